This is an optimization exercise on Yosys and OpenROAD, whose aim is a short achievable clock period and few clock cycles, not a production implementation. Where RTL was checked, it was by simulation tests only, not by an equivalence proof against the original. Order is by start time. A run may have started before the one above it ended, and the first run may already hold edits. The series may have gaps, and a smaller design here may also do less where the tests do not look. For runs 1, 9, 12 and 13, only the layout was checked, not whether the RTL still works. No activity file was given, so power comes from the tool's default toggle rates.

==> design/flow/design.v <==
package definitions_pkg;
typedef enum logic [5:0] {
	R_TYPE  = 6'd0,
	ADDI = 6'd1,
	SUBI = 6'd2,	
	ANDI = 6'd3,
	ORI  = 6'd4,
	XORI = 6'd5,
	LUI  = 6'd6,
	LLI  = 6'd7,
	LWR  = 6'd8,
	SWR  = 6'd9,
	LWI  = 6'd10,
	SWI  = 6'd11,
	BEQ  = 6'd12,
	BNE  = 6'd13,
	J    = 6'd14,
	JAL  = 6'd15,
	RET  = 6'd16,
	BLTE = 6'd17
} op_t;
typedef enum logic [5:0] {
	ADD_R  = 6'd0,
	SUB_R  = 6'd1,	
	AND_R  = 6'd2,
	OR_R   = 6'd3,
	XOR_R  = 6'd4,
	SLL_R  = 6'd5,
	SRL_R  = 6'd6,
	SLA_R  = 6'd7,
	SRA_R  = 6'd8
} func_t;
typedef enum logic [3:0] {
	ADD =	4'b0000,
	SUB =	4'b0001,	
	AND =	4'b0010,
	OR =	4'b0011,
	XOR =	4'b0100,
	SLL =	4'b0101,
	SRL =	4'b0110,
	SLA =	4'b0111,
	SRA =	4'b1000,
	LU =	4'b1001,
	LL =	4'b1010,
	NO_OP = 4'b1011
} alu_op_t;
typedef enum logic [1:0] {
	INCREMENT =	2'd0,
	BRANCH    = 2'd1,
	JUMP 		 = 2'd2,
	RETURN 	 = 2'd3
} pc_sel_t;
typedef enum logic [1:0] {
	ALU_RESULT  =	2'd0,
	DATA_MEM    =  2'd1,
	R31_DATA 	=  2'd2
} data_write_t;
typedef enum logic [1:0] {
	RD_VALUE    =	2'd0,
	RT_VALUE   =  2'd1,
	R31_ADDR 	=  2'd2
} rd_t;
typedef enum logic {
	IMM_VALUE    =	1'd0,
	QT_VALUE   =  1'd1
} b_t;
typedef enum logic {
	ADDR_RT_VALUE =  1'd0,
	ADDR_R31      =  1'd1
} rt_t;
endpackage
module extend #(parameter N_IN=16, parameter N_OUT = 32)(
		input logic [N_IN-1:0]	immediate,
		input sign,
		output logic [N_OUT -1:0]	extended	
		);
		logic [N_OUT -1:0] zero_extended;
		logic [N_OUT -1:0] sign_extended;
		always_comb begin
			if(sign) extended = sign_extended;
			else extended = zero_extended;
		end
		assign zero_extended = {{N_OUT - N_IN{1'b0}},immediate};
		assign sign_extended = immediate[N_IN-1] ? {{N_OUT - N_IN{1'b1}},immediate}:{{N_OUT - N_IN{1'b0}},immediate};
endmodule
module controller(
	input clk,
	input definitions_pkg::op_t op,
	input definitions_pkg::func_t func,
	input logic equal,
	input logic lte,
	output logic we,
	output logic muxSel_sa,
	output logic dm_we,
	output definitions_pkg::rd_t muxSel_rd,
	output definitions_pkg::rt_t muxSel_rt,
	output definitions_pkg::b_t muxSel_b,
	output definitions_pkg::data_write_t muxSel_result,
	output logic muxSel_dm_address,
	output definitions_pkg::pc_sel_t muxSel_pc,
	output logic sel_sign
	);
	always_comb begin	
		case(op)
			definitions_pkg::R_TYPE:begin
				case(func)
					definitions_pkg::SLL : muxSel_sa = 1'b1;
					definitions_pkg::SRL : muxSel_sa = 1'b1;
					definitions_pkg::SLA : muxSel_sa = 1'b1;
					definitions_pkg::SRA : muxSel_sa = 1'b1;
					default : muxSel_sa = 1'b0;
				endcase
			end
			default muxSel_sa = 1'b0;
		endcase
	end
	always_comb begin	
		case(op)
			definitions_pkg::R_TYPE:muxSel_rd = definitions_pkg::RD_VALUE;
			definitions_pkg::JAL   :muxSel_rd = definitions_pkg::R31_ADDR;
			default muxSel_rd = definitions_pkg::RT_VALUE;
		endcase
	end
	always_comb begin	
		case(op)
			definitions_pkg::R_TYPE:muxSel_b = definitions_pkg::QT_VALUE;
			definitions_pkg::BEQ : muxSel_b = definitions_pkg::QT_VALUE;
			definitions_pkg::BNE : muxSel_b = definitions_pkg::QT_VALUE;
			definitions_pkg::BLTE : muxSel_b = definitions_pkg::QT_VALUE;
			default muxSel_b = definitions_pkg::IMM_VALUE;
		endcase
	end
	always_comb begin	
		case(op)
			definitions_pkg::RET : muxSel_rt = definitions_pkg::ADDR_R31;
			default muxSel_rt = definitions_pkg::ADDR_RT_VALUE;
		endcase
	end
	always_comb begin	
		case(op)
			definitions_pkg::SWR : we = 1'b0;
			definitions_pkg::SWI : we = 1'b0;
			definitions_pkg::BEQ : we = 1'b0;
			definitions_pkg::BNE : we = 1'b0;
			definitions_pkg::BLTE: we = 1'b0;
			definitions_pkg::J   : we = 1'b0;
			definitions_pkg::RET : we = 1'b0;
			default we = 1'b1;
		endcase
	end
	always_comb begin	
		case(op)
			definitions_pkg::SWR : dm_we = 1'b1;
			definitions_pkg::SWI :  dm_we = 1'b1;
			default dm_we = 1'b0;
		endcase
	end
	always_comb begin	
		case(op)
			definitions_pkg::LWR : muxSel_result = definitions_pkg::DATA_MEM;
			definitions_pkg::LWI : muxSel_result = definitions_pkg::DATA_MEM;
			definitions_pkg::JAL : muxSel_result = definitions_pkg::R31_DATA;
			default muxSel_result = definitions_pkg::ALU_RESULT;
		endcase
	end
	always_comb begin	
		case(op)
			definitions_pkg::LWR : muxSel_dm_address = 1'b1;
			definitions_pkg::SWR : muxSel_dm_address = 1'b1;
			definitions_pkg::LWI : muxSel_dm_address = 1'b0;
			definitions_pkg::SWI : muxSel_dm_address = 1'b0;
			default muxSel_dm_address = 1'b0;
		endcase
	end
	always_comb begin	
		case(op)
			definitions_pkg::BEQ : muxSel_pc = (equal)  ? definitions_pkg::BRANCH : definitions_pkg::INCREMENT;
			definitions_pkg::BNE : muxSel_pc = (~equal) ? definitions_pkg::BRANCH : definitions_pkg::INCREMENT;
			definitions_pkg::BLTE: muxSel_pc = (lte) ? definitions_pkg::BRANCH : definitions_pkg::INCREMENT;
			definitions_pkg::J   : muxSel_pc = definitions_pkg::JUMP;
			definitions_pkg::JAL : muxSel_pc = definitions_pkg::JUMP;
			definitions_pkg::RET : muxSel_pc = definitions_pkg::RETURN;
			default muxSel_pc = definitions_pkg::INCREMENT;
		endcase
	end
	always_comb begin	
		case(op)
			definitions_pkg::ANDI : sel_sign = 1'b0;
			definitions_pkg::ORI  : sel_sign = 1'b0;
			definitions_pkg::XORI : sel_sign = 1'b0;
			default sel_sign = 1'b1;
		endcase
	end
endmodule
module instruction_decoder(
	input definitions_pkg::op_t op,
	input definitions_pkg::func_t func,
	output definitions_pkg::alu_op_t alu_op
	);
	always_comb begin
		case(op)
			definitions_pkg::R_TYPE:begin
				case(func)
					definitions_pkg::ADD_R: 	alu_op	=	definitions_pkg::ADD;
					definitions_pkg::SUB_R:	alu_op	=	definitions_pkg::SUB;
					definitions_pkg::AND_R:	alu_op	=	definitions_pkg::AND;
					definitions_pkg::OR_R:	alu_op	=	definitions_pkg::OR;
					definitions_pkg::XOR_R:	alu_op	=	definitions_pkg::XOR;
					definitions_pkg::SLL_R:	alu_op	=	definitions_pkg::SLL;
					definitions_pkg::SRL_R:	alu_op	=	definitions_pkg::SRL;
					definitions_pkg::SLA_R:	alu_op	=	definitions_pkg::SLA;
					definitions_pkg::SRA_R:	alu_op	= 	definitions_pkg::SRA;
					default alu_op = definitions_pkg::NO_OP;
				endcase
			end
			definitions_pkg::ADDI: alu_op	=	definitions_pkg::ADD;
			definitions_pkg::SUBI:	alu_op	=	definitions_pkg::SUB;
			definitions_pkg::ANDI:	alu_op	=	definitions_pkg::AND;
			definitions_pkg::ORI:	alu_op	=	definitions_pkg::OR;
			definitions_pkg::XORI:	alu_op	=	definitions_pkg::XOR;
			definitions_pkg::LUI:	alu_op	=	definitions_pkg::LU;
			definitions_pkg::LLI:	alu_op	=	definitions_pkg::LL;
			default alu_op = definitions_pkg::NO_OP;
		endcase
	end
endmodule
module alu(
	input logic  [31:0] a,
	input logic  [31:0] b,
	input definitions_pkg::alu_op_t op,
	output logic Z,
	output logic C,
	output logic N,
	output logic O,
	output logic lte,
	output logic equal,
	output logic [31:0] r
	);
	logic extend;
	logic [32:0] extended_sum;
	logic [31:0] sum_result;
	always_comb begin
		case(op)
			definitions_pkg::ADD: 	r	=	sum_result;
			definitions_pkg::SUB:	r	=	a-b;
			definitions_pkg::AND:	r	=	a&b;
			definitions_pkg::OR:	r	=	a|b;
			definitions_pkg::XOR:	r	=	a^b;
			definitions_pkg::SLL:	r	=	b<<a;
			definitions_pkg::SRL:	r	=	b>>a;
			definitions_pkg::SLA:	r	=	$signed(b)<<<a;
			definitions_pkg::SRA:	r	= 	$signed(b)>>>a;
			definitions_pkg::LU:	r	=	{b[15:0],16'b0};
			definitions_pkg::LL:	r	=	{16'b0,b[15:0]};
			default: r = '0;
		endcase
	end
	always_comb begin
		extended_sum = {1'b0, a} + {1'b0, b}; 
		C = extended_sum[32];
		{extend, sum_result} = {a[31], a} + {b[31], b}; 
		O = ({extend, sum_result[31]} == 2'b01);
	end
		assign Z	= (r==0);
		assign N = r[31];
		assign equal = (a==b);
		assign lte = (b <= a);
endmodule
module regfile #(parameter SECT=5)(
	input logic clk,
	input logic we,
	input logic [SECT-1:0]	rs,
	input logic [SECT-1:0]	rt,
	input logic	[SECT-1:0]	rd,
	input logic	[31:0]	d,
	output logic	[31:0]	qs,
	output logic	[31:0]	qt
	);
	logic [31:0] RF	[31:0];
	assign qs = RF[rs];
	assign qt = RF[rt];
	always_ff @(posedge clk)begin	
		if(we) RF[rd] <= d;
	end
endmodule
module status_reg(
	input logic clk,
	input logic asyn_n_rst,
	input logic Z_in,
	input logic C_in,
	input logic N_in,
	input logic O_in,
	output logic Z,
	output logic C,
	output logic N,
	output logic O
	);
	always_ff @(posedge clk or negedge asyn_n_rst) begin
		if(!asyn_n_rst) begin
			{Z,C,N,O} <= 4'b0;
		end else begin
			{Z,C,N,O} <= {Z_in, C_in, N_in, O_in};
		end
	end
endmodule
module PC(
input logic clk,
	input logic asyn_n_rst,
	input logic [31:0] D,
	output logic [31:0] PC
	);
	always_ff @(posedge clk or negedge asyn_n_rst) begin	
		if(!asyn_n_rst) PC <= 32'b0;
		else PC <= D;
	end
endmodule
module mips_single_cycle(
	input logic asyn_n_rst,
	input logic clk,
	input logic [31:0] instruction,
	input logic [31:0] dm_q,
	output logic [31:0] PC,
	output logic [15:0] dm_address,
	output logic [31:0] dm_d,
	output logic dm_we
	);
	definitions_pkg::op_t op;
	definitions_pkg::func_t func;
	definitions_pkg::alu_op_t alu_op;
	logic [31:0] next_pc;
	logic we;
	logic muxSel_sa;
	definitions_pkg::b_t muxSel_b;
	definitions_pkg::rd_t muxSel_rd;
	definitions_pkg::rt_t muxSel_rt;
	definitions_pkg::data_write_t muxSel_result;
	logic muxSel_dm_address;
	definitions_pkg::pc_sel_t muxSel_pc;
	logic sel_sign;
	logic [31:0] a;
	logic [31:0] qt;
	logic [31:0] d;
	logic [31:0] r;
	logic [31:0] qs;
	logic [31:0] b;
	logic [15:0] imm;
	logic [25:0] addr;
	logic [31:0] imm_b;
	logic [31:0] sa_extend;
	logic [4:0] sa;
	logic [4:0] rs;
	logic [4:0] rt;
	logic [4:0] rd;
	logic [4:0] rt_in;
	logic Z;
	logic C;
	logic N;
	logic O;
	logic Z_flag;
	logic C_flag;
	logic N_flag;
	logic O_flag;
	logic equal;
	logic lte;
	assign op = definitions_pkg::op_t'(instruction[31:26]);
	assign func = definitions_pkg::func_t'(instruction[5:0]);
	assign rs = instruction[25:21];
	assign rt = instruction[20:16];
	assign sa = instruction[10:6];
	assign imm = instruction[15:0];
	assign addr = instruction[25:0];
	assign dm_d = qt;
	always_comb begin	
		if(muxSel_dm_address)
			dm_address = qs[15:0];
		else
			dm_address = imm;
	end
	extend #(.N_IN(16), .N_OUT(32)) signExtend_imm (
		.immediate(imm),
		.extended(imm_b),
		.sign(sel_sign)
		);
	extend #(.N_IN(5), .N_OUT(32)) signExtend_sa (
		.immediate(sa),
		.extended(sa_extend),
		.sign(1'b1)	
		);
	controller control_unit(
	.clk(clk),
	.op(op),
	.func(func),
	.equal(equal),
	.lte(lte),
	.we(we),
	.muxSel_sa(muxSel_sa),
	.dm_we(dm_we),
	.muxSel_rd(muxSel_rd),
	.muxSel_rt(muxSel_rt),
	.muxSel_result(muxSel_result),
	.muxSel_b(muxSel_b),
	.muxSel_dm_address(muxSel_dm_address),
	.muxSel_pc(muxSel_pc),
	.sel_sign(sel_sign)
	);
	instruction_decoder i_decoder(
	.op(op),
	.func(func),
	.alu_op(alu_op)
	);
	always_comb begin		
		case(muxSel_result)
			definitions_pkg::ALU_RESULT : d = r;
			definitions_pkg::DATA_MEM   : d = dm_q;
			definitions_pkg::R31_DATA   : d = PC + 32'd1;
			default d = r;
		endcase
	end
	always_comb begin		
		case(muxSel_rd)
			definitions_pkg::RD_VALUE : rd = instruction[15:11];
			definitions_pkg::RT_VALUE : rd = rt;
			definitions_pkg::R31_ADDR : rd = 5'd31;
			default rd = rt;
		endcase
	end
	always_comb begin	
		case(muxSel_rt)
			definitions_pkg::ADDR_RT_VALUE  : rt_in = rt;
			definitions_pkg::ADDR_R31 : rt_in = 5'd31;
			default rt_in = rt;
		endcase
	end
	regfile rf(
	.clk(clk),
	.we(we),
	.rs(rs),
	.rt(rt_in),
	.rd(rd),
	.d(d),
	.qs(qs),
	.qt(qt)
	);
	always_comb begin	
		if(muxSel_sa)
			a = sa_extend;
		else
			a = qs;
	end
	always_comb begin	
		case(muxSel_b)
			definitions_pkg::QT_VALUE  : b = qt;
			definitions_pkg::IMM_VALUE : b = imm_b;
			default b = imm_b;
		endcase
	end
	alu alu(
	.a(a),
	.b(b),
	.op(alu_op),
	.Z(Z),
	.C(C),
	.N(N),
	.O(O),
	.equal(equal),
	.lte(lte),
	.r(r)
	);
 status_reg status_reg(
	.clk(clk),
	.asyn_n_rst(asyn_n_rst),
	.Z_in(Z),
	.C_in(C),
	.N_in(N),
	.O_in(O),
	.Z(Z_flag),
	.C(C_flag),
	.N(N_flag),
	.O(O_flag)
	);
	always_comb begin	
		case(muxSel_pc)
			definitions_pkg::INCREMENT : next_pc = PC + 32'd1;
			definitions_pkg::BRANCH    : next_pc = imm_b;
			definitions_pkg::JUMP      : next_pc = {{6'b0},addr};
			definitions_pkg::RETURN    : next_pc = qt;
			default     next_pc = PC;
		endcase
	end
	PC program_counter(
	.clk(clk),
	.asyn_n_rst(asyn_n_rst),
	.D(next_pc),
	.PC(PC)
	);
endmodule
==> design/flow/run.sh <==
#!/bin/bash
# synth_recipe.tcl (not shown) runs the flow's synth.tcl, then flattens the netlist and writes it again
# the make line also repeats each setting of config.mk as NAME=value (left out here)
make -C /OpenROAD-flow-scripts/flow DESIGN_CONFIG=/design/flow/config.mk WORK_HOME=/design/flow/orfs CLKGATE_MAP_FILE= SYNTH_SCRIPT=/design/flow/synth_recipe.tcl finish
==> design/flow/config.mk <==
export PLATFORM = sky130hd
export DESIGN_NAME = mips_single_cycle
export DESIGN_NICKNAME = mips_single_cycle
export VERILOG_FILES = /design/flow/design.v
export SDC_FILE = /design/flow/constraint.sdc
export NUM_CORES = 4
export LEC_CHECK = 0
export CAP_MARGIN = 20
export CORE_MARGIN = 2
export CORE_UTILIZATION = 40
export SLEW_MARGIN = 20
==> design/flow/constraint.sdc <==
create_clock -name core_clock -period 9.0 [get_ports {clk}]
set_input_delay 1.8000 -clock core_clock [delete_from_list [all_inputs] [get_ports {clk}]]
set_output_delay 1.8000 -clock core_clock [all_outputs]
set_load 0.01 [all_outputs]
==> results of run 1 <==
## per-stage QoR
step / std cells / instance area [um2] / hold WS, ns / worst slack (ns) / power (mW)
after global routing: 7562 / 73000 / 0.6037 / 0.4287 / 13.71
after global placement: 7346 / 69100 / 0.5293 / 0.3172 / 8.549
after floorplan: 5012 / 61920 / 0.4850 / 0.7534 / 7.141
after CTS: 7559 / 72920 / 0.5487 / 0.8832 / 13.31
after detailed placement: 7347 / 69120 / 0.5411 / 0.1409 / 8.539
final: 7575 / 73040 / 0.5824 / 0.5648 / 13.44
## how the worst min path moves through the flow
stage	end	startpoint	depth (start not counted)	slack [ns]
2_1_floorplan	program_counter.PC[29]	rf.RF[31][29]	2	0.49
3_3_place_gp	program_counter.PC[0]	program_counter.PC[0]	1	0.53
3_5_place_dp	program_counter.PC[0]	program_counter.PC[0]	1	0.54
4_1_cts	program_counter.PC[0]	program_counter.PC[0]	1	0.55
5_1_grt	program_counter.PC[0]	program_counter.PC[0]	1	0.60
6_report	program_counter.PC[0]	program_counter.PC[0]	1	0.58
## where the power goes
| part | switching, mW | internal (mW) |
|---|---|---|
| Combinational | 1.93 | 1.08 |
| Sequential | 0.111 | 5.46 |
| Clock | 2.11 | 2.75 |
| Total | 4.15 | 9.29 |
## final cells by class
type                       instances  area (um2)
fill                           13698       80830
antenna                           13       32.53
tap                             2044        2557
clock buffer                     131        2874
multi-input combinational       3434       28450
inverter                         131       491.7
clock inverter                    81       932.1
sequential                      1056       31550
timing repair buffer             685        6150
## registers in the layout, summed over array words and instances (netlist names)
name / flops
rf.RF: 1024
program_counter.PC: 32
## layer usage
| metal | vias to the layer above | part of all wire |
|---|---|---|
| li1 | 20875 | - |
| met1 | 26751 | 0.36 |
| met2 | 4758 | 0.42 |
| met3 | 1108 | 0.15 |
| met4 | 32 | 0.075 |
| met5 | - | 0.0013 |
## synth_stat cells, drive strengths merged (37+ instances only)
| master | count | area, um2 |
|---|---|---|
| edfxtp | 1024 | 30750 |
| nand2 | 369 | 1388 |
| nor2 | 360 | 1380 |
| mux2i | 343 | 3433 |
| mux4 | 307 | 6914 |
| a21oi | 244 | 1225 |
| o21ai | 237 | 1209 |
| buf | 219 | 1271 |
| clkbuf | 172 | 645.6 |
| inv | 129 | 484.2 |
| a22oi | 126 | 945.9 |
| nand3 | 123 | 620.6 |
| ha | 100 | 1251 |
| o22ai | 94 | 600.6 |
| a211oi | 80 | 605.6 |
| o211ai | 79 | 611.8 |
| nor3 | 68 | 356.6 |
| mux2 | 66 | 743.2 |
| a31oi | 57 | 362.8 |
| a221oi | 51 | 446.7 |
| nor2b | 42 | 262.8 |
| and2 | 41 | 256.5 |
| xnor2 | 38 | 332.8 |
| nand2b | 37 | 231.5 |
## critical path: stages
cell	delay, ns
clkdlybuf4s50_1	0.51
or4_4	0.80
a22oi_1	0.38
buf_4	0.22
o221ai_1	0.13
a211oi_1	0.35
o21bai_1	0.27
nor2_1	0.08
nor2_1	0.35
inv_1	0.12
ha_1	0.26
or3_1	0.40
a211oi_1	0.31
o21ai_0	0.21
nand3_1	0.29
o211ai_1	0.20
a2111o_1	0.43
a2111oi_0	0.58
o31ai_1	0.21
a22oi_1	0.21
nor4_1	0.08
a311oi_1	0.29
buf_4	0.17
o21ai_2	0.06
buf_12	0.16
## cells by family (layout without fill, tap and decap cells)
logic type | Yosys count | count (layout)
AND/OR/NAND/NOR | 1206 | 1206
other | 0 | 13
flip-flops | 1056 | 1056
adder cells (fa/ha/maj) | 102 | 102
multiplexers | 716 | 716
AO/OA/AOI/OAI | 1352 | 1352
XOR/XNOR | 58 | 58
buffers and inverters | 522 | 1028
==> results by group, run 1 <==
Floorplan
  • Starting density of the core: 0.4024
  • Die height: 397.4 um
  • Die ar.: 158,000 um2
  • Top Ports: around 150
  • Die X: 397.4 um
  • Core box area: 153,900 um2
  • Core Rows: roughly 140

Final layout
  • Most frequent cells in the layout: 1,024 x edfxtp_1, 490 x buf_4, 367 x nand2_1
  • Nets@finish: 5,588
  • Commonest non-fill, non-tap cell in the layout: edfxtp_1
  • Share of layout cells above drive strength 1: 0.2224
  • Util after Layout: 0.4747
  • Area growth from synthesis to layout: 17.95%

Timing
  • Final slew viol count: 0
  • Clock period minus worst slack: between 8 and 9 ns
  • Setup-failing EPs final: 0
  • Fmax: roughly 120 MHz
  • Slew @ Worst Pin: about 1.2 ns
  • Post-Route Setup TNS: 0 ns
  • Count of final hold-check violations: 0
  • Relative slew margins: 0.1694
  • Final period utilization: 0.9372
  • Worst Clk Skew: about 0.093 ns
  • RSZ-0062 raised after global routing: false

Clocking
  • Hold_buf cts: 0
  • Root Driver: clkbuf_16
  • Clock sinks: 1,056
  • Worst-Skew Late Latency: ~0.78 ns
  • H-tree levels: 3
  • Num CTS Buffers: about 110
  • Worst-path clk slew: 0.06 ns
  • Post CTS Setup Buffer Count: 0
  • Gates resized, CTS repair: 0
  • Max Root-Sink Buffers: 3
  • CTS tree: done

Global routing
  • Met1 Use GR: 0.4947
  • GRT Total Usage: 0.3836
  • Top Usage Layer GRT: met2
  • Grt met3 use: 0.1375
  • Met2 Track Usage GR: 0.5480
  • Grt total ovfl: 0
  • Largest net degree at the start of global routing: 56
  • Antenna violations before repair: 34
  • Number of global-route vias before repair: 51.22k
  • First-pass GRT wire length: 420.6 mm

Flow run
  • Maxcap violations: 0

Placement
  • Detailed Place HPWL: about 230 mm
  • RD Place Congestion: 1.103
  • PortBufs: 146

Critical path
  • Reg2reg path depth: 21
  • Worst r2r dst: rf.RF[1][29]
  • Flop2flop setup slack: 2.39 ns
  • Startpoint Class: input pin
  • Worst Setup EP: rf.RF[1][29]
  • Worst EP arrival: between 8 and 9 ns
  • Crit. Startpoint: instruction[26]
  • Reg-to-Reg Start: rf.RF[31][7]
  • Worst Path Required: between 9 and 10 ns
  • CP Max Fanout: 32
  • Worst setup EP type: register
  • Critical path class: in -> reg

Routing
  • Vias per std cell: around 7.1
  • Remaining DRCs: 0
  • DR WL/cell: between 40 and 50 um
  • DRT Wirelength: slightly above 300 mm
  • Drt first-iter violations: between 9k and 10k
  • Routed vias: roughly 54k
  • DRT Pass-1 Iters: 9
  • Antenna viol nets, final: 0

Logic synthesis
  • Sequential element share of the synthesized area: 0.5095
  • Count of cell types in the netlist: ~110
  • Synth Area in Adders: 0.02085
  • #FFs+latches synth: between 1k and 1.5k
  • Post-Syn Area: 61,920 um2
  • Compound-Gate Fraction of Synth Area: 0.1517
  • Post-synthesis xor/xnor area fraction: 0.008204
  • Ys flop type: edfxtp_1
  • Synth Area in Simple Gates: 0.09170
  • Main combinational cell family by area after synthesis: multiplexers
  • Post-synth net total: 5,180
  • Mux contribution to synthesized area: 0.1791
  • Cells after synthesis: 5,012
  • Async S/R FF share, synth: 0.03030
  • Mapped Avg Cell Area: approximately 12 um2
  • Post-synth EDFFs: roughly 1k
  • Yosys warning count: 9

Pwr
  • Peak supply drop: 167.8 uV
  • Power Dens Cells: between 150 and 200 nW/um2
  • Standby leakage power: between 20 and 30 nW

Worst hold path
  • HP Class: reg -> reg

Status
  • Outcome: complete, no violations
==> inputs of run 2 (changes only) <==
--- a/design/flow/design.v
+++ b/design/flow/design.v
@@ -324,173 +324,208 @@
 	output logic [31:0] dm_d,
 	output logic dm_we
 	);
-	definitions_pkg::op_t op;
-	definitions_pkg::func_t func;
-	definitions_pkg::alu_op_t alu_op;
-	logic [31:0] next_pc;
-	logic we;
-	logic muxSel_sa;
-	definitions_pkg::b_t muxSel_b;
-	definitions_pkg::rd_t muxSel_rd;
-	definitions_pkg::rt_t muxSel_rt;
-	definitions_pkg::data_write_t muxSel_result;
-	logic muxSel_dm_address;
-	definitions_pkg::pc_sel_t muxSel_pc;
-	logic sel_sign;
-	logic [31:0] a;
-	logic [31:0] qt;
-	logic [31:0] d;
-	logic [31:0] r;
-	logic [31:0] qs;
-	logic [31:0] b;
-	logic [15:0] imm;
-	logic [25:0] addr;
-	logic [31:0] imm_b;
-	logic [31:0] sa_extend;
-	logic [4:0] sa;
-	logic [4:0] rs;
-	logic [4:0] rt;
-	logic [4:0] rd;
-	logic [4:0] rt_in;
-	logic Z;
-	logic C;
-	logic N;
-	logic O;
-	logic Z_flag;
-	logic C_flag;
-	logic N_flag;
-	logic O_flag;
-	logic equal;
-	logic lte;
-	assign op = definitions_pkg::op_t'(instruction[31:26]);
-	assign func = definitions_pkg::func_t'(instruction[5:0]);
-	assign rs = instruction[25:21];
-	assign rt = instruction[20:16];
-	assign sa = instruction[10:6];
-	assign imm = instruction[15:0];
-	assign addr = instruction[25:0];
-	assign dm_d = qt;
-	always_comb begin	
-		if(muxSel_dm_address)
-			dm_address = qs[15:0];
-		else
-			dm_address = imm;
-	end
-	extend #(.N_IN(16), .N_OUT(32)) signExtend_imm (
-		.immediate(imm),
-		.extended(imm_b),
-		.sign(sel_sign)
-		);
-	extend #(.N_IN(5), .N_OUT(32)) signExtend_sa (
-		.immediate(sa),
-		.extended(sa_extend),
-		.sign(1'b1)	
-		);
-	controller control_unit(
-	.clk(clk),
-	.op(op),
-	.func(func),
-	.equal(equal),
-	.lte(lte),
-	.we(we),
-	.muxSel_sa(muxSel_sa),
-	.dm_we(dm_we),
-	.muxSel_rd(muxSel_rd),
-	.muxSel_rt(muxSel_rt),
-	.muxSel_result(muxSel_result),
-	.muxSel_b(muxSel_b),
-	.muxSel_dm_address(muxSel_dm_address),
-	.muxSel_pc(muxSel_pc),
-	.sel_sign(sel_sign)
-	);
-	instruction_decoder i_decoder(
-	.op(op),
-	.func(func),
-	.alu_op(alu_op)
-	);
-	always_comb begin		
-		case(muxSel_result)
-			definitions_pkg::ALU_RESULT : d = r;
-			definitions_pkg::DATA_MEM   : d = dm_q;
-			definitions_pkg::R31_DATA   : d = PC + 32'd1;
-			default d = r;
-		endcase
-	end
-	always_comb begin		
-		case(muxSel_rd)
-			definitions_pkg::RD_VALUE : rd = instruction[15:11];
-			definitions_pkg::RT_VALUE : rd = rt;
-			definitions_pkg::R31_ADDR : rd = 5'd31;
-			default rd = rt;
-		endcase
-	end
-	always_comb begin	
-		case(muxSel_rt)
-			definitions_pkg::ADDR_RT_VALUE  : rt_in = rt;
-			definitions_pkg::ADDR_R31 : rt_in = 5'd31;
-			default rt_in = rt;
-		endcase
-	end
-	regfile rf(
-	.clk(clk),
-	.we(we),
-	.rs(rs),
-	.rt(rt_in),
-	.rd(rd),
-	.d(d),
-	.qs(qs),
-	.qt(qt)
-	);
-	always_comb begin	
-		if(muxSel_sa)
-			a = sa_extend;
-		else
-			a = qs;
-	end
-	always_comb begin	
-		case(muxSel_b)
-			definitions_pkg::QT_VALUE  : b = qt;
-			definitions_pkg::IMM_VALUE : b = imm_b;
-			default b = imm_b;
-		endcase
-	end
-	alu alu(
-	.a(a),
-	.b(b),
-	.op(alu_op),
-	.Z(Z),
-	.C(C),
-	.N(N),
-	.O(O),
-	.equal(equal),
-	.lte(lte),
-	.r(r)
-	);
- status_reg status_reg(
-	.clk(clk),
-	.asyn_n_rst(asyn_n_rst),
-	.Z_in(Z),
-	.C_in(C),
-	.N_in(N),
-	.O_in(O),
-	.Z(Z_flag),
-	.C(C_flag),
-	.N(N_flag),
-	.O(O_flag)
-	);
-	always_comb begin	
-		case(muxSel_pc)
-			definitions_pkg::INCREMENT : next_pc = PC + 32'd1;
-			definitions_pkg::BRANCH    : next_pc = imm_b;
-			definitions_pkg::JUMP      : next_pc = {{6'b0},addr};
-			definitions_pkg::RETURN    : next_pc = qt;
-			default     next_pc = PC;
-		endcase
-	end
-	PC program_counter(
-	.clk(clk),
-	.asyn_n_rst(asyn_n_rst),
-	.D(next_pc),
-	.PC(PC)
-	);
+	localparam int A_ADD = 0, A_SUB = 1, A_AND = 2, A_OR = 3, A_XOR = 4,
+	               A_SLL = 5, A_SRL = 6, A_SRA = 7, A_PASS = 8, A_LOAD = 9;
+	logic [5:0]  f_op;
+	logic [4:0]  f_rs, f_rt, f_rd;
+	logic [15:0] f_imm;
+	logic [31:0] f_sext, f_pc1, next_pc;
+	logic        f_r, f_addi, f_subi, f_andi, f_ori, f_xori, f_lui, f_lli;
+	logic        f_lwr, f_swr, f_lwi, f_swi, f_beq, f_bne, f_j, f_jal, f_ret, f_blte;
+	logic        f_br, f_pred, f_we, f_bimm;
+	logic [4:0]  f_rsi, f_wri;
+	logic [31:0] f_immval, f_alt;
+	logic [9:0]  f_alu;
+	logic [31:0] ras;
+	logic        redirect;
+	logic [31:0] redirect_pc;
+	assign f_op  = instruction[31:26];
+	assign f_rs  = instruction[25:21];
+	assign f_rt  = instruction[20:16];
+	assign f_rd  = instruction[15:11];
+	assign f_imm = instruction[15:0];
+	assign f_sext = {{16{f_imm[15]}}, f_imm};
+	assign f_pc1 = PC + 32'd1;
+	assign f_r    = (f_op == 6'd0);
+	assign f_addi = (f_op == 6'd1);
+	assign f_subi = (f_op == 6'd2);
+	assign f_andi = (f_op == 6'd3);
+	assign f_ori  = (f_op == 6'd4);
+	assign f_xori = (f_op == 6'd5);
+	assign f_lui  = (f_op == 6'd6);
+	assign f_lli  = (f_op == 6'd7);
+	assign f_lwr  = (f_op == 6'd8);
+	assign f_swr  = (f_op == 6'd9);
+	assign f_lwi  = (f_op == 6'd10);
+	assign f_swi  = (f_op == 6'd11);
+	assign f_beq  = (f_op == 6'd12);
+	assign f_bne  = (f_op == 6'd13);
+	assign f_j    = (f_op == 6'd14);
+	assign f_jal  = (f_op == 6'd15);
+	assign f_ret  = (f_op == 6'd16);
+	assign f_blte = (f_op == 6'd17);
+	assign f_br   = f_beq | f_bne | f_blte;
+	assign f_pred = (f_rs == f_rt) ? !f_bne : !f_beq;
+	assign f_we  = f_r | f_addi | f_subi | f_andi | f_ori | f_xori | f_lui | f_lli |
+	               f_lwr | f_lwi | f_jal;
+	assign f_rsi = f_ret ? 5'd31 : f_rs;
+	assign f_wri = f_r ? f_rd : (f_jal ? 5'd31 : f_rt);
+	assign f_bimm = !(f_r | f_br);
+	always_comb begin
+		f_immval = f_sext;
+		if (f_andi | f_ori | f_xori | f_lli) f_immval = {16'b0, f_imm};
+		if (f_lui) f_immval = {f_imm, 16'b0};
+		if (f_jal) f_immval = f_pc1;
+	end
+	always_comb begin
+		if (f_ret) f_alt = ras;
+		else if (f_pred) f_alt = f_pc1;
+		else f_alt = f_sext;
+	end
+	always_comb begin
+		f_alu = '0;
+		if (f_r) begin
+			case (instruction[5:0])
+				6'd0: f_alu[A_ADD] = 1'b1;
+				6'd1: f_alu[A_SUB] = 1'b1;
+				6'd2: f_alu[A_AND] = 1'b1;
+				6'd3: f_alu[A_OR]  = 1'b1;
+				6'd4: f_alu[A_XOR] = 1'b1;
+				6'd5: f_alu[A_SLL] = 1'b1;
+				6'd6: f_alu[A_SRL] = 1'b1;
+				6'd7: f_alu[A_SLL] = 1'b1;
+				6'd8: f_alu[A_SRA] = 1'b1;
+				default: ;
+			endcase
+		end
+		if (f_addi) f_alu[A_ADD] = 1'b1;
+		if (f_subi) f_alu[A_SUB] = 1'b1;
+		if (f_andi) f_alu[A_AND] = 1'b1;
+		if (f_ori)  f_alu[A_OR]  = 1'b1;
+		if (f_xori) f_alu[A_XOR] = 1'b1;
+		if (f_lui | f_lli | f_jal) f_alu[A_PASS] = 1'b1;
+		if (f_lwr | f_lwi) f_alu[A_LOAD] = 1'b1;
+	end
+	always_comb begin
+		if (redirect) next_pc = redirect_pc;
+		else if (f_j | f_jal) next_pc = {6'b0, instruction[25:0]};
+		else if (f_br & f_pred) next_pc = f_sext;
+		else if (f_ret) next_pc = ras;
+		else next_pc = f_pc1;
+	end
+	logic        d_valid, d_we, d_load, d_store, d_memimm, d_bimm;
+	logic        d_beq, d_bne, d_blte, d_ret, d_pred;
+	logic        d_fwds, d_fwdt;
+	logic [4:0]  d_rsi, d_rti, d_wri, d_sa;
+	logic [15:0] d_imm;
+	logic [31:0] d_immval, d_alt;
+	logic [9:0]  d_alu;
+	always_ff @(posedge clk or negedge asyn_n_rst) begin
+		if (!asyn_n_rst) begin
+			PC <= 32'b0;
+			ras <= 32'b0;
+			d_valid <= 1'b0;
+			d_we <= 1'b0;
+			d_store <= 1'b0;
+			d_beq <= 1'b0;
+			d_bne <= 1'b0;
+			d_blte <= 1'b0;
+			d_ret <= 1'b0;
+		end else begin
+			PC <= next_pc;
+			if (f_jal & !redirect) ras <= f_pc1;
+			d_valid <= !redirect;
+			d_we    <= f_we & !redirect;
+			d_store <= (f_swr | f_swi) & !redirect;
+			d_beq   <= f_beq & !redirect;
+			d_bne   <= f_bne & !redirect;
+			d_blte  <= f_blte & !redirect;
+			d_ret   <= f_ret & !redirect;
+		end
+	end
+	always_ff @(posedge clk) begin
+		d_load   <= f_lwr | f_lwi;
+		d_memimm <= f_lwi | f_swi;
+		d_bimm   <= f_bimm;
+		d_pred   <= f_pred;
+		d_rsi    <= f_rsi;
+		d_rti    <= f_rt;
+		d_wri    <= f_wri;
+		d_sa     <= instruction[10:6];
+		d_imm    <= f_imm;
+		d_immval <= f_immval;
+		d_alt    <= f_alt;
+		d_alu    <= f_alu;
+		d_fwds   <= d_we & (f_rsi == d_wri);
+		d_fwdt   <= d_we & (f_rt == d_wri);
+	end
+	logic [31:0] rf [0:31];
+	logic [31:0] qs, qt, a_val, t_val, e_result;
+	logic        e_we;
+	logic [4:0]  e_wri;
+	assign qs = rf[d_rsi];
+	assign qt = rf[d_rti];
+	assign a_val = d_fwds ? e_result : qs;
+	assign t_val = d_fwdt ? e_result : qt;
+	logic        e_beq, e_bne, e_blte, e_ret, e_pred;
+	logic [31:0] e_a, e_b, e_alt;
+	logic [4:0]  e_sa;
+	logic [9:0]  e_alu;
+	always_ff @(posedge clk or negedge asyn_n_rst) begin
+		if (!asyn_n_rst) begin
+			e_we <= 1'b0;
+			e_beq <= 1'b0;
+			e_bne <= 1'b0;
+			e_blte <= 1'b0;
+			e_ret <= 1'b0;
+			dm_we <= 1'b0;
+		end else begin
+			e_we   <= d_we & !redirect;
+			e_beq  <= d_beq & !redirect;
+			e_bne  <= d_bne & !redirect;
+			e_blte <= d_blte & !redirect;
+			e_ret  <= d_ret & !redirect;
+			dm_we  <= d_store & !redirect;
+		end
+	end
+	always_ff @(posedge clk) begin
+		e_a   <= a_val;
+		e_b   <= d_bimm ? d_immval : t_val;
+		e_alt <= d_alt;
+		e_pred <= d_pred;
+		e_sa  <= d_sa;
+		e_alu <= d_alu;
+		e_wri <= d_wri;
+		dm_d  <= t_val;
+		dm_address <= d_memimm ? d_imm : a_val[15:0];
+	end
+	logic [31:0] r_add, r_sub, r_sll, r_srl, r_sra, alu_r;
+	logic        eq, lte, taken;
+	assign r_add = e_a + e_b;
+	assign r_sub = e_a - e_b;
+	assign r_sll = e_sa[4] ? 32'b0 : (e_b << e_sa[3:0]);
+	assign r_srl = e_sa[4] ? 32'b0 : (e_b >> e_sa[3:0]);
+	logic signed [31:0] e_bs, r_sra4;
+	assign e_bs = e_b;
+	assign r_sra4 = e_bs >>> e_sa[3:0];
+	assign r_sra = e_sa[4] ? {32{e_b[31]}} : r_sra4;
+	assign alu_r = ({32{e_alu[A_ADD]}}  & r_add) |
+	               ({32{e_alu[A_SUB]}}  & r_sub) |
+	               ({32{e_alu[A_AND]}}  & (e_a & e_b)) |
+	               ({32{e_alu[A_OR]}}   & (e_a | e_b)) |
+	               ({32{e_alu[A_XOR]}}  & (e_a ^ e_b)) |
+	               ({32{e_alu[A_SLL]}}  & r_sll) |
+	               ({32{e_alu[A_SRL]}}  & r_srl) |
+	               ({32{e_alu[A_SRA]}}  & r_sra) |
+	               ({32{e_alu[A_PASS]}} & e_b);
+	assign e_result = e_alu[A_LOAD] ? dm_q : alu_r;
+	always_ff @(posedge clk) begin
+		if (e_we) rf[e_wri] <= e_result;
+	end
+	assign eq  = (e_a == e_b);
+	assign lte = (e_b <= e_a);
+	assign taken = (e_beq & eq) | (e_bne & !eq) | (e_blte & lte);
+	assign redirect = ((e_beq | e_bne | e_blte) & (taken != e_pred)) |
+	                  (e_ret & (e_a != e_alt));
+	assign redirect_pc = e_ret ? e_a : e_alt;
 endmodule
==> results by group, run 2 <==
Status
  • Outcome: complete, no violations

Placement
  • Post-DP Area: 73,600 um2 (+6.5%)
  • PortBufs: 146 (unchanged)
  • Detailed Place HPWL: 158.5 mm (-30%)
  • RD Place Congestion: 0.9841 (-11%)
  • Pre-CTS setup slack: 3.294 ns (+3.153 ns)

Logic synthesis
  • Post-synth net total: 4,784 (-7.6%)
  • Async S/R FF share, synth: 0.05527 (+0.02497)
  • Sequential element share of the synthesized area: 0.5512 (+0.04166)
  • Yosys warning count: 1 (-8)
  • Cells after synthesis: 4,610 (-8.0%)
  • Most common cell in the synthesized netlist: edfxtp_1
  • Yosys top cell area share: 0.4442 (-0.05241)
  • Cell taking the most area after synthesis: edfxtp_1
  • Commonest cells post-synth: 1,024 x edfxtp_1, 680 x mux4_2, 275 x dfxtp_1
  • Ys flop type: edfxtp_1
  • Mapped Avg Cell Area: 15.02 um2 (+22%)
  • Post-Syn Area: 69,230 um2 (+12%)
  • #FFs+latches synth: 1,375 (+30%)
  • Area contributors post-synth: edfxtp_1 44%, mux4_2 22%, dfxtp_1 8.0%
  • Post-synth EDFFs: 1,024 (unchanged)
  • Count of cell types in the netlist: 85 (-23%)

Final layout
  • Most frequent cells in the layout: 1,024 x edfxtp_1, 680 x mux4_2, 260 x dfxtp_1
  • Post-route cell area: 78,670 um2 (+7.7%)
  • Max reg flops: 1,024 (unchanged)
  • Share of layout cells above drive strength 1: 0.2580 (+0.03561)
  • Commonest non-fill, non-tap cell in the layout: edfxtp_1
  • Largest Register: rf
  • Fill cells: 14.83k (+8.3%)
  • Area growth from synthesis to layout: 13.65%
  • Nets@finish: 4,853 (-13%)

Critical path
  • Worst EP arrival: 5.94 ns (-2.99 ns)
  • Worst setup EP type: register
  • Critical path class: reg -> reg
  • Worst Path Required: 9.34 ns (-0.16 ns)
  • Startpoint Class: register
  • CP Max Fanout: 32 (unchanged)

Global routing
  • Top Usage Layer GRT: met2
  • GRT Total Usage: 0.2752 (-0.1084)
  • Largest net degree at the start of global routing: 113 (+100%)
  • First-pass GRT wire length: 341.7 mm (-19%)
  • Antenna violations before repair: 12 (-65%)
  • Grt met3 use: 0.05747 (-0.08006)
  • Grt total ovfl: 0 (unchanged)
  • Number of global-route vias before repair: 44.67k (-13%)
  • Met1 Use GR: 0.3651 (-0.1296)
  • Met2 Track Usage GR: 0.4264 (-0.1217)

Floorplan
  • Die X: 420.0 um (+5.7%)
  • Top Ports: 147 (unchanged)
  • Starting density of the core: 0.4031 (+0.0006735)
  • Core box area: 171,700 um2 (+12%)
  • Die ar.: 176,400 um2 (+12%)
  • Core Rows: 152 (+5.6%)
  • Die height: 420.0 um (+5.7%)

Routing
  • Vias per std cell: 6.433 (-9.0%)
  • Drt first-iter violations: 5,967 (-39%)
  • DR WL/cell: 34.27 um (-16%)
  • DRT Pass-1 Iters: 6 (-3)
  • Routed vias: 45.73k (-15%)
  • DRT Wirelength: 243.6 mm (-21%)
  • Antenna viol nets, final: 0 (unchanged)
  • Remaining DRCs: 0 (unchanged)

Timing
  • RSZ-0062 raised after global routing: false
  • Worst Clk Skew: 0.05632 ns (-0.03649 ns)
  • Final period utilization: 0.6224 (-0.3149)
  • Final worst slack: 3.399 ns (+2.834 ns)
  • Relative slew margins: 0.2395 (+0.07008)
  • Slew @ Worst Pin: 1.134 ns (-0.1090 ns)
  • Fmax: 178.5 MHz (+51%)
  • Post-Route Setup TNS: 0 ns (unchanged)
  • Count of final hold-check violations: 0 (unchanged)
  • Clock period minus worst slack: 5.601 ns (-2.834 ns)
  • Setup-failing EPs final: 0 (unchanged)
  • Final slew viol count: 0 (unchanged)

Pwr
  • Net Switching: 4.838 mW (+17%)
  • Final Power: 16.87 mW (+26%)
  • Register share of total power: 0.454 (+0.040)
  • Standby leakage power: 26.78 nW (+3.5%)
  • Clock share of power: 0.371 (+0.009)
  • Peak supply drop: 175.4 uV (+4.5%)
  • Power Dens Cells: 214.4 nW/um2 (+17%)
  • Pint: 12.03 mW (+30%)
  • Logic pwr share: 0.175 (-0.049)
  • Sw frac: 0.2868 (-0.02197)

Clocking
  • H-tree levels: 4 (+1)
  • Max Root-Sink Buffers: 3 (unchanged)
  • Clock sinks: 1,375 (+30%)
  • Gates resized, CTS repair: 0 (unchanged)
  • Post CTS Setup Buffer Count: 0 (unchanged)
  • Num CTS Buffers: 147 (+31%)
  • Worst-Skew Late Latency: 0.81 ns (+0.03 ns)
  • CTS tree: done
  • Worst-path clk slew: 0.06 ns (about the same)
  • Root Driver: clkbuf_16
  • Hold_buf cts: 0 (unchanged)

Worst hold path
  • HP Class: reg -> reg

Flow run
  • Maxcap violations: 0 (unchanged)
## run 2: path summary, 6_finish.rpt
check                      depth (start not counted)    endpoint  slack, ns  startpoint
min in group asynchronous                          1     ras[21]       0.94  asyn_n_rst
max reg2reg                                       11  rf[17][30]       3.40     e_b[15]
min                                                0   e_alt[15]       0.31   d_alt[15]
max in group asynchronous                          2       e_ret       6.89  asyn_n_rst
min reg2reg                                        0   e_alt[15]       0.31   d_alt[15]
max                                               11  rf[17][30]       3.40     e_b[15]
## run 2: power by group through the flow
stage | registers (mW) | logic, mW | clock network [mW]
after global routing | 7.68 | 3.12 | 6.61
final | 7.65 | 2.95 | 6.26
after global placement | 7.77 | 2.88 | 0
after detailed placement | 7.77 | 2.89 | 0
after floorplan | 7.60 | 1.79 | 0
after CTS | 7.65 | 2.90 | 6.35
## run 2: cell type report
cell class,count,area [um2],area share
Multi-Input combinational cell,2736,29490,0.3748
Timing Repair Buffer,266,2460,0.03127
Antenna cell,3,7.507,0.00009542
Clock inverter,71,837.1,0.01064
Inverter,153,574.3,0.007300
Sequential cell,1375,38210,0.4857
Tap cell,2310,2890,0.03674
Clock buffer,194,4208,0.05349
## run 2: layer usage
layer	wire (um)	up-vias
met5	53	-
met4	14480	8
met3	22150	512
met2	113000	2591
met1	93950	23965
li1	-	18649
## run 2: kinds of logic (layout without fill, tap and decap cells)
logic type                 count (synthesis)  in the layout  share of synthesized area
DFF                                     1375           1375                     0.5512
AOI/OAI and AO/OA                        802            802                    0.07653
xor gates and xnor gates                  98             98                    0.01240
muxes                                    894            894                     0.2552
adders and majority gates                108            108                    0.01974
and+or+nand+nor                          834            834                    0.05710
other                                      0              3                          0
buffers and inverters                    499            684                    0.02782
## run 2: critical path: stages (launching register included)
cell	delay (ns)
dfxtp_1	0.58
inv_1	0.15
ha_1	0.51
nor4_1	0.86
or4_1	0.21
o32ai_1	0.11
o21ba_2	0.27
a211oi_1	0.61
or2_2	0.23
o211ai_1	0.10
a2bb2oi_1	0.80
inv_1	0.68
## run 2: metrics by stage
stage,std cells,hold slack [ns],utilization
after global placement,6840,0.3115,0.4285
after CTS,7105,0.3046,0.4580
after global routing,7105,0.3155,0.4581
after detailed placement,6840,0.3121,0.4286
final,7108,0.3125,0.4581
after floorplan,4610,0.3096,-
Testbench counts for the RTL of run 2, summed over its fixed seeds: cycles 20,651.
==> inputs of run 3 (changes only) <==
--- a/design/flow/config.mk
+++ b/design/flow/config.mk
@@ -5,7 +5,11 @@
 export SDC_FILE = /design/flow/constraint.sdc
 export NUM_CORES = 4
 export LEC_CHECK = 0
+export ABC_CLOCK_PERIOD_IN_PS = 2000
 export CAP_MARGIN = 20
 export CORE_MARGIN = 2
 export CORE_UTILIZATION = 40
+export GPL_TIMING_DRIVEN = 1
+export SETUP_SLACK_MARGIN = 5
 export SLEW_MARGIN = 20
+export TNS_END_PERCENT = 100
==> results by group, run 3 <==
Critical path
  • Startpoint Class: register
  • Worst-path cell chain: buf_4, buf_4, mux4_2, mux2_2, nand2_1, a21oi_1, a21oi_1, o221ai_1, a221o_1, o21ai_0, buf_4, clkinvlp_4
  • Worst Path Required: 9.43 ns (+0.09 ns)
  • CP most frequent cell: buf_4
  • Critical path class: reg -> reg
  • CP Max Fanout: 38 (+19%)
  • Slowest cell on crit path: buf_4
  • Worst EP arrival: 4.46 ns (-1.48 ns)
  • Slowest cell delay on critical path: 0.48 ns (-0.38 ns)
  • Worst setup EP type: register

Global routing
  • Largest net degree at the start of global routing: 129 (+14%)
  • Number of global-route vias before repair: 46.00k (+3.0%)
  • GRT Total Usage: 0.2813 (+0.006149)
  • Grt total ovfl: 0 (unchanged)
  • First-pass GRT wire length: 350.1 mm (+2.5%)
  • Antenna violations before repair: 13 (+1)

Status
  • Outcome: complete, no violations

Logic synthesis
  • Mapped Avg Cell Area: 15.02 um2 (unchanged)
  • Ys flop type: edfxtp_1
  • Cells after synthesis: 4,610 (unchanged)
  • Cell taking the most area after synthesis: edfxtp_1
  • Post-synth EDFFs: 1,024 (unchanged)
  • Yosys top cell area share: 0.4442 (unchanged)
  • Post-synth net total: 4,784 (unchanged)
  • Post-Syn Area: 69,230 um2 (unchanged)
  • Yosys warning count: 1 (unchanged)
  • Async S/R FF share, synth: 0.05527 (unchanged)
  • Area contributors post-synth: edfxtp_1 44%, mux4_2 22%, dfxtp_1 8.0%
  • Commonest cells post-synth: 1,024 x edfxtp_1, 680 x mux4_2, 275 x dfxtp_1
  • Most common cell in the synthesized netlist: edfxtp_1
  • Sequential element share of the synthesized area: 0.5512 (unchanged)
  • Count of cell types in the netlist: 85 (unchanged)
  • #FFs+latches synth: 1,375 (unchanged)

Clocking
  • Worst-path clk slew: 0.06 ns (about the same)
  • H-tree levels: 4 (unchanged)
  • Clock sinks: 1,375 (unchanged)
  • Worst-Skew Late Latency: 0.79 ns (-0.02 ns)
  • CTS tree: done
  • Num CTS Buffers: 149 (+1.4%)
  • Root Driver: clkbuf_16
  • Max Root-Sink Buffers: 3 (unchanged)
  • Hold_buf cts: 0 (unchanged)

Timing
  • Worst Clk Skew: 0.04209 ns (-0.01422 ns)
  • Fmax: 248.0 MHz (+39%)
  • Slew @ Worst Pin: 1.283 ns (+0.1495 ns)
  • Clock period minus worst slack: 4.032 ns (-1.569 ns)
  • Post-Route Setup TNS: 0 ns (unchanged)
  • Setup-failing EPs final: 0 (unchanged)
  • Final period utilization: 0.4480 (-0.1744)
  • Hold WS: 0.3171 ns (+0.004624 ns)
  • Relative slew margins: 0.1353 (-0.1042)
  • RSZ-0062 raised after global routing: true
  • Count of final hold-check violations: 0 (unchanged)
  • Final slew viol count: 0 (unchanged)

Routing
  • Vias per std cell: 6.483 (+0.79%)
  • Met3 wire len: 23.97 mm (+8.2%)
  • Remaining DRCs: 0 (unchanged)
  • Routed vias: 46.66k (+2.0%)
  • WL met2: 117.2 mm (+3.8%)
  • DRT Pass-1 Iters: 6 (unchanged)
  • Top routing layer in use: met5
  • DR WL/cell: 34.80 um (+1.5%)
  • DRT Wirelength: 250.4 mm (+2.8%)
  • Routed metal-1 wirelength: 96.20 mm (+2.4%)
  • Drt first-iter violations: 6,685 (+12%)
  • Antenna viol nets, final: 0 (unchanged)

Final layout
  • Nets@finish: 4,939 (+1.8%)
  • Layout Cells excl Fill: 7,197 (+1.3%)
  • Largest Register: rf
  • Area of the multi-input gates: 30,450 um2 (+3.3%)
  • Fill cells: 14.81k (-0.16%)
  • Max reg flops: 1,024 (unchanged)
  • Util after Layout: 0.4689 (+0.01083)
  • Share of layout cells above drive strength 1: 0.3094 (+0.05140)
  • Most frequent cells in the layout: 1,024 x edfxtp_1, 680 x mux4_2, 241 x nand2_1
  • Commonest non-fill, non-tap cell in the layout: edfxtp_1
  • Area growth from synthesis to layout: 16.33%
  • Register Area: 38,310 um2 (+0.26%)

Floorplan
  • Die X: 420.0 um (unchanged)
  • Starting density of the core: 0.4031 (unchanged)
  • Die ar.: 176,400 um2 (unchanged)
  • Core Rows: 152 (unchanged)
  • Core box area: 171,700 um2 (unchanged)
  • Die height: 420.0 um (unchanged)
  • Top Ports: 147 (unchanged)

Pwr
  • Standby leakage power: 27.07 nW (+1.1%)
  • Peak supply drop: 181.7 uV (+3.6%)
  • Power Dens Cells: 210.4 nW/um2 (-1.9%)
  • Final Power: 16.95 mW (+0.46%)

Placement
  • RD Place Congestion: 0.9884 (+0.44%)
  • Dpl cells: 6,846 (+0.088%)
  • PortBufs: 146 (unchanged)
  • Detailed Place HPWL: 159.8 mm (+0.80%)

Worst hold path
  • HP Class: reg -> reg

Flow run
  • Maxcap violations: 0 (unchanged)
-- run 3: cell counts after synthesis --
Identical to the previous run, type by type.
-- run 3: metrics by stage --
step,area (um2),setup slack [ns]
after floorplan,69240,5.126
after CTS,79840,4.751
final,80530,4.968
after detailed placement,73630,3.357
after global placement,73630,3.401
after global routing,80520,4.908
-- run 3: routing by layer --
| layer | vias up | GRT usage |
|---|---|---|
| met1 | 24615 | 0.3735 |
| met5 | - | 0 |
| li1 | 18844 | - |
| met4 | 6 | 0.1339 |
| met3 | 504 | 0.05707 |
| met2 | 2692 | 0.4432 |
-- run 3: kinds of logic after synthesis --
| logic type | share of synthesized area |
|---|---|
| buffers and inverters | 0.02782 |
| and+or+nand+nor | 0.05710 |
| xor gates and xnor gates | 0.01240 |
| AOI/OAI and AO/OA | 0.07653 |
| muxes | 0.2552 |
| adders and majority gates | 0.01974 |
| DFF | 0.5512 |
-- run 3: critical path: cells and delay by family, from the launching register on --
kind                   cells  cell delay, ns
AO/OA/AOI/OAI              5            1.05
buffers and inverters      4            1.46
flip-flops                 1            0.31
multiplexers               2            0.71
AND/OR/NAND/NOR            1            0.08
-- run 3: layout make-up --
type                    instances  area share
diodes                          3  0.00009322
well taps                    2310     0.03589
repair buffers                325     0.04002
inverters                     153    0.008188
multi-input cells            2739      0.3781
clock inverters                84     0.01025
repair inverters               22    0.002051
clock buffers                 186     0.04969
flip-flops and latches       1375      0.4757
-- run 3: final timing paths --
path                            cells after the start         end  startpoint  slack (ns)
worst max register to register                     12  rf[17][21]     e_sa[2]        4.97
worst min-delay path                                0    e_alt[3]    d_alt[3]        0.32
max in group asynchronous                           2       e_ret  asyn_n_rst        6.91
worst max-delay path                               12  rf[17][21]     e_sa[2]        4.97
min in group asynchronous                           1        d_we  asyn_n_rst        0.95
worst min register to register                      0    e_alt[3]    d_alt[3]        0.32
-- run 3: report_power, final --
part,total (mW),switching (mW),internal [mW]
registers,7.65,0.399,7.25
logic,3.25,1.93,1.32
clock network,6.05,2.60,3.45
total,16.9,4.93,12.0
-- run 3: what timing repair did --
item | 4_1_cts | 5_1_grt
endpoints found under the hold margin | 0 | 0
gates cloned | 21 | 4
setup endpoints to repair | 948 | 781
pin swaps | 9 | 10
resized for setup | 226 | 113
buffers inserted | 37 | 16
==> inputs of run 4 (changes only) <==
==> design/flow/config.mk (replaced) <==
export PLATFORM = sky130hd
export DESIGN_NAME = mips_single_cycle
export DESIGN_NICKNAME = mips_single_cycle
export VERILOG_FILES = /design/flow/design.v
export SDC_FILE = /design/flow/constraint.sdc
export NUM_CORES = 4
export LEC_CHECK = 0
export ABC_CLOCK_PERIOD_IN_PS = 3000
export CAP_MARGIN = 20
export CORE_MARGIN = 2
export CORE_UTILIZATION = 40
export SETUP_SLACK_MARGIN = 5
export SLEW_MARGIN = 20
==> results by group, run 4 <==
Global routing
  • Antenna violations before repair: 13 (unchanged)
  • Largest net degree at the start of global routing: 129 (unchanged)
  • Grt total ovfl: 0 (unchanged)
  • GRT Total Usage: 0.2813 (unchanged)
  • Number of global-route vias before repair: 46.00k (unchanged)
  • First-pass GRT wire length: 350.1 mm (unchanged)

Clocking
  • Max Root-Sink Buffers: 3 (unchanged)
  • CTS tree: done
  • Worst-Skew Late Latency: 0.79 ns (about the same)
  • Worst-path clk slew: 0.06 ns (about the same)
  • Clock sinks: 1,375 (unchanged)
  • Num CTS Buffers: 149 (unchanged)
  • H-tree levels: 4 (unchanged)
  • Root Driver: clkbuf_16

Critical path
  • Slowest cell on crit path: buf_4
  • Worst Path Required: 9.43 ns (about the same)
  • Slowest cell delay on critical path: 0.48 ns (about the same)
  • Worst setup EP type: register
  • Worst r2r dst: rf[17][21]
  • Startpoint Class: register
  • CP Max Fanout: 38 (unchanged)
  • Flop2flop setup slack: 4.97 ns (about the same)
  • CP most frequent cell: buf_4
  • Worst EP arrival: 4.46 ns (about the same)
  • Critical path class: reg -> reg
  • Worst-path cell chain: buf_4, buf_4, mux4_2, mux2_2, nand2_1, a21oi_1, a21oi_1, o221ai_1, a221o_1, o21ai_0, buf_4, clkinvlp_4
  • Reg2reg path depth: 12 (unchanged)
  • Reg-to-Reg Start: e_sa[2]

Logic synthesis
  • Mapped Avg Cell Area: 15.02 um2 (unchanged)
  • Cell taking the most area after synthesis: edfxtp_1
  • Commonest cells post-synth: 1,024 x edfxtp_1, 680 x mux4_2, 275 x dfxtp_1
  • Ys flop type: edfxtp_1
  • Cells after synthesis: 4,610 (unchanged)
  • Sequential element share of the synthesized area: 0.5512 (unchanged)
  • Area contributors post-synth: edfxtp_1 44%, mux4_2 22%, dfxtp_1 8.0%
  • #FFs+latches synth: 1,375 (unchanged)
  • Mux contribution to synthesized area: 0.2552 (unchanged)
  • Synth Area in Adders: 0.01974 (unchanged)
  • Post-synthesis xor/xnor area fraction: 0.01240 (unchanged)
  • Compound-Gate Fraction of Synth Area: 0.07653 (unchanged)
  • Async S/R FF share, synth: 0.05527 (unchanged)
  • Post-Syn Area: 69,230 um2 (unchanged)
  • Most common cell in the synthesized netlist: edfxtp_1
  • Yosys top cell area share: 0.4442 (unchanged)
  • Post-synth net total: 4,784 (unchanged)
  • Count of cell types in the netlist: 85 (unchanged)
  • Post-synth EDFFs: 1,024 (unchanged)
  • Synth Area in Simple Gates: 0.05710 (unchanged)
  • Main combinational cell family by area after synthesis: multiplexers
  • Yosys warning count: 1 (unchanged)

Pwr
  • Standby leakage power: 27.07 nW (unchanged)
  • Peak supply drop: 181.7 uV (unchanged)
  • Power Dens Cells: 210.4 nW/um2 (unchanged)
  • Final Power: 16.95 mW (unchanged)

Floorplan
  • Die ar.: 176,400 um2 (unchanged)
  • Top Ports: 147 (unchanged)
  • Starting density of the core: 0.4031 (unchanged)
  • Die X: 420.0 um (unchanged)
  • Core Rows: 152 (unchanged)
  • Core box area: 171,700 um2 (unchanged)
  • Die height: 420.0 um (unchanged)

Status
  • Outcome: complete, no violations

Timing
  • Clock period minus worst slack: 4.032 ns (unchanged)
  • Final slew viol count: 0 (unchanged)
  • Relative slew margins: 0.1353 (unchanged)
  • Post-Route Setup TNS: 0 ns (unchanged)
  • Slew @ Worst Pin: 1.283 ns (unchanged)
  • Count of final hold-check violations: 0 (unchanged)
  • Worst Clk Skew: 0.04209 ns (unchanged)
  • Fmax: 248.0 MHz (unchanged)
  • Final period utilization: 0.4480 (unchanged)
  • Setup-failing EPs final: 0 (unchanged)
  • RSZ-0062 raised after global routing: true

Routing
  • Met3 wire len: 23.97 mm (unchanged)
  • Antenna viol nets, final: 0 (unchanged)
  • Drt first-iter violations: 6,685 (unchanged)
  • WL met2: 117.2 mm (unchanged)
  • DR WL/cell: 34.80 um (unchanged)
  • Routed metal-1 wirelength: 96.20 mm (unchanged)
  • Top routing layer in use: met5
  • DRT Pass-1 Iters: 6 (unchanged)
  • DRT Wirelength: 250.4 mm (unchanged)
  • Routed vias: 46.66k (unchanged)
  • Vias per std cell: 6.483 (unchanged)
  • Remaining DRCs: 0 (unchanged)

Final layout
  • Fill cells: 14.81k (unchanged)
  • Largest Register: rf
  • Post-route cell area: 80,530 um2 (unchanged)
  • Area of the multi-input gates: 30,450 um2 (unchanged)
  • Max reg flops: 1,024 (unchanged)
  • Nets@finish: 4,939 (unchanged)
  • Area growth from synthesis to layout: 16.33% (unchanged)
  • Most frequent cells in the layout: 1,024 x edfxtp_1, 680 x mux4_2, 241 x nand2_1
  • Commonest non-fill, non-tap cell in the layout: edfxtp_1
  • Share of layout cells above drive strength 1: 0.3094 (unchanged)
  • Register Area: 38,310 um2 (unchanged)

Placement
  • Detailed Place HPWL: 159.8 mm (unchanged)
  • RD Place Congestion: 0.9884 (unchanged)
  • Post-DP Area: 73,630 um2 (unchanged)
  • PortBufs: 146 (unchanged)

Worst hold path
  • Hold_sp: d_alt[3]
  • Worst Hold End: e_alt[3]
  • Worst hold stages: 0 (unchanged)
  • HP Class: reg -> reg

Flow run
  • Maxcap violations: 0 (unchanged)
==> run 4: cell counts after synthesis <==
No cell type changed its count.
==> run 4: layout make-up <==
type                       count  share of cell area
tap                         2310             0.03589
antenna                        3          0.00009322
timing repair inverter        22            0.002051
sequential                  1375              0.4757
clock buffer                 186             0.04969
timing repair buffer         325             0.04002
multi-input combinational   2739              0.3781
inverter                     153            0.008188
clock inverter                84             0.01025
==> run 4: through the flow <==
stage | setup slack [ns] | utilization | instances | hold WS (ns)
floorplan | 5.126 | - | 4610 | 0.3096
global placement | 3.401 | 0.4287 | 6846 | 0.3102
detailed placement | 3.357 | 0.4287 | 6846 | 0.3121
CTS | 4.751 | 0.4649 | 7174 | 0.3179
global route | 4.908 | 0.4689 | 7194 | 0.3216
finish | 4.968 | 0.4689 | 7197 | 0.3171
==> run 4: logic make-up (layout without fill, tap and decap cells) <==
logic type | Yosys count | after routing
buffers and inverters | 499 | 770
adders and majority gates | 108 | 108
DFF | 1375 | 1375
AOI/OAI and AO/OA | 802 | 804
xor gates and xnor gates | 98 | 98
and+or+nand+nor | 834 | 835
muxes | 894 | 894
other | 0 | 3
==> run 4: where the power goes <==
part / leakage, nW / internal (mW) / switching (mW)
Sequential: 12.7 / 7.25 / 0.399
Clock: 2.35 / 3.45 / 2.60
Combinational: 12.0 / 1.32 / 1.93
==> run 4: how the worst max path moves through the flow <==
stage | startpoint | to | slack (ns) | cells past startpoint
2_1_floorplan | instruction[20] | PC[27] | 5.13 | 13
3_3_place_gp | instruction[17] | PC[24] | 3.40 | 11
3_5_place_dp | instruction[17] | PC[20] | 3.36 | 11
4_1_cts | e_a[4] | rf[19][6] | 4.75 | 10
5_1_grt | e_sa[2] | rf[17][21] | 4.91 | 12
6_report | e_sa[2] | rf[17][21] | 4.97 | 12
==> run 4: timing repair <==
item / 4_1_cts / 5_1_grt
pin swaps: 9 / 10
gates resized for setup: 226 / 113
setup endpoints to repair: 948 / 781
cloned: 21 / 4
buffers inserted: 37 / 16
hold buffers: 0 / 0
==> run 4: worst max-delay path: cells and delay by family, from the launching register on <==
kind / cells / cell delay, ns
AOI/OAI and AO/OA: 5 / 1.05
buffers and inverters: 4 / 1.46
DFF: 1 / 0.31
and+or+nand+nor: 1 / 0.08
muxes: 2 / 0.71
==> run 4: metal layers <==
layer | vias to the layer above | global-route usage
met4 | 6 | 0.1339
met1 | 24615 | 0.3735
met3 | 504 | 0.05707
met5 | - | 0
met2 | 2692 | 0.4432
li1 | 18844 | -
==> inputs of run 5 (changes only) <==
==> design/flow/flow/run.sh (new file) <==
#!/bin/bash
set -euo pipefail
bash standard.sh SETUP_SLACK_MARGIN=6.5 finish > standard_flow.log 2>&1
==> design/flow/standard.sh (new file) <==
#!/bin/bash
# synth_recipe.tcl (not shown) runs the flow's synth.tcl, then flattens the netlist and writes it again
# the make line also repeats each setting of config.mk as NAME=value (left out here)
make -C /OpenROAD-flow-scripts/flow DESIGN_CONFIG=/design/flow/config.mk WORK_HOME=/design/flow/orfs CLKGATE_MAP_FILE= SYNTH_SCRIPT=/design/flow/synth_recipe.tcl "${@:-finish}"
--- a/design/flow/config.mk
+++ b/design/flow/config.mk
@@ -5,9 +5,9 @@
 export SDC_FILE = /design/flow/constraint.sdc
 export NUM_CORES = 4
 export LEC_CHECK = 0
-export ABC_CLOCK_PERIOD_IN_PS = 3000
+export ABC_CLOCK_PERIOD_IN_PS = 2500
 export CAP_MARGIN = 20
 export CORE_MARGIN = 2
 export CORE_UTILIZATION = 40
-export SETUP_SLACK_MARGIN = 5
 export SLEW_MARGIN = 20
+export TNS_END_PERCENT = 100
removed: design/flow/run.sh
==> results by group, run 5 <==
Logic synthesis
  • Synth Area in Simple Gates: 0.05710 (unchanged)
  • Cell taking the most area after synthesis: edfxtp_1
  • Post-Syn Area: 69,230 um2 (unchanged)
  • Area contributors post-synth: edfxtp_1 44%, mux4_2 22%, dfxtp_1 8.0%
  • Ys flop type: edfxtp_1
  • Mux contribution to synthesized area: 0.2552 (unchanged)
  • Sequential element share of the synthesized area: 0.5512 (unchanged)
  • Synth Area in Adders: 0.01974 (unchanged)
  • Yosys warning count: 1 (unchanged)
  • Post-synth EDFFs: 1,024 (unchanged)
  • Commonest cells post-synth: 1,024 x edfxtp_1, 680 x mux4_2, 275 x dfxtp_1
  • Post-synthesis xor/xnor area fraction: 0.01240 (unchanged)
  • Post-synth net total: 4,784 (unchanged)
  • Main combinational cell family by area after synthesis: multiplexers
  • Most common cell in the synthesized netlist: edfxtp_1
  • Mapped Avg Cell Area: 15.02 um2 (unchanged)
  • Yosys top cell area share: 0.4442 (unchanged)
  • Compound-Gate Fraction of Synth Area: 0.07653 (unchanged)
  • #FFs+latches synth: 1,375 (unchanged)
  • Async S/R FF share, synth: 0.05527 (unchanged)
  • Count of cell types in the netlist: 85 (unchanged)
  • Cells after synthesis: 4,610 (unchanged)

Pwr
  • Standby leakage power: 32.33 nW (+19%)
  • Final Power: 18.51 mW (+9.2%)
  • Power Dens Cells: 199.8 nW/um2 (-5.0%)
  • Peak supply drop: 142.4 uV (-22%)

Critical path
  • Worst setup EP type: register
  • Reg2reg path depth: 12 (unchanged)
  • Startpoint Class: register
  • Worst EP arrival: 4.31 ns (-0.15 ns)
  • Critical path class: reg -> reg
  • Worst Path Required: 9.70 ns (+0.27 ns)
  • CP Max Fanout: 12 (-68%)

Placement
  • RD Place Congestion: 0.9607 (-2.8%)
  • Detailed Place HPWL: 156.6 mm (-2.0%)
  • Post-DP Area: 74,830 um2 (+1.6%)
  • Pre-CTS setup slack: 3.826 ns (+0.4689 ns)
  • Dpl cells: 6,821 (-0.37%)
  • PortBufs: 146 (unchanged)

Final layout
  • Share of layout cells above drive strength 1: 0.4982 (+0.1888)
  • Nets@finish: 5,504 (+11%)
  • Area growth from synthesis to layout: 33.81%
  • Largest Register: rf
  • Util after Layout: 0.5394 (+0.07046)
  • Fill cells: 13.44k (-9.3%)
  • Post-route cell area: 92,630 um2 (+15%)
  • Max reg flops: 1,024 (unchanged)
  • Layout Cells excl Fill: 7,769 (+7.9%)
  • Commonest non-fill, non-tap cell in the layout: edfxtp_1
  • Most frequent cells in the layout: 1,024 x edfxtp_1, 680 x mux4_2, 357 x buf_4

Timing
  • Hold WS: 0.2867 ns (-0.03039 ns)
  • RSZ-0062 raised after global routing: true
  • Clock period minus worst slack: 3.610 ns (-0.4217 ns)
  • Final slew viol count: 0 (unchanged)
  • Post-Route Setup TNS: 0 ns (unchanged)
  • Count of final hold-check violations: 0 (unchanged)
  • Fmax: 277.0 MHz (+12%)
  • Final worst slack: 5.390 ns (+0.4217 ns)
  • Final period utilization: 0.4011 (-0.04685)
  • Relative slew margins: 0.2415 (+0.1061)
  • Worst Clk Skew: 0.06364 ns (+0.02155 ns)
  • Setup-failing EPs final: 0 (unchanged)
  • Slew @ Worst Pin: 1.130 ns (-0.1532 ns)

Status
  • Outcome: complete, no violations

Global routing
  • Antenna violations before repair: 8 (-5)
  • Grt total ovfl: 0 (unchanged)
  • Largest net degree at the start of global routing: 70 (-46%)
  • GRT Total Usage: 0.3225 (+0.04117)
  • Number of global-route vias before repair: 49.71k (+8.1%)
  • First-pass GRT wire length: 393.7 mm (+12%)

Routing
  • Antenna viol nets, final: 0 (unchanged)
  • Drt first-iter violations: 7,578 (+13%)
  • Routed vias: 51.56k (+10%)
  • Remaining DRCs: 0 (unchanged)
  • DRT Pass-1 Iters: 6 (unchanged)
  • Vias per std cell: 6.636 (+2.4%)
  • DRT Wirelength: 290.8 mm (+16%)
  • DR WL/cell: 37.43 um (+7.6%)

Clocking
  • Root Driver: clkbuf_16
  • H-tree levels: 4 (unchanged)
  • CTS tree: done
  • Max Root-Sink Buffers: 3 (unchanged)
  • Worst-Skew Late Latency: 0.83 ns (+0.04 ns)
  • Num CTS Buffers: 148 (-0.67%)
  • Worst-path clk slew: 0.06 ns (about the same)
  • Clock sinks: 1,375 (unchanged)

Worst hold path
  • HP Class: reg -> reg
  • Worst hold stages: 0 (unchanged)

Floorplan
  • Top Ports: 147 (unchanged)
  • Core Rows: 152 (unchanged)
  • Die X: 420.0 um (unchanged)
  • Starting density of the core: 0.4031 (unchanged)
  • Die ar.: 176,400 um2 (unchanged)
  • Core box area: 171,700 um2 (unchanged)
  • Die height: 420.0 um (unchanged)

Flow run
  • Maxcap violations: 0 (unchanged)
run 5: cell counts after synthesis:
Identical to the previous run, type by type.
run 5: critical path, cell delays in order (launching register included):
cell and delay [ns]:
dfxtp_4 0.42, inv_1 0.12, ha_2 0.53, clkinv_2 0.27, a21oi_1 0.18, o21bai_1 0.11
o311a_4 0.17, and2_1 0.17, o311a_1 0.35, a211o_4 0.34, buf_6 0.16, or2_4 0.33
mux2_4 0.33
run 5: cells by family (layout without fill, tap and decap cells):
family / after synthesis / in the layout
AOI/OAI and AO/OA: 802 / 819
xor gates and xnor gates: 98 / 98
adders and majority gates: 108 / 108
buffers and inverters: 499 / 1321
DFF: 1375 / 1375
muxes: 894 / 894
other: 0 / 3
and+or+nand+nor: 834 / 841
run 5: routing by layer:
layer / GRT usage / wire length, um
met1: 0.4179 / 105100
met2: 0.4824 / 129900
met3: 0.07961 / 32970
met4: 0.2116 / 22820
met5: 0 / 0
run 5: report_power, final:
part           total, mW  leakage [nW]  switching [mW]  internal [mW]
Combinational       4.73          17.2            2.59           2.14
Clock               6.19          2.40            2.73           3.45
Sequential          7.59          12.7           0.335           7.26
run 5: area by class of cell:
type / count / area, um2 / area share
Antenna cell: 3 / 7.507 / 0.00008104
Sequential cell: 1375 / 38520 / 0.4158
Inverter: 153 / 855.8 / 0.009239
Timing Repair Buffer: 864 / 10560 / 0.1139
Timing Repair inverter: 28 / 270.3 / 0.002918
Clock inverter: 86 / 855.8 / 0.009239
Multi-Input combinational cell: 2760 / 34640 / 0.3739
Clock buffer: 190 / 4038 / 0.04359
Tap cell: 2310 / 2890 / 0.03120
run 5: repair_timing:
| action | CTS | global route |
|---|---|---|
| gates cloned | 100 | 19 |
| pin swaps | 187 | 159 |
| endpoints found under the hold margin | 0 | 0 |
| endpoints found under the setup margin | 1604 | 1611 |
| hold buffers | 0 | 0 |
| resized for setup | 1466 | 385 |
| buffers inserted | 393 | 157 |
run 5: final timing paths:
path	startpoint	end	slack, ns
setup / recovery	e_b[26]	ras[24]	5.39
setup reg to reg	e_b[26]	ras[24]	5.39
hold / removal	d_alt[15]	e_alt[15]	0.29
hold reg to reg	d_alt[15]	e_alt[15]	0.29
min in group asynchronous	asyn_n_rst	PC[16]	0.80
max in group asynchronous	asyn_n_rst	PC[2]	6.90
==> inputs of run 6 (changes only) <==
==> design/flow/flow/run.sh (replaced) <==
#!/bin/bash
set -euo pipefail
bash standard.sh SETUP_SLACK_MARGIN=6 finish > standard_flow.log 2>&1
==> results by group, run 6 <==
Status
  • Outcome: complete, no violations

Final layout
  • Max reg flops: 1,024 (unchanged)
  • Most frequent cells in the layout: 1,024 x edfxtp_1, 680 x mux4_2, 300 x buf_4
  • Layout Cells excl Fill: 7,633 (-1.8%)
  • Area growth from synthesis to layout: 29.45%
  • Nets@finish: 5,374 (-2.4%)
  • Share of layout cells above drive strength 1: 0.4589 (-0.03925)
  • Util after Layout: 0.5218 (-0.01758)
  • Post-route cell area: 89,610 um2 (-3.3%)
  • Commonest non-fill, non-tap cell in the layout: edfxtp_1
  • Largest Register: rf

Critical path
  • Worst Path Required: 9.50 ns (-0.20 ns)
  • Slowest cell delay on critical path: 0.42 ns (-0.11 ns)
  • Critical path class: reg -> reg
  • Startpoint Class: register
  • Worst Setup EP: rf[14][25]
  • Reg2reg path depth: 12 (unchanged)
  • Crit. Startpoint: e_a[15]
  • Worst setup EP type: register
  • Worst r2r dst: rf[14][25]
  • Reg-to-Reg Start: e_a[15]
  • CP Max Fanout: 8 (-4)
  • Worst EP arrival: 4.10 ns (-0.21 ns)
  • Flop2flop setup slack: 5.39 ns (about the same)
  • Slowest cell on crit path: or3_4
  • Worst-path cell chain: buf_6, inv_1, ha_4, buf_4, or3_4, nor3_1, o211ai_1, a31oi_4, mux2_4, a221oi_4, o21bai_4, clkinvlp_4

Clocking
  • Worst-path clk slew: 0.07 ns (about the same)
  • CTS tree: done
  • Max Root-Sink Buffers: 3 (unchanged)
  • Num CTS Buffers: 148 (unchanged)
  • H-tree levels: 4 (unchanged)
  • Hold_buf cts: 0 (unchanged)
  • Worst-Skew Late Latency: 0.83 ns (about the same)
  • Root Driver: clkbuf_16
  • Clock sinks: 1,375 (unchanged)

Global routing
  • GRT Total Usage: 0.3062 (-0.01632)
  • Antenna violations before repair: 12 (+4)
  • Grt met3 use: 0.07564 (-0.003971)
  • Met2 Track Usage GR: 0.4779 (-0.004523)
  • Largest net degree at the start of global routing: 64 (-8.6%)
  • First-pass GRT wire length: 378.1 mm (-3.9%)
  • Number of global-route vias before repair: 48.88k (-1.7%)
  • Met1 Use GR: 0.3870 (-0.03083)
  • Top Usage Layer GRT: met2
  • Grt total ovfl: 0 (unchanged)

Pwr
  • Logic pwr share: 0.250 (-0.005)
  • Net Switching: 5.566 mW (-1.7%)
  • Standby leakage power: 31.10 nW (-3.8%)
  • Register share of total power: 0.416 (+0.006)
  • Sw frac: 0.3046 (-0.001178)
  • Power Dens Cells: 203.9 nW/um2 (+2.0%)
  • Peak supply drop: 147.6 uV (+3.7%)
  • Pint: 12.71 mW (-1.1%)
  • Clock share of power: 0.334 (about the same)
  • Final Power: 18.27 mW (-1.3%)

Placement
  • Dpl cells: 6,832 (+0.16%)
  • Post-DP Area: 74,300 um2 (-0.70%)
  • Pre-CTS setup slack: 3.336 ns (-0.4902 ns)
  • RD Place Congestion: 1.012 (+5.3%)
  • Detailed Place HPWL: 159.0 mm (+1.5%)
  • PortBufs: 146 (unchanged)

Floorplan
  • Starting density of the core: 0.4031 (unchanged)
  • Die ar.: 176,400 um2 (unchanged)
  • Die height: 420.0 um (unchanged)
  • Core box area: 171,700 um2 (unchanged)
  • Die X: 420.0 um (unchanged)
  • Top Ports: 147 (unchanged)
  • Core Rows: 152 (unchanged)

Timing
  • RSZ-0062 raised after global routing: true
  • Slew @ Worst Pin: 1.139 ns (+0.008375 ns)
  • Post-Route Setup TNS: 0 ns (unchanged)
  • Count of final hold-check violations: 0 (unchanged)
  • Final worst slack: 5.395 ns (+0.004770 ns)
  • Setup-failing EPs final: 0 (unchanged)
  • Final period utilization: 0.4006 (-0.0005300)
  • Relative slew margins: 0.2359 (-0.005621)
  • Worst Clk Skew: 0.05680 ns (-0.006845 ns)
  • Final slew viol count: 0 (unchanged)
  • Clock period minus worst slack: 3.605 ns (-0.004770 ns)
  • Hold WS: 0.3002 ns (+0.01343 ns)
  • Fmax: 277.4 MHz (+0.13%)

Flow run
  • Maxcap violations: 0 (unchanged)

Logic synthesis
  • Commonest cells post-synth: 1,024 x edfxtp_1, 680 x mux4_2, 275 x dfxtp_1
  • Yosys top cell area share: 0.4442 (unchanged)
  • #FFs+latches synth: 1,375 (unchanged)
  • Area contributors post-synth: edfxtp_1 44%, mux4_2 22%, dfxtp_1 8.0%
  • Cells after synthesis: 4,610 (unchanged)
  • Mapped Avg Cell Area: 15.02 um2 (unchanged)
  • Async S/R FF share, synth: 0.05527 (unchanged)
  • Cell taking the most area after synthesis: edfxtp_1
  • Post-synth EDFFs: 1,024 (unchanged)
  • Ys flop type: edfxtp_1
  • Most common cell in the synthesized netlist: edfxtp_1
  • Post-synth net total: 4,784 (unchanged)
  • Post-Syn Area: 69,230 um2 (unchanged)
  • Yosys warning count: 1 (unchanged)
  • Sequential element share of the synthesized area: 0.5512 (unchanged)
  • Count of cell types in the netlist: 85 (unchanged)

Routing
  • Drt first-iter violations: 7,932 (+4.7%)
  • Vias per std cell: 6.594 (-0.64%)
  • DRT Wirelength: 273.8 mm (-5.8%)
  • DRT Pass-1 Iters: 13 (+7)
  • Routed vias: 50.33k (-2.4%)
  • Antenna viol nets, final: 0 (unchanged)
  • DR WL/cell: 35.87 um (-4.1%)
  • Remaining DRCs: 0 (unchanged)

Worst hold path
  • Worst hold stages: 0 (unchanged)
  • HP Class: reg -> reg
==> run 6: power by group through the flow <==
stage	sequential, mW	combinational [mW]	clock, mW
2_1_floorplan	7.60	1.94	0
3_3_place_gp	7.77	3.07	0
3_5_place_dp	7.78	3.07	0
4_1_cts	7.59	4.11	6.16
5_1_grt	7.62	4.70	6.42
6_report	7.61	4.57	6.10
==> run 6: worst min-delay path by stage <==
stage                     startpoint        end  slack, ns
after global routing        d_alu[7]   e_alu[7]       0.31
after CTS                   d_alu[7]   e_alu[7]       0.31
final                       d_alu[7]   e_alu[7]       0.30
after global placement      d_alt[6]   e_alt[6]       0.31
after detailed placement   d_alt[15]  e_alt[15]       0.31
after floorplan             d_alt[0]   e_alt[0]       0.31
==> run 6: cell families (layout without fill, tap and decap cells) <==
logic type | after synthesis | after routing | share of synthesized area
AND/OR/NAND/NOR | 834 | 840 | 0.05710
XOR/XNOR | 98 | 98 | 0.01240
multiplexers | 894 | 894 | 0.2552
buffers and inverters | 499 | 1183 | 0.02782
AO/OA/AOI/OAI | 802 | 821 | 0.07653
adder cells (fa/ha/maj) | 108 | 108 | 0.01974
flip-flops | 1375 | 1375 | 0.5512
other | 0 | 4 | 0
==> run 6: per-layer routing <==
| metal | routed length [um] | part of all wire | vias up |
|---|---|---|---|
| met5 | 40 | 0.00015 | - |
| li1 | - | - | 19824 |
| met3 | 30650 | 0.11 | 878 |
| met4 | 19870 | 0.073 | 6 |
| met2 | 125900 | 0.46 | 3602 |
| met1 | 97350 | 0.36 | 26019 |
==> run 6: what timing repair did <==
item / 4_1_cts / 5_1_grt
buffers inserted: 330 / 101
endpoints found under the hold margin: 0 / 0
gates resized for setup: 1352 / 280
pin swaps: 183 / 127
setup endpoints to repair: 1396 / 1265
cloned: 83 / 14
==> run 6: critical path, delay by kind of cell, from the launching register on <==
| family | cells | cell delay, ns |
|---|---|---|
| AO/OA/AOI/OAI | 4 | 1.09 |
| adder cells (fa/ha/maj) | 1 | 0.25 |
| buffers and inverters | 4 | 0.60 |
| flip-flops | 1 | 0.33 |
| multiplexers | 1 | 0.34 |
| AND/OR/NAND/NOR | 2 | 0.67 |
==> run 6: area by class of cell <==
| class | count | area [um2] |
|---|---|---|
| Clock buffer | 191 | 3914 |
| Timing Repair Buffer | 732 | 8533 |
| Antenna cell | 4 | 10.01 |
| Timing Repair inverter | 29 | 267.8 |
| Tap cell | 2310 | 2890 |
| Clock inverter | 78 | 910.9 |
| Multi-Input combinational cell | 2761 | 33850 |
| Fill cell | 13692 | 82120 |
| Inverter | 153 | 774.5 |
| Sequential cell | 1375 | 38460 |
==> inputs of run 7 (changes only) <==
--- a/design/flow/design.v
+++ b/design/flow/design.v
@@ -413,9 +413,12 @@
 		else if (f_ret) next_pc = ras;
 		else next_pc = f_pc1;
 	end
-	logic        d_valid, d_we, d_load, d_store, d_memimm, d_bimm;
-	logic        d_beq, d_bne, d_blte, d_ret, d_pred;
-	logic        d_fwds, d_fwdt;
+	logic        k1, k2;
+	logic        d_we, d_load, d_store, d_memimm, d_bimm;
+	logic        d_chkeq, d_chkne, d_chkle, d_chkgt, d_ret;
+	logic        d_fwds, d_fwdt, d_fwds2, d_fwdt2;
+	logic        e_we;
+	logic [4:0]  e_wri;
 	logic [4:0]  d_rsi, d_rti, d_wri, d_sa;
 	logic [15:0] d_imm;
 	logic [31:0] d_immval, d_alt;
@@ -424,30 +427,28 @@
 		if (!asyn_n_rst) begin
 			PC <= 32'b0;
 			ras <= 32'b0;
-			d_valid <= 1'b0;
-			d_we <= 1'b0;
-			d_store <= 1'b0;
-			d_beq <= 1'b0;
-			d_bne <= 1'b0;
-			d_blte <= 1'b0;
-			d_ret <= 1'b0;
+			k1 <= 1'b1;
+			k2 <= 1'b1;
 		end else begin
 			PC <= next_pc;
-			if (f_jal & !redirect) ras <= f_pc1;
-			d_valid <= !redirect;
-			d_we    <= f_we & !redirect;
-			d_store <= (f_swr | f_swi) & !redirect;
-			d_beq   <= f_beq & !redirect;
-			d_bne   <= f_bne & !redirect;
-			d_blte  <= f_blte & !redirect;
-			d_ret   <= f_ret & !redirect;
+			if (f_jal) ras <= f_pc1;
+			k1 <= redirect;
+			k2 <= k1;
 		end
 	end
 	always_ff @(posedge clk) begin
+		d_we    <= f_we;
+		d_store <= f_swr | f_swi;
+		d_chkeq <= (f_beq & !f_pred) | (f_bne & f_pred);
+		d_chkne <= (f_beq & f_pred) | (f_bne & !f_pred);
+		d_chkle <= f_blte & !f_pred;
+		d_chkgt <= f_blte & f_pred;
+		d_ret   <= f_ret;
+	end
+	always_ff @(posedge clk) begin
 		d_load   <= f_lwr | f_lwi;
 		d_memimm <= f_lwi | f_swi;
 		d_bimm   <= f_bimm;
-		d_pred   <= f_pred;
 		d_rsi    <= f_rsi;
 		d_rti    <= f_rt;
 		d_wri    <= f_wri;
@@ -456,43 +457,39 @@
 		d_immval <= f_immval;
 		d_alt    <= f_alt;
 		d_alu    <= f_alu;
-		d_fwds   <= d_we & (f_rsi == d_wri);
-		d_fwdt   <= d_we & (f_rt == d_wri);
+		d_fwds   <= d_we & !k1 & (f_rsi == d_wri);
+		d_fwdt   <= d_we & !k1 & (f_rt == d_wri);
+		d_fwds2  <= e_we & e_valid & (f_rsi == e_wri);
+		d_fwdt2  <= e_we & e_valid & (f_rt == e_wri);
 	end
 	logic [31:0] rf [0:31];
 	logic [31:0] qs, qt, a_val, t_val, e_result;
-	logic        e_we;
-	logic [4:0]  e_wri;
-	assign qs = rf[d_rsi];
-	assign qt = rf[d_rti];
+	logic        w_we;
+	logic [4:0]  w_wri;
+	logic [31:0] w_data;
+	assign qs = d_fwds2 ? w_data : rf[d_rsi];
+	assign qt = d_fwdt2 ? w_data : rf[d_rti];
 	assign a_val = d_fwds ? e_result : qs;
 	assign t_val = d_fwdt ? e_result : qt;
-	logic        e_beq, e_bne, e_blte, e_ret, e_pred;
+	logic        e_chkeq, e_chkne, e_chkle, e_chkgt, e_ret, e_valid;
 	logic [31:0] e_a, e_b, e_alt;
 	logic [4:0]  e_sa;
 	logic [9:0]  e_alu;
+	assign e_valid = !k1 & !k2;
 	always_ff @(posedge clk or negedge asyn_n_rst) begin
-		if (!asyn_n_rst) begin
-			e_we <= 1'b0;
-			e_beq <= 1'b0;
-			e_bne <= 1'b0;
-			e_blte <= 1'b0;
-			e_ret <= 1'b0;
-			dm_we <= 1'b0;
-		end else begin
-			e_we   <= d_we & !redirect;
-			e_beq  <= d_beq & !redirect;
-			e_bne  <= d_bne & !redirect;
-			e_blte <= d_blte & !redirect;
-			e_ret  <= d_ret & !redirect;
-			dm_we  <= d_store & !redirect;
-		end
+		if (!asyn_n_rst) dm_we <= 1'b0;
+		else dm_we <= d_store & !k1 & !redirect;
 	end
 	always_ff @(posedge clk) begin
 		e_a   <= a_val;
 		e_b   <= d_bimm ? d_immval : t_val;
 		e_alt <= d_alt;
-		e_pred <= d_pred;
+		e_we   <= d_we;
+		e_chkeq <= d_chkeq;
+		e_chkne <= d_chkne;
+		e_chkle <= d_chkle;
+		e_chkgt <= d_chkgt;
+		e_ret  <= d_ret;
 		e_sa  <= d_sa;
 		e_alu <= d_alu;
 		e_wri <= d_wri;
@@ -500,7 +497,7 @@
 		dm_address <= d_memimm ? d_imm : a_val[15:0];
 	end
 	logic [31:0] r_add, r_sub, r_sll, r_srl, r_sra, alu_r;
-	logic        eq, lte, taken;
+	logic        eq, lte;
 	assign r_add = e_a + e_b;
 	assign r_sub = e_a - e_b;
 	assign r_sll = e_sa[4] ? 32'b0 : (e_b << e_sa[3:0]);
@@ -519,13 +516,19 @@
 	               ({32{e_alu[A_SRA]}}  & r_sra) |
 	               ({32{e_alu[A_PASS]}} & e_b);
 	assign e_result = e_alu[A_LOAD] ? dm_q : alu_r;
+	always_ff @(posedge clk or negedge asyn_n_rst) begin
+		if (!asyn_n_rst) w_we <= 1'b0;
+		else w_we <= e_we & e_valid;
+	end
 	always_ff @(posedge clk) begin
-		if (e_we) rf[e_wri] <= e_result;
+		w_wri  <= e_wri;
+		w_data <= e_result;
+		if (w_we) rf[w_wri] <= w_data;
 	end
 	assign eq  = (e_a == e_b);
 	assign lte = (e_b <= e_a);
-	assign taken = (e_beq & eq) | (e_bne & !eq) | (e_blte & lte);
-	assign redirect = ((e_beq | e_bne | e_blte) & (taken != e_pred)) |
-	                  (e_ret & (e_a != e_alt));
+	assign redirect = e_valid & ((e_chkeq & eq) | (e_chkne & !eq) |
+	                             (e_chkle & lte) | (e_chkgt & !lte) |
+	                             (e_ret & (e_a != e_alt)));
 	assign redirect_pc = e_ret ? e_a : e_alt;
 endmodule
==> design/flow/flow/run.sh (replaced) <==
#!/bin/bash
set -euo pipefail
bash standard.sh SETUP_SLACK_MARGIN=6.3 finish > standard_flow.log 2>&1
==> results by group, run 7 <==
Status
  • Outcome: complete, no violations

Final layout
  • Register Area: 39,350 um2 (+2.3%)
  • Share of layout cells above drive strength 1: 0.4676 (+0.008706)
  • Largest Register: rf
  • Nets@finish: 5,536 (+3.0%)
  • Area of the multi-input gates: 34,030 um2 (+0.51%)
  • Area growth from synthesis to layout: 29.68%
  • Most frequent cells in the layout: 1,024 x edfxtp_1, 680 x mux4_2, 386 x buf_4
  • Commonest non-fill, non-tap cell in the layout: edfxtp_1
  • Util after Layout: 0.5236 (+0.001774)
  • Fill cells: 13.95k (+1.9%)
  • Max reg flops: 1,024 (unchanged)

Timing
  • Setup-failing EPs final: 0 (unchanged)
  • Final slew viol count: 0 (unchanged)
  • Final worst slack: 5.526 ns (+0.1310 ns)
  • Count of final hold-check violations: 0 (unchanged)
  • Fmax: 287.8 MHz (+3.8%)
  • Post-Route Setup TNS: 0 ns (unchanged)
  • Slew @ Worst Pin: 1.235 ns (+0.09684 ns)
  • RSZ-0062 raised after global routing: true
  • Relative slew margins: 0.1528 (-0.08303)
  • Clock period minus worst slack: 3.474 ns (-0.1310 ns)
  • Final period utilization: 0.3860 (-0.01456)
  • Worst Clk Skew: 0.02690 ns (-0.02990 ns)

Clocking
  • Clock sinks: 1,417 (+3.1%)
  • Root Driver: clkbuf_16
  • Worst-path clk slew: 0.06 ns (about the same)
  • H-tree levels: 4 (unchanged)
  • Num CTS Buffers: 149 (+0.68%)
  • Max Root-Sink Buffers: 3 (unchanged)
  • Worst-Skew Late Latency: 0.81 ns (-0.02 ns)
  • CTS tree: done

Global routing
  • Number of global-route vias before repair: 49.29k (+0.84%)
  • GRT Total Usage: 0.3066 (+0.0004010)
  • First-pass GRT wire length: 387.0 mm (+2.3%)
  • Antenna violations before repair: 10 (-2)
  • Grt total ovfl: 0 (unchanged)
  • Largest net degree at the start of global routing: 69 (+7.8%)

Logic synthesis
  • Synth Area in Adders: 0.01943 (-0.0003111)
  • Cell taking the most area after synthesis: edfxtp_1
  • Async S/R FF share, synth: 0.04799 (-0.007284)
  • Area contributors post-synth: edfxtp_1 44%, mux4_2 22%, dfxtp_1 9.3%
  • Most common cell in the synthesized netlist: edfxtp_1
  • Compound-Gate Fraction of Synth Area: 0.07464 (-0.001882)
  • Sequential element share of the synthesized area: 0.5539 (+0.002733)
  • Synth Area in Simple Gates: 0.05547 (-0.001629)
  • Yosys top cell area share: 0.4372 (-0.007001)
  • Commonest cells post-synth: 1,024 x edfxtp_1, 680 x mux4_2, 347 x nor2_1
  • Mapped Avg Cell Area: 14.84 um2 (-1.1%)
  • Post-synth EDFFs: 1,024 (unchanged)
  • Post-synth net total: 4,912 (+2.7%)
  • Yosys warning count: 1 (unchanged)
  • Mux contribution to synthesized area: 0.2552 (about the same)
  • Main combinational cell family by area after synthesis: multiplexers
  • Post-Syn Area: 70,330 um2 (+1.6%)
  • Count of cell types in the netlist: 86 (+1.2%)
  • Cells after synthesis: 4,738 (+2.8%)
  • Ys flop type: edfxtp_1
  • Post-synthesis xor/xnor area fraction: 0.01320 (+0.0008008)
  • #FFs+latches synth: 1,417 (+3.1%)

Critical path
  • Worst Path Required: 9.69 ns (+0.19 ns)
  • Slowest cell delay on critical path: 0.54 ns (+0.12 ns)
  • Crit. Startpoint: e_sa[0]
  • Slowest cell on crit path: mux4_2
  • CP top delay family: multiplexers
  • CP most frequent cell: mux2_4
  • Worst-path cell chain: buf_12, mux4_2, mux2_4, a221oi_2, a211oi_2, a311oi_2, nand3_1, o32a_4, mux2_4, mux2_4
  • Worst r2r dst: e_b[21]
  • Startpoint Class: register
  • WP depth: 10 (-2)
  • Reg2reg path depth: 10 (-2)
  • Buf/Inv on CP: 1 (-3)
  • CP Max Fanout: 6 (-2)
  • Critical path class: reg -> reg
  • Worst Setup EP: e_b[21]
  • Worst EP arrival: 4.16 ns (+0.06 ns)
  • Reg-to-Reg Start: e_sa[0]
  • Flop2flop setup slack: 5.53 ns (+0.13 ns)
  • Worst setup EP type: register

Routing
  • Vias per std cell: 6.568 (-0.39%)
  • DR WL/cell: 36.09 um (+0.59%)
  • DRT Wirelength: 282.1 mm (+3.0%)
  • Top routing layer in use: met5
  • Routed vias: 51.35k (+2.0%)
  • Antenna viol nets, final: 0 (unchanged)
  • Remaining DRCs: 0 (unchanged)
  • Met3 wire len: 30.45 mm (-0.65%)
  • WL met2: 128.4 mm (+2.0%)
  • DRT Pass-1 Iters: 6 (-7)
  • Drt first-iter violations: 8,221 (+3.6%)
  • Routed metal-1 wirelength: 100.2 mm (+2.9%)

Floorplan
  • Core Rows: 153 (+0.66%)
  • Top Ports: 147 (unchanged)
  • Die X: 423.3 um (+0.79%)
  • Starting density of the core: 0.4037 (+0.0006485)
  • Core box area: 174,200 um2 (+1.4%)
  • Die ar.: 179,200 um2 (+1.6%)
  • Die height: 423.3 um (+0.79%)

Pwr
  • Power Dens Cells: 206.4 nW/um2 (+1.2%)
  • Standby leakage power: 31.98 nW (+2.8%)
  • Peak supply drop: 180.1 uV (+22%)

Placement
  • Detailed Place HPWL: 163.9 mm (+3.1%)
  • PortBufs: 146 (unchanged)
  • Pre-CTS setup slack: 3.970 ns (+0.6341 ns)
  • RD Place Congestion: 1.002 (-1.0%)

Worst hold path
  • Worst hold stages: 0 (unchanged)
  • HP Class: reg -> reg

Flow run
  • Maxcap violations: 0 (unchanged)
run 7: cell count changes after synthesis, sizes merged, moves of 20 or more:
| cell | before | now |
|---|---|---|
| a21oi | 217 | 280 |
| nor2 | 252 | 347 |
| xor2 | 55 | 33 |
| clkbuf | 243 | 221 |
| nor2b | 48 | 21 |
| a211oi | 74 | 43 |
| xnor2 | 43 | 73 |
| mux2i | 108 | 203 |
| mux2 | 106 | 53 |
| dfxtp | 275 | 325 |
| nor4 | 40 | 14 |
| buf | 103 | 123 |
| nand2 | 245 | 221 |
run 7: routing by layer:
metal  track usage  vias to the layer above
li1              -                    20213
met1        0.3906                    26566
met2        0.4717                     3695
met3       0.06613                      870
met4        0.2051                        2
met5             0                        -
run 7: cell families after synthesis:
logic type	after synthesis
adders and majority gates	108
muxes	936
AOI/OAI and AO/OA	818
DFF	1417
and+or+nand+nor	861
buffers and inverters	491
other	1
xor gates and xnor gates	106
run 7: where the power goes:
| group | switching (mW) | internal (mW) |
|---|---|---|
| combinational | 2.50 | 2.08 |
| sequential | 0.610 | 7.51 |
| clock | 2.71 | 3.41 |
| total | 5.83 | 13.0 |
run 7: worst min path at each step:
stage | end | slack (ns) | from
6_report | e_alt[30] | 0.32 | d_alt[30]
5_1_grt | e_alt[12] | 0.33 | d_alt[12]
4_1_cts | e_alt[12] | 0.32 | d_alt[12]
3_5_place_dp | e_ret | 0.31 | d_ret
3_3_place_gp | e_ret | 0.31 | d_ret
2_1_floorplan | e_alt[0] | 0.31 | d_alt[0]
run 7: metrics by stage:
step,instances,area [um2],power (mW),hold WS [ns]
final,7818,91210,18.83,0.3222
after global routing,7811,91190,19.30,0.3274
after CTS,7605,87950,18.29,0.3234
after detailed placement,6964,75220,11.40,0.3127
after global placement,6963,75190,11.40,0.3105
after floorplan,4738,71750,9.931,0.3096
run 7: area by class of cell:
cell class | instances | area share
Sequential cell | 1417 | 0.4314
Multi-Input combinational cell | 2832 | 0.3730
Timing Repair Buffer | 814 | 0.1038
Clock buffer | 184 | 0.04402
Tap cell | 2325 | 0.03189
Clock inverter | 88 | 0.008711
Inverter | 147 | 0.006873
Antenna cell | 10 | 0.0002744
Timing Repair inverter | 1 | 0.00005487
run 7: repair_timing:
action,4_1_cts,5_1_grt
endpoints found under the hold margin,0,0
resized for setup,1351,358
buffers inserted,307,188
pin swaps,141,146
endpoints found under the setup margin,836,298
gates cloned,62,14
hold buffers,0,0
Testbench counts for the RTL of run 7, summed over its fixed seeds: cycles 20,653.
==> inputs of run 8 (changes only) <==
--- a/design/flow/config.mk
+++ b/design/flow/config.mk
@@ -8,6 +8,6 @@
 export ABC_CLOCK_PERIOD_IN_PS = 2500
 export CAP_MARGIN = 20
 export CORE_MARGIN = 2
-export CORE_UTILIZATION = 40
+export CORE_UTILIZATION = 60
 export SLEW_MARGIN = 20
 export TNS_END_PERCENT = 100
==> results by group, run 8 <==
Status
  • Outcome: complete, no violations

Logic synthesis
  • Sequential element share of the synthesized area: 0.5539 (unchanged)
  • Ys flop type: edfxtp_1
  • Cells after synthesis: 4,738 (unchanged)
  • Yosys top cell area share: 0.4372 (unchanged)
  • Count of cell types in the netlist: 86 (unchanged)
  • Post-synth net total: 4,912 (unchanged)
  • Mapped Avg Cell Area: 14.84 um2 (unchanged)
  • #FFs+latches synth: 1,417 (unchanged)
  • Async S/R FF share, synth: 0.04799 (unchanged)
  • Cell taking the most area after synthesis: edfxtp_1
  • Most common cell in the synthesized netlist: edfxtp_1
  • Post-Syn Area: 70,330 um2 (unchanged)
  • Post-synth EDFFs: 1,024 (unchanged)
  • Yosys warning count: 1 (unchanged)
  • Area contributors post-synth: edfxtp_1 44%, mux4_2 22%, dfxtp_1 9.3%
  • Commonest cells post-synth: 1,024 x edfxtp_1, 680 x mux4_2, 347 x nor2_1

Floorplan
  • Starting density of the core: 0.6053 (+0.2015)
  • Top Ports: 147 (unchanged)
  • Die X: 346.4 um (-18%)
  • Die height: 346.4 um (-18%)
  • Core box area: 116,200 um2 (-33%)
  • Die ar.: 120,000 um2 (-33%)
  • Core Rows: 125 (-18%)

Timing
  • Final slew viol count: 0 (unchanged)
  • Fmax: 295.9 MHz (+2.8%)
  • Count of final hold-check violations: 0 (unchanged)
  • Post-Route Setup TNS: 0 ns (unchanged)
  • Worst Clk Skew: 0.05605 ns (+0.02915 ns)
  • Setup-failing EPs final: 0 (unchanged)
  • Slew @ Worst Pin: 1.160 ns (-0.07499 ns)
  • Relative slew margins: 0.2043 (+0.05143)
  • Final period utilization: 0.3755 (-0.01060)
  • Final worst slack: 5.621 ns (+0.09538 ns)
  • RSZ-0062 raised after global routing: true
  • Clock period minus worst slack: 3.379 ns (-0.09538 ns)
  • Hold WS: 0.3258 ns (+0.003554 ns)

Pwr
  • Power Dens Cells: 210.5 nW/um2 (+2.0%)
  • Logic pwr share: 0.233 (-0.011)
  • Standby leakage power: 31.65 nW (-1.0%)
  • Net Switching: 5.839 mW (+0.19%)
  • Peak supply drop: 295.6 uV (+64%)
  • Sw frac: 0.3086 (-0.0009377)
  • Pint: 13.08 mW (+0.64%)
  • Clock share of power: 0.339 (+0.014)
  • Register share of total power: 0.428 (-0.003)

Final layout
  • Most frequent cells in the layout: 1,024 x edfxtp_1, 680 x mux4_2, 377 x buf_4
  • Area growth from synthesis to layout: 27.81%
  • Nets@finish: 5,501 (-0.63%)
  • Commonest non-fill, non-tap cell in the layout: edfxtp_1
  • Largest Register: rf
  • Max reg flops: 1,024 (unchanged)
  • Post-route cell area: 89,890 um2 (-1.4%)
  • Share of layout cells above drive strength 1: 0.4600 (-0.007657)

Worst hold path
  • HP Class: reg -> reg
  • Hold_sp: d_alu[0]
  • Worst hold stages: 0 (unchanged)
  • Worst Hold End: e_alu[0]

Routing
  • Antenna viol nets, final: 0 (unchanged)
  • Drt first-iter violations: 9,067 (+10%)
  • DR WL/cell: 42.63 um (+18%)
  • DRT Wirelength: 297.2 mm (+5.3%)
  • Routed vias: 53.42k (+4.0%)
  • Remaining DRCs: 0 (unchanged)
  • Vias per std cell: 7.664 (+17%)
  • DRT Pass-1 Iters: 8 (+2)

Placement
  • RD Place Congestion: 1.012 (+1.1%)
  • PortBufs: 146 (unchanged)
  • Detailed Place HPWL: 148.7 mm (-9.3%)
  • Pre-CTS setup slack: 4.180 ns (+0.2105 ns)
  • Post-DP Area: 74,180 um2 (-1.4%)

Critical path
  • Flop2flop setup slack: 5.62 ns (+0.10 ns)
  • Startpoint Class: register
  • Slowest cell delay on critical path: 0.49 ns (-0.05 ns)
  • Worst r2r dst: PC[19]
  • Critical path class: reg -> reg
  • Worst-path cell chain: inv_1, ha_4, inv_1, a21oi_4, a2111oi_4, o21ai_2, a21boi_2, nor4b_4, mux2i_2, a21boi_4, buf_6, buf_16, mux2i_1
  • CP Max Fanout: 11 (+5)
  • Worst setup EP type: register
  • Reg2reg path depth: 13 (+3)
  • Reg-to-Reg Start: e_b[15]
  • Worst Path Required: 9.71 ns (+0.02 ns)
  • Worst EP arrival: 4.09 ns (-0.07 ns)
  • Slowest cell on crit path: a2111oi_4
  • CP most frequent cell: inv_1

Global routing
  • First-pass GRT wire length: 388.2 mm (+0.31%)
  • Number of global-route vias before repair: 50.68k (+2.8%)
  • GRT Total Usage: 0.4659 (+0.1594)
  • Grt total ovfl: 0 (unchanged)
  • Antenna violations before repair: 4 (-6)
  • Largest net degree at the start of global routing: 74 (+7.2%)

Clocking
  • Num CTS Buffers: 148 (-0.67%)
  • CTS tree: done
  • Worst-path clk slew: 0.07 ns (about the same)
  • Max Root-Sink Buffers: 3 (unchanged)
  • H-tree levels: 4 (unchanged)
  • Clock sinks: 1,417 (unchanged)
  • Hold_buf cts: 0 (unchanged)
  • Root Driver: clkbuf_16
  • Worst-Skew Late Latency: 0.82 ns (about the same)

Flow run
  • Maxcap violations: 0 (unchanged)
==> run 8: area by class of cell <==
class                           count  area [um2]
Inverter                          147       603.1
Antenna cell                        1       2.502
Tap cell                         1524        1907
Sequential cell                  1417       39360
Clock buffer                      189        4055
Clock inverter                     80       927.1
Fill cell                        6532       26310
Multi-Input combinational cell   2832       33790
Timing Repair Buffer              781        9246
==> run 8: power by group through the flow <==
stage                     registers, mW  clock network (mW)  logic, mW
after CTS                          8.05                6.32       3.79
after global placement             8.24                   0       2.97
final                              8.09                6.42       4.41
after floorplan                    7.97                   0       1.96
after detailed placement           8.24                   0       2.98
after global routing               8.10                6.63       4.54
==> run 8: cell families (layout without fill, tap and decap cells) <==
family	count (synthesis)	after routing	synth area share
flops	1417	1417	0.5539
simple gates	861	863	0.05547
compound gates	818	818	0.07464
fa+ha+maj	108	108	0.01943
other cells	1	2	0.00005332
buf+inv	491	1197	0.02805
mux	936	936	0.2552
xor+xnor	106	106	0.01320
==> run 8: routing by layer <==
metal	vias up	share of wire	track usage
li1	20092	-	-
met1	26436	0.31	0.5717
met2	5317	0.44	0.7076
met3	1577	0.14	0.1148
met4	2	0.11	0.3795
met5	-	0.000044	0
==> run 8: critical path, delay by kind of cell, from the launching register on <==
family	cells	cell delay, ns
buf+inv	4	0.64
mux	2	0.45
compound gates	5	1.32
simple gates	1	0.13
fa+ha+maj	1	0.31
flops	1	0.42
==> run 8: worst max-delay path by stage <==
stage,start,endpoint,slack (ns),depth (start not counted)
4_1_cts,e_sa[0],e_b[14],5.74,10
5_1_grt,e_b[15],PC[19],5.62,13
3_5_place_dp,instruction[16],d_alt[30],4.18,9
3_3_place_gp,instruction[16],d_alt[24],4.25,9
2_1_floorplan,instruction[20],PC[10],5.50,12
6_report,e_b[15],PC[19],5.62,13
==> run 8: timing repair <==
item / in CTS / in global routing
setup buffers: 276 / 191
pin swaps: 102 / 139
gates cloned: 52 / 19
setup endpoints to repair: 449 / 308
resized for setup: 1221 / 438
==> run 8: through the flow <==
step	std cells	power [mW]	utilization
floorplan	4738	9.931	-
global placement	6162	11.21	0.6382
detailed placement	6163	11.23	0.6383
CTS	6760	18.16	0.7405
global route	6970	19.27	0.7735
finish	6971	18.92	0.7736
==> inputs of run 9 (changes only) <==
--- a/design/flow/design.v
+++ b/design/flow/design.v
@@ -365,7 +365,16 @@
 	assign f_ret  = (f_op == 6'd16);
 	assign f_blte = (f_op == 6'd17);
 	assign f_br   = f_beq | f_bne | f_blte;
-	assign f_pred = (f_rs == f_rt) ? !f_bne : !f_beq;
+	logic [15:0]     bh_valid;
+	logic [15:0][3:0] bh_tag;
+	logic [15:0][1:0] bh_ctr;
+	logic            f_hit, f_same, f_spred;
+	logic [1:0]      f_ctr;
+	assign f_hit = bh_valid[PC[3:0]] & (bh_tag[PC[3:0]] == PC[7:4]);
+	assign f_ctr = bh_ctr[PC[3:0]];
+	assign f_same = (f_rs == f_rt);
+	assign f_spred = !f_beq;
+	assign f_pred = f_same ? !f_bne : (f_hit ? f_ctr[1] : f_spred);
 	assign f_we  = f_r | f_addi | f_subi | f_andi | f_ori | f_xori | f_lui | f_lli |
 	               f_lwr | f_lwi | f_jal;
 	assign f_rsi = f_ret ? 5'd31 : f_rs;
@@ -419,10 +428,17 @@
 	logic        d_fwds, d_fwdt, d_fwds2, d_fwdt2;
 	logic        e_we;
 	logic [4:0]  e_wri;
-	logic [4:0]  d_rsi, d_rti, d_wri, d_sa;
+	logic [4:0]  d_rsi, d_rti, d_wri;
 	logic [15:0] d_imm;
 	logic [31:0] d_immval, d_alt;
 	logic [9:0]  d_alu;
+	logic        d_dyn, d_pred, d_hit;
+	logic [1:0]  d_ctr;
+	logic [7:0]  d_bpc;
+	logic        d_fwdb, d_fwdm, d_srafill, d_log, d_sh, d_fwdl, d_fwdlb, d_fwdsh;
+	logic [15:0] d_sll, d_srl, d_sra;
+	logic [15:0] f_shoh;
+	assign f_shoh = instruction[10] ? 16'b0 : (16'b1 << instruction[9:6]);
 	always_ff @(posedge clk or negedge asyn_n_rst) begin
 		if (!asyn_n_rst) begin
 			PC <= 32'b0;
@@ -452,13 +468,28 @@
 		d_rsi    <= f_rsi;
 		d_rti    <= f_rt;
 		d_wri    <= f_wri;
-		d_sa     <= instruction[10:6];
+		d_sll    <= f_alu[A_SLL] ? f_shoh : 16'b0;
+		d_srl    <= f_alu[A_SRL] ? f_shoh : 16'b0;
+		d_sra    <= f_alu[A_SRA] ? f_shoh : 16'b0;
+		d_srafill <= f_alu[A_SRA] & instruction[10];
+		d_log    <= f_alu[A_AND] | f_alu[A_OR] | f_alu[A_XOR] | f_alu[A_PASS];
+		d_sh     <= f_alu[A_SLL] | f_alu[A_SRL] | f_alu[A_SRA];
 		d_imm    <= f_imm;
 		d_immval <= f_immval;
 		d_alt    <= f_alt;
+		d_dyn    <= f_br & !f_same;
+		d_pred   <= f_pred;
+		d_hit    <= f_hit;
+		d_ctr    <= f_hit ? f_ctr : (f_spred ? 2'd2 : 2'd1);
+		d_bpc    <= PC[7:0];
 		d_alu    <= f_alu;
 		d_fwds   <= d_we & !k1 & (f_rsi == d_wri);
 		d_fwdt   <= d_we & !k1 & (f_rt == d_wri);
+		d_fwdb   <= d_we & !k1 & (f_rt == d_wri) & !f_bimm;
+		d_fwdm   <= d_we & !k1 & (f_rsi == d_wri) & !(f_lwi | f_swi);
+		d_fwdl   <= d_we & !k1 & (f_rsi == d_wri) & (f_alu[A_AND] | f_alu[A_OR] | f_alu[A_XOR]);
+		d_fwdlb  <= d_we & !k1 & (f_rt == d_wri) & !f_bimm & (f_alu[A_AND] | f_alu[A_OR] | f_alu[A_XOR]);
+		d_fwdsh  <= d_we & !k1 & (f_rt == d_wri) & (f_alu[A_SLL] | f_alu[A_SRL] | f_alu[A_SRA]);
 		d_fwds2  <= e_we & e_valid & (f_rsi == e_wri);
 		d_fwdt2  <= e_we & e_valid & (f_rt == e_wri);
 	end
@@ -473,7 +504,12 @@
 	assign t_val = d_fwdt ? e_result : qt;
 	logic        e_chkeq, e_chkne, e_chkle, e_chkgt, e_ret, e_valid;
 	logic [31:0] e_a, e_b, e_alt;
-	logic [4:0]  e_sa;
+	logic        e_dyn, e_pred;
+	logic [1:0]  e_ctr;
+	logic [7:0]  e_bpc;
+	logic [31:0] e_la, e_lb, e_sb;
+	logic [15:0] e_sll, e_srl, e_sra;
+	logic        e_srafill;
 	logic [9:0]  e_alu;
 	assign e_valid = !k1 & !k2;
 	always_ff @(posedge clk or negedge asyn_n_rst) begin
@@ -482,39 +518,53 @@
 	end
 	always_ff @(posedge clk) begin
 		e_a   <= a_val;
-		e_b   <= d_bimm ? d_immval : t_val;
+		e_b   <= d_fwdb ? e_result : (d_bimm ? d_immval : qt);
+		e_la  <= d_fwdl ? e_result : (d_log ? qs : 32'b0);
+		e_lb  <= d_fwdlb ? e_result : (d_log ? (d_bimm ? d_immval : qt) : 32'b0);
+		e_sb  <= d_fwdsh ? e_result : (d_sh ? qt : 32'b0);
 		e_alt <= d_alt;
+		e_dyn <= d_dyn;
+		e_pred <= d_pred;
+		e_ctr <= d_ctr;
+		e_bpc <= d_bpc;
 		e_we   <= d_we;
 		e_chkeq <= d_chkeq;
 		e_chkne <= d_chkne;
 		e_chkle <= d_chkle;
 		e_chkgt <= d_chkgt;
 		e_ret  <= d_ret;
-		e_sa  <= d_sa;
+		e_sll <= d_sll;
+		e_srl <= d_srl;
+		e_sra <= d_sra;
+		e_srafill <= d_srafill;
 		e_alu <= d_alu;
 		e_wri <= d_wri;
 		dm_d  <= t_val;
-		dm_address <= d_memimm ? d_imm : a_val[15:0];
+		dm_address <= d_fwdm ? e_result[15:0] : (d_memimm ? d_imm : qs[15:0]);
 	end
-	logic [31:0] r_add, r_sub, r_sll, r_srl, r_sra, alu_r;
+	logic [31:0] r_add, r_sub, r_sll, r_sr, alu_r;
 	logic        eq, lte;
 	assign r_add = e_a + e_b;
 	assign r_sub = e_a - e_b;
-	assign r_sll = e_sa[4] ? 32'b0 : (e_b << e_sa[3:0]);
-	assign r_srl = e_sa[4] ? 32'b0 : (e_b >> e_sa[3:0]);
-	logic signed [31:0] e_bs, r_sra4;
-	assign e_bs = e_b;
-	assign r_sra4 = e_bs >>> e_sa[3:0];
-	assign r_sra = e_sa[4] ? {32{e_b[31]}} : r_sra4;
+	assign lte = (e_b <= e_a);
+	always_comb begin
+		for (int i = 0; i < 32; i++) begin
+			r_sll[i] = 1'b0;
+			r_sr[i] = e_srafill & e_sb[31];
+			for (int k = 0; k < 16; k++) begin
+				if (i - k >= 0) r_sll[i] = r_sll[i] | (e_sll[k] & e_sb[i - k]);
+				if (i + k < 32) r_sr[i] = r_sr[i] | ((e_srl[k] | e_sra[k]) & e_sb[i + k]);
+				else r_sr[i] = r_sr[i] | (e_sra[k] & e_sb[31]);
+			end
+		end
+	end
 	assign alu_r = ({32{e_alu[A_ADD]}}  & r_add) |
 	               ({32{e_alu[A_SUB]}}  & r_sub) |
-	               ({32{e_alu[A_AND]}}  & (e_a & e_b)) |
-	               ({32{e_alu[A_OR]}}   & (e_a | e_b)) |
-	               ({32{e_alu[A_XOR]}}  & (e_a ^ e_b)) |
-	               ({32{e_alu[A_SLL]}}  & r_sll) |
-	               ({32{e_alu[A_SRL]}}  & r_srl) |
-	               ({32{e_alu[A_SRA]}}  & r_sra) |
-	               ({32{e_alu[A_PASS]}} & e_b);
+	               ({32{e_alu[A_AND]}}  & (e_la & e_lb)) |
+	               ({32{e_alu[A_OR]}}   & (e_la | e_lb)) |
+	               ({32{e_alu[A_XOR]}}  & (e_la ^ e_lb)) |
+	               r_sll | r_sr |
+	               ({32{e_alu[A_PASS]}} & e_lb);
 	assign e_result = e_alu[A_LOAD] ? dm_q : alu_r;
 	always_ff @(posedge clk or negedge asyn_n_rst) begin
 		if (!asyn_n_rst) w_we <= 1'b0;
@@ -526,9 +576,51 @@
 		if (w_we) rf[w_wri] <= w_data;
 	end
 	assign eq  = (e_a == e_b);
-	assign lte = (e_b <= e_a);
-	assign redirect = e_valid & ((e_chkeq & eq) | (e_chkne & !eq) |
-	                             (e_chkle & lte) | (e_chkgt & !lte) |
-	                             (e_ret & (e_a != e_alt)));
+	logic mis_br, e_taken;
+	logic [1:0] e_ctr_new;
+	assign mis_br = (e_chkeq & eq) | (e_chkne & !eq) | (e_chkle & lte) | (e_chkgt & !lte);
+	assign redirect = e_valid & (mis_br | (e_ret & (e_a != e_alt)));
+	assign e_taken = e_pred ^ mis_br;
+	assign e_ctr_new = e_taken ? ((e_ctr == 2'd3) ? 2'd3 : e_ctr + 2'd1)
+	                           : ((e_ctr == 2'd0) ? 2'd0 : e_ctr - 2'd1);
+	always_ff @(posedge clk or negedge asyn_n_rst) begin
+		if (!asyn_n_rst) bh_valid <= 16'b0;
+		else if (e_valid & e_dyn) bh_valid[e_bpc[3:0]] <= 1'b1;
+	end
+	always_ff @(posedge clk) begin
+		if (e_valid & e_dyn) begin
+			bh_tag[e_bpc[3:0]] <= e_bpc[7:4];
+			bh_ctr[e_bpc[3:0]] <= e_ctr_new;
+		end
+	end
 	assign redirect_pc = e_ret ? e_a : e_alt;
 endmodule
+module ks_add(
+	input logic [31:0] a,
+	input logic [31:0] b,
+	input logic cin,
+	output logic [31:0] s,
+	output logic cout
+	);
+	logic [5:0][31:0] g, p;
+	logic [31:0] x;
+	assign x = a ^ b;
+	assign g[0] = (a & b) | {31'b0, x[0] & cin};
+	assign p[0] = x;
+	genvar l, i;
+	generate
+		for (l = 0; l < 5; l++) begin : lvl
+			for (i = 0; i < 32; i++) begin : bit_
+				if (i >= (1 << l)) begin : cmb
+					assign g[l+1][i] = g[l][i] | (p[l][i] & g[l][i - (1 << l)]);
+					assign p[l+1][i] = p[l][i] & p[l][i - (1 << l)];
+				end else begin : pass
+					assign g[l+1][i] = g[l][i];
+					assign p[l+1][i] = p[l][i];
+				end
+			end
+		end
+	endgenerate
+	assign s = x ^ {g[5][30:0], cin};
+	assign cout = g[5][31];
+endmodule
==> results by group, run 9 <==
Global routing
  • First-pass GRT wire length: 483.8 mm (+25%)
  • GRT Total Usage: 0.4827 (+0.01674)
  • Met1 Use GR: 0.6295 (+0.05786)
  • Largest net degree at the start of global routing: 69 (-6.8%)
  • Grt total ovfl: 0 (unchanged)
  • Number of global-route vias before repair: 64.49k (+27%)
  • Top Usage Layer GRT: met2
  • Met2 Track Usage GR: 0.6892 (-0.01844)
  • Antenna violations before repair: 18 (+14)
  • Grt met3 use: 0.1729 (+0.05812)

Routing
  • DR WL/cell: 40.35 um (-5.3%)
  • DRT Wirelength: 356.5 mm (+20%)
  • Routed vias: 68.52k (+28%)
  • Antenna viol nets, final: 0 (unchanged)
  • Drt first-iter violations: 13.63k (+50%)
  • Remaining DRCs: 0 (unchanged)
  • Vias per std cell: 7.755 (+1.2%)
  • DRT Pass-1 Iters: 11 (+3)

Final layout
  • Max reg flops: 1,024 (unchanged)
  • Nets@finish: 7,004 (+27%)
  • Commonest non-fill, non-tap cell in the layout: edfxtp_1
  • Layout Cells excl Fill: 8,835 (+27%)
  • Share of layout cells above drive strength 1: 0.4075 (-0.05244)
  • Largest Register: rf
  • Most frequent cells in the layout: 1,120 x edfxtp_1, 666 x mux4_2, 417 x dfxtp_1
  • Area growth from synthesis to layout: 28.52%

Logic synthesis
  • Area contributors post-synth: edfxtp_1 40%, mux4_2 18%, dfxtp_1 13%
  • Async S/R FF share, synth: 0.04819 (+0.0002041)
  • Commonest cells post-synth: 1,120 x edfxtp_1, 666 x mux4_2, 539 x dfxtp_1
  • #FFs+latches synth: 1,743 (+23%)
  • Post-synth net total: 6,373 (+30%)
  • Yosys warning count: 1 (unchanged)
  • Ys flop type: edfxtp_1
  • Yosys top cell area share: 0.3995 (-0.03766)
  • Cells after synthesis: 6,172 (+30%)
  • Sequential element share of the synthesized area: 0.5527 (-0.001207)
  • Cell taking the most area after synthesis: edfxtp_1
  • Post-Syn Area: 84,180 um2 (+20%)
  • Most common cell in the synthesized netlist: edfxtp_1
  • Post-synth EDFFs: 1,120 (+9.4%)
  • Count of cell types in the netlist: 96 (+12%)
  • Mapped Avg Cell Area: 13.64 um2 (-8.1%)

Timing
  • Setup-failing EPs final: 0 (unchanged)
  • Worst Clk Skew: 0.09575 ns (+0.03970 ns)
  • Fmax: 273.1 MHz (-7.7%)
  • Hold WS: 0.3196 ns (-0.006137 ns)
  • Count of final hold-check violations: 0 (unchanged)
  • Final slew viol count: 0 (unchanged)
  • Relative slew margins: 0.07624 (-0.1280)
  • RSZ-0062 raised after global routing: true
  • Final period utilization: 0.4068 (+0.03138)
  • Clock period minus worst slack: 3.661 ns (+0.2824 ns)
  • Post-Route Setup TNS: 0 ns (unchanged)
  • Slew @ Worst Pin: 1.384 ns (+0.2233 ns)

Critical path
  • Worst Path Required: 9.56 ns (-0.15 ns)
  • Critical path class: reg -> reg
  • Worst setup EP type: register
  • Worst EP arrival: 4.22 ns (+0.13 ns)
  • CP Max Fanout: 9 (-2)
  • Startpoint Class: register

Floorplan
  • Core box area: 139,400 um2 (+20%)
  • Core Rows: 137 (+9.6%)
  • Starting density of the core: 0.6040 (-0.001220)
  • Top Ports: 147 (unchanged)
  • Die height: 378.6 um (+9.3%)
  • Die X: 378.6 um (+9.3%)
  • Die ar.: 143,300 um2 (+19%)

Clocking
  • Root Driver: clkbuf_16
  • Max Root-Sink Buffers: 3 (unchanged)
  • Worst-Skew Late Latency: 0.89 ns (+0.07 ns)
  • H-tree levels: 4 (unchanged)
  • CTS tree: done
  • Num CTS Buffers: 180 (+22%)
  • Worst-path clk slew: 0.07 ns (about the same)
  • Hold_buf cts: 0 (unchanged)
  • Clock sinks: 1,743 (+23%)

Pwr
  • Power Dens Cells: 217.1 nW/um2 (+3.2%)
  • Logic pwr share: 0.248 (+0.015)
  • Register share of total power: 0.417 (-0.011)
  • Net Switching: 7.268 mW (+24%)
  • Peak supply drop: 214.8 uV (-27%)
  • Pint: 16.22 mW (+24%)
  • Clock share of power: 0.335 (-0.004)
  • Standby leakage power: 38.33 nW (+21%)
  • Sw frac: 0.3094 (+0.0008242)

Placement
  • RD Place Congestion: 1.010 (-0.26%)
  • PortBufs: 146 (unchanged)
  • Detailed Place HPWL: 185.2 mm (+25%)
  • Dpl cells: 7,827 (+27%)

Flow run
  • Maxcap violations: 0 (unchanged)

Worst hold path
  • HP Class: reg -> reg

Status
  • Outcome: complete, no violations
## run 9: changes by cell type after synthesis, moves of 96 or more
cell and change:
dfxtp_1 +214, clkbuf_1 +163, a22oi_1 +139, o21ai_0 +134, nand2_1 +218, edfxtp_1 +96
## run 9: metrics by stage
stage	util	total power, mW	setup slack, ns	area, um2
CTS	0.7496	22.55	5.447	104500
global placement	0.6336	13.58	3.493	88290
detailed placement	0.6336	13.62	3.474	88300
global route	0.7762	23.96	5.323	108200
finish	0.7763	23.49	5.339	108200
floorplan	-	12.08	5.506	85440
## run 9: power by group through the flow
stage                     Combinational (mW)  Sequential (mW)  Clock, mW
after floorplan                         2.43             9.65          0
after global placement                  3.65             9.93          0
after detailed placement                3.68             9.94          0
after CTS                               5.06             9.75       7.74
after global routing                    6.00             9.82       8.14
final                                   5.83             9.80       7.87
## run 9: layout make-up
type | count | area (um2)
Timing Repair Buffer | 970 | 11710
Clock inverter | 91 | 1092
Multi-Input combinational cell | 3715 | 40390
Clock buffer | 242 | 4994
Inverter | 191 | 787.0
Tap cell | 1876 | 2347
Fill cell | 7881 | 31180
Sequential cell | 1743 | 46820
Timing Repair inverter | 2 | 32.53
Antenna cell | 5 | 12.51
## run 9: path summary, 6_finish.rpt
kind / start / endpoint / slack, ns / depth (start not counted)
setup / recovery: e_a[3] / bh_ctr[1] / 5.34 / 11
hold / removal: d_alt[18] / e_alt[18] / 0.32 / 0
setup reg to reg: e_a[3] / bh_ctr[1] / 5.34 / 11
hold reg to reg: d_alt[18] / e_alt[18] / 0.32 / 0
max in group asynchronous: asyn_n_rst / PC[7] / 6.83 / 2
min in group asynchronous: asyn_n_rst / dm_we / 0.99 / 1
## run 9: logic make-up (layout without fill, tap and decap cells)
logic type      count (synthesis)  after routing  synth area share
compound gates               1344           1344            0.1112
xor+xnor                      100            100           0.01040
fa+ha+maj                     135            135           0.02024
buf+inv                       720           1496           0.03291
flops                        1743           1743            0.5527
mux                           887            887            0.2053
other cells                     0              5                 0
simple gates                 1243           1249           0.06732
## run 9: per-layer routing
layer	up-vias	part of all wire
met5	-	0.00043
met4	24	0.089
met3	1943	0.17
met2	7064	0.42
met1	33722	0.33
li1	25765	-
## run 9: worst max-delay path: stages, from the launching register on
cell	delay, ns
dfxtp_2	0.42
ha_4	0.39
nand4_1	0.17
nor4_2	0.29
or3b_4	0.46
mux2_4	0.33
a311oi_4	0.38
and3b_2	0.33
nor3b_4	0.07
buf_12	0.15
o21ai_2	0.26
mux2i_1	0.13
## run 9: what timing repair did
item	4_1_cts	5_1_grt
pin swaps	179	181
setup endpoints to repair	1091	650
gates cloned	83	8
gates resized for setup	1520	489
buffers inserted	391	187
==> inputs of run 10 (changes only) <==
--- a/design/flow/design.v
+++ b/design/flow/design.v
@@ -365,11 +365,11 @@
 	assign f_ret  = (f_op == 6'd16);
 	assign f_blte = (f_op == 6'd17);
 	assign f_br   = f_beq | f_bne | f_blte;
-	logic [15:0]     bh_valid;
+	logic [15:0]      bh_valid;
 	logic [15:0][3:0] bh_tag;
 	logic [15:0][1:0] bh_ctr;
-	logic            f_hit, f_same, f_spred;
-	logic [1:0]      f_ctr;
+	logic             f_hit, f_same, f_spred;
+	logic [1:0]       f_ctr;
 	assign f_hit = bh_valid[PC[3:0]] & (bh_tag[PC[3:0]] == PC[7:4]);
 	assign f_ctr = bh_ctr[PC[3:0]];
 	assign f_same = (f_rs == f_rt);
@@ -428,17 +428,13 @@
 	logic        d_fwds, d_fwdt, d_fwds2, d_fwdt2;
 	logic        e_we;
 	logic [4:0]  e_wri;
-	logic [4:0]  d_rsi, d_rti, d_wri;
+	logic [4:0]  d_rsi, d_rti, d_wri, d_sa;
 	logic [15:0] d_imm;
 	logic [31:0] d_immval, d_alt;
 	logic [9:0]  d_alu;
-	logic        d_dyn, d_pred, d_hit;
+	logic        d_dyn, d_pred, d_fwdb, d_fwdm;
 	logic [1:0]  d_ctr;
 	logic [7:0]  d_bpc;
-	logic        d_fwdb, d_fwdm, d_srafill, d_log, d_sh, d_fwdl, d_fwdlb, d_fwdsh;
-	logic [15:0] d_sll, d_srl, d_sra;
-	logic [15:0] f_shoh;
-	assign f_shoh = instruction[10] ? 16'b0 : (16'b1 << instruction[9:6]);
 	always_ff @(posedge clk or negedge asyn_n_rst) begin
 		if (!asyn_n_rst) begin
 			PC <= 32'b0;
@@ -468,28 +464,19 @@
 		d_rsi    <= f_rsi;
 		d_rti    <= f_rt;
 		d_wri    <= f_wri;
-		d_sll    <= f_alu[A_SLL] ? f_shoh : 16'b0;
-		d_srl    <= f_alu[A_SRL] ? f_shoh : 16'b0;
-		d_sra    <= f_alu[A_SRA] ? f_shoh : 16'b0;
-		d_srafill <= f_alu[A_SRA] & instruction[10];
-		d_log    <= f_alu[A_AND] | f_alu[A_OR] | f_alu[A_XOR] | f_alu[A_PASS];
-		d_sh     <= f_alu[A_SLL] | f_alu[A_SRL] | f_alu[A_SRA];
+		d_sa     <= instruction[10:6];
 		d_imm    <= f_imm;
 		d_immval <= f_immval;
 		d_alt    <= f_alt;
+		d_alu    <= f_alu;
 		d_dyn    <= f_br & !f_same;
 		d_pred   <= f_pred;
-		d_hit    <= f_hit;
 		d_ctr    <= f_hit ? f_ctr : (f_spred ? 2'd2 : 2'd1);
 		d_bpc    <= PC[7:0];
-		d_alu    <= f_alu;
 		d_fwds   <= d_we & !k1 & (f_rsi == d_wri);
 		d_fwdt   <= d_we & !k1 & (f_rt == d_wri);
 		d_fwdb   <= d_we & !k1 & (f_rt == d_wri) & !f_bimm;
 		d_fwdm   <= d_we & !k1 & (f_rsi == d_wri) & !(f_lwi | f_swi);
-		d_fwdl   <= d_we & !k1 & (f_rsi == d_wri) & (f_alu[A_AND] | f_alu[A_OR] | f_alu[A_XOR]);
-		d_fwdlb  <= d_we & !k1 & (f_rt == d_wri) & !f_bimm & (f_alu[A_AND] | f_alu[A_OR] | f_alu[A_XOR]);
-		d_fwdsh  <= d_we & !k1 & (f_rt == d_wri) & (f_alu[A_SLL] | f_alu[A_SRL] | f_alu[A_SRA]);
 		d_fwds2  <= e_we & e_valid & (f_rsi == e_wri);
 		d_fwdt2  <= e_we & e_valid & (f_rt == e_wri);
 	end
@@ -507,9 +494,7 @@
 	logic        e_dyn, e_pred;
 	logic [1:0]  e_ctr;
 	logic [7:0]  e_bpc;
-	logic [31:0] e_la, e_lb, e_sb;
-	logic [15:0] e_sll, e_srl, e_sra;
-	logic        e_srafill;
+	logic [4:0]  e_sa;
 	logic [9:0]  e_alu;
 	assign e_valid = !k1 & !k2;
 	always_ff @(posedge clk or negedge asyn_n_rst) begin
@@ -519,52 +504,42 @@
 	always_ff @(posedge clk) begin
 		e_a   <= a_val;
 		e_b   <= d_fwdb ? e_result : (d_bimm ? d_immval : qt);
-		e_la  <= d_fwdl ? e_result : (d_log ? qs : 32'b0);
-		e_lb  <= d_fwdlb ? e_result : (d_log ? (d_bimm ? d_immval : qt) : 32'b0);
-		e_sb  <= d_fwdsh ? e_result : (d_sh ? qt : 32'b0);
-		e_alt <= d_alt;
 		e_dyn <= d_dyn;
 		e_pred <= d_pred;
 		e_ctr <= d_ctr;
 		e_bpc <= d_bpc;
+		e_alt <= d_alt;
 		e_we   <= d_we;
 		e_chkeq <= d_chkeq;
 		e_chkne <= d_chkne;
 		e_chkle <= d_chkle;
 		e_chkgt <= d_chkgt;
 		e_ret  <= d_ret;
-		e_sll <= d_sll;
-		e_srl <= d_srl;
-		e_sra <= d_sra;
-		e_srafill <= d_srafill;
+		e_sa  <= d_sa;
 		e_alu <= d_alu;
 		e_wri <= d_wri;
 		dm_d  <= t_val;
 		dm_address <= d_fwdm ? e_result[15:0] : (d_memimm ? d_imm : qs[15:0]);
 	end
-	logic [31:0] r_add, r_sub, r_sll, r_sr, alu_r;
+	logic [31:0] r_add, r_sub, r_sll, r_srl, r_sra, alu_r;
 	logic        eq, lte;
 	assign r_add = e_a + e_b;
 	assign r_sub = e_a - e_b;
-	assign lte = (e_b <= e_a);
-	always_comb begin
-		for (int i = 0; i < 32; i++) begin
-			r_sll[i] = 1'b0;
-			r_sr[i] = e_srafill & e_sb[31];
-			for (int k = 0; k < 16; k++) begin
-				if (i - k >= 0) r_sll[i] = r_sll[i] | (e_sll[k] & e_sb[i - k]);
-				if (i + k < 32) r_sr[i] = r_sr[i] | ((e_srl[k] | e_sra[k]) & e_sb[i + k]);
-				else r_sr[i] = r_sr[i] | (e_sra[k] & e_sb[31]);
-			end
-		end
-	end
+	assign r_sll = e_sa[4] ? 32'b0 : (e_b << e_sa[3:0]);
+	assign r_srl = e_sa[4] ? 32'b0 : (e_b >> e_sa[3:0]);
+	logic signed [31:0] e_bs, r_sra4;
+	assign e_bs = e_b;
+	assign r_sra4 = e_bs >>> e_sa[3:0];
+	assign r_sra = e_sa[4] ? {32{e_b[31]}} : r_sra4;
 	assign alu_r = ({32{e_alu[A_ADD]}}  & r_add) |
 	               ({32{e_alu[A_SUB]}}  & r_sub) |
-	               ({32{e_alu[A_AND]}}  & (e_la & e_lb)) |
-	               ({32{e_alu[A_OR]}}   & (e_la | e_lb)) |
-	               ({32{e_alu[A_XOR]}}  & (e_la ^ e_lb)) |
-	               r_sll | r_sr |
-	               ({32{e_alu[A_PASS]}} & e_lb);
+	               ({32{e_alu[A_AND]}}  & (e_a & e_b)) |
+	               ({32{e_alu[A_OR]}}   & (e_a | e_b)) |
+	               ({32{e_alu[A_XOR]}}  & (e_a ^ e_b)) |
+	               ({32{e_alu[A_SLL]}}  & r_sll) |
+	               ({32{e_alu[A_SRL]}}  & r_srl) |
+	               ({32{e_alu[A_SRA]}}  & r_sra) |
+	               ({32{e_alu[A_PASS]}} & e_b);
 	assign e_result = e_alu[A_LOAD] ? dm_q : alu_r;
 	always_ff @(posedge clk or negedge asyn_n_rst) begin
 		if (!asyn_n_rst) w_we <= 1'b0;
@@ -576,51 +551,30 @@
 		if (w_we) rf[w_wri] <= w_data;
 	end
 	assign eq  = (e_a == e_b);
-	logic mis_br, e_taken;
-	logic [1:0] e_ctr_new;
+	assign lte = (e_b <= e_a);
+	logic       mis_br, e_taken, w_bhen;
+	logic [1:0] w_ctr;
+	logic [7:0] w_bpc;
 	assign mis_br = (e_chkeq & eq) | (e_chkne & !eq) | (e_chkle & lte) | (e_chkgt & !lte);
 	assign redirect = e_valid & (mis_br | (e_ret & (e_a != e_alt)));
 	assign e_taken = e_pred ^ mis_br;
-	assign e_ctr_new = e_taken ? ((e_ctr == 2'd3) ? 2'd3 : e_ctr + 2'd1)
-	                           : ((e_ctr == 2'd0) ? 2'd0 : e_ctr - 2'd1);
 	always_ff @(posedge clk or negedge asyn_n_rst) begin
-		if (!asyn_n_rst) bh_valid <= 16'b0;
-		else if (e_valid & e_dyn) bh_valid[e_bpc[3:0]] <= 1'b1;
+		if (!asyn_n_rst) begin
+			w_bhen <= 1'b0;
+			bh_valid <= 16'b0;
+		end else begin
+			w_bhen <= e_valid & e_dyn;
+			if (w_bhen) bh_valid[w_bpc[3:0]] <= 1'b1;
+		end
 	end
 	always_ff @(posedge clk) begin
-		if (e_valid & e_dyn) begin
-			bh_tag[e_bpc[3:0]] <= e_bpc[7:4];
-			bh_ctr[e_bpc[3:0]] <= e_ctr_new;
+		w_bpc <= e_bpc;
+		w_ctr <= e_taken ? ((e_ctr == 2'd3) ? 2'd3 : e_ctr + 2'd1)
+		                 : ((e_ctr == 2'd0) ? 2'd0 : e_ctr - 2'd1);
+		if (w_bhen) begin
+			bh_tag[w_bpc[3:0]] <= w_bpc[7:4];
+			bh_ctr[w_bpc[3:0]] <= w_ctr;
 		end
 	end
 	assign redirect_pc = e_ret ? e_a : e_alt;
 endmodule
-module ks_add(
-	input logic [31:0] a,
-	input logic [31:0] b,
-	input logic cin,
-	output logic [31:0] s,
-	output logic cout
-	);
-	logic [5:0][31:0] g, p;
-	logic [31:0] x;
-	assign x = a ^ b;
-	assign g[0] = (a & b) | {31'b0, x[0] & cin};
-	assign p[0] = x;
-	genvar l, i;
-	generate
-		for (l = 0; l < 5; l++) begin : lvl
-			for (i = 0; i < 32; i++) begin : bit_
-				if (i >= (1 << l)) begin : cmb
-					assign g[l+1][i] = g[l][i] | (p[l][i] & g[l][i - (1 << l)]);
-					assign p[l+1][i] = p[l][i] & p[l][i - (1 << l)];
-				end else begin : pass
-					assign g[l+1][i] = g[l][i];
-					assign p[l+1][i] = p[l][i];
-				end
-			end
-		end
-	endgenerate
-	assign s = x ^ {g[5][30:0], cin};
-	assign cout = g[5][31];
-endmodule
==> results by group, run 10 <==
Status
  • Outcome: complete, no violations

Final layout
  • Register Area: 43,310 um2 (-7.5%)
  • Largest Register: rf
  • Fill cells: 7,438 (-5.6%)
  • Post-route cell area: 96,740 um2 (-11%)
  • Most frequent cells in the layout: 1,120 x edfxtp_1, 712 x mux4_2, 309 x buf_4
  • Area of the multi-input gates: 36,600 um2 (-9.4%)
  • Share of layout cells above drive strength 1: 0.4374 (+0.02984)
  • Commonest non-fill, non-tap cell in the layout: edfxtp_1
  • Max reg flops: 1,024 (unchanged)
  • Area growth from synthesis to layout: 25.65%
  • Nets@finish: 5,933 (-15%)

Timing
  • Fmax: 271.4 MHz (-0.62%)
  • Count of final hold-check violations: 0 (unchanged)
  • Relative slew margins: 0.2394 (+0.1631)
  • Final slew viol count: 0 (unchanged)
  • Hold WS: 0.3084 ns (-0.01118 ns)
  • Post-Route Setup TNS: 0 ns (unchanged)
  • Clock period minus worst slack: 3.684 ns (+0.02301 ns)
  • Worst Clk Skew: 0.06169 ns (-0.03406 ns)
  • Slew @ Worst Pin: 1.140 ns (-0.2441 ns)
  • RSZ-0062 raised after global routing: true
  • Final period utilization: 0.4094 (+0.002557)
  • Setup-failing EPs final: 0 (unchanged)

Worst hold path
  • HP Class: reg -> reg

Placement
  • RD Place Congestion: 0.9946 (-1.5%)
  • Detailed Place HPWL: 156.8 mm (-15%)
  • PortBufs: 146 (unchanged)
  • Post-DP Area: 80,930 um2 (-8.3%)

Critical path
  • Worst Path Required: 9.67 ns (+0.11 ns)
  • Slowest cell delay on critical path: 0.40 ns (-0.06 ns)
  • CP Max Fanout: 8 (-1)
  • Worst EP arrival: 4.36 ns (+0.14 ns)
  • Worst setup EP type: register
  • CP most frequent cell: buf_6
  • CP top delay family: compound AO/OA/AOI/OAI gates
  • Startpoint Class: register
  • Buf/Inv on CP: 6 (+5)
  • Worst-path cell chain: inv_4, ha_4, inv_2, fa_2, nor3b_4, o31a_1, o31ai_4, buf_6, a311oi_4, a211oi_4, buf_12, mux2i_4, nand2b_4, clkinv_8, a21oi_4, buf_6, a311oi_1
  • Critical path class: reg -> reg
  • Slowest cell on crit path: dfxtp_4

Routing
  • Remaining DRCs: 0 (unchanged)
  • Vias per std cell: 7.366 (-5.0%)
  • DR WL/cell: 37.91 um (-6.1%)
  • DRT Wirelength: 286.5 mm (-20%)
  • Antenna viol nets, final: 0 (unchanged)
  • Routed vias: 55.68k (-19%)
  • Drt first-iter violations: 8,417 (-38%)
  • DRT Pass-1 Iters: 6 (-5)

Floorplan
  • Die height: 362.2 um (-4.3%)
  • Die X: 362.2 um (-4.3%)
  • Top Ports: 147 (unchanged)
  • Die ar.: 131,200 um2 (-8.4%)
  • Core Rows: 131 (-4.4%)
  • Core box area: 127,500 um2 (-8.5%)
  • Starting density of the core: 0.6038 (about the same)

Logic synthesis
  • Most common cell in the synthesized netlist: edfxtp_1
  • Cells after synthesis: 5,225 (-15%)
  • Mapped Avg Cell Area: 14.74 um2 (+8.0%)
  • Commonest cells post-synth: 1,120 x edfxtp_1, 710 x mux4_2, 396 x nor2_1
  • #FFs+latches synth: 1,566 (-10%)
  • Post-synth net total: 5,404 (-15%)
  • Post-synth EDFFs: 1,120 (unchanged)
  • Async S/R FF share, synth: 0.05428 (+0.006086)
  • Post-Syn Area: 77,000 um2 (-8.5%)
  • Area contributors post-synth: edfxtp_1 44%, mux4_2 21%, dfxtp_1 9.4%
  • Count of cell types in the netlist: 89 (-7.3%)
  • Cell taking the most area after synthesis: edfxtp_1
  • Ys flop type: edfxtp_1
  • Yosys top cell area share: 0.4368 (+0.03727)
  • Sequential element share of the synthesized area: 0.5583 (+0.005609)
  • Yosys warning count: 1 (unchanged)

Global routing
  • GRT Total Usage: 0.4257 (-0.05692)
  • Largest net degree at the start of global routing: 71 (+2.9%)
  • Number of global-route vias before repair: 53.81k (-17%)
  • Antenna violations before repair: 17 (-1)
  • First-pass GRT wire length: 393.1 mm (-19%)
  • Grt total ovfl: 0 (unchanged)

Clocking
  • Root Driver: clkbuf_16
  • Worst-Skew Late Latency: 0.84 ns (-0.05 ns)
  • H-tree levels: 4 (unchanged)
  • Clock sinks: 1,566 (-10%)
  • Worst-path clk slew: 0.07 ns (about the same)
  • Max Root-Sink Buffers: 3 (unchanged)
  • CTS tree: done
  • Hold_buf cts: 0 (unchanged)
  • Num CTS Buffers: 162 (-10%)

Pwr
  • Peak supply drop: 269.9 uV (+26%)
  • Final Power: 21.56 mW (-8.2%)
  • Standby leakage power: 34.71 nW (-9.5%)
  • Power Dens Cells: 222.8 nW/um2 (+2.6%)

Flow run
  • Maxcap violations: 0 (unchanged)
==> run 10: per-layer routing <==
| layer | global-route usage | wire length (um) | vias to the layer above | share of wire |
|---|---|---|---|---|
| met5 | 0 | 74 | - | 0.00026 |
| met4 | 0.2319 | 20550 | 12 | 0.072 |
| met3 | 0.1099 | 36860 | 1070 | 0.13 |
| met2 | 0.6476 | 129900 | 4462 | 0.45 |
| met1 | 0.5675 | 99090 | 28314 | 0.35 |
| li1 | - | - | 21820 | - |
==> run 10: path summary, 6_finish.rpt <==
| path | slack, ns | endpoint | cells after the start | from |
|---|---|---|---|---|
| setup / recovery | 5.32 | PC[24] | 17 | e_a[0] |
| hold / removal | 0.31 | e_alt[19] | 0 | d_alt[19] |
| setup reg to reg | 5.32 | PC[24] | 17 | e_a[0] |
| hold reg to reg | 0.31 | e_alt[19] | 0 | d_alt[19] |
| max in group asynchronous | 6.78 | w_bhen | 2 | asyn_n_rst |
| min in group asynchronous | 0.99 | PC[7] | 1 | asyn_n_rst |
==> run 10: final cells by class <==
type                       count  area share
inverter                     157    0.006868
multi-input combinational   3133      0.3783
clock inverter                92     0.01037
clock buffer                 210     0.04678
sequential                  1566      0.4477
timing repair buffer         731     0.08791
tap                         1662     0.02150
antenna                        5   0.0001293
timing repair inverter         3   0.0005173
==> run 10: kinds of logic (layout without fill, tap and decap cells) <==
kind of cell | count (synthesis) | after routing | share of synthesized area
compound gates | 876 | 877 | 0.07326
xor+xnor | 100 | 100 | 0.01138
fa+ha+maj | 115 | 115 | 0.01882
buf+inv | 534 | 1193 | 0.02657
flops | 1566 | 1566 | 0.5583
mux | 1026 | 1026 | 0.2519
other cells | 0 | 5 | 0
simple gates | 1008 | 1015 | 0.05977
==> run 10: worst register-to-register path, stage by stage, from the launching register on <==
cell and delay (ns):
dfxtp_4 0.40, inv_4 0.08, ha_4 0.13, inv_2 0.04
fa_2 0.39, nor3b_4 0.17, o31a_1 0.33, o31ai_4 0.29
buf_6 0.16, a311oi_4 0.11, a211oi_4 0.27, buf_12 0.16
mux2i_4 0.22, nand2b_4 0.25, clkinv_8 0.12, a21oi_4 0.18
buf_6 0.16, a311oi_1 0.11
==> run 10: what timing repair did <==
| action | 4_1_cts | 5_1_grt |
|---|---|---|
| pin swaps | 167 | 135 |
| endpoints found under the setup margin | 549 | 453 |
| buffers inserted | 320 | 98 |
| cloned | 57 | 6 |
| gates resized for setup | 1341 | 308 |
==> run 10: per-stage QoR <==
step / utilization / cells / worst slack, ns
CTS: 0.7397 / 7449 / 5.404
finish: 0.7586 / 7559 / 5.316
detailed placement: 0.6346 / 6770 / 3.744
floorplan: - / 5225 / 5.471
global placement: 0.6346 / 6770 / 3.822
global route: 0.7586 / 7555 / 5.183
==> run 10: where the power goes <==
group	internal [mW]	switching, mW
Clock	3.94	3.04
Sequential	8.39	0.670
Combinational	2.58	2.94
Total	14.9	6.64
Testbench counts for the RTL of run 10, summed over its fixed seeds: cycles 20,461.
==> inputs of run 11 (changes only) <==
--- a/design/flow/config.mk
+++ b/design/flow/config.mk
@@ -8,6 +8,7 @@
 export ABC_CLOCK_PERIOD_IN_PS = 2500
 export CAP_MARGIN = 20
 export CORE_MARGIN = 2
-export CORE_UTILIZATION = 60
+export CORE_UTILIZATION = 72
+export PLACE_DENSITY = 0.75
 export SLEW_MARGIN = 20
 export TNS_END_PERCENT = 100
==> results by group, run 11 <==
Status
  • Outcome: stopped before the end
  • Halt Stage: clock tree synthesis
  • First error message: [ERROR DPL-0033] detailed placement checks failed during check placement.

Logic synthesis
  • Area contributors post-synth: edfxtp_1 44%, mux4_2 21%, dfxtp_1 9.4%
  • Post-synthesis xor/xnor area fraction: 0.01138 (unchanged)
  • Cell taking the most area after synthesis: edfxtp_1
  • Cells after synthesis: 5,225 (unchanged)
  • Ys flop type: edfxtp_1
  • Post-synth net total: 5,404 (unchanged)
  • Post-synth EDFFs: 1,120 (unchanged)
  • Compound-Gate Fraction of Synth Area: 0.07326 (unchanged)
  • Most common cell in the synthesized netlist: edfxtp_1
  • Count of cell types in the netlist: 89 (unchanged)
  • Main combinational cell family by area after synthesis: multiplexers
  • Yosys top cell area share: 0.4368 (unchanged)
  • Async S/R FF share, synth: 0.05428 (unchanged)
  • #FFs+latches synth: 1,566 (unchanged)
  • Sequential element share of the synthesized area: 0.5583 (unchanged)
  • Mapped Avg Cell Area: 14.74 um2 (unchanged)
  • Synth Area in Simple Gates: 0.05977 (unchanged)
  • Mux contribution to synthesized area: 0.2519 (unchanged)
  • Commonest cells post-synth: 1,120 x edfxtp_1, 710 x mux4_2, 396 x nor2_1
  • Synth Area in Adders: 0.01882 (unchanged)
  • Post-Syn Area: 77,000 um2 (unchanged)
  • Yosys warning count: 1 (unchanged)

Clocking
  • Max Root-Sink Buffers: 3 (unchanged)
  • Num CTS Buffers: 154 (-4.9%)
  • Post CTS Setup Buffer Count: 388 (+21%)
  • Root Driver: clkbuf_16
  • Clock sinks: 1,566 (unchanged)
  • Gates resized, CTS repair: 1,482 (+11%)
  • H-tree levels: 4 (unchanged)
  • Hold_buf cts: 0 (unchanged)

Placement
  • PortBufs: 146 (unchanged)
  • Pre-CTS setup slack: 3.777 ns (+0.03313 ns)
  • Post-DP Area: 80,510 um2 (-0.52%)
  • Detailed Place HPWL: 175.9 mm (+12%)
  • RD Place Congestion: 1.036 (+4.2%)
  • Dpl cells: 6,490 (-4.1%)

Floorplan
  • Core Rows: 119 (-9.2%)
  • Die height: 331.0 um (-8.6%)
  • Starting density of the core: 0.7283 (+0.1245)
  • Die X: 331.0 um (-8.6%)
  • Top Ports: 147 (unchanged)
## run 11: worst max path at each step
stage | start | end | slack (ns) | cells after the start
2_1_floorplan | instruction[18] | PC[0] | 5.47 | 10
3_3_place_gp | instruction[17] | d_alt[0] | 3.82 | 10
3_5_place_dp | instruction[18] | d_alt[0] | 3.78 | 9
## run 11: power by group through the flow
stage               combinational, mW  sequential, mW  clock [mW]
floorplan                        2.48            8.91           0
global placement                 3.49            9.19           0
detailed placement               3.59            9.23           0
## run 11: cells by family after synthesis
| group | count (synthesis) |
|---|---|
| flip-flops | 1566 |
| multiplexers | 1026 |
| AND/OR/NAND/NOR | 1008 |
| AO/OA/AOI/OAI | 876 |
| buffers and inverters | 534 |
| adder cells (fa/ha/maj) | 115 |
| XOR/XNOR | 100 |
## run 11: metrics by stage
step / utilization / hold slack (ns)
after detailed placement: 0.7616 / 0.3121
after global placement: 0.7616 / 0.3096
after floorplan: - / 0.3096
==> inputs of run 12 (changes only) <==
--- a/design/flow/design.v
+++ b/design/flow/design.v
@@ -370,8 +370,15 @@
 	logic [15:0][1:0] bh_ctr;
 	logic             f_hit, f_same, f_spred;
 	logic [1:0]       f_ctr;
-	assign f_hit = bh_valid[PC[3:0]] & (bh_tag[PC[3:0]] == PC[7:4]);
-	assign f_ctr = bh_ctr[PC[3:0]];
+	logic [7:0]       pc_prev;
+	always_ff @(posedge clk or negedge asyn_n_rst) begin
+		if (!asyn_n_rst) f_hit <= 1'b0;
+		else f_hit <= bh_valid[PC[3:0]] & (bh_tag[PC[3:0]] == PC[7:4]);
+	end
+	always_ff @(posedge clk) begin
+		pc_prev <= PC[7:0];
+		f_ctr   <= bh_ctr[PC[3:0]];
+	end
 	assign f_same = (f_rs == f_rt);
 	assign f_spred = !f_beq;
 	assign f_pred = f_same ? !f_bne : (f_hit ? f_ctr[1] : f_spred);
@@ -456,6 +463,7 @@
 		d_chkle <= f_blte & !f_pred;
 		d_chkgt <= f_blte & f_pred;
 		d_ret   <= f_ret;
+		d_cmp   <= f_br | f_ret;
 	end
 	always_ff @(posedge clk) begin
 		d_load   <= f_lwr | f_lwi;
@@ -472,7 +480,7 @@
 		d_dyn    <= f_br & !f_same;
 		d_pred   <= f_pred;
 		d_ctr    <= f_hit ? f_ctr : (f_spred ? 2'd2 : 2'd1);
-		d_bpc    <= PC[7:0];
+		d_bpc    <= pc_prev;
 		d_fwds   <= d_we & !k1 & (f_rsi == d_wri);
 		d_fwdt   <= d_we & !k1 & (f_rt == d_wri);
 		d_fwdb   <= d_we & !k1 & (f_rt == d_wri) & !f_bimm;
@@ -491,6 +499,8 @@
 	assign t_val = d_fwdt ? e_result : qt;
 	logic        e_chkeq, e_chkne, e_chkle, e_chkgt, e_ret, e_valid;
 	logic [31:0] e_a, e_b, e_alt;
+	logic [31:0] e_ca, e_cb;
+	logic        d_cmp;
 	logic        e_dyn, e_pred;
 	logic [1:0]  e_ctr;
 	logic [7:0]  e_bpc;
@@ -510,11 +520,13 @@
 		e_bpc <= d_bpc;
 		e_alt <= d_alt;
 		e_we   <= d_we;
-		e_chkeq <= d_chkeq;
-		e_chkne <= d_chkne;
-		e_chkle <= d_chkle;
-		e_chkgt <= d_chkgt;
-		e_ret  <= d_ret;
+		e_chkeq <= d_chkeq & !k1 & !redirect;
+		e_chkne <= d_chkne & !k1 & !redirect;
+		e_chkle <= d_chkle & !k1 & !redirect;
+		e_chkgt <= d_chkgt & !k1 & !redirect;
+		e_ret  <= d_ret & !k1 & !redirect;
+		e_ca  <= d_cmp ? a_val : 32'b0;
+		e_cb  <= d_cmp ? t_val : 32'b0;
 		e_sa  <= d_sa;
 		e_alu <= d_alu;
 		e_wri <= d_wri;
@@ -550,13 +562,13 @@
 		w_data <= e_result;
 		if (w_we) rf[w_wri] <= w_data;
 	end
-	assign eq  = (e_a == e_b);
-	assign lte = (e_b <= e_a);
+	assign eq  = (e_ca == e_cb);
+	assign lte = (e_cb <= e_ca);
 	logic       mis_br, e_taken, w_bhen;
 	logic [1:0] w_ctr;
 	logic [7:0] w_bpc;
 	assign mis_br = (e_chkeq & eq) | (e_chkne & !eq) | (e_chkle & lte) | (e_chkgt & !lte);
-	assign redirect = e_valid & (mis_br | (e_ret & (e_a != e_alt)));
+	assign redirect = mis_br | (e_ret & (e_ca != e_alt));
 	assign e_taken = e_pred ^ mis_br;
 	always_ff @(posedge clk or negedge asyn_n_rst) begin
 		if (!asyn_n_rst) begin
@@ -576,5 +588,5 @@
 			bh_ctr[w_bpc[3:0]] <= w_ctr;
 		end
 	end
-	assign redirect_pc = e_ret ? e_a : e_alt;
+	assign redirect_pc = e_ret ? e_ca : e_alt;
 endmodule
--- a/design/flow/config.mk
+++ b/design/flow/config.mk
@@ -8,7 +8,6 @@
 export ABC_CLOCK_PERIOD_IN_PS = 2500
 export CAP_MARGIN = 20
 export CORE_MARGIN = 2
-export CORE_UTILIZATION = 72
-export PLACE_DENSITY = 0.75
+export CORE_UTILIZATION = 60
 export SLEW_MARGIN = 20
 export TNS_END_PERCENT = 100
==> results by group, run 12 <==
Critical path
  • Worst Path Required: around 9.7 ns
  • CP Max Fanout: 3
  • Critical path class: reg -> reg
  • Worst setup EP type: register
  • Slowest cell on crit path: or4_4
  • Slowest cell delay on critical path: 0.55 ns
  • CP top delay family: compound AO/OA/AOI/OAI gates
  • Worst EP arrival: between 4 and 5 ns
  • Buf/Inv on CP: 2
  • Startpoint Class: register
  • Worst-path cell chain: inv_4, ha_4, or4_4, or3_4, a31o_4, a2111oi_4, mux2_4, a211o_1, o31a_1, buf_6

Logic synthesis
  • Yosys top cell area share: 0.4211 (-0.01570)
  • Post-synthesis xor/xnor area fraction: 0.01206 (+0.0006876)
  • Commonest cells post-synth: 1,120 x edfxtp_1, 711 x mux4_2, 436 x dfxtp_1
  • Area contributors post-synth: edfxtp_1 42%, mux4_2 20%, dfxtp_1 11%
  • Yosys warning count: 1 (unchanged)
  • Synth Area in Simple Gates: 0.06169 (+0.001924)
  • Synth Area in Adders: 0.02159 (+0.002770)
  • Post-synth net total: 5,720 (+5.8%)
  • Async S/R FF share, synth: 0.05238 (-0.001903)
  • Mux contribution to synthesized area: 0.2404 (-0.01148)
  • Post-synth EDFFs: 1,120 (unchanged)
  • Sequential element share of the synthesized area: 0.5574 (-0.0009614)
  • Cell taking the most area after synthesis: edfxtp_1
  • Count of cell types in the netlist: 99 (+11%)
  • Most common cell in the synthesized netlist: edfxtp_1
  • Main combinational cell family by area after synthesis: multiplexers
  • Post-Syn Area: 79,870 um2 (+3.7%)
  • Compound-Gate Fraction of Synth Area: 0.07747 (+0.004212)
  • Mapped Avg Cell Area: 14.47 um2 (-1.8%)
  • Ys flop type: edfxtp_1
  • Cells after synthesis: 5,519 (+5.6%)
  • #FFs+latches synth: 1,642 (+4.9%)

Global routing
  • Grt total ovfl: 0
  • First-pass GRT wire length: between 400 and 500 mm
  • Number of global-route vias before repair: approximately 57k
  • GRT Total Usage: 0.4317
  • Antenna violations before repair: 8
  • Largest net degree at the start of global routing: slightly above 70

Clocking
  • H-tree levels: 4 (unchanged)
  • Max Root-Sink Buffers: 3 (unchanged)
  • Clock sinks: 1,642 (+4.9%)
  • Root Driver: clkbuf_16
  • CTS tree: done
  • Worst-Skew Late Latency: roughly 0.84 ns
  • Worst-path clk slew: 0.06 ns
  • Num CTS Buffers: 165 (+7.1%)

Placement
  • RD Place Congestion: 0.9995 (-3.5%)
  • PortBufs: 146 (unchanged)
  • Detailed Place HPWL: 163.8 mm (-6.9%)
  • Dpl cells: 7,132 (+9.9%)

Routing
  • DR WL/cell: around 37 um
  • Routed vias: 58.79k
  • Remaining DRCs: 0
  • DRT Pass-1 Iters: 6
  • Vias per std cell: about 7.3
  • DRT Wirelength: 300.2 mm
  • Antenna viol nets, final: 0
  • Drt first-iter violations: about 9k

Floorplan
  • Starting density of the core: 0.6060 (-0.1224)
  • Top Ports: 147 (unchanged)
  • Die ar.: ~140,000 um2
  • Die X: 368.8 um (+11%)
  • Core box area: between 100,000 and 150,000 um2
  • Core Rows: 133 (+12%)
  • Die height: 368.8 um (+11%)

Pwr
  • Final Power: 21.88 mW
  • Logic pwr share: 0.251
  • Peak supply drop: about 230 uV
  • Register share of total power: 0.427
  • Standby leakage power: approximately 37 nW
  • Net Switching: around 6.6 mW
  • Clock share of power: 0.322
  • Power Dens Cells: 212.2 nW/um2
  • Sw frac: 0.3034
  • Pint: between 15 and 20 mW

Timing
  • Worst Clk Skew: 0.05947 ns
  • RSZ-0062 raised after global routing: true
  • Setup-failing EPs final: 0
  • Fmax: around 290 MHz
  • Slew @ Worst Pin: about 1.1 ns
  • Post-Route Setup TNS: 0 ns
  • Final period utilization: 0.3878
  • Final slew viol count: 0
  • Count of final hold-check violations: 0
  • Relative slew margins: 0.2475
  • Clock period minus worst slack: ~3.5 ns

Final layout
  • Nets@finish: approximately 6.4k
  • Util after Layout: 0.7825
  • Area growth from synthesis to layout: 29.14%
  • Layout Cells excl Fill: a little over 8k
  • Area of the multi-input gates: 38,570 um2
  • Register Area: between 40,000 and 50,000 um2
  • Most frequent cells in the layout: 1,120 x edfxtp_1, 711 x mux4_2, 371 x buf_4
  • Largest Register: rf
  • Share of layout cells above drive strength 1: 0.4568
  • Max reg flops: just over 1k
  • Fill cells: 7,311
  • Commonest non-fill, non-tap cell in the layout: edfxtp_1

Flow run
  • Maxcap violations: 0

Worst hold path
  • HP Class: reg -> reg

Status
  • Outcome: complete, no violations
-- run 12: changes by cell type after synthesis, sizes merged, moves of 15 or more --
| cell | delta |
|---|---|
| mux2 | -18 |
| nor2b | -22 |
| nand2 | +61 |
| buf | +34 |
| and2 | +44 |
| nor2 | -16 |
| inv | +38 |
| ha | +22 |
| o31ai | -15 |
| o21ai | -68 |
| dfxtp | +75 |
| a21oi | +94 |
-- run 12: cell type report --
| class | count | share of cell area |
|---|---|---|
| inverter | 195 | 0.007910 |
| timing repair buffer | 893 | 0.1064 |
| sequential | 1642 | 0.4361 |
| tap | 1755 | 0.02129 |
| timing repair inverter | 5 | 0.0008856 |
| clock buffer | 209 | 0.04447 |
| multi-input combinational | 3287 | 0.3740 |
| clock inverter | 84 | 0.008917 |
| antenna | 4 | 0.00009705 |
-- run 12: cells by family (layout without fill, tap and decap cells) --
logic type	count (synthesis)	in the layout
mux	1017	1017
fa+ha+maj	137	137
buf+inv	592	1386
simple gates	1075	1077
xor+xnor	110	110
flops	1642	1642
compound gates	946	946
other cells	0	4
-- run 12: worst paths after layout --
kind	cells after the start	slack (ns)	start	end
worst max-delay path	10	5.51	e_a[17]	dm_d[25]
max in group asynchronous	2	6.77	asyn_n_rst	w_bhen
worst min-delay path	0	0.31	d_alt[21]	e_alt[21]
worst min register to register	0	0.31	d_alt[21]	e_alt[21]
min in group asynchronous	1	0.84	asyn_n_rst	PC[3]
worst max register to register	10	5.51	e_a[17]	dm_d[25]
-- run 12: power by group through the flow --
stage / combinational, mW / sequential, mW / clock (mW)
floorplan: 2.50 / 9.21 / 0
global placement: 3.57 / 9.51 / 0
detailed placement: 3.60 / 9.52 / 0
CTS: 4.76 / 9.31 / 7.00
global route: 5.70 / 9.39 / 7.34
finish: 5.49 / 9.35 / 7.04
-- run 12: metal layers --
layer / wire (um) / GRT usage / vias to the layer above / share of wire
met3: 40330 / 0.1154 / 1110 / 0.13
met4: 21550 / 0.2377 / 6 / 0.072
met2: 135500 / 0.6524 / 4879 / 0.45
met5: 39 / 0 / - / 0.00013
met1: 102700 / 0.5740 / 29699 / 0.34
li1: - / - / 23096 / -
-- run 12: repair_timing --
item | in CTS | in global routing
pin swaps | 217 | 195
cloned | 67 | 4
setup endpoints to repair | 797 | 484
gates resized for setup | 1557 | 456
hold buffers | 0 | 0
setup buffers | 411 | 161
-- run 12: through the flow --
stage,cell area [um2],setup slack (ns),hold WS [ns]
after global placement,84130,3.571,0.3097
after global routing,103100,5.468,0.3154
final,103100,5.510,0.3120
after detailed placement,84130,3.618,0.3121
after floorplan,81570,5.524,0.3096
after CTS,99560,5.551,0.3126
==> inputs of run 13 (changes only) <==
--- a/design/flow/design.v
+++ b/design/flow/design.v
@@ -489,14 +489,14 @@
 		d_fwdt2  <= e_we & e_valid & (f_rt == e_wri);
 	end
 	logic [31:0] rf [0:31];
-	logic [31:0] qs, qt, a_val, t_val, e_result;
+	logic [31:0] qs, qt, e_result, dm_address_n;
 	logic        w_we;
 	logic [4:0]  w_wri;
 	logic [31:0] w_data;
 	assign qs = d_fwds2 ? w_data : rf[d_rsi];
 	assign qt = d_fwdt2 ? w_data : rf[d_rti];
-	assign a_val = d_fwds ? e_result : qs;
-	assign t_val = d_fwdt ? e_result : qt;
+	assign dm_address_n = ({32{d_fwdm & e_alu[A_ADD]}} & r_add) | ({32{d_fwdm & e_alu[A_SUB]}} & r_sub) |
+		         ({32{d_fwdm}} & r_rest) | ({32{!(d_fwdm)}} & (d_memimm ? {16'b0, d_imm} : qs));
 	logic        e_chkeq, e_chkne, e_chkle, e_chkgt, e_ret, e_valid;
 	logic [31:0] e_a, e_b, e_alt;
 	logic [31:0] e_ca, e_cb;
@@ -512,8 +512,10 @@
 		else dm_we <= d_store & !k1 & !redirect;
 	end
 	always_ff @(posedge clk) begin
-		e_a   <= a_val;
-		e_b   <= d_fwdb ? e_result : (d_bimm ? d_immval : qt);
+		e_a   <= ({32{d_fwds & e_alu[A_ADD]}} & r_add) | ({32{d_fwds & e_alu[A_SUB]}} & r_sub) |
+		         ({32{d_fwds}} & r_rest) | ({32{!(d_fwds)}} & (qs));
+		e_b   <= ({32{d_fwdb & e_alu[A_ADD]}} & r_add) | ({32{d_fwdb & e_alu[A_SUB]}} & r_sub) |
+		         ({32{d_fwdb}} & r_rest) | ({32{!(d_fwdb)}} & (d_bimm ? d_immval : qt));
 		e_dyn <= d_dyn;
 		e_pred <= d_pred;
 		e_ctr <= d_ctr;
@@ -525,15 +527,18 @@
 		e_chkle <= d_chkle & !k1 & !redirect;
 		e_chkgt <= d_chkgt & !k1 & !redirect;
 		e_ret  <= d_ret & !k1 & !redirect;
-		e_ca  <= d_cmp ? a_val : 32'b0;
-		e_cb  <= d_cmp ? t_val : 32'b0;
+		e_ca  <= ({32{d_fwds & d_cmp & e_alu[A_ADD]}} & r_add) | ({32{d_fwds & d_cmp & e_alu[A_SUB]}} & r_sub) |
+		         ({32{d_fwds & d_cmp}} & r_rest) | ({32{!(d_fwds & d_cmp)}} & (d_cmp ? qs : 32'b0));
+		e_cb  <= ({32{d_fwdt & d_cmp & e_alu[A_ADD]}} & r_add) | ({32{d_fwdt & d_cmp & e_alu[A_SUB]}} & r_sub) |
+		         ({32{d_fwdt & d_cmp}} & r_rest) | ({32{!(d_fwdt & d_cmp)}} & (d_cmp ? qt : 32'b0));
 		e_sa  <= d_sa;
 		e_alu <= d_alu;
 		e_wri <= d_wri;
-		dm_d  <= t_val;
-		dm_address <= d_fwdm ? e_result[15:0] : (d_memimm ? d_imm : qs[15:0]);
+		dm_d  <= ({32{d_fwdt & e_alu[A_ADD]}} & r_add) | ({32{d_fwdt & e_alu[A_SUB]}} & r_sub) |
+		         ({32{d_fwdt}} & r_rest) | ({32{!(d_fwdt)}} & (qt));
+		dm_address <= dm_address_n[15:0];
 	end
-	logic [31:0] r_add, r_sub, r_sll, r_srl, r_sra, alu_r;
+	logic [31:0] r_add, r_sub, r_sll, r_srl, r_sra, r_rest;
 	logic        eq, lte;
 	assign r_add = e_a + e_b;
 	assign r_sub = e_a - e_b;
@@ -543,16 +548,15 @@
 	assign e_bs = e_b;
 	assign r_sra4 = e_bs >>> e_sa[3:0];
 	assign r_sra = e_sa[4] ? {32{e_b[31]}} : r_sra4;
-	assign alu_r = ({32{e_alu[A_ADD]}}  & r_add) |
-	               ({32{e_alu[A_SUB]}}  & r_sub) |
-	               ({32{e_alu[A_AND]}}  & (e_a & e_b)) |
+	assign r_rest = ({32{e_alu[A_AND]}}  & (e_a & e_b)) |
 	               ({32{e_alu[A_OR]}}   & (e_a | e_b)) |
 	               ({32{e_alu[A_XOR]}}  & (e_a ^ e_b)) |
 	               ({32{e_alu[A_SLL]}}  & r_sll) |
 	               ({32{e_alu[A_SRL]}}  & r_srl) |
 	               ({32{e_alu[A_SRA]}}  & r_sra) |
-	               ({32{e_alu[A_PASS]}} & e_b);
-	assign e_result = e_alu[A_LOAD] ? dm_q : alu_r;
+	               ({32{e_alu[A_PASS]}} & e_b) |
+	               ({32{e_alu[A_LOAD]}} & dm_q);
+	assign e_result = ({32{e_alu[A_ADD]}} & r_add) | ({32{e_alu[A_SUB]}} & r_sub) | r_rest;
 	always_ff @(posedge clk or negedge asyn_n_rst) begin
 		if (!asyn_n_rst) w_we <= 1'b0;
 		else w_we <= e_we & e_valid;
==> results by group, run 13 <==
Critical path
  • Slowest cell on crit path: o41ai_4
  • Worst EP arrival: 4.14 ns (-0.03 ns)
  • CP top delay family: compound AO/OA/AOI/OAI gates
  • Worst setup EP type: register
  • Worst Path Required: 9.70 ns (+0.02 ns)
  • Slowest cell delay on critical path: 0.44 ns (-0.11 ns)
  • Worst-path cell chain: buf_6, fa_2, a211o_1, a211o_1, o211a_4, o31ai_4, nand2_2, o41ai_4, xnor2_2, nand2_4, a311oi_1
  • Buf/Inv on CP: 1 (-1)
  • Critical path class: reg -> reg
  • Flop2flop setup slack: 5.56 ns (+0.05 ns)
  • Startpoint Class: register
  • CP most frequent cell: a211o_1
  • CP Max Fanout: 6 (+3)

Routing
  • DRT Wirelength: 298.1 mm (-0.69%)
  • DR WL/cell: 36.82 um (-0.94%)
  • Drt first-iter violations: 10.25k (+11%)
  • Routed vias: 59.54k (+1.3%)
  • Vias per std cell: 7.355 (+1.0%)
  • Antenna viol nets, final: 0 (unchanged)
  • Remaining DRCs: 0 (unchanged)
  • DRT Pass-1 Iters: 7 (+1)

Global routing
  • First-pass GRT wire length: 410.0 mm (-0.93%)
  • Grt total ovfl: 0 (unchanged)
  • Antenna violations before repair: 11 (+3)
  • GRT Total Usage: 0.4246 (-0.007088)
  • Largest net degree at the start of global routing: 91 (+26%)
  • Number of global-route vias before repair: 56.65k (+0.21%)

Logic synthesis
  • Yosys top cell area share: 0.4210 (about the same)
  • Synth Area in Adders: 0.02158 (about the same)
  • Synth Area in Simple Gates: 0.06271 (+0.001019)
  • Compound-Gate Fraction of Synth Area: 0.07989 (+0.002425)
  • Most common cell in the synthesized netlist: edfxtp_1
  • Async S/R FF share, synth: 0.05238 (unchanged)
  • Mapped Avg Cell Area: 14.57 um2 (+0.70%)
  • Commonest cells post-synth: 1,120 x edfxtp_1, 717 x mux4_2, 436 x dfxtp_1
  • Cell taking the most area after synthesis: edfxtp_1
  • Count of cell types in the netlist: 105 (+6.1%)
  • Yosys warning count: 1 (unchanged)
  • Post-synth net total: 5,683 (-0.65%)
  • Post-synth EDFFs: 1,120 (unchanged)
  • Post-synthesis xor/xnor area fraction: 0.01469 (+0.002628)
  • Post-Syn Area: 79,890 um2 (about the same)
  • Main combinational cell family by area after synthesis: multiplexers
  • #FFs+latches synth: 1,642 (unchanged)
  • Cells after synthesis: 5,482 (-0.67%)
  • Area contributors post-synth: edfxtp_1 42%, mux4_2 20%, dfxtp_1 11%
  • Ys flop type: edfxtp_1
  • Sequential element share of the synthesized area: 0.5572 (about the same)
  • Mux contribution to synthesized area: 0.2354 (-0.005006)

Clocking
  • CTS tree: done
  • Max Root-Sink Buffers: 3 (unchanged)
  • Root Driver: clkbuf_16
  • Clock sinks: 1,642 (unchanged)
  • H-tree levels: 4 (unchanged)
  • Worst-Skew Late Latency: 0.84 ns (about the same)
  • Num CTS Buffers: 170 (+3.0%)
  • Worst-path clk slew: 0.06 ns (about the same)

Placement
  • PortBufs: 146 (unchanged)
  • RD Place Congestion: 0.9736 (-2.6%)
  • Detailed Place HPWL: 161.6 mm (-1.4%)
  • Post-DP Area: 84,040 um2 (-0.11%)

Final layout
  • Area growth from synthesis to layout: 29.39%
  • Most frequent cells in the layout: 1,120 x edfxtp_1, 717 x mux4_2, 408 x buf_4
  • Area of the multi-input gates: 38,740 um2 (+0.44%)
  • Commonest non-fill, non-tap cell in the layout: edfxtp_1
  • Max reg flops: 1,024 (unchanged)
  • Util after Layout: 0.7843 (+0.001709)
  • Share of layout cells above drive strength 1: 0.4650 (+0.008113)
  • Fill cells: 7,167 (-2.0%)
  • Largest Register: rf
  • Register Area: 44,920 um2 (-0.12%)
  • Nets@finish: 6,388 (-0.031%)
  • Post-route cell area: 103,400 um2 (+0.22%)

Pwr
  • Peak supply drop: 199.7 uV (-12%)
  • Standby leakage power: 37.05 nW (-0.38%)
  • Pint: 15.60 mW (+2.3%)
  • Power Dens Cells: 218.1 nW/um2 (+2.8%)
  • Final Power: 22.54 mW (+3.0%)
  • Register share of total power: 0.415 (-0.012)
  • Sw frac: 0.3078 (+0.004408)
  • Net Switching: 6.938 mW (+4.5%)
  • Clock share of power: 0.322 (about the same)
  • Logic pwr share: 0.263 (+0.012)

Timing
  • Worst Clk Skew: 0.05481 ns (-0.004654 ns)
  • Post-Route Setup TNS: 0 ns (unchanged)
  • Relative slew margins: 0.1992 (-0.04831)
  • Clock period minus worst slack: 3.440 ns (-0.05021 ns)
  • Slew @ Worst Pin: 1.201 ns (+0.07401 ns)
  • Setup-failing EPs final: 0 (unchanged)
  • Final slew viol count: 0 (unchanged)
  • Fmax: 290.7 MHz (+1.5%)
  • RSZ-0062 raised after global routing: true
  • Final period utilization: 0.3822 (-0.005579)
  • Count of final hold-check violations: 0 (unchanged)

Worst hold path
  • HP Class: reg -> reg

Floorplan
  • Top Ports: 147 (unchanged)
  • Die height: 368.9 um (about the same)
  • Core Rows: 133 (unchanged)
  • Die ar.: 136,100 um2 (about the same)
  • Starting density of the core: 0.6061 (about the same)
  • Core box area: 131,800 um2 (unchanged)
  • Die X: 368.9 um (about the same)

Status
  • Outcome: complete, no violations

Flow run
  • Maxcap violations: 0 (unchanged)
==> run 13: power groups by stage <==
stage / sequential, mW / combinational [mW] / clock [mW]
final: 9.35 / 5.92 / 7.26
after global routing: 9.38 / 6.13 / 7.59
after CTS: 9.30 / 5.21 / 7.26
after detailed placement: 9.53 / 3.86 / 0
after global placement: 9.51 / 3.83 / 0
after floorplan: 9.21 / 2.69 / 0
==> run 13: what timing repair did <==
action / 4_1_cts / 5_1_grt
gates cloned: 61 / 11
hold buffers: 0 / 0
endpoints found under the hold margin: 0 / 0
endpoints found under the setup margin: 548 / 467
setup buffers: 433 / 166
resized for setup: 1552 / 443
pin swaps: 244 / 204
==> run 13: worst register-to-register path: stages (launching register included) <==
cell and delay, ns:
dfxtp_4 0.37, buf_6 0.12, fa_2 0.38, a211o_1 0.28, a211o_1 0.33, o211a_4 0.19, o31ai_4 0.31, nand2_2 0.19
o41ai_4 0.44, xnor2_2 0.25, nand2_4 0.14, a311oi_1 0.32
==> run 13: path summary, 6_finish.rpt <==
check | from | end | cells past startpoint
min in group asynchronous | asyn_n_rst | PC[6] | 1
max in group asynchronous | asyn_n_rst | w_bhen | 2
hold reg to reg | d_bpc[3] | e_bpc[3] | 0
setup reg to reg | e_b[1] | e_ca[26] | 11
hold / removal | d_bpc[3] | e_bpc[3] | 0
setup / recovery | e_b[1] | e_ca[26] | 11
==> run 13: cell families after synthesis <==
logic type	count (synthesis)
fa+ha+maj	137
mux	970
xor+xnor	134
buf+inv	565
compound gates	953
flops	1642
simple gates	1081
==> run 13: layout make-up <==
| cell class | instances | share of cell area |
|---|---|---|
| Sequential cell | 1642 | 0.4346 |
| Clock buffer | 229 | 0.04559 |
| Clock inverter | 92 | 0.01046 |
| Antenna cell | 4 | 0.00009684 |
| Inverter | 177 | 0.007154 |
| Multi-Input combinational cell | 3281 | 0.3748 |
| Timing Repair Buffer | 915 | 0.1060 |
| Tap cell | 1755 | 0.02124 |
==> run 13: routing by layer <==
| metal | track usage | up-vias | wire length [um] |
|---|---|---|---|
| met3 | 0.1172 | 1272 | 40980 |
| met2 | 0.6308 | 5087 | 131700 |
| met1 | 0.5730 | 30051 | 103100 |
| met5 | 0 | - | 157 |
| met4 | 0.2319 | 14 | 22160 |
| li1 | - | 23111 | - |
==> run 13: metrics by stage <==
stage | hold slack (ns) | std cells | setup slack (ns)
floorplan | 0.3096 | 5482 | 5.472
global placement | 0.3096 | 7099 | 3.939
detailed placement | 0.3121 | 7099 | 3.869
CTS | 0.3244 | 7914 | 5.663
global route | 0.3293 | 8092 | 5.551
finish | 0.3233 | 8095 | 5.560
==> inputs of run 14 (changes only) <==
--- a/design/flow/design.v
+++ b/design/flow/design.v
@@ -365,23 +365,7 @@
 	assign f_ret  = (f_op == 6'd16);
 	assign f_blte = (f_op == 6'd17);
 	assign f_br   = f_beq | f_bne | f_blte;
-	logic [15:0]      bh_valid;
-	logic [15:0][3:0] bh_tag;
-	logic [15:0][1:0] bh_ctr;
-	logic             f_hit, f_same, f_spred;
-	logic [1:0]       f_ctr;
-	logic [7:0]       pc_prev;
-	always_ff @(posedge clk or negedge asyn_n_rst) begin
-		if (!asyn_n_rst) f_hit <= 1'b0;
-		else f_hit <= bh_valid[PC[3:0]] & (bh_tag[PC[3:0]] == PC[7:4]);
-	end
-	always_ff @(posedge clk) begin
-		pc_prev <= PC[7:0];
-		f_ctr   <= bh_ctr[PC[3:0]];
-	end
-	assign f_same = (f_rs == f_rt);
-	assign f_spred = !f_beq;
-	assign f_pred = f_same ? !f_bne : (f_hit ? f_ctr[1] : f_spred);
+	assign f_pred = (f_rs == f_rt) ? !f_bne : !f_beq;
 	assign f_we  = f_r | f_addi | f_subi | f_andi | f_ori | f_xori | f_lui | f_lli |
 	               f_lwr | f_lwi | f_jal;
 	assign f_rsi = f_ret ? 5'd31 : f_rs;
@@ -439,9 +423,7 @@
 	logic [15:0] d_imm;
 	logic [31:0] d_immval, d_alt;
 	logic [9:0]  d_alu;
-	logic        d_dyn, d_pred, d_fwdb, d_fwdm;
-	logic [1:0]  d_ctr;
-	logic [7:0]  d_bpc;
+	logic        d_fwdb, d_fwdm;
 	always_ff @(posedge clk or negedge asyn_n_rst) begin
 		if (!asyn_n_rst) begin
 			PC <= 32'b0;
@@ -463,7 +445,6 @@
 		d_chkle <= f_blte & !f_pred;
 		d_chkgt <= f_blte & f_pred;
 		d_ret   <= f_ret;
-		d_cmp   <= f_br | f_ret;
 	end
 	always_ff @(posedge clk) begin
 		d_load   <= f_lwr | f_lwi;
@@ -477,10 +458,6 @@
 		d_immval <= f_immval;
 		d_alt    <= f_alt;
 		d_alu    <= f_alu;
-		d_dyn    <= f_br & !f_same;
-		d_pred   <= f_pred;
-		d_ctr    <= f_hit ? f_ctr : (f_spred ? 2'd2 : 2'd1);
-		d_bpc    <= pc_prev;
 		d_fwds   <= d_we & !k1 & (f_rsi == d_wri);
 		d_fwdt   <= d_we & !k1 & (f_rt == d_wri);
 		d_fwdb   <= d_we & !k1 & (f_rt == d_wri) & !f_bimm;
@@ -499,11 +476,6 @@
 		         ({32{d_fwdm}} & r_rest) | ({32{!(d_fwdm)}} & (d_memimm ? {16'b0, d_imm} : qs));
 	logic        e_chkeq, e_chkne, e_chkle, e_chkgt, e_ret, e_valid;
 	logic [31:0] e_a, e_b, e_alt;
-	logic [31:0] e_ca, e_cb;
-	logic        d_cmp;
-	logic        e_dyn, e_pred;
-	logic [1:0]  e_ctr;
-	logic [7:0]  e_bpc;
 	logic [4:0]  e_sa;
 	logic [9:0]  e_alu;
 	assign e_valid = !k1 & !k2;
@@ -516,21 +488,13 @@
 		         ({32{d_fwds}} & r_rest) | ({32{!(d_fwds)}} & (qs));
 		e_b   <= ({32{d_fwdb & e_alu[A_ADD]}} & r_add) | ({32{d_fwdb & e_alu[A_SUB]}} & r_sub) |
 		         ({32{d_fwdb}} & r_rest) | ({32{!(d_fwdb)}} & (d_bimm ? d_immval : qt));
-		e_dyn <= d_dyn;
-		e_pred <= d_pred;
-		e_ctr <= d_ctr;
-		e_bpc <= d_bpc;
 		e_alt <= d_alt;
 		e_we   <= d_we;
-		e_chkeq <= d_chkeq & !k1 & !redirect;
-		e_chkne <= d_chkne & !k1 & !redirect;
-		e_chkle <= d_chkle & !k1 & !redirect;
-		e_chkgt <= d_chkgt & !k1 & !redirect;
-		e_ret  <= d_ret & !k1 & !redirect;
-		e_ca  <= ({32{d_fwds & d_cmp & e_alu[A_ADD]}} & r_add) | ({32{d_fwds & d_cmp & e_alu[A_SUB]}} & r_sub) |
-		         ({32{d_fwds & d_cmp}} & r_rest) | ({32{!(d_fwds & d_cmp)}} & (d_cmp ? qs : 32'b0));
-		e_cb  <= ({32{d_fwdt & d_cmp & e_alu[A_ADD]}} & r_add) | ({32{d_fwdt & d_cmp & e_alu[A_SUB]}} & r_sub) |
-		         ({32{d_fwdt & d_cmp}} & r_rest) | ({32{!(d_fwdt & d_cmp)}} & (d_cmp ? qt : 32'b0));
+		e_chkeq <= d_chkeq;
+		e_chkne <= d_chkne;
+		e_chkle <= d_chkle;
+		e_chkgt <= d_chkgt;
+		e_ret  <= d_ret;
 		e_sa  <= d_sa;
 		e_alu <= d_alu;
 		e_wri <= d_wri;
@@ -566,31 +530,10 @@
 		w_data <= e_result;
 		if (w_we) rf[w_wri] <= w_data;
 	end
-	assign eq  = (e_ca == e_cb);
-	assign lte = (e_cb <= e_ca);
-	logic       mis_br, e_taken, w_bhen;
-	logic [1:0] w_ctr;
-	logic [7:0] w_bpc;
-	assign mis_br = (e_chkeq & eq) | (e_chkne & !eq) | (e_chkle & lte) | (e_chkgt & !lte);
-	assign redirect = mis_br | (e_ret & (e_ca != e_alt));
-	assign e_taken = e_pred ^ mis_br;
-	always_ff @(posedge clk or negedge asyn_n_rst) begin
-		if (!asyn_n_rst) begin
-			w_bhen <= 1'b0;
-			bh_valid <= 16'b0;
-		end else begin
-			w_bhen <= e_valid & e_dyn;
-			if (w_bhen) bh_valid[w_bpc[3:0]] <= 1'b1;
-		end
-	end
-	always_ff @(posedge clk) begin
-		w_bpc <= e_bpc;
-		w_ctr <= e_taken ? ((e_ctr == 2'd3) ? 2'd3 : e_ctr + 2'd1)
-		                 : ((e_ctr == 2'd0) ? 2'd0 : e_ctr - 2'd1);
-		if (w_bhen) begin
-			bh_tag[w_bpc[3:0]] <= w_bpc[7:4];
-			bh_ctr[w_bpc[3:0]] <= w_ctr;
-		end
-	end
-	assign redirect_pc = e_ret ? e_ca : e_alt;
+	assign eq  = (e_a == e_b);
+	assign lte = (e_b <= e_a);
+	assign redirect = e_valid & ((e_chkeq & eq) | (e_chkne & !eq) |
+	                             (e_chkle & lte) | (e_chkgt & !lte) |
+	                             (e_ret & (e_a != e_alt)));
+	assign redirect_pc = e_ret ? e_a : e_alt;
 endmodule
--- a/design/flow/config.mk
+++ b/design/flow/config.mk
@@ -8,6 +8,6 @@
 export ABC_CLOCK_PERIOD_IN_PS = 2500
 export CAP_MARGIN = 20
 export CORE_MARGIN = 2
-export CORE_UTILIZATION = 60
+export CORE_UTILIZATION = 66
 export SLEW_MARGIN = 20
 export TNS_END_PERCENT = 100
==> results by group, run 14 <==
Clocking
  • Root Driver: clkbuf_16
  • CTS tree: done
  • Num CTS Buffers: 147 (-14%)
  • Worst-path clk slew: 0.08 ns (+0.02 ns)
  • Worst-Skew Late Latency: 0.92 ns (+0.08 ns)
  • Clock sinks: 1,419 (-14%)
  • Max Root-Sink Buffers: 3 (unchanged)
  • H-tree levels: 4 (unchanged)

Timing
  • Post-Route Setup TNS: 0 ns (unchanged)
  • Clock period minus worst slack: 3.779 ns (+0.3391 ns)
  • Final worst slack: 5.221 ns (-0.3391 ns)
  • Fmax: 264.6 MHz (-9.0%)
  • Worst Clk Skew: 0.1173 ns (+0.06244 ns)
  • Final period utilization: 0.4199 (+0.03768)
  • Final slew viol count: 0 (unchanged)
  • Slew @ Worst Pin: 1.414 ns (+0.2124 ns)
  • Relative slew margins: 0.05465 (-0.1445)
  • RSZ-0062 raised after global routing: true
  • Count of final hold-check violations: 0 (unchanged)
  • Setup-failing EPs final: 0 (unchanged)

Logic synthesis
  • Post-synth EDFFs: 1,024 (-8.6%)
  • Mapped Avg Cell Area: 14.72 um2 (+1.0%)
  • Cell taking the most area after synthesis: edfxtp_1
  • Count of cell types in the netlist: 94 (-10%)
  • Yosys warning count: 1 (unchanged)
  • Post-Syn Area: 70,280 um2 (-12%)
  • Sequential element share of the synthesized area: 0.5549 (-0.002306)
  • #FFs+latches synth: 1,419 (-14%)
  • Ys flop type: edfxtp_1
  • Cells after synthesis: 4,774 (-13%)
  • Yosys top cell area share: 0.4375 (+0.01653)
  • Commonest cells post-synth: 1,024 x edfxtp_1, 674 x mux4_2, 366 x nor2_1
  • Post-synth net total: 4,940 (-13%)
  • Async S/R FF share, synth: 0.04792 (-0.004454)
  • Most common cell in the synthesized netlist: edfxtp_1
  • Area contributors post-synth: edfxtp_1 44%, mux4_2 22%, dfxtp_1 9.3%

Final layout
  • Share of layout cells above drive strength 1: 0.4757 (+0.01076)
  • Largest Register: rf
  • Util after Layout: 0.8581 (+0.07384)
  • Max reg flops: 1,024 (unchanged)
  • Area growth from synthesis to layout: 28.71%
  • Most frequent cells in the layout: 1,024 x edfxtp_1, 674 x mux4_2, 432 x buf_4
  • Nets@finish: 5,583 (-13%)
  • Commonest non-fill, non-tap cell in the layout: edfxtp_1

Critical path
  • Critical path class: reg -> reg
  • Worst-path cell chain: inv_1, ha_4, buf_12, buf_8, a21oi_4, o21ai_4, a211oi_4, nand3_4, o21ai_4, o41ai_2, xnor2_1, a221oi_4, buf_6, mux2i_1
  • Reg2reg path depth: 14 (+3)
  • Worst Setup EP: e_a[24]
  • Slowest cell delay on critical path: 0.78 ns (+0.34 ns)
  • CP most frequent cell: o21ai_4
  • Worst EP arrival: 4.44 ns (+0.30 ns)
  • Startpoint Class: register
  • CP Max Fanout: 6 (unchanged)
  • Slowest cell on crit path: mux2i_1
  • Crit. Startpoint: e_a[13]
  • Flop2flop setup slack: 5.22 ns (-0.34 ns)
  • Reg-to-Reg Start: e_a[13]
  • Worst Path Required: 9.66 ns (-0.04 ns)
  • Worst r2r dst: e_a[24]
  • Worst setup EP type: register

Routing
  • Drt first-iter violations: 19.68k (+92%)
  • DRT Pass-1 Iters: 29 (+22)
  • Remaining DRCs: 0 (unchanged)
  • Vias per std cell: 9.420 (+28%)
  • Routed vias: 65.70k (+10%)
  • Antenna viol nets, final: 0 (unchanged)
  • DR WL/cell: 53.77 um (+46%)
  • DRT Wirelength: 375.0 mm (+26%)

Global routing
  • Antenna violations before repair: 33 (+22)
  • Number of global-route vias before repair: 56.78k (+0.23%)
  • Grt total ovfl: 0 (unchanged)
  • First-pass GRT wire length: 440.4 mm (+7.4%)
  • Largest net degree at the start of global routing: 69 (-24%)
  • GRT Total Usage: 0.5885 (+0.1639)

Placement
  • Detailed Place HPWL: 148.4 mm (-8.2%)
  • PortBufs: 146 (unchanged)
  • Pre-CTS setup slack: 3.775 ns (-0.09402 ns)
  • RD Place Congestion: 1.043 (+7.1%)

Floorplan
  • Die height: 330.3 um (-10%)
  • Die X: 330.3 um (-10%)
  • Core Rows: 119 (-11%)
  • Core box area: 105,400 um2 (-20%)
  • Starting density of the core: 0.6667 (+0.06055)
  • Top Ports: 147 (unchanged)
  • Die ar.: 109,100 um2 (-20%)

Flow run
  • Maxcap violations: 0 (unchanged)

Pwr
  • Peak supply drop: 226.3 uV (+13%)
  • Power Dens Cells: 221.4 nW/um2 (+1.5%)
  • Standby leakage power: 31.92 nW (-14%)

Status
  • Outcome: complete, no violations

Worst hold path
  • Worst hold stages: 0 (unchanged)
  • HP Class: reg -> reg
==> run 14: cell count changes in the layout (fill, tap and decap cells not counted), moves of 30 or more <==
cell	previous run	this run
and2_1	43	5
diode_2	4	44
buf_6	227	145
mux2_2	80	14
o21ai_1	70	40
nand2_1	278	200
mux2i_1	99	159
mux4_2	717	674
inv_1	136	90
dfxtp_1	291	177
nor2b_1	49	14
edfxtp_1	1120	1024
==> run 14: final cells by class <==
cell class	count	area [um2]
Antenna cell	44	110.1
Multi-Input combinational cell	2855	33680
Tap cell	1391	1740
Sequential cell	1419	39400
Timing Repair Buffer	857	10150
Timing Repair inverter	1	8.758
Clock inverter	56	575.6
Fill cell	3958	14960
Inverter	136	569.3
Clock buffer	215	4220
==> run 14: stage by stage <==
step,instances,hold slack (ns),total power [mW],area [um2]
after floorplan,4774,0.3096,9.998,71100
after global placement,6029,0.3101,11.16,73320
after detailed placement,6029,0.3121,11.18,73320
after CTS,6718,0.3263,18.19,86350
after global routing,6950,0.3255,19.99,90400
final,6974,0.3191,20.02,90460
==> run 14: cell families (layout without fill, tap and decap cells) <==
group,count (synthesis),in the layout,share of synthesized area
adder cells (fa/ha/maj),100,100,0.01802
AND/OR/NAND/NOR,881,889,0.05589
multiplexers,889,889,0.2470
flip-flops,1419,1419,0.5549
other,1,45,0.00005336
buffers and inverters,508,1265,0.03096
AO/OA/AOI/OAI,873,873,0.08028
XOR/XNOR,103,103,0.01284
==> run 14: power breakdown <==
part / switching [mW] / internal, mW / leakage (nW)
clock network: 3.29 / 3.45 / 2.36
registers: 0.730 / 7.60 / 13.0
logic: 2.84 / 2.12 / 16.6
total: 6.86 / 13.2 / 31.9
==> run 14: what timing repair did <==
action	CTS	global route
gates cloned	64	18
pin swaps	185	162
setup endpoints to repair	596	534
buffers inserted	354	194
resized for setup	1348	467
hold buffers	0	0
==> run 14: worst max-delay path: cells and delay by family (launching register included) <==
kind / cells / cell delay (ns)
xor+xnor: 1 / 0.29
simple gates: 1 / 0.12
flops: 1 / 0.47
mux: 1 / 0.78
compound gates: 6 / 1.12
fa+ha+maj: 1 / 0.25
buf+inv: 4 / 0.56
==> run 14: worst min path at each step <==
stage	startpoint	end	slack, ns
finish	d_alu[4]	e_alu[4]	0.32
global route	d_alu[8]	e_alu[8]	0.33
CTS	d_alu[0]	e_alu[0]	0.33
detailed placement	d_alu[0]	e_alu[0]	0.31
global placement	d_alt[7]	e_alt[7]	0.31
floorplan	d_alt[0]	e_alt[0]	0.31
==> run 14: per-layer routing <==
layer	GRT usage	share of wire	vias up
li1	-	-	20387
met4	0.5452	0.15	80
met5	0.001739	0.0067	-
met2	0.8232	0.38	10581
met1	0.6643	0.26	30112
met3	0.2819	0.20	4535
Testbench counts for the RTL of run 14, summed over its fixed seeds: cycles 20,653.
==> inputs of run 15 (changes only) <==
--- a/design/flow/config.mk
+++ b/design/flow/config.mk
@@ -8,6 +8,6 @@
 export ABC_CLOCK_PERIOD_IN_PS = 2500
 export CAP_MARGIN = 20
 export CORE_MARGIN = 2
-export CORE_UTILIZATION = 66
+export CORE_UTILIZATION = 60
 export SLEW_MARGIN = 20
 export TNS_END_PERCENT = 100
==> results by group, run 15 <==
Clocking
  • Num CTS Buffers: 147 (unchanged)
  • Worst-Skew Late Latency: 0.81 ns (-0.11 ns)
  • Clock sinks: 1,419 (unchanged)
  • Hold_buf cts: 0 (unchanged)
  • H-tree levels: 4 (unchanged)
  • Root Driver: clkbuf_16
  • Max Root-Sink Buffers: 3 (unchanged)
  • CTS tree: done
  • Worst-path clk slew: 0.06 ns (-0.02 ns)

Pwr
  • Standby leakage power: 31.53 nW (-1.2%)
  • Peak supply drop: 235.0 uV (+3.9%)
  • Final Power: 19.02 mW (-5.0%)
  • Power Dens Cells: 212.2 nW/um2 (-4.1%)

Critical path
  • Worst Path Required: 9.64 ns (-0.02 ns)
  • Startpoint Class: register
  • CP Max Fanout: 7 (+1)
  • Critical path class: reg -> reg
  • Reg2reg path depth: 14 (unchanged)
  • Worst EP arrival: 3.92 ns (-0.52 ns)
  • Worst setup EP type: register

Timing
  • Fmax: 305.4 MHz (+15%)
  • Final worst slack: 5.725 ns (+0.5047 ns)
  • Clock period minus worst slack: 3.275 ns (-0.5047 ns)
  • Slew @ Worst Pin: 1.177 ns (-0.2368 ns)
  • Count of final hold-check violations: 0 (unchanged)
  • Final period utilization: 0.3638 (-0.05607)
  • Setup-failing EPs final: 0 (unchanged)
  • Relative slew margins: 0.2154 (+0.1608)
  • RSZ-0062 raised after global routing: true
  • Final slew viol count: 0 (unchanged)
  • Post-Route Setup TNS: 0 ns (unchanged)
  • Worst Clk Skew: 0.04653 ns (-0.07073 ns)

Routing
  • Routed vias: 52.44k (-20%)
  • DR WL/cell: 39.33 um (-27%)
  • DRT Wirelength: 275.0 mm (-27%)
  • Antenna viol nets, final: 0 (unchanged)
  • Remaining DRCs: 0 (unchanged)
  • Drt first-iter violations: 8,601 (-56%)
  • DRT Pass-1 Iters: 9 (-69%)
  • Vias per std cell: 7.500 (-20%)

Logic synthesis
  • Yosys top cell area share: 0.4375 (unchanged)
  • Post-synth net total: 4,940 (unchanged)
  • Cells after synthesis: 4,774 (unchanged)
  • Area contributors post-synth: edfxtp_1 44%, mux4_2 22%, dfxtp_1 9.3%
  • #FFs+latches synth: 1,419 (unchanged)
  • Cell taking the most area after synthesis: edfxtp_1
  • Count of cell types in the netlist: 94 (unchanged)
  • Yosys warning count: 1 (unchanged)
  • Post-Syn Area: 70,280 um2 (unchanged)
  • Ys flop type: edfxtp_1
  • Sequential element share of the synthesized area: 0.5549 (unchanged)
  • Async S/R FF share, synth: 0.04792 (unchanged)
  • Commonest cells post-synth: 1,024 x edfxtp_1, 674 x mux4_2, 366 x nor2_1
  • Post-synth EDFFs: 1,024 (unchanged)
  • Most common cell in the synthesized netlist: edfxtp_1
  • Mapped Avg Cell Area: 14.72 um2 (unchanged)

Floorplan
  • Top Ports: 147 (unchanged)
  • Core box area: 116,200 um2 (+10%)
  • Die X: 346.2 um (+4.8%)
  • Starting density of the core: 0.6048 (-0.06190)
  • Die ar.: 119,900 um2 (+9.9%)
  • Core Rows: 125 (+5.0%)
  • Die height: 346.2 um (+4.8%)

Worst hold path
  • HP Class: reg -> reg
  • Worst hold stages: 0 (unchanged)

Final layout
  • Post-route cell area: 89,610 um2 (-0.94%)
  • Max reg flops: 1,024 (unchanged)
  • Commonest non-fill, non-tap cell in the layout: edfxtp_1
  • Largest Register: rf
  • Most frequent cells in the layout: 1,024 x edfxtp_1, 674 x mux4_2, 349 x buf_4
  • Share of layout cells above drive strength 1: 0.4570 (-0.01871)
  • Nets@finish: 5,513 (-1.3%)
  • Area growth from synthesis to layout: 27.50%

Global routing
  • Number of global-route vias before repair: 50.72k (-11%)
  • Grt total ovfl: 0 (unchanged)
  • Antenna violations before repair: 9 (-73%)
  • GRT Total Usage: 0.4486 (-0.1398)
  • Largest net degree at the start of global routing: 71 (+2.9%)
  • First-pass GRT wire length: 378.2 mm (-14%)

Placement
  • Detailed Place HPWL: 143.7 mm (-3.1%)
  • PortBufs: 146 (unchanged)
  • RD Place Congestion: 1.003 (-3.8%)
  • Post-DP Area: 73,510 um2 (+0.25%)
  • Pre-CTS setup slack: 3.718 ns (-0.05739 ns)

Status
  • Outcome: complete, no violations

Flow run
  • Maxcap violations: 0 (unchanged)
run 15: area by class of cell:
class	instances	area, um2
clock buffers	199	4172
flip-flops and latches	1419	39400
clock inverters	69	780.7
well taps	1524	1907
inverters	136	578.1
repair inverters	1	8.758
fillers	6648	26600
multi-input cells	2857	33350
repair buffers	785	9400
diodes	2	5.005
run 15: path summary, 6_finish.rpt:
kind                                 start       endpoint  slack [ns]
worst max register to register    register  dm_address[4]        5.73
worst max-delay path              register  dm_address[4]        5.73
worst min-delay path             d_alt[10]      e_alt[10]        0.31
worst min register to register   d_alt[10]      e_alt[10]        0.31
min in group asynchronous       asyn_n_rst          PC[2]        1.19
max in group asynchronous       asyn_n_rst          PC[8]        7.06
run 15: routing by layer:
metal	global-route usage	part of all wire	vias up
met2	0.6772	0.45	4760
met3	0.1188	0.13	1155
li1	-	-	20181
met4	0.2963	0.088	4
met1	0.5784	0.33	26340
met5	0	0.000076	-
run 15: kinds of logic after synthesis:
group                      share of synthesized area
DFF                                           0.5549
AOI/OAI and AO/OA                            0.08028
buffers and inverters                        0.03096
adders and majority gates                    0.01802
other                                     0.00005336
xor gates and xnor gates                     0.01284
muxes                                         0.2470
and+or+nand+nor                              0.05589
run 15: what timing repair did:
item / CTS / global route
gates resized for setup: 1385 / 371
pin swaps: 181 / 136
buffers inserted: 361 / 119
gates cloned: 65 / 9
endpoints found under the hold margin: 0 / 0
setup endpoints to repair: 406 / 348
run 15: critical path, stage by stage (launching register included):
cell	delay [ns]
dfxtp_4	0.37
buf_16	0.16
buf_6	0.12
buf_12	0.14
buf_6	0.12
buf_12	0.09
buf_16	0.12
mux4_2	0.50
mux4_2	0.50
mux2i_2	0.20
nor2_2	0.09
a21oi_4	0.34
nor2_1	0.07
a211oi_1	0.20
a21oi_1	0.06
run 15: metrics by stage:
step | std cells | utilization | hold slack (ns)
floorplan | 4774 | - | 0.3096
global route | 6991 | 0.7711 | 0.3182
detailed placement | 6166 | 0.6326 | 0.3121
finish | 6992 | 0.7711 | 0.3138
global placement | 6166 | 0.6325 | 0.3097
CTS | 6860 | 0.7478 | 0.3119
run 15: power breakdown:
group | leakage, nW | switching [mW] | internal [mW]
Sequential | 13.0 | 0.607 | 7.61
Clock | 2.43 | 2.68 | 3.66
Combinational | 16.1 | 2.39 | 2.08
Total | 31.5 | 5.67 | 13.3
==> inputs of run 16 (changes only) <==
--- a/design/flow/design.v
+++ b/design/flow/design.v
@@ -365,7 +365,23 @@
 	assign f_ret  = (f_op == 6'd16);
 	assign f_blte = (f_op == 6'd17);
 	assign f_br   = f_beq | f_bne | f_blte;
-	assign f_pred = (f_rs == f_rt) ? !f_bne : !f_beq;
+	logic [15:0]      bh_valid;
+	logic [15:0][3:0] bh_tag;
+	logic [15:0][1:0] bh_ctr;
+	logic             f_hit, f_same, f_spred;
+	logic [1:0]       f_ctr;
+	logic [7:0]       pc_prev;
+	always_ff @(posedge clk or negedge asyn_n_rst) begin
+		if (!asyn_n_rst) f_hit <= 1'b0;
+		else f_hit <= bh_valid[PC[3:0]] & (bh_tag[PC[3:0]] == PC[7:4]);
+	end
+	always_ff @(posedge clk) begin
+		pc_prev <= PC[7:0];
+		f_ctr   <= bh_ctr[PC[3:0]];
+	end
+	assign f_same = (f_rs == f_rt);
+	assign f_spred = !f_beq;
+	assign f_pred = f_same ? !f_bne : (f_hit ? f_ctr[1] : f_spred);
 	assign f_we  = f_r | f_addi | f_subi | f_andi | f_ori | f_xori | f_lui | f_lli |
 	               f_lwr | f_lwi | f_jal;
 	assign f_rsi = f_ret ? 5'd31 : f_rs;
@@ -424,6 +440,9 @@
 	logic [31:0] d_immval, d_alt;
 	logic [9:0]  d_alu;
 	logic        d_fwdb, d_fwdm;
+	logic        d_dyn, d_pred;
+	logic [1:0]  d_ctr;
+	logic [7:0]  d_bpc;
 	always_ff @(posedge clk or negedge asyn_n_rst) begin
 		if (!asyn_n_rst) begin
 			PC <= 32'b0;
@@ -458,6 +477,10 @@
 		d_immval <= f_immval;
 		d_alt    <= f_alt;
 		d_alu    <= f_alu;
+		d_dyn    <= f_br & !f_same;
+		d_pred   <= f_pred;
+		d_ctr    <= f_hit ? f_ctr : (f_spred ? 2'd2 : 2'd1);
+		d_bpc    <= pc_prev;
 		d_fwds   <= d_we & !k1 & (f_rsi == d_wri);
 		d_fwdt   <= d_we & !k1 & (f_rt == d_wri);
 		d_fwdb   <= d_we & !k1 & (f_rt == d_wri) & !f_bimm;
@@ -476,6 +499,9 @@
 		         ({32{d_fwdm}} & r_rest) | ({32{!(d_fwdm)}} & (d_memimm ? {16'b0, d_imm} : qs));
 	logic        e_chkeq, e_chkne, e_chkle, e_chkgt, e_ret, e_valid;
 	logic [31:0] e_a, e_b, e_alt;
+	logic        e_dyn, e_pred;
+	logic [1:0]  e_ctr;
+	logic [7:0]  e_bpc;
 	logic [4:0]  e_sa;
 	logic [9:0]  e_alu;
 	assign e_valid = !k1 & !k2;
@@ -489,6 +515,10 @@
 		e_b   <= ({32{d_fwdb & e_alu[A_ADD]}} & r_add) | ({32{d_fwdb & e_alu[A_SUB]}} & r_sub) |
 		         ({32{d_fwdb}} & r_rest) | ({32{!(d_fwdb)}} & (d_bimm ? d_immval : qt));
 		e_alt <= d_alt;
+		e_dyn <= d_dyn;
+		e_pred <= d_pred;
+		e_ctr <= d_ctr;
+		e_bpc <= d_bpc;
 		e_we   <= d_we;
 		e_chkeq <= d_chkeq;
 		e_chkne <= d_chkne;
@@ -532,8 +562,29 @@
 	end
 	assign eq  = (e_a == e_b);
 	assign lte = (e_b <= e_a);
-	assign redirect = e_valid & ((e_chkeq & eq) | (e_chkne & !eq) |
-	                             (e_chkle & lte) | (e_chkgt & !lte) |
-	                             (e_ret & (e_a != e_alt)));
+	logic       mis_br, e_taken, w_bhen;
+	logic [1:0] w_ctr;
+	logic [7:0] w_bpc;
+	assign mis_br = (e_chkeq & eq) | (e_chkne & !eq) | (e_chkle & lte) | (e_chkgt & !lte);
+	assign redirect = e_valid & (mis_br | (e_ret & (e_a != e_alt)));
+	assign e_taken = e_pred ^ mis_br;
+	always_ff @(posedge clk or negedge asyn_n_rst) begin
+		if (!asyn_n_rst) begin
+			w_bhen <= 1'b0;
+			bh_valid <= 16'b0;
+		end else begin
+			w_bhen <= e_valid & e_dyn;
+			if (w_bhen) bh_valid[w_bpc[3:0]] <= 1'b1;
+		end
+	end
+	always_ff @(posedge clk) begin
+		w_bpc <= e_bpc;
+		w_ctr <= e_taken ? ((e_ctr == 2'd3) ? 2'd3 : e_ctr + 2'd1)
+		                 : ((e_ctr == 2'd0) ? 2'd0 : e_ctr - 2'd1);
+		if (w_bhen) begin
+			bh_tag[w_bpc[3:0]] <= w_bpc[7:4];
+			bh_ctr[w_bpc[3:0]] <= w_ctr;
+		end
+	end
 	assign redirect_pc = e_ret ? e_a : e_alt;
 endmodule
==> results by group, run 16 <==
Global routing
  • Grt met3 use: 0.1100 (-0.008804)
  • Grt total ovfl: 0 (unchanged)
  • Met1 Use GR: 0.5605 (-0.01788)
  • GRT Total Usage: 0.4236 (-0.02504)
  • Met2 Track Usage GR: 0.6363 (-0.04084)
  • First-pass GRT wire length: 388.8 mm (+2.8%)
  • Top Usage Layer GRT: met2
  • Number of global-route vias before repair: 52.51k (+3.5%)
  • Largest net degree at the start of global routing: 84 (+18%)
  • Antenna violations before repair: 8 (-1)

Timing
  • Count of final hold-check violations: 0 (unchanged)
  • RSZ-0062 raised after global routing: true
  • Fmax: 266.2 MHz (-13%)
  • Final slew viol count: 0 (unchanged)
  • Relative slew margins: 0.2122 (-0.003233)
  • Setup-failing EPs final: 0 (unchanged)
  • Worst Clk Skew: 0.03468 ns (-0.01185 ns)
  • Hold WS: 0.3185 ns (+0.004693 ns)
  • Final period utilization: 0.4174 (+0.05353)
  • Clock period minus worst slack: 3.756 ns (+0.4818 ns)
  • Final worst slack: 5.244 ns (-0.4818 ns)
  • Post-Route Setup TNS: 0 ns (unchanged)
  • Slew @ Worst Pin: 1.182 ns (+0.004850 ns)

Critical path
  • Critical path class: reg -> reg
  • Worst setup EP type: register
  • CP Max Fanout: 9 (+2)
  • Worst-path cell chain: inv_1, ha_4, inv_1, a21oi_2, o31ai_2, a21oi_2, o221a_2, o31a_1, mux2i_4, o41ai_4, buf_6, buf_12, buf_16, a211o_1, o31a_1
  • Worst r2r dst: PC[29]
  • Slowest cell on crit path: dfxtp_2
  • Flop2flop setup slack: 5.24 ns (-0.48 ns)
  • Startpoint Class: register
  • Buf/Inv on CP: 5 (-1)
  • Slowest cell delay on critical path: 0.52 ns (+0.02 ns)
  • Reg2reg path depth: 15 (+1)
  • Reg-to-Reg Start: e_a[19]
  • Worst EP arrival: 4.44 ns (+0.52 ns)
  • Worst Path Required: 9.68 ns (+0.04 ns)
  • CP top delay family: compound AO/OA/AOI/OAI gates

Clocking
  • Worst-path clk slew: 0.06 ns (about the same)
  • Worst-Skew Late Latency: 0.83 ns (+0.02 ns)
  • H-tree levels: 4 (unchanged)
  • Clock sinks: 1,577 (+11%)
  • Num CTS Buffers: 161 (+9.5%)
  • Root Driver: clkbuf_16
  • CTS tree: done
  • Max Root-Sink Buffers: 3 (unchanged)

Pwr
  • Register share of total power: 0.440 (+0.008)
  • Sw frac: 0.3009 (+0.002638)
  • Pint: 14.70 mW (+10%)
  • Net Switching: 6.329 mW (+12%)
  • Final Power: 21.03 mW (+11%)
  • Logic pwr share: 0.233 (-0.002)
  • Peak supply drop: 202.3 uV (-14%)
  • Clock share of power: 0.327 (-0.006)
  • Standby leakage power: 33.60 nW (+6.6%)
  • Power Dens Cells: 220.3 nW/um2 (+3.8%)

Placement
  • Pre-CTS setup slack: 3.152 ns (-0.5653 ns)
  • Post-DP Area: 80,320 um2 (+9.3%)
  • PortBufs: 146 (unchanged)
  • Dpl cells: 6,750 (+9.5%)
  • Detailed Place HPWL: 154.9 mm (+7.7%)
  • RD Place Congestion: 1.007 (+0.32%)

Final layout
  • Share of layout cells above drive strength 1: 0.4282 (-0.02883)
  • Largest Register: rf
  • Most frequent cells in the layout: 1,120 x edfxtp_1, 696 x mux4_2, 316 x buf_4
  • Util after Layout: 0.7572 (-0.01389)
  • Area growth from synthesis to layout: 24.84%
  • Max reg flops: 1,024 (unchanged)
  • Layout Cells excl Fill: 7,515 (+7.5%)
  • Nets@finish: 5,899 (+7.0%)
  • Post-route cell area: 95,450 um2 (+6.5%)
  • Commonest non-fill, non-tap cell in the layout: edfxtp_1

Logic synthesis
  • Cell taking the most area after synthesis: edfxtp_1
  • Sequential element share of the synthesized area: 0.5652 (+0.01027)
  • Cells after synthesis: 5,219 (+9.3%)
  • Async S/R FF share, synth: 0.05453 (+0.006613)
  • Count of cell types in the netlist: 97 (+3.2%)
  • Post-Syn Area: 76,460 um2 (+8.8%)
  • Ys flop type: edfxtp_1
  • #FFs+latches synth: 1,577 (+11%)
  • Post-synth net total: 5,390 (+9.1%)
  • Yosys top cell area share: 0.4399 (+0.002347)
  • Most common cell in the synthesized netlist: edfxtp_1
  • Yosys warning count: 1 (unchanged)
  • Area contributors post-synth: edfxtp_1 44%, mux4_2 21%, dfxtp_1 9.7%
  • Mapped Avg Cell Area: 14.65 um2 (-0.48%)
  • Commonest cells post-synth: 1,120 x edfxtp_1, 696 x mux4_2, 371 x dfxtp_1
  • Post-synth EDFFs: 1,120 (+9.4%)

Floorplan
  • Top Ports: 147 (unchanged)
  • Core Rows: 130 (+4.0%)
  • Starting density of the core: 0.6065 (+0.001740)
  • Core box area: 126,100 um2 (+8.5%)
  • Die X: 361.0 um (+4.3%)
  • Die ar.: 130,300 um2 (+8.7%)
  • Die height: 361.0 um (+4.3%)

Routing
  • Antenna viol nets, final: 0 (unchanged)
  • DRT Wirelength: 279.7 mm (+1.7%)
  • Routed vias: 54.91k (+4.7%)
  • Vias per std cell: 7.306 (-2.6%)
  • DR WL/cell: 37.22 um (-5.4%)
  • DRT Pass-1 Iters: 9 (unchanged)
  • Remaining DRCs: 0 (unchanged)
  • Drt first-iter violations: 8,523 (-0.91%)

Worst hold path
  • HP Class: reg -> reg
  • Worst hold stages: 0 (unchanged)
  • Worst Hold End: w_bpc[1]
  • Hold_sp: e_bpc[1]

Status
  • Outcome: complete, no violations

Flow run
  • Maxcap violations: 0 (unchanged)
-- run 16: cell count changes after synthesis, moves of 22 or more --
cell | previous run | this run
dfxtp_1 | 327 | 371
mux2_2 | 20 | 109
nor2_1 | 366 | 342
buf_4 | 31 | 4
nor2b_1 | 19 | 46
xor2_1 | 54 | 31
nand2_1 | 260 | 347
clkbuf_1 | 207 | 251
mux4_2 | 674 | 696
mux2i_1 | 191 | 133
edfxtp_1 | 1024 | 1120
inv_1 | 129 | 154
o21ai_0 | 161 | 213
-- run 16: repair_timing --
| item | 4_1_cts | 5_1_grt |
|---|---|---|
| endpoints found under the setup margin | 512 | 471 |
| hold buffers | 0 | 0 |
| pin swaps | 151 | 115 |
| buffers inserted | 278 | 124 |
| resized for setup | 1265 | 315 |
| gates cloned | 55 | 8 |
-- run 16: cells by family (layout without fill, tap and decap cells) --
| logic type | Yosys count | count (layout) | synth area share |
|---|---|---|---|
| other cells | 0 | 3 | 0 |
| xor+xnor | 100 | 100 | 0.01146 |
| simple gates | 976 | 977 | 0.05641 |
| compound gates | 975 | 975 | 0.08241 |
| mux | 938 | 938 | 0.2385 |
| buf+inv | 546 | 1188 | 0.02839 |
| flops | 1577 | 1577 | 0.5652 |
| fa+ha+maj | 107 | 107 | 0.01764 |
-- run 16: worst max-delay path by stage --
stage | depth (start not counted) | to | slack (ns) | start
floorplan | 11 | PC[29] | 5.46 | instruction[18]
global placement | 13 | PC[0] | 3.23 | instruction[27]
detailed placement | 13 | PC[0] | 3.15 | instruction[27]
CTS | 15 | dm_d[29] | 5.47 | e_a[0]
global route | 16 | PC[29] | 5.30 | e_a[0]
finish | 15 | PC[29] | 5.24 | e_a[19]
-- run 16: power by group through the flow --
stage	Combinational (mW)	Clock [mW]	Sequential, mW
after floorplan	2.33	0	9.05
after global placement	3.45	0	9.35
after detailed placement	3.46	0	9.37
final	4.91	6.88	9.24
after global routing	5.10	7.17	9.29
after CTS	4.44	6.86	9.19
-- run 16: final cells by class --
cell class / count / area [um2]
diodes: 3 / 7.507
inverters: 163 / 686.9
well taps: 1650 / 2064
repair inverters: 2 / 17.52
multi-input cells: 3097 / 34820
fillers: 7399 / 30610
repair buffers: 726 / 8902
clock buffers: 209 / 4574
clock inverters: 88 / 820.8
flip-flops and latches: 1577 / 43560
-- run 16: routing by layer --
metal | part of all wire | vias up
li1 | - | 21717
met3 | 0.13 | 990
met5 | 0.000086 | -
met4 | 0.074 | 4
met1 | 0.35 | 27839
met2 | 0.45 | 4358
-- run 16: worst register-to-register path, cell delays in order, from the launching register on --
cell and delay (ns):
dfxtp_2 0.52, inv_1 0.13, ha_4 0.34, inv_1 0.13, a21oi_2 0.22, o31ai_2 0.13, a21oi_2 0.21, o221a_2 0.31
o31a_1 0.29, mux2i_4 0.42, o41ai_4 0.10, buf_6 0.18, buf_12 0.14, buf_16 0.15, a211o_1 0.26, o31a_1 0.12
Testbench counts for the RTL of run 16, summed over its fixed seeds: cycles 20,481.
==> inputs of run 17 (changes only) <==
--- a/design/flow/design.v
+++ b/design/flow/design.v
@@ -365,23 +365,7 @@
 	assign f_ret  = (f_op == 6'd16);
 	assign f_blte = (f_op == 6'd17);
 	assign f_br   = f_beq | f_bne | f_blte;
-	logic [15:0]      bh_valid;
-	logic [15:0][3:0] bh_tag;
-	logic [15:0][1:0] bh_ctr;
-	logic             f_hit, f_same, f_spred;
-	logic [1:0]       f_ctr;
-	logic [7:0]       pc_prev;
-	always_ff @(posedge clk or negedge asyn_n_rst) begin
-		if (!asyn_n_rst) f_hit <= 1'b0;
-		else f_hit <= bh_valid[PC[3:0]] & (bh_tag[PC[3:0]] == PC[7:4]);
-	end
-	always_ff @(posedge clk) begin
-		pc_prev <= PC[7:0];
-		f_ctr   <= bh_ctr[PC[3:0]];
-	end
-	assign f_same = (f_rs == f_rt);
-	assign f_spred = !f_beq;
-	assign f_pred = f_same ? !f_bne : (f_hit ? f_ctr[1] : f_spred);
+	assign f_pred = (f_rs == f_rt) ? !f_bne : !f_beq;
 	assign f_we  = f_r | f_addi | f_subi | f_andi | f_ori | f_xori | f_lui | f_lli |
 	               f_lwr | f_lwi | f_jal;
 	assign f_rsi = f_ret ? 5'd31 : f_rs;
@@ -435,14 +419,12 @@
 	logic        d_fwds, d_fwdt, d_fwds2, d_fwdt2;
 	logic        e_we;
 	logic [4:0]  e_wri;
-	logic [4:0]  d_rsi, d_rti, d_wri, d_sa;
+	logic [4:0]  d_wri, d_sa;
+	logic [31:0] d_rsoh, d_rtoh;
 	logic [15:0] d_imm;
 	logic [31:0] d_immval, d_alt;
 	logic [9:0]  d_alu;
 	logic        d_fwdb, d_fwdm;
-	logic        d_dyn, d_pred;
-	logic [1:0]  d_ctr;
-	logic [7:0]  d_bpc;
 	always_ff @(posedge clk or negedge asyn_n_rst) begin
 		if (!asyn_n_rst) begin
 			PC <= 32'b0;
@@ -469,18 +451,14 @@
 		d_load   <= f_lwr | f_lwi;
 		d_memimm <= f_lwi | f_swi;
 		d_bimm   <= f_bimm;
-		d_rsi    <= f_rsi;
-		d_rti    <= f_rt;
+		d_rsoh   <= 32'b1 << f_rsi;
+		d_rtoh   <= 32'b1 << f_rt;
 		d_wri    <= f_wri;
 		d_sa     <= instruction[10:6];
 		d_imm    <= f_imm;
 		d_immval <= f_immval;
 		d_alt    <= f_alt;
 		d_alu    <= f_alu;
-		d_dyn    <= f_br & !f_same;
-		d_pred   <= f_pred;
-		d_ctr    <= f_hit ? f_ctr : (f_spred ? 2'd2 : 2'd1);
-		d_bpc    <= pc_prev;
 		d_fwds   <= d_we & !k1 & (f_rsi == d_wri);
 		d_fwdt   <= d_we & !k1 & (f_rt == d_wri);
 		d_fwdb   <= d_we & !k1 & (f_rt == d_wri) & !f_bimm;
@@ -493,15 +471,21 @@
 	logic        w_we;
 	logic [4:0]  w_wri;
 	logic [31:0] w_data;
-	assign qs = d_fwds2 ? w_data : rf[d_rsi];
-	assign qt = d_fwdt2 ? w_data : rf[d_rti];
+	logic [31:0] rs_q, rt_q;
+	always_comb begin
+		rs_q = 32'b0;
+		rt_q = 32'b0;
+		for (int k = 0; k < 32; k++) begin
+			rs_q = rs_q | ({32{d_rsoh[k]}} & rf[k]);
+			rt_q = rt_q | ({32{d_rtoh[k]}} & rf[k]);
+		end
+	end
+	assign qs = d_fwds2 ? w_data : rs_q;
+	assign qt = d_fwdt2 ? w_data : rt_q;
 	assign dm_address_n = ({32{d_fwdm & e_alu[A_ADD]}} & r_add) | ({32{d_fwdm & e_alu[A_SUB]}} & r_sub) |
 		         ({32{d_fwdm}} & r_rest) | ({32{!(d_fwdm)}} & (d_memimm ? {16'b0, d_imm} : qs));
 	logic        e_chkeq, e_chkne, e_chkle, e_chkgt, e_ret, e_valid;
 	logic [31:0] e_a, e_b, e_alt;
-	logic        e_dyn, e_pred;
-	logic [1:0]  e_ctr;
-	logic [7:0]  e_bpc;
 	logic [4:0]  e_sa;
 	logic [9:0]  e_alu;
 	assign e_valid = !k1 & !k2;
@@ -515,10 +499,6 @@
 		e_b   <= ({32{d_fwdb & e_alu[A_ADD]}} & r_add) | ({32{d_fwdb & e_alu[A_SUB]}} & r_sub) |
 		         ({32{d_fwdb}} & r_rest) | ({32{!(d_fwdb)}} & (d_bimm ? d_immval : qt));
 		e_alt <= d_alt;
-		e_dyn <= d_dyn;
-		e_pred <= d_pred;
-		e_ctr <= d_ctr;
-		e_bpc <= d_bpc;
 		e_we   <= d_we;
 		e_chkeq <= d_chkeq;
 		e_chkne <= d_chkne;
@@ -561,30 +541,9 @@
 		if (w_we) rf[w_wri] <= w_data;
 	end
 	assign eq  = (e_a == e_b);
-	assign lte = (e_b <= e_a);
-	logic       mis_br, e_taken, w_bhen;
-	logic [1:0] w_ctr;
-	logic [7:0] w_bpc;
-	assign mis_br = (e_chkeq & eq) | (e_chkne & !eq) | (e_chkle & lte) | (e_chkgt & !lte);
-	assign redirect = e_valid & (mis_br | (e_ret & (e_a != e_alt)));
-	assign e_taken = e_pred ^ mis_br;
-	always_ff @(posedge clk or negedge asyn_n_rst) begin
-		if (!asyn_n_rst) begin
-			w_bhen <= 1'b0;
-			bh_valid <= 16'b0;
-		end else begin
-			w_bhen <= e_valid & e_dyn;
-			if (w_bhen) bh_valid[w_bpc[3:0]] <= 1'b1;
-		end
-	end
-	always_ff @(posedge clk) begin
-		w_bpc <= e_bpc;
-		w_ctr <= e_taken ? ((e_ctr == 2'd3) ? 2'd3 : e_ctr + 2'd1)
-		                 : ((e_ctr == 2'd0) ? 2'd0 : e_ctr - 2'd1);
-		if (w_bhen) begin
-			bh_tag[w_bpc[3:0]] <= w_bpc[7:4];
-			bh_ctr[w_bpc[3:0]] <= w_ctr;
-		end
-	end
+	assign lte = ((~e_a) <= (~e_b));
+	assign redirect = e_valid & ((e_chkeq & eq) | (e_chkne & !eq) |
+	                             (e_chkle & lte) | (e_chkgt & !lte) |
+	                             (e_ret & (e_a != e_alt)));
 	assign redirect_pc = e_ret ? e_a : e_alt;
 endmodule
==> results by group, run 17 <==
Status
  • Outcome: complete, no violations

Final layout
  • Nets@finish: 6,080 (+3.1%)
  • Share of layout cells above drive strength 1: 0.2670 (-0.1612)
  • Post-route cell area: 82,110 um2 (-14%)
  • Area growth from synthesis to layout: 22.56%
  • Commonest non-fill, non-tap cell in the layout: edfxtp_1
  • Layout Cells excl Fill: 7,505 (-0.13%)
  • Fill cells: 7,193 (-2.8%)
  • Max reg flops: 1,024 (unchanged)
  • Largest Register: rf
  • Util after Layout: 0.7420 (-0.01523)
  • Most frequent cells in the layout: 1,024 x edfxtp_1, 375 x buf_4, 349 x a221oi_1

Global routing
  • Antenna violations before repair: 27 (+19)
  • GRT Total Usage: 0.5625 (+0.1389)
  • Number of global-route vias before repair: 57.42k (+9.3%)
  • Largest net degree at the start of global routing: 71 (-15%)
  • First-pass GRT wire length: 448.0 mm (+15%)
  • Grt total ovfl: 0 (unchanged)

Clocking
  • Hold_buf cts: 0 (unchanged)
  • Worst-path clk slew: 0.07 ns (about the same)
  • Max Root-Sink Buffers: 3 (unchanged)
  • CTS tree: done
  • H-tree levels: 4 (unchanged)
  • Root Driver: clkbuf_16
  • Num CTS Buffers: 149 (-7.5%)
  • Clock sinks: 1,473 (-6.6%)
  • Worst-Skew Late Latency: 0.83 ns (about the same)

Routing
  • Remaining DRCs: 0 (unchanged)
  • DRT Pass-1 Iters: 15 (+6)
  • Routed vias: 62.63k (+14%)
  • Drt first-iter violations: 17.39k (+100%)
  • DRT Wirelength: 336.3 mm (+20%)
  • DR WL/cell: 44.82 um (+20%)
  • Vias per std cell: 8.346 (+14%)
  • Antenna viol nets, final: 0 (unchanged)

Placement
  • Pre-CTS setup slack: 3.587 ns (+0.4345 ns)
  • PortBufs: 146 (unchanged)
  • Post-DP Area: 71,060 um2 (-12%)
  • Detailed Place HPWL: 183.3 mm (+18%)
  • RD Place Congestion: 1.005 (-0.20%)
  • Dpl cells: 6,838 (+1.3%)

Timing
  • Post-Route Setup TNS: 0 ns (unchanged)
  • Setup-failing EPs final: 0 (unchanged)
  • Count of final hold-check violations: 0 (unchanged)
  • RSZ-0062 raised after global routing: true
  • Final slew viol count: 0 (unchanged)
  • Hold WS: 0.3192 ns (+0.0007400 ns)
  • Slew @ Worst Pin: 1.390 ns (+0.2087 ns)
  • Worst Clk Skew: 0.04854 ns (+0.01386 ns)
  • Fmax: 280.8 MHz (+5.5%)
  • Final worst slack: 5.438 ns (+0.1945 ns)
  • Final period utilization: 0.3958 (-0.02161)
  • Relative slew margins: 0.07306 (-0.1391)
  • Clock period minus worst slack: 3.562 ns (-0.1945 ns)

Critical path
  • Flop2flop setup slack: 5.44 ns (+0.19 ns)
  • Startpoint Class: register
  • Slowest cell delay on critical path: 0.47 ns (-0.05 ns)
  • Slowest cell on crit path: dfxtp_4
  • Critical path class: reg -> reg
  • WP depth: 14 (-1)
  • Reg-to-Reg Start: e_a[12]
  • Reg2reg path depth: 14 (-1)
  • CP Max Fanout: 5 (-4)
  • Worst Setup EP: PC[28]
  • Worst Path Required: 9.72 ns (+0.04 ns)
  • Crit. Startpoint: e_a[12]
  • Worst r2r dst: PC[28]
  • Worst-path cell chain: inv_4, ha_4, nor4_4, and2_4, nand4_1, nor3_4, buf_12, mux2i_1, nand2_2, nor2_2, a2111oi_4, buf_6, buf_12, mux2i_1
  • Worst setup EP type: register
  • Buf/Inv on CP: 4 (-1)
  • Worst EP arrival: 4.28 ns (-0.16 ns)
  • CP top delay family: simple AND/OR/NAND/NOR gates

Floorplan
  • Die X: 338.2 um (-6.3%)
  • Die ar.: 114,400 um2 (-12%)
  • Core Rows: 122 (-6.2%)
  • Core box area: 110,700 um2 (-12%)
  • Top Ports: 147 (unchanged)
  • Die height: 338.2 um (-6.3%)
  • Starting density of the core: 0.6054 (-0.001106)

Pwr
  • Final Power: 19.22 mW (-8.6%)
  • Power Dens Cells: 234.0 nW/um2 (+6.2%)
  • Logic pwr share: 0.222 (-0.011)
  • Clock share of power: 0.326 (about the same)
  • Pint: 13.25 mW (-9.9%)
  • Sw frac: 0.3106 (+0.009627)
  • Net Switching: 5.968 mW (-5.7%)
  • Register share of total power: 0.452 (+0.012)
  • Peak supply drop: 198.7 uV (-1.8%)
  • Standby leakage power: 29.54 nW (-12%)

Logic synthesis
  • Post-synth net total: 5,660 (+5.0%)
  • Count of cell types in the netlist: 97 (unchanged)
  • Commonest cells post-synth: 1,024 x edfxtp_1, 381 x dfxtp_1, 369 x a221oi_1
  • Area contributors post-synth: edfxtp_1 46%, dfxtp_1 11%, a221oi_1 4.8%
  • Sequential element share of the synthesized area: 0.5982 (+0.03301)
  • Most common cell in the synthesized netlist: edfxtp_1
  • Post-synth EDFFs: 1,024 (-8.6%)
  • Yosys warning count: 1 (unchanged)
  • Ys flop type: edfxtp_1
  • Post-Syn Area: 67,000 um2 (-12%)
  • Mapped Avg Cell Area: 12.26 um2 (-16%)
  • Yosys top cell area share: 0.4589 (+0.01906)
  • Cells after synthesis: 5,464 (+4.7%)
  • Async S/R FF share, synth: 0.04616 (-0.008370)
  • #FFs+latches synth: 1,473 (-6.6%)
  • Cell taking the most area after synthesis: edfxtp_1

Worst hold path
  • Worst hold stages: 0 (unchanged)
  • HP Class: reg -> reg

Flow run
  • Maxcap violations: 0 (unchanged)
## run 17: changes by cell type after synthesis, sizes merged, moves of 96 or more
cell / delta
a221oi: +333
edfxtp: -96
a22oi: +258
nand4: +114
a22o: +315
mux4: -660
## run 17: power groups by stage
stage               registers [mW]  clock network, mW  logic (mW)
floorplan                     8.53                  0        1.77
global placement              8.79                  0        2.88
detailed placement            8.81                  0        2.89
CTS                           8.60               6.18        3.69
global route                  8.69               6.47        4.34
finish                        8.68               6.27        4.26
## run 17: how the worst min path moves through the flow
stage,from,end,slack [ns]
floorplan,d_alt[0],e_alt[0],0.31
global placement,d_alt[26],e_alt[26],0.31
detailed placement,d_alt[1],e_alt[1],0.31
CTS,d_alt[2],e_alt[2],0.31
global route,d_chkle,e_chkle,0.33
finish,d_alt[2],e_alt[2],0.32
## run 17: kinds of logic after synthesis
kind of cell    Yosys count  synth area share
compound gates         1852            0.2088
mux                     254           0.04568
fa+ha+maj               130           0.02450
buf+inv                 561           0.03236
simple gates           1104           0.07879
other cells               1        0.00005597
xor+xnor                 89           0.01163
flops                  1473            0.5982
## run 17: what timing repair did
action,CTS,global route
buffers inserted,278,79
endpoints found under the setup margin,833,409
pin swaps,159,97
gates cloned,19,7
gates resized for setup,993,238
## run 17: final cells by class
type                    instances  area, um2  share of cell area
multi-input cells            3438      27880              0.3395
inverters                     156      643.1            0.007832
diodes                         13      32.53           0.0003962
flip-flops and latches       1473      40520              0.4935
repair inverters                3      45.04           0.0005485
well taps                    1488       1862             0.02267
clock inverters                64      649.4            0.007908
repair buffers                663       6290             0.07660
clock buffers                 207       4190             0.05103
## run 17: routing by layer
metal  part of all wire  GRT usage  up-vias
li1                   -          -    22788
met5             0.0011    0.02125        -
met2               0.37     0.7110     8028
met1               0.32     0.7082    29392
met3               0.21     0.3252     2399
met4               0.10     0.3996       26
Testbench counts for the RTL of run 17, summed over its fixed seeds: cycles 20,653.
==> inputs of run 18 (changes only) <==
--- a/design/flow/design.v
+++ b/design/flow/design.v
@@ -419,8 +419,7 @@
 	logic        d_fwds, d_fwdt, d_fwds2, d_fwdt2;
 	logic        e_we;
 	logic [4:0]  e_wri;
-	logic [4:0]  d_wri, d_sa;
-	logic [31:0] d_rsoh, d_rtoh;
+	logic [4:0]  d_rsi, d_rti, d_wri, d_sa;
 	logic [15:0] d_imm;
 	logic [31:0] d_immval, d_alt;
 	logic [9:0]  d_alu;
@@ -451,8 +450,8 @@
 		d_load   <= f_lwr | f_lwi;
 		d_memimm <= f_lwi | f_swi;
 		d_bimm   <= f_bimm;
-		d_rsoh   <= 32'b1 << f_rsi;
-		d_rtoh   <= 32'b1 << f_rt;
+		d_rsi    <= f_rsi;
+		d_rti    <= f_rt;
 		d_wri    <= f_wri;
 		d_sa     <= instruction[10:6];
 		d_imm    <= f_imm;
@@ -471,17 +470,8 @@
 	logic        w_we;
 	logic [4:0]  w_wri;
 	logic [31:0] w_data;
-	logic [31:0] rs_q, rt_q;
-	always_comb begin
-		rs_q = 32'b0;
-		rt_q = 32'b0;
-		for (int k = 0; k < 32; k++) begin
-			rs_q = rs_q | ({32{d_rsoh[k]}} & rf[k]);
-			rt_q = rt_q | ({32{d_rtoh[k]}} & rf[k]);
-		end
-	end
-	assign qs = d_fwds2 ? w_data : rs_q;
-	assign qt = d_fwdt2 ? w_data : rt_q;
+	assign qs = d_fwds2 ? w_data : rf[d_rsi];
+	assign qt = d_fwdt2 ? w_data : rf[d_rti];
 	assign dm_address_n = ({32{d_fwdm & e_alu[A_ADD]}} & r_add) | ({32{d_fwdm & e_alu[A_SUB]}} & r_sub) |
 		         ({32{d_fwdm}} & r_rest) | ({32{!(d_fwdm)}} & (d_memimm ? {16'b0, d_imm} : qs));
 	logic        e_chkeq, e_chkne, e_chkle, e_chkgt, e_ret, e_valid;
==> results by group, run 18 <==
Floorplan
  • Die X: 346.9 um (+2.6%)
  • Core box area: 116,400 um2 (+5.1%)
  • Die ar.: 120,300 um2 (+5.2%)
  • Core Rows: 125 (+2.5%)
  • Starting density of the core: 0.6063 (+0.0008533)
  • Top Ports: 147 (unchanged)
  • Die height: 346.9 um (+2.6%)

Clocking
  • Num CTS Buffers: 148 (-0.67%)
  • Hold_buf cts: 0 (unchanged)
  • Worst-path clk slew: 0.07 ns (about the same)
  • H-tree levels: 4 (unchanged)
  • CTS tree: done
  • Max Root-Sink Buffers: 3 (unchanged)
  • Root Driver: clkbuf_16
  • Worst-Skew Late Latency: 0.79 ns (-0.04 ns)
  • Clock sinks: 1,419 (-3.7%)

Final layout
  • Fill cells: 6,711 (-6.7%)
  • Most frequent cells in the layout: 1,024 x edfxtp_1, 670 x mux4_2, 324 x buf_4
  • Util after Layout: 0.7586 (+0.01661)
  • Max reg flops: 1,024 (unchanged)
  • Largest Register: rf
  • Layout Cells excl Fill: 6,941 (-7.5%)
  • Commonest non-fill, non-tap cell in the layout: edfxtp_1
  • Share of layout cells above drive strength 1: 0.4220 (+0.1550)
  • Area growth from synthesis to layout: 25.12%
  • Nets@finish: 5,484 (-9.8%)

Timing
  • Fmax: 285.3 MHz (+1.6%)
  • Worst Clk Skew: 0.03288 ns (-0.01566 ns)
  • Count of final hold-check violations: 0 (unchanged)
  • Clock period minus worst slack: 3.505 ns (-0.05658 ns)
  • RSZ-0062 raised after global routing: true
  • Setup-failing EPs final: 0 (unchanged)
  • Final period utilization: 0.3895 (-0.006287)
  • Final slew viol count: 0 (unchanged)
  • Slew @ Worst Pin: 1.258 ns (-0.1328 ns)
  • Relative slew margins: 0.1616 (+0.08856)
  • Post-Route Setup TNS: 0 ns (unchanged)

Logic synthesis
  • #FFs+latches synth: 1,419 (-3.7%)
  • Count of cell types in the netlist: 93 (-4.1%)
  • Cell taking the most area after synthesis: edfxtp_1
  • Post-synth EDFFs: 1,024 (unchanged)
  • Post-synth net total: 4,985 (-12%)
  • Area contributors post-synth: edfxtp_1 44%, mux4_2 21%, dfxtp_1 9.3%
  • Mapped Avg Cell Area: 14.73 um2 (+20%)
  • Yosys top cell area share: 0.4359 (-0.02307)
  • Ys flop type: edfxtp_1
  • Cells after synthesis: 4,788 (-12%)
  • Post-Syn Area: 70,550 um2 (+5.3%)
  • Async S/R FF share, synth: 0.04792 (+0.001757)
  • Most common cell in the synthesized netlist: edfxtp_1
  • Commonest cells post-synth: 1,024 x edfxtp_1, 670 x mux4_2, 358 x nor2_1
  • Yosys warning count: 1 (unchanged)
  • Sequential element share of the synthesized area: 0.5528 (-0.04539)

Global routing
  • Antenna violations before repair: 14 (-48%)
  • GRT Total Usage: 0.4582 (-0.1043)
  • First-pass GRT wire length: 384.4 mm (-14%)
  • Grt total ovfl: 0 (unchanged)
  • Largest net degree at the start of global routing: 69 (-2.8%)
  • Number of global-route vias before repair: 50.65k (-12%)

Critical path
  • Worst r2r dst: e_b[25]
  • Buf/Inv on CP: 3 (-1)
  • Worst-path cell chain: buf_12, buf_12, buf_16, mux4_2, mux4_2, mux2i_1, nor2_1, a21oi_4, nor2_1, a211oi_1, a21oi_2
  • Flop2flop setup slack: 5.49 ns (+0.06 ns)
  • Reg2reg path depth: 11 (-3)
  • Slowest cell delay on critical path: 0.53 ns (+0.06 ns)
  • Startpoint Class: register
  • Worst EP arrival: 4.15 ns (-0.13 ns)
  • CP top delay family: multiplexers
  • Critical path class: reg -> reg
  • Worst setup EP type: register
  • CP Max Fanout: 12 (+7)
  • Slowest cell on crit path: mux4_2
  • Worst Path Required: 9.64 ns (-0.08 ns)

Pwr
  • Clock share of power: 0.329 (+0.003)
  • Power Dens Cells: 217.3 nW/um2 (-7.1%)
  • Register share of total power: 0.439 (-0.013)
  • Sw frac: 0.3044 (-0.006134)
  • Net Switching: 5.841 mW (-2.1%)
  • Pint: 13.34 mW (+0.73%)
  • Final Power: 19.19 mW (-0.16%)
  • Peak supply drop: 206.7 uV (+4.0%)
  • Standby leakage power: 30.96 nW (+4.8%)
  • Logic pwr share: 0.233 (+0.011)

Routing
  • Vias per std cell: 7.592 (-9.0%)
  • Antenna viol nets, final: 0 (unchanged)
  • DR WL/cell: 40.33 um (-10%)
  • Top routing layer in use: met5
  • Met3 wire len: 40.21 mm (-43%)
  • Routed metal-1 wirelength: 92.16 mm (-13%)
  • Remaining DRCs: 0 (unchanged)
  • DRT Wirelength: 279.9 mm (-17%)
  • Routed vias: 52.70k (-16%)
  • WL met2: 123.9 mm (+0.63%)
  • DRT Pass-1 Iters: 8 (-7)
  • Drt first-iter violations: 9,557 (-45%)

Placement
  • Dpl cells: 6,198 (-9.4%)
  • PortBufs: 146 (unchanged)
  • Detailed Place HPWL: 151.2 mm (-18%)
  • RD Place Congestion: 0.9960 (-0.85%)

Flow run
  • Maxcap violations: 0 (unchanged)

Worst hold path
  • HP Class: reg -> reg
  • Worst hold stages: 0 (unchanged)
  • Worst Hold End: e_alt[12]
  • Hold_sp: d_alt[12]

Status
  • Outcome: complete, no violations
-- run 18: cell types whose count changed after synthesis, moves of 40 or more --
cell      before  now
a221oi_1     369   30
a22o_1       321    3
nand4_1      137   26
nor3_1        97   32
buf_2         16   80
a211oi_1      30   90
a222oi_1      80   20
a22oi_1      282    7
xnor2_1       29   69
clkbuf_1     338  218
mux2i_1      164  212
mux4_2        36  670
dfxtp_1      381  327
nand3_1      131   51
-- run 18: kinds of logic (layout without fill, tap and decap cells) --
| kind of cell | count (synthesis) | in the layout | share of synthesized area |
|---|---|---|---|
| muxes | 904 | 904 | 0.2476 |
| AOI/OAI and AO/OA | 886 | 886 | 0.08222 |
| and+or+nand+nor | 847 | 853 | 0.05340 |
| buffers and inverters | 506 | 1124 | 0.02879 |
| xor gates and xnor gates | 94 | 94 | 0.01167 |
| adders and majority gates | 131 | 131 | 0.02345 |
| DFF | 1419 | 1419 | 0.5528 |
| other | 1 | 6 | 0.00005316 |
-- run 18: worst max path at each step --
stage	startpoint	to	slack, ns	cells after the start
after detailed placement	instruction[26]	d_fwdm	3.55	9
after floorplan	instruction[16]	PC[15]	5.51	12
after CTS	e_a[7]	dm_d[29]	5.60	13
final	register	e_b[25]	5.49	11
after global routing	e_a[6]	dm_d[25]	5.49	14
after global placement	instruction[26]	d_fwdm	3.51	9
-- run 18: metrics by stage --
| step | hold WS, ns | worst slack (ns) | cell area, um2 |
|---|---|---|---|
| 2_1_floorplan | 0.3096 | 5.507 | 71370 |
| 3_3_place_gp | 0.3101 | 3.515 | 74060 |
| 3_5_place_dp | 0.3121 | 3.546 | 74060 |
| 4_1_cts | 0.3207 | 5.603 | 85860 |
| 5_1_grt | 0.3289 | 5.490 | 88260 |
| 6_report | 0.3182 | 5.495 | 88270 |
-- run 18: cell type report --
type	instances	area, um2	share of cell area
timing repair buffer	706	8259	0.09357
multi-input combinational	2869	33210	0.3762
antenna	5	12.51	0.0001417
clock inverter	82	809.5	0.009171
inverter	142	610.6	0.006917
clock buffer	193	4141	0.04692
tap	1524	1907	0.02160
sequential	1419	39310	0.4453
timing repair inverter	1	11.26	0.0001276
-- run 18: what timing repair did --
item / in CTS / in global routing
gates resized for setup: 1149 / 341
endpoints found under the setup margin: 517 / 324
setup buffers: 295 / 110
pin swaps: 134 / 125
hold endpoints to repair: 0 / 0
cloned: 47 / 10
-- run 18: power groups by stage --
stage          Clock, mW  Combinational, mW  Sequential (mW)
2_1_floorplan          0               1.94             8.25
3_3_place_gp           0               3.05             8.52
3_5_place_dp           0               3.05             8.54
4_1_cts             6.27               4.00             8.37
5_1_grt             6.56               4.61             8.44
6_report            6.31               4.46             8.42
-- run 18: per-layer routing --
metal | global-route usage | vias up
li1 | - | 20156
met1 | 0.6071 | 26437
met2 | 0.6791 | 4999
met3 | 0.1150 | 1099
met4 | 0.3026 | 6
met5 | 0 | -
Testbench counts for the RTL of run 18, summed over its fixed seeds: cycles 20,653.

what the ideal ports hide:
How much do the figures lean on ideal ports? The routed layouts below were timed once more, with nothing changed but the port constraints.
Step 1, drivers: a clkbuf_16 drives clk and a buf_2 each remaining input, both assumed.
Step 2, shift: input delay + t, output delay - t, t = (earliest + latest rising clock arrival at the registers) / 2. This alone moves slack from input paths to output paths.
Slacks: no drivers / after step 1 / after step 2; pairs: no drivers / after step 1.
| run | t, ns | slack for setup (ns) | worst hold slack (ns) | latest minus earliest clock arrival (ns) | worst slew at a driven data input, ns |
|---|---|---|---|---|---|
| run 1 | 0.815 | 0.565 / 0.620 / -0.195 | 0.582 / 0.582 / 0.582 | 0.092 / 0.092 | 0.10 |
| run 2 | 0.865 | 3.399 / 3.399 / 3.174 | 0.312 / 0.312 / 0.312 | 0.061 / 0.061 | 0.14 |
| run 3 | 0.851 | 4.968 / 4.968 / 4.268 | 0.317 / 0.317 / 0.317 | 0.042 / 0.043 | 0.15 |
| run 4 | 0.851 | 4.968 / 4.968 / 4.268 | 0.317 / 0.317 / 0.317 | 0.042 / 0.043 | 0.15 |
| run 5 | 0.884 | 5.390 / 5.390 / 4.839 | 0.287 / 0.287 / 0.287 | 0.064 / 0.064 | 0.12 |
| run 6 | 0.881 | 5.395 / 5.395 / 4.822 | 0.300 / 0.300 / 0.300 | 0.061 / 0.061 | 0.16 |
| run 7 | 0.882 | 5.526 / 5.526 / 5.049 | 0.322 / 0.322 / 0.322 | 0.028 / 0.028 | 0.27 |
| run 8 | 0.875 | 5.621 / 5.621 / 5.196 | 0.326 / 0.326 / 0.326 | 0.062 / 0.062 | 0.08 |
| run 9 | 0.921 | 5.339 / 5.339 / 4.755 | 0.320 / 0.320 / 0.320 | 0.105 / 0.105 | 0.08 |
| run 10 | 0.885 | 5.316 / 5.301 / 4.416 | 0.308 / 0.308 / 0.308 | 0.065 / 0.064 | 0.20 |
| run 12 | 0.883 | 5.510 / 5.510 / 5.032 | 0.312 / 0.312 / 0.312 | 0.060 / 0.059 | 0.15 |
| run 13 | 0.903 | 5.560 / 5.560 / 4.913 | 0.323 / 0.323 / 0.323 | 0.058 / 0.057 | 0.14 |
| run 14 | 0.937 | 5.221 / 5.221 / 4.924 | 0.319 / 0.319 / 0.319 | 0.152 / 0.152 | 0.12 |
| run 15 | 0.863 | 5.725 / 5.722 / 5.032 | 0.314 / 0.314 / 0.314 | 0.048 / 0.049 | 0.06 |
| run 16 | 0.884 | 5.244 / 5.244 / 4.860 | 0.318 / 0.318 / 0.318 | 0.048 / 0.048 | 0.22 |
| run 17 | 0.891 | 5.438 / 5.438 / 4.867 | 0.319 / 0.319 / 0.319 | 0.048 / 0.049 | 0.07 |
| run 18 | 0.859 | 5.495 / 5.495 / 4.842 | 0.318 / 0.318 / 0.318 | 0.043 / 0.043 | 0.08 |
With both steps, setup timing fails in run 1, where it was met with ideal ports. The setup slack of run 10, which loses most, moves by -0.015 ns with the drivers and by -0.900 ns with both steps.
